This is an optimization exercise on Yosys and OpenROAD, whose aim is small area, a short achievable clock period and few clock cycles per item, not a production implementation. RTL that was checked went through simulation tests only; none was proved equivalent to the original. The runs stand in the order in which they began. Some may have run side by side, so a run need not build on the results above it, and the first need not be the original design. Some runs may be left out. An edit can pass the tests and still lose a function that they never use. No functional check of the RTL was part of runs 15, 16, 24, 31 and 32. No driver is modelled on the clock port, so clocking that relies on it looks cheaper here than on a real chip. Power and IR drop assume default switching activity.

==> flow/design.v <==
module jpc_idecode(
    input  wire        clk,
    input  wire        rst,
    input  wire [31:0] instr_I,
    input  wire        instr_valid_I,
    input  wire        decode_ready_I,
    output reg         instr_ready_O,
    output reg  [6:0]  opcode_O,
    output reg  [2:0]  funct3_O,
    output reg  [4:0]  rd_O,
    output reg  [31:0] imm32_O,
    output reg  [4:0]  rs1_O,
    output reg  [4:0]  rs2_O,
    output reg  [6:0]  funct7_O,
    output reg         ecall_O,
    output reg         ebreak_O,
    output reg         fence_O,
    output reg         fence_i_O,
    output reg         error_O,
    output reg         decode_valid_O
);
    reg [31:0] instr_reg;
    reg        instr_reg_valid;
    reg [6:0]  opcode_dec;
    reg [2:0]  funct3_dec;
    reg [4:0]  rd_dec;
    reg [31:0] imm32_dec;
    reg [4:0]  rs1_dec;
    reg [4:0]  rs2_dec;
    reg [6:0]  funct7_dec;
    reg        ecall_dec;
    reg        ebreak_dec;
    reg        fence_dec;
    reg        fence_i_dec;
    reg        error_dec;
    reg [3-1:0] curr_state;
    wire [31:0] dec_src = (curr_state == 3'b001) ? instr_I : instr_reg;
    always @(*) begin
        opcode_dec    = 7'b0;
        funct3_dec    = 3'b0;
        rd_dec        = 5'b0;
        imm32_dec     = 32'b0;
        rs1_dec       = 5'b0;
        rs2_dec       = 5'b0;
        funct7_dec    = 7'b0;
        ecall_dec     = 1'b0;
        ebreak_dec    = 1'b0;
        fence_dec     = 1'b0;
        fence_i_dec   = 1'b0;
        error_dec     = 1'b0;
        opcode_dec    = dec_src[6:0];
        rd_dec        = dec_src[11:7];
        funct3_dec    = dec_src[14:12];
        rs1_dec       = dec_src[19:15];
        rs2_dec       = dec_src[24:20];
        funct7_dec    = dec_src[31:25];
        case (dec_src[6:0])
            7'b0010011, 7'b0000011:
                imm32_dec = {{20{dec_src[31]}}, dec_src[31:20]};
            7'b1100011: 
                imm32_dec = {{19{dec_src[31]}}, dec_src[31], dec_src[7], dec_src[30:25], dec_src[11:8], 1'b0};
            7'b0100011: 
                imm32_dec = {{20{dec_src[31]}}, dec_src[31:25], dec_src[11:7]};
            7'b0110111, 7'b0010111: 
                imm32_dec = {12'b0, dec_src[31:12]};
            7'b0110011:
                imm32_dec = 32'b0;
            7'b1101111: 
                imm32_dec = {{11{dec_src[31]}}, dec_src[31], dec_src[19:12], dec_src[20], dec_src[30:21], 1'b0};
            7'b1100111: begin
                rd_dec = dec_src[11:7];
                rs1_dec = dec_src[19:15];
                imm32_dec = {{20{dec_src[31]}}, dec_src[31:20]};
                if (dec_src[14:12] != 3'b000) begin
                    error_dec = 1'b1;
                end
            end
            7'b1110011: begin 
                if (dec_src[31:20] == 12'b000000000000) begin
                    ecall_dec = 1'b1;
                end else if (dec_src[31:20] == 12'b000000000001) begin
                    ebreak_dec = 1'b1; 
                end else begin
                    error_dec = 1'b1;
                end
            end
            7'b0001111: begin 
                case (dec_src[14:12])
                    3'b000: fence_dec = 1'b1;  
                    3'b001: fence_i_dec = 1'b1;
                    default:
                    error_dec = 1'b1;
                endcase
            end
            default: begin
                error_dec = 1'b1;
                imm32_dec = 32'b0;
            end
        endcase
    end
    always @(posedge clk or posedge rst) begin
        if (rst) begin
            instr_reg <= 32'b0;
            instr_reg_valid <= 1'b0;
            instr_ready_O <= 1'b1;
            opcode_O <= 7'b0;
            funct3_O <= 3'b0;
            rd_O <= 5'b0;
            imm32_O <= 32'b0;
            rs1_O <= 5'b0;
            rs2_O <= 5'b0;
            funct7_O <= 7'b0;
            ecall_O <= 1'b0;
            ebreak_O <= 1'b0;
            fence_O <= 1'b0;
            fence_i_O <= 1'b0;
            error_O <= 1'b0;
            decode_valid_O <= 1'b0;
            curr_state <= 3'b001;  
        end else begin
            instr_ready_O <= 1'b0;
            decode_valid_O <= 1'b0;
            opcode_O <= opcode_O;
            funct3_O <= funct3_O;
            rd_O <= rd_O;
            imm32_O <= imm32_O;
            rs1_O <= rs1_O;
            rs2_O <= rs2_O;
            funct7_O <= funct7_O;
            ecall_O <= ecall_O;
            ebreak_O <= ebreak_O;
            fence_O <= fence_O;
            fence_i_O <= fence_i_O;
            error_O <= error_O;
            curr_state <= 3'b000;
            case (curr_state)
                3'b000: begin
                    instr_ready_O <= 1'b1;
                    curr_state <= 3'b001;
                end
                3'b001: begin
                    if (instr_valid_I == 1'b1) begin
                        instr_reg <= instr_I;
                        instr_ready_O <= 1'b0;
                        curr_state <= 3'b011;
                        if (decode_ready_I == 1'b1) begin
                            opcode_O   <= opcode_dec;
                            funct3_O   <= funct3_dec;
                            rd_O       <= rd_dec;
                            imm32_O    <= imm32_dec;
                            rs1_O      <= rs1_dec;
                            rs2_O      <= rs2_dec;
                            funct7_O   <= funct7_dec;
                            ecall_O    <= ecall_dec;
                            ebreak_O   <= ebreak_dec;
                            fence_O    <= fence_dec;
                            fence_i_O  <= fence_i_dec;
                            error_O    <= error_dec;
                            decode_valid_O <= 1'b1;
                            curr_state <= 3'b000;
                        end else begin
                            curr_state <= 3'b011;
                        end
                    end else
                    begin
                        instr_ready_O <= 1'b1;
                        curr_state <= 3'b001;
                    end
                end
                3'b011: begin
                    if (decode_ready_I == 1'b1) begin
                        opcode_O   <= opcode_dec;
                        funct3_O   <= funct3_dec;
                        rd_O       <= rd_dec;
                        imm32_O    <= imm32_dec;
                        rs1_O      <= rs1_dec;
                        rs2_O      <= rs2_dec;
                        funct7_O   <= funct7_dec;
                        ecall_O    <= ecall_dec;
                        ebreak_O   <= ebreak_dec;
                        fence_O    <= fence_dec;
                        fence_i_O  <= fence_i_dec;
                        error_O    <= error_dec;
                        decode_valid_O <= 1'b1;
                        curr_state <= 3'b000;
                    end else
                    begin
                        decode_valid_O <= 1'b0;
                        curr_state <= 3'b011;
                    end
                end
                default: begin
                    curr_state <= 3'b000;
                end
            endcase
        end
    end
endmodule
==> flow/run.sh <==
#!/bin/bash
# synth_recipe.tcl (not shown) runs the flow's synth.tcl, then flattens the netlist and writes it again
# the make line also repeats each setting of config.mk as NAME=value (left out here)
make -C /OpenROAD-flow-scripts/flow DESIGN_CONFIG=/design/flow/config.mk WORK_HOME=/design/flow/orfs CLKGATE_MAP_FILE= SYNTH_SCRIPT=/design/flow/synth_recipe.tcl finish
==> flow/config.mk <==
export PLATFORM = sky130hd
export DESIGN_NAME = jpc_idecode
export DESIGN_NICKNAME = jpc_idecode
export VERILOG_FILES = /design/flow/design.v
export SDC_FILE = /design/flow/constraint.sdc
export NUM_CORES = 4
export LEC_CHECK = 0
export CAP_MARGIN = 20
export CORE_MARGIN = 2
export CORE_UTILIZATION = 40
export SLEW_MARGIN = 20
==> flow/constraint.sdc <==
create_clock -name core_clock -period 5.0 [get_ports {clk}]
set_input_delay 1.0000 -clock core_clock [delete_from_list [all_inputs] [get_ports {clk}]]
set_output_delay 1.0000 -clock core_clock [all_outputs]
set_load 0.01 [all_outputs]
==> flow_summary.json, run 1 <==
{
  "outcome": "timing/DRC/antenna clean",
  "min_path_cells": 2,
  "yosysWarningCount": 1,
  "drive_gt1_share_pct": 14.89,
  "maxSlewViolCount": 0,
  "die_area_um2": 12310,
  "core_region_area_um2": 11270,
  "synth-compound-area-share_pct": 14.44,
  "ys_ff_latch": 94,
  "htree_levels": 3,
  "rsz0062_at_grt": "false",
  "synthArstFlopShare_pct": 100.0,
  "r2r_slack_ns": 1.83,
  "finalHoldViolations": 0,
  "grt_max_degree": 73,
  "ys_seq_area_share_pct": 51.48,
  "p_int_mw": 1.840,
  "p_leak_nw": 2.501,
  "fillers": 1004,
  "yosys.area.top_type_share_pct": 50.33,
  "path_clk_slew_ns": 0.07,
  "cts_setup_buffers": 0,
  "routed_via_density": 5.374,
  "antenna_found_initial": 0,
  "worst_pin_slew_ns": 1.058,
  "cp-end-kind": "flip-flop",
  "routedWlPerCell_um": 18.15,
  "synth_nets": 461,
  "die_h_um": 110.9,
  "r2r-start": "curr_state[0]",
  "num_vias": 3547,
  "yosys.area_share.simple_pct": 13.95,
  "required_ns": 5.28,
  "p_sw_share_pct": 31.79,
  "synthFlopType": "dfrtp_1",
  "rows": 39,
  "root_buffer": "clkbuf_16",
  "place.gp.congestion": 0.8301,
  "io_pins": 107,
  "cts_sinks": 94,
  "rr_endpoint": "imm32_O[15]",
  "syn_area_um2": 4574,
  "drt_pass1_iterations": 4,
  "final_nets": 548,
  "synthTopCellsByCount": "dfrtp_1 (92), nand2_1 (75), mux2_2 (32), o21ai_0 (32), mux2i_1 (28)",
  "seq_power_share_pct": 40.5,
  "finalSetupTns_ns": 0,
  "grt_pass1_wl_um": 19420,
  "worstHoldStart": "rs2_O[2]",
  "yosys.area_share.xor_xnor_pct": 0,
  "worstPathCellList": "nor2b_4 > buf_4 > mux2i_1 > a22oi_2 > o21a_4 > o21ai_4 > o221a_2",
  "min_period_over_period_pct": 63.31,
  "num_antenna_cells": 0,
  "synth.avg_cell_area_um2": 10.76,
  "worstPathMaxFanout": 23,
  "grt_pass1_vias": 3508,
  "post-route-drc-count": 0,
  "setup.worst_path.class": "flip-flop to flip-flop",
  "largest_reg_flops": 32,
  "cts_max_path_buffers": 2,
  "r2r_cells": 7,
  "ctsResizeCount": 0,
  "grt_usage_pct": 20.00,
  "dp_hpwl_um": 8554,
  "synth_most_common_cell": "dfrtp_1",
  "postRouteAntennaNets": 0,
  "routed_wl_um": 11980,
  "synth_top_family_by_area": "multiplexers",
  "synth_edf_count": 0,
  "fmax_ghz": 0.3159,
  "synth.distinct_cells": 52,
  "placed_area_um2": 5649,
  "drtIter0Drc": 195,
  "setup_violations": 0,
  "clock_latency_ns": 0.34,
  "crit_slowest_cell": "nor2b_4",
  "cts_made_buffers": 9,
  "relSlewSlack_pct": 29.27,
  "switchingPower_mw": 0.8575,
  "die_x_um": 110.9,
  "skew_ns": 0.01055,
  "start_util_pct": 40.58,
  "layout_min_cycle_time_ns": 3.166,
  "drv_cap": 0,
  "cp-start-kind": "flip-flop",
  "cts_tree": "yes",
  "powerDensity_nw_per_um2": 451.8,
  "grt.overflow.total": 0,
  "hold_class": "flip-flop to flip-flop",
  "final_area_um2": 5971,
  "postCtsHoldBufs": 0,
  "p_clk_share_pct": 27.6,
  "finish.utilization_pct": 52.97,
  "syn2layout_area_growth_pct": 30.53,
  "syn_inst": 425,
  "synth_fa_ha_area_share_pct": 0,
  "cp_slowest_stage_delay_ns": 0.67,
  "synth_area_leaders": "dfrtp_1 (50%), mux2_2 (7.9%), nand2_1 (6.2%)",
  "vdd_drop_max_uv": 164.6,
  "synth.area.mux_share_pct": 15.10,
  "critPathArrivalTime_ns": 3.45,
  "port_buffers": 106,
  "yosys.area.top_type": "dfrtp_1",
  "holdPathEnd": "rs2_O[2]",
  "p_comb_share_pct": 31.9
}
## layer usage
layer,global-route usage (%),vias up,share of wire (%)
li1,-,1701,-
met1,29.65,1719,47
met2,29.57,116,45
met3,3.335,11,6.5
met4,7.333,0,1.5
met5,0,-,0
## power groups by stage
stage	Sequential [mW]	Combinational (mW)	Clock, mW
2_1_floorplan	1.13	0.417	0
3_3_place_gp	1.10	0.855	0
3_5_place_dp	1.11	0.868	0
4_1_cts	1.09	0.871	0.757
5_1_grt	1.12	0.937	0.791
6_report	1.09	0.861	0.744
## how the worst max path moves through the flow
stage | startpoint | endpoint | slack (ns) | cells after the start
2_1_floorplan | rst | curr_state[1] | 1.55 | 1
3_3_place_gp | instr_I[4] | imm32_O[11] | 1.71 | 6
3_5_place_dp | instr_I[4] | imm32_O[11] | 1.67 | 6
4_1_cts | curr_state[0] | imm32_O[16] | 1.84 | 7
5_1_grt | curr_state[0] | imm32_O[14] | 1.64 | 7
6_report | curr_state[0] | imm32_O[15] | 1.83 | 7
## layout make-up
type | count | area (um2) | share of cell area (%)
clock inverter | 6 | 92.59 | 1.551
multi-input combinational | 291 | 1997 | 33.45
timing repair buffer | 111 | 1099 | 18.40
sequential | 94 | 2355 | 39.44
clock buffer | 10 | 229.0 | 3.835
tap | 143 | 178.9 | 2.997
inverter | 5 | 20.02 | 0.3353
## cell usage in the layout (no fill, tap or decap), types with 3 or more instances in the layout
master,count
nand4_1,3
o22ai_1,8
clkbuf_16,9
clkdlybuf4s50_1,106
buf_4,5
o21ai_0,32
nand2_1,75
nor2_1,20
o211ai_1,3
o21ai_1,8
nand2b_1,6
a21oi_1,10
dfrtp_1,92
mux2_2,32
inv_1,3
a31oi_1,4
nor3_1,9
o221ai_1,5
o221a_1,4
mux2i_1,28
o221a_2,3
nor4_1,4
nor3b_1,6
o221ai_2,3
## logic make-up after synthesis
group | after synthesis
mux | 63
buf+inv | 40
flops | 94
simple gates | 135
compound gates | 93
## critical path: cells and delay by family, from the launching register on
family                 cells  cell delay (ns)
and+or+nand+nor            1             0.67
muxes                      1             0.48
AOI/OAI and AO/OA          4             0.86
buffers and inverters      1             0.46
DFF                        1             0.60
## metrics by stage
stage               hold slack [ns]  setup slack (ns)  power, mW  instances
floorplan                    0.4583             1.555      1.548        425
global placement             0.4605             1.712      1.957        644
detailed placement           0.4647             1.667      1.975        644
CTS                          0.4815             1.844      2.722        660
global route                 0.4934             1.638      2.848        660
finish                       0.4753             1.834      2.698        660
Testbench counts, summed over its fixed seeds: cycles 24,640, items 12,000.
==> run 2, diff against run 1 <==
==> flow/design.v (replaced) <==
module jpc_idecode(
    input  wire        clk,
    input  wire        rst,
    input  wire [31:0] instr_I,
    input  wire        instr_valid_I,
    input  wire        decode_ready_I,
    output wire        instr_ready_O,
    output wire [6:0]  opcode_O,
    output wire [2:0]  funct3_O,
    output wire [4:0]  rd_O,
    output reg  [31:0] imm32_O,
    output wire [4:0]  rs1_O,
    output wire [4:0]  rs2_O,
    output wire [6:0]  funct7_O,
    output reg         ecall_O,
    output reg         ebreak_O,
    output reg         fence_O,
    output reg         fence_i_O,
    output reg         error_O,
    output reg         decode_valid_O
);
    reg [31:0] instr_reg;
    assign instr_ready_O = decode_ready_I;
    always @(posedge clk)
        instr_reg <= instr_I;
    always @(posedge clk or posedge rst) begin
        if (rst)
            decode_valid_O <= 1'b0;
        else
            decode_valid_O <= instr_valid_I & decode_ready_I;
    end
    assign opcode_O = instr_reg[6:0];
    assign rd_O     = instr_reg[11:7];
    assign funct3_O = instr_reg[14:12];
    assign rs1_O    = instr_reg[19:15];
    assign rs2_O    = instr_reg[24:20];
    assign funct7_O = instr_reg[31:25];
    always @(*) begin
        imm32_O   = 32'b0;
        ecall_O   = 1'b0;
        ebreak_O  = 1'b0;
        fence_O   = 1'b0;
        fence_i_O = 1'b0;
        error_O   = 1'b0;
        case (instr_reg[6:0])
            7'b0010011, 7'b0000011:
                imm32_O = {{20{instr_reg[31]}}, instr_reg[31:20]};
            7'b1100111: begin
                imm32_O = {{20{instr_reg[31]}}, instr_reg[31:20]};
                if (instr_reg[14:12] != 3'b000)
                    error_O = 1'b1;
            end
            7'b1100011:
                imm32_O = {{19{instr_reg[31]}}, instr_reg[31], instr_reg[7], instr_reg[30:25], instr_reg[11:8], 1'b0};
            7'b0100011:
                imm32_O = {{20{instr_reg[31]}}, instr_reg[31:25], instr_reg[11:7]};
            7'b0110111, 7'b0010111:
                imm32_O = {12'b0, instr_reg[31:12]};
            7'b0110011:
                imm32_O = 32'b0;
            7'b1101111:
                imm32_O = {{11{instr_reg[31]}}, instr_reg[31], instr_reg[19:12], instr_reg[20], instr_reg[30:21], 1'b0};
            7'b1110011: begin
                if (instr_reg[31:20] == 12'd0)
                    ecall_O = 1'b1;
                else if (instr_reg[31:20] == 12'd1)
                    ebreak_O = 1'b1;
                else
                    error_O = 1'b1;
            end
            7'b0001111: begin
                case (instr_reg[14:12])
                    3'b000:  fence_O = 1'b1;
                    3'b001:  fence_i_O = 1'b1;
                    default: error_O = 1'b1;
                endcase
            end
            default:
                error_O = 1'b1;
        endcase
    end
endmodule
==> flow_summary.json, run 2 <==
{
  "grt_pass1_wl_um": 6258,
  "grt_pass1_vias": 1303,
  "setup_violations": 0,
  "placed_area_um2": 2332,
  "antenna_found_initial": 0,
  "vdd_drop_max_uv": 194.5,
  "cts_tree": "yes",
  "ys_seq_area_share_pct": 50.43,
  "worstPathCellList": "nand4bb_4 > nor3_2 > or2_1 > and2_1 > clkdlybuf4s50_1",
  "p_total_mw": 0.5821,
  "cts_setup_buffers": 0,
  "synth.avg_cell_area_um2": 10.65,
  "fmax_ghz": 0.2727,
  "syn2layout_area_growth_pct": 82.46,
  "layout_setup_ws_ns": 1.334,
  "synthTopCellsByCount": "dfxtp_1 (32), buf_4 (13), a221o_1 (8), inv_1 (8)",
  "synth_most_common_cell": "dfxtp_1",
  "synth.distinct_cells": 36,
  "die_h_um": 61.45,
  "crit_buf_inv": 1,
  "cp_slowest_stage_delay_ns": 0.61,
  "ys_ff_latch": 33,
  "start_util_pct": 42.54,
  "drtIter0Drc": 122,
  "syn_inst": 124,
  "io_pins": 107,
  "postRouteAntennaNets": 0,
  "num_antenna_cells": 0,
  "routed_via_density": 5.135,
  "drv_cap": 0,
  "dp_hpwl_um": 3302,
  "place.gp.congestion": 0.8032,
  "min_period_over_period_pct": 73.33,
  "cts_made_buffers": 5,
  "outcome": "timing/DRC/antenna clean",
  "post-route-drc-count": 0,
  "fillers": 227,
  "syn_area_um2": 1320,
  "grt_usage_pct": 22.74,
  "synth_nets": 160,
  "grt_max_degree": 21,
  "final_nets": 257,
  "synth_area_leaders": "dfxtp_1 (49%), buf_4 (7.4%), a221o_1 (6.1%)",
  "drt_pass1_iterations": 4,
  "required_ns": 4.00,
  "yosys.area.top_type_share_pct": 48.53,
  "dp_cells": 258,
  "place_ws_ns": 1.686,
  "die_area_um2": 3775,
  "layout_min_cycle_time_ns": 3.666,
  "synthFlopType": "dfxtp_1",
  "synthArstFlopShare_pct": 3.030,
  "crit_slowest_cell": "clkdlybuf4s50_1",
  "yosysWarningCount": 1,
  "p_leak_nw": 0.9385,
  "port_buffers": 106,
  "powerDensity_nw_per_um2": 241.7,
  "htree_levels": 2,
  "finalHoldViolations": 0,
  "hold_class": "primary input to asynchronous set/reset pin",
  "maxSlewViolCount": 0,
  "final_common_cell": "clkdlybuf4s50_1",
  "finalSetupTns_ns": 0,
  "worstPathMaxFanout": 12,
  "yosys.area.top_type": "dfxtp_1",
  "drive_gt1_share_pct": 6.306,
  "cp-start-kind": "flip-flop",
  "critPathArrivalTime_ns": 2.67,
  "worst_pin_slew_ns": 0.6314,
  "postCtsHoldBufs": 0,
  "largest_reg_flops": 32,
  "critPathTopFamily": "simple AND/OR/NAND/NOR gates",
  "synth_edf_count": 0,
  "rsz0062_at_grt": "false",
  "final_cell_mix": "clkdlybuf4s50_1 (106), dfxtp_1 (32), inv_1 (8), a221o_1 (8)",
  "die_x_um": 61.45,
  "hold_slack_ns": 0.7937,
  "ctsResizeCount": 0,
  "relSlewSlack_pct": 57.75,
  "grt.overflow.total": 0,
  "root_buffer": "clkbuf_4",
  "fin_cells": 266,
  "setup.worst_path.class": "flip-flop to primary output",
  "final_area_um2": 2409,
  "core_region_area_um2": 3103,
  "rows": 20,
  "path_clk_slew_ns": 0.10,
  "finish.utilization_pct": 77.62,
  "routed_wl_um": 4163,
  "routedWlPerCell_um": 15.65,
  "cts_sinks": 33,
  "cp-end-kind": "primary output",
  "cts_max_path_buffers": 2,
  "num_vias": 1366
}
[run 2: path summary, 6_finish.rpt]
kind / from / endpoint / cells after the start
max in group asynchronous: rst / decode_valid_O / 2
worst min-delay path: rst / decode_valid_O / 2
worst max-delay path: instr_reg[3] / imm32_O[23] / 5
min in group core_clock: instr_I[24] / instr_reg[24] / 1
[run 2: where the power goes]
part           switching, mW  total, mW  internal, mW
logic                 0.0309     0.0957        0.0648
registers             0.0183      0.296         0.277
clock network         0.0861      0.191         0.105
total                  0.135      0.582         0.447
[run 2: final cells by class]
| cell class | instances | area, um2 | share of cell area [%] |
|---|---|---|---|
| Clock buffer | 6 | 41.29 | 1.714 |
| Clock inverter | 2 | 35.03 | 1.455 |
| Inverter | 8 | 30.03 | 1.247 |
| Multi-Input combinational cell | 66 | 513.0 | 21.30 |
| Sequential cell | 33 | 665.6 | 27.64 |
| Tap cell | 44 | 55.05 | 2.286 |
| Timing Repair Buffer | 107 | 1069 | 44.36 |
[run 2: kinds of logic (layout without fill, tap and decap cells)]
| logic type | count (synthesis) | in the layout | share of synthesized area, % |
|---|---|---|---|
| AOI/OAI and AO/OA | 30 | 30 | 20.76 |
| DFF | 33 | 33 | 50.43 |
| buffers and inverters | 25 | 123 | 11.18 |
| and+or+nand+nor | 36 | 36 | 17.63 |
[run 2: per-layer routing]
layer	GRT usage, %	share of wire, %
met2	37.39	52
met3	9.664	11
met5	0	0
met4	6.383	0.62
met1	27.31	37
Testbench counts for the RTL of run 2, summed over its fixed seeds: cycles 12,646, items 12,000.
==> run 3, diff against run 2 <==
==> flow/flow/run.sh (new file) <==
#!/bin/bash
# Standard layout, except that the port buffers are the platform's smallest plain buffer
# (the default pick is a delay cell, clkdlybuf4s50_1) and timing repair aims for positive
# setup slack. Full tool output goes to flow_standard.log.
set -euo pipefail
bash standard.sh "BUFFER_PORTS_ARGS=-buffer_cell sky130_fd_sc_hd__buf_1" finish > flow_standard.log 2>&1
==> flow/standard.sh (new file) <==
#!/bin/bash
# synth_recipe.tcl (not shown) runs the flow's synth.tcl, then flattens the netlist and writes it again
# the make line also repeats each setting of config.mk as NAME=value (left out here)
make -C /OpenROAD-flow-scripts/flow DESIGN_CONFIG=/design/flow/config.mk WORK_HOME=/design/flow/orfs CLKGATE_MAP_FILE= SYNTH_SCRIPT=/design/flow/synth_recipe.tcl "${@:-finish}"
removed: flow/run.sh
==> flow_summary.json, run 3 <==
{
  "outcome": "timing/DRC/antenna clean",
  "grt_max_degree": 21,
  "cp-start-kind": "flip-flop",
  "ctsResizeCount": 0,
  "routed_wl_um": 3651,
  "yosysWarningCount": 1,
  "antenna_found_initial": 0,
  "cts_tree": "yes",
  "ys_ff_latch": 33,
  "grt_pass1_wl_um": 5230,
  "cts_max_path_buffers": 2,
  "io_pins": 107,
  "cts_made_buffers": 5,
  "p_total_mw": 0.5171,
  "root_buffer": "clkbuf_4",
  "synth.avg_cell_area_um2": 10.65,
  "fin_cells": 266,
  "dp_cells": 258,
  "worstPathCellList": "nand4bb_4 > nor3_2 > or2_1 > and2_1 > buf_1",
  "finalHoldViolations": 0,
  "die_area_um2": 3775,
  "port_buffers": 106,
  "drt_pass1_iterations": 4,
  "min_period_over_period_pct": 65.20,
  "hold_class": "primary input to asynchronous set/reset pin",
  "register_area_um2": 665.6,
  "fmax_ghz": 0.3068,
  "core_region_area_um2": 3103,
  "final_common_cell": "buf_1",
  "routed_via_density": 5.030,
  "yosys.area.top_type_share_pct": 48.53,
  "syn_area_um2": 1320,
  "die_x_um": 61.45,
  "routedWlPerCell_um": 13.73,
  "cts_setup_buffers": 0,
  "cts_sinks": 33,
  "syn_inst": 124,
  "synth.area.mux_share_pct": 0,
  "grt_usage_pct": 19.14,
  "start_util_pct": 42.54,
  "synth_fa_ha_area_share_pct": 0,
  "drive_gt1_share_pct": 6.757,
  "critPathArrivalTime_ns": 2.26,
  "synth_nets": 160,
  "synthFlopType": "dfxtp_1",
  "yosys.area.top_type": "dfxtp_1",
  "htree_levels": 2,
  "synth-compound-area-share_pct": 20.76,
  "route.met3.wl_um": 355,
  "p_leak_nw": 0.6658,
  "postCtsHoldBufs": 0,
  "top_layer": "met4",
  "grt.overflow.total": 0,
  "synth_area_leaders": "dfxtp_1 (49%), buf_4 (7.4%), a221o_1 (6.1%)",
  "path_clk_slew_ns": 0.10,
  "cp-end-kind": "primary output",
  "final_cell_mix": "buf_1 (106), dfxtp_1 (32), inv_1 (8), a221o_1 (8)",
  "die_h_um": 61.45,
  "setup.worst_path.class": "flip-flop to primary output",
  "multi_input_area_um2": 513.0,
  "setup_violations": 0,
  "worst_pin_slew_ns": 0.6567,
  "synth.distinct_cells": 36,
  "yosys.area_share.simple_pct": 17.63,
  "num_vias": 1338,
  "worstPathMaxFanout": 12,
  "synthTopCellsByCount": "dfxtp_1 (32), buf_4 (13), a221o_1 (8), inv_1 (8)",
  "post-route-drc-count": 0,
  "rows": 20,
  "ys_seq_area_share_pct": 50.43,
  "required_ns": 4.00,
  "drv_cap": 0,
  "finalSetupTns_ns": 0,
  "wl_met2_um": 1699,
  "synth_top_family_by_area": "compound AO/OA/AOI/OAI gates",
  "rsz0062_at_grt": "false",
  "num_antenna_cells": 0,
  "setup.worst_path.start": "instr_reg[3]",
  "place.gp.congestion": 0.7835,
  "synthArstFlopShare_pct": 3.030,
  "cp_slowest_stage_delay_ns": 0.41,
  "fillers": 312,
  "powerDensity_nw_per_um2": 297.3,
  "yosys.area_share.xor_xnor_pct": 0,
  "maxSlewViolCount": 0,
  "layout_min_cycle_time_ns": 3.260,
  "final_nets": 257,
  "drtIter0Drc": 60,
  "dp_hpwl_um": 2770,
  "largest_reg_flops": 32,
  "synth_most_common_cell": "dfxtp_1",
  "vdd_drop_max_uv": 195.1,
  "crit_end": "imm32_O[21]",
  "syn2layout_area_growth_pct": 31.75,
  "synth_edf_count": 0,
  "postRouteAntennaNets": 0,
  "crit_slowest_cell": "dfxtp_1",
  "grt_pass1_vias": 1150,
  "relSlewSlack_pct": 56.06,
  "met1Wirelength_um": 1545
}
## run 3: cell counts after synthesis
No cell type changed its count.
## run 3: worst min-delay path by stage
stage	to	slack, ns
6_report	decode_valid_O	0.46
5_1_grt	decode_valid_O	0.44
4_1_cts	decode_valid_O	0.45
3_5_place_dp	decode_valid_O	0.81
3_3_place_gp	decode_valid_O	0.81
2_1_floorplan	decode_valid_O	0.73
## run 3: per-stage QoR
| stage | util (%) | hold slack (ns) | instance area, um2 | worst slack (ns) |
|---|---|---|---|---|
| global route | 56.05 | 0.4449 | 1739 | 1.512 |
| floorplan | - | 0.7287 | 1320 | 2.244 |
| global placement | 53.79 | 0.8088 | 1669 | 2.220 |
| CTS | 56.05 | 0.4472 | 1739 | 1.723 |
| finish | 56.05 | 0.4551 | 1739 | 1.740 |
| detailed placement | 53.79 | 0.8091 | 1669 | 2.109 |
## run 3: logic make-up after synthesis
group / count (synthesis)
simple gates: 36
buf+inv: 25
flops: 33
compound gates: 30
## run 3: layout make-up
class                   instances  area share (%)
clock inverters                 1          0.2878
repair buffers                107           23.31
well taps                      44           3.165
multi-input cells              66           29.50
clock buffers                   7           3.741
inverters                       8           1.727
flip-flops and latches         33           38.27
## run 3: worst max-delay path, delay by kind of cell (launching register included)
family / cells / cell delay (ns)
DFF: 1 / 0.41
and+or+nand+nor: 4 / 1.31
buffers and inverters: 1 / 0.19
## run 3: power by group
| part | internal, mW | total [mW] | switching, mW |
|---|---|---|---|
| Combinational | 0.0231 | 0.0525 | 0.0294 |
| Sequential | 0.277 | 0.295 | 0.0178 |
| Clock | 0.0814 | 0.170 | 0.0882 |
## run 3: metal layers
layer  global-route usage (%)  vias to the layer above
met4                    7.295                        0
li1                         -                      651
met5                        0                        -
met2                    28.88                       81
met3                    6.933                        6
met1                    25.13                      600
==> run 4, diff against run 3 <==
==> flow/design.v (replaced) <==
module jpc_idecode(
    input  wire        clk,
    input  wire        rst,
    input  wire [31:0] instr_I,
    input  wire        instr_valid_I,
    input  wire        decode_ready_I,
    output wire        instr_ready_O,
    output wire [6:0]  opcode_O,
    output wire [2:0]  funct3_O,
    output wire [4:0]  rd_O,
    output wire [31:0] imm32_O,
    output wire [4:0]  rs1_O,
    output wire [4:0]  rs2_O,
    output wire [6:0]  funct7_O,
    output wire        ecall_O,
    output wire        ebreak_O,
    output wire        fence_O,
    output wire        fence_i_O,
    output wire        error_O,
    output reg         decode_valid_O
);
    assign instr_ready_O = decode_ready_I;
    always @(posedge clk or posedge rst) begin
        if (rst)
            decode_valid_O <= 1'b0;
        else
            decode_valid_O <= instr_valid_I & decode_ready_I;
    end
    wire [31:0] i  = instr_I;
    wire [6:0]  op = i[6:0];
    wire        s  = i[31];
    wire op_opimm = (op == 7'b0010011);
    wire op_load  = (op == 7'b0000011);
    wire op_jalr  = (op == 7'b1100111);
    wire op_store = (op == 7'b0100011);
    wire op_br    = (op == 7'b1100011);
    wire op_jal   = (op == 7'b1101111);
    wire op_lui   = (op == 7'b0110111);
    wire op_auipc = (op == 7'b0010111);
    wire op_op    = (op == 7'b0110011);
    wire op_sys   = (op == 7'b1110011);
    wire op_fence = (op == 7'b0001111);
    wire fmt_i = op_opimm | op_load | op_jalr;
    wire fmt_u = op_lui | op_auipc;
    wire upper_zero = (i[31:21] == 11'd0);
    wire d_imm0  = (fmt_i & i[20]) | (op_store & i[7]) | (fmt_u & i[12]);
    wire d_imm11 = ((fmt_i | op_store) & s) | (op_br & i[7]) | (op_jal & i[20]) | (fmt_u & i[23]);
    wire d_hi    = (fmt_i | op_store | op_br | op_jal) & s;
    wire d_mid   = (fmt_i | op_store | op_br) & s;
    wire d_ij    = fmt_i | op_jal;
    wire d_sb    = op_store | op_br;
    wire d_isbj  = fmt_i | op_store | op_br | op_jal;
    wire d_sysz  = op_sys & upper_zero;
    wire d_fen   = op_fence & (i[14:13] == 2'b00);
    wire d_err   = ~(fmt_i | op_store | op_br | op_jal | fmt_u | op_op | op_sys | op_fence)
                 | (op_jalr & (i[14:12] != 3'b000))
                 | (op_sys & ~upper_zero)
                 | (op_fence & (i[14:13] != 2'b00));
    reg [31:0] ir;
    reg        imm0_r, imm11_r, hi_r, mid_r, ij_r, sb_r, isbj_r, j_r, u_r;
    reg        sysz_r, fen_r, err_r;
    always @(posedge clk) begin
        ir      <= instr_I;
        imm0_r  <= d_imm0;
        imm11_r <= d_imm11;
        hi_r    <= d_hi;
        mid_r   <= d_mid;
        ij_r    <= d_ij;
        sb_r    <= d_sb;
        isbj_r  <= d_isbj;
        j_r     <= op_jal;
        u_r     <= fmt_u;
        sysz_r  <= d_sysz;
        fen_r   <= d_fen;
        err_r   <= d_err;
    end
    assign opcode_O = ir[6:0];
    assign rd_O     = ir[11:7];
    assign funct3_O = ir[14:12];
    assign rs1_O    = ir[19:15];
    assign rs2_O    = ir[24:20];
    assign funct7_O = ir[31:25];
    assign imm32_O[0]     = imm0_r;
    assign imm32_O[4:1]   = ({4{ij_r}} & ir[24:21]) | ({4{sb_r}} & ir[11:8]) | ({4{u_r}} & ir[16:13]);
    assign imm32_O[10:5]  = ({6{isbj_r}} & ir[30:25]) | ({6{u_r}} & ir[22:17]);
    assign imm32_O[11]    = imm11_r;
    assign imm32_O[19:12] = {8{mid_r}} | ({8{j_r}} & ir[19:12]) | ({8{u_r}} & ir[31:24]);
    assign imm32_O[31:20] = {12{hi_r}};
    assign ecall_O   = sysz_r & ~ir[20];
    assign ebreak_O  = sysz_r &  ir[20];
    assign fence_O   = fen_r  & ~ir[12];
    assign fence_i_O = fen_r  &  ir[12];
    assign error_O   = err_r;
endmodule
--- a/flow/config.mk
+++ b/flow/config.mk
@@ -8,4 +8,5 @@
 export CAP_MARGIN = 20
 export CORE_MARGIN = 2
 export CORE_UTILIZATION = 40
+export SETUP_SLACK_MARGIN = 3.0
 export SLEW_MARGIN = 20
==> flow_summary.json, run 4 <==
{
  "outcome": "timing/DRC/antenna clean",
  "drtIter0Drc": 74,
  "place.gp.congestion": 0.8871,
  "ys_seq_area_share_pct": 55.14,
  "synthFlopType": "dfxtp_1",
  "synth_nets": 182,
  "yosys.area.top_type": "dfxtp_1",
  "die_x_um": 68.09,
  "grt.overflow.total": 0,
  "routedWlPerCell_um": 14.98,
  "finalSetupTns_ns": 0,
  "cts_tree": "yes",
  "relSlewSlack_pct": 66.03,
  "powerDensity_nw_per_um2": 313.2,
  "ys_ff_latch": 45,
  "p_clk_share_pct": 31.6,
  "synth_most_common_cell": "dfxtp_1",
  "postCtsHoldBufs": 0,
  "grt_pass1_wl_um": 5927,
  "critical_path_depth": 3,
  "grt_usage_pct": 18.09,
  "synth.distinct_cells": 36,
  "hold_class": "primary input to asynchronous set/reset pin",
  "crit_slowest_cell": "dfxtp_4",
  "setup_violations": 0,
  "critPathTopFamily": "flip-flops",
  "htree_levels": 2,
  "grt_max_degree": 18,
  "synth_area_leaders": "dfxtp_1 (54%), buf_4 (6.9%), a221o_1 (5.5%)",
  "cts_sinks": 45,
  "routed_wl_um": 4389,
  "die_area_um2": 4636,
  "seq_power_share_pct": 58.4,
  "synthArstFlopShare_pct": 2.222,
  "port_buffers": 106,
  "syn2layout_area_growth_pct": 28.26,
  "switchingPower_mw": 0.1626,
  "p_sw_share_pct": 24.64,
  "maxSlewViolCount": 0,
  "p_comb_share_pct": 9.9,
  "path_clk_slew_ns": 0.08,
  "final_common_cell": "buf_1",
  "yosysWarningCount": 1,
  "synthTopCellsByCount": "dfxtp_1 (44), buf_4 (15), a221o_1 (9), nand2_1 (9), inv_1 (8)",
  "drv_cap": 0,
  "hold_slack_ns": 0.4981,
  "worst_pin_slew_ns": 0.5095,
  "crit_buf_inv": 2,
  "routed_via_density": 5.164,
  "cp-end-kind": "primary output",
  "layout_min_cycle_time_ns": 2.256,
  "rows": 23,
  "num_antenna_cells": 0,
  "register_area_um2": 918.4,
  "final_nets": 278,
  "worstPathCellList": "buf_4 > a221o_1 > buf_2",
  "start_util_pct": 41.37,
  "dp_hpwl_um": 3344,
  "cp-start-kind": "flip-flop",
  "fillers": 373,
  "cp_slowest_stage_delay_ns": 0.38,
  "largest_reg_flops": 32,
  "syn_area_um2": 1643,
  "cts_max_path_buffers": 2,
  "p_leak_nw": 0.8681,
  "io_pins": 107,
  "syn_inst": 146,
  "die_h_um": 68.09,
  "min_period_over_period_pct": 45.11,
  "setup.worst_path.class": "flip-flop to primary output",
  "vdd_drop_max_uv": 192.0,
  "fmax_ghz": 0.4433,
  "antenna_found_initial": 0,
  "synth.avg_cell_area_um2": 11.25,
  "post-route-drc-count": 0,
  "multi_input_area_um2": 550.5,
  "synth_edf_count": 0,
  "yosys.area.top_type_share_pct": 53.62,
  "cts_made_buffers": 5,
  "grt_pass1_vias": 1211,
  "drt_pass1_iterations": 4,
  "root_buffer": "clkbuf_8",
  "num_vias": 1513,
  "postRouteAntennaNets": 0,
  "finalHoldViolations": 0,
  "final_cell_mix": "buf_1 (88), dfxtp_1 (36)",
  "p_int_mw": 0.4973,
  "required_ns": 4.00,
  "critPathArrivalTime_ns": 1.26,
  "rsz0062_at_grt": "true",
  "worstPathMaxFanout": 8,
  "drive_gt1_share_pct": 18.52,
  "core_region_area_um2": 3971
}
-- run 4: layer usage --
metal	share of wire, %	GRT usage, %	vias to the layer above	wire length, um
met5	0	0	-	0
li1	-	-	717	-
met3	11	6.414	6	503
met2	45	27.31	109	1967
met1	42	22.46	681	1855
met4	1.4	9.750	0	63
-- run 4: area by class of cell --
| class | instances | share of cell area (%) |
|---|---|---|
| flip-flops and latches | 45 | 43.59 |
| multi-input cells | 71 | 26.13 |
| repair buffers | 111 | 21.91 |
| clock buffers | 7 | 3.622 |
| well taps | 50 | 2.969 |
| inverters | 8 | 1.425 |
| clock inverters | 1 | 0.3563 |
-- run 4: how the worst max path moves through the flow --
stage / start / end / slack [ns]
2_1_floorplan: decode_ready_I / instr_ready_O / 2.90
3_3_place_gp: instr_I[6] / imm11_r / 2.68
3_5_place_dp: instr_I[6] / imm11_r / 2.70
4_1_cts: u_r / imm32_O[1] / 2.76
5_1_grt: u_r / imm32_O[7] / 2.69
6_report: u_r / imm32_O[16] / 2.74
-- run 4: power by group through the flow --
| stage | sequential (mW) | clock [mW] | combinational [mW] |
|---|---|---|---|
| final | 0.386 | 0.209 | 0.0656 |
| after global routing | 0.387 | 0.239 | 0.0723 |
| after CTS | 0.385 | 0.221 | 0.0640 |
| after detailed placement | 0.394 | 0 | 0.0634 |
| after global placement | 0.394 | 0 | 0.0648 |
| after floorplan | 0.398 | 0 | 0.0283 |
-- run 4: per-stage QoR --
step | area [um2] | instances | power [mW] | util [%] | setup slack (ns)
detailed placement | 1947 | 280 | 0.4575 | 49.02 | 2.696
global placement | 1947 | 280 | 0.4590 | 49.02 | 2.683
finish | 2107 | 293 | 0.6599 | 53.06 | 2.744
global route | 2107 | 293 | 0.6984 | 53.06 | 2.689
CTS | 2047 | 289 | 0.6705 | 51.54 | 2.761
floorplan | 1648 | 146 | 0.4264 | - | 2.904
-- run 4: cell families (layout without fill, tap and decap cells) --
group                  Yosys count  count (layout)  share of synthesized area, %
AO/OA/AOI/OAI                   31              31                         17.37
flip-flops                      45              45                         55.14
buffers and inverters           30             127                         11.35
AND/OR/NAND/NOR                 39              39                         15.54
multiplexers                     1               1                        0.6093
-- run 4: repair_timing --
action,CTS,global route
gates resized for setup,6,31
pin swaps,1,10
setup buffers,1,4
setup endpoints to repair,19,35
Testbench counts for the RTL of run 4, summed over its fixed seeds: cycles 12,646, items 12,000.
==> run 5, diff against run 4 <==
--- a/flow/config.mk
+++ b/flow/config.mk
@@ -8,5 +8,4 @@
 export CAP_MARGIN = 20
 export CORE_MARGIN = 2
 export CORE_UTILIZATION = 40
-export SETUP_SLACK_MARGIN = 3.0
 export SLEW_MARGIN = 20
==> flow_summary.json, run 5 <==
{
  "outcome": "timing/DRC/antenna clean",
  "setup.worst_path.start": "u_r",
  "cp-end-kind": "primary output",
  "rsz0062_at_grt": "false",
  "synthTopCellsByCount": "dfxtp_1 (44), buf_4 (15), a221o_1 (9), nand2_1 (9), inv_1 (8)",
  "setup_violations": 0,
  "layout_min_cycle_time_ns": 2.517,
  "num_vias": 1486,
  "synth_most_common_cell": "dfxtp_1",
  "multi_input_area_um2": 550.5,
  "synth.distinct_cells": 36,
  "setup.worst_path.class": "flip-flop to primary output",
  "syn_inst": 146,
  "synthFlopType": "dfxtp_1",
  "cts_sinks": 45,
  "drv_cap": 0,
  "htree_levels": 2,
  "worst_pin_slew_ns": 0.6859,
  "synth_area_leaders": "dfxtp_1 (54%), buf_4 (6.9%), a221o_1 (5.5%)",
  "critPathArrivalTime_ns": 1.52,
  "vdd_drop_max_uv": 150.9,
  "cts_made_buffers": 5,
  "ctsResizeCount": 0,
  "worstPathMaxFanout": 18,
  "hold_class": "primary input to asynchronous set/reset pin",
  "grt_usage_pct": 18.05,
  "ys_seq_area_share_pct": 55.14,
  "die_area_um2": 4636,
  "p_leak_nw": 0.7764,
  "die_h_um": 68.09,
  "grt_max_degree": 19,
  "gr-usage-met1_pct": 22.76,
  "final_nets": 273,
  "synth_edf_count": 0,
  "root_buffer": "clkbuf_8",
  "grt.overflow.total": 0,
  "path_clk_slew_ns": 0.09,
  "final_common_cell": "buf_1",
  "fmax_ghz": 0.3973,
  "synthArstFlopShare_pct": 2.222,
  "die_x_um": 68.09,
  "cts_setup_buffers": 0,
  "cp-start-kind": "flip-flop",
  "min_period_over_period_pct": 50.34,
  "finish.utilization_pct": 51.29,
  "post-route-drc-count": 0,
  "place.gp.congestion": 0.8960,
  "antenna_found_initial": 0,
  "crit_end": "imm32_O[2]",
  "finalSetupTns_ns": 0,
  "drive_gt1_share_pct": 6.723,
  "largest_reg_flops": 32,
  "routed_wl_um": 4351,
  "register_area_um2": 905.9,
  "cts_tree": "yes",
  "core_region_area_um2": 3971,
  "grt_pass1_wl_um": 5968,
  "final_cell_mix": "buf_1 (106), dfxtp_1 (44), a221o_1 (9), nand2_1 (9), inv_1 (8)",
  "postRouteAntennaNets": 0,
  "drt_pass1_iterations": 4,
  "start_util_pct": 41.37,
  "port_buffers": 106,
  "yosys.area.top_type_share_pct": 53.62,
  "synth.avg_cell_area_um2": 11.25,
  "relSlewSlack_pct": 54.28,
  "num_antenna_cells": 0,
  "required_ns": 4.00,
  "routedWlPerCell_um": 15.11,
  "grt_pass1_vias": 1201,
  "synth_nets": 182,
  "drtIter0Drc": 99,
  "grt_use_met3_pct": 5.592,
  "syn_area_um2": 1643,
  "cts_max_path_buffers": 2,
  "busiest_layer": "met2",
  "finalHoldViolations": 0,
  "maxSlewViolCount": 0,
  "rows": 23,
  "ys_ff_latch": 45,
  "powerDensity_nw_per_um2": 330.8,
  "syn2layout_area_growth_pct": 23.99,
  "yosys.area.top_type": "dfxtp_1",
  "grt_use_met2_pct": 28.88,
  "dp_hpwl_um": 3380,
  "fillers": 399,
  "postCtsHoldBufs": 0,
  "io_pins": 107,
  "routed_via_density": 5.160,
  "yosysWarningCount": 1
}
[run 5: cell counts after synthesis]
No cell type changed its count.
[run 5: how the worst min path moves through the flow]
stage	depth (start not counted)	slack, ns	from	endpoint
2_1_floorplan	1	0.73	rst	decode_valid_O
3_3_place_gp	2	0.81	rst	decode_valid_O
3_5_place_dp	2	0.81	rst	decode_valid_O
4_1_cts	2	0.47	rst	decode_valid_O
5_1_grt	2	0.48	rst	decode_valid_O
6_report	2	0.48	rst	decode_valid_O
[run 5: layer usage]
layer / routed length, um / vias up
met1: 1865 / 683
met4: 55 / 0
li1: - / 710
met5: 0 / -
met3: 468 / 5
met2: 1962 / 88
[run 5: area by class of cell]
class                           count  share of cell area [%]
Timing Repair Buffer              106                   19.53
Clock inverter                      3                   1.044
Tap cell                           50                   3.071
Multi-Input combinational cell     71                   27.03
Sequential cell                    45                   44.47
Inverter                            8                   1.474
Clock buffer                        5                   3.378
[run 5: per-stage QoR]
| stage | std cells | cell area [um2] | power [mW] | hold slack [ns] | setup slack [ns] |
|---|---|---|---|---|---|
| 4_1_cts | 288 | 2037 | 0.6851 | 0.4710 | 2.506 |
| 3_3_place_gp | 280 | 1947 | 0.4585 | 0.8074 | 2.710 |
| 6_report | 288 | 2037 | 0.6739 | 0.4849 | 2.483 |
| 5_1_grt | 288 | 2037 | 0.7046 | 0.4811 | 2.362 |
| 3_5_place_dp | 280 | 1947 | 0.4579 | 0.8079 | 2.662 |
| 2_1_floorplan | 146 | 1643 | 0.4262 | 0.7287 | 2.881 |
[run 5: logic make-up (layout without fill, tap and decap cells)]
logic type / count (synthesis) / after routing / synth area share [%]
muxes: 1 / 1 / 0.6093
DFF: 45 / 45 / 55.14
AOI/OAI and AO/OA: 31 / 31 / 17.37
and+or+nand+nor: 39 / 39 / 15.54
buffers and inverters: 30 / 122 / 11.35
[run 5: worst max-delay path, stage by stage (launching register included)]
cell	delay, ns
dfxtp_1	0.73
a222oi_1	0.24
inv_1	0.09
buf_1	0.15
[run 5: power by group]
group          internal, mW  switching [mW]  total [mW]  leakage (nW)
Sequential            0.374          0.0115       0.386         0.380
Clock                0.0991           0.125       0.224        0.0445
Combinational        0.0230          0.0408      0.0638         0.352
Total                 0.496           0.178       0.674         0.776
==> run 6, diff against run 5 <==
--- a/flow/config.mk
+++ b/flow/config.mk
@@ -7,5 +7,8 @@
 export LEC_CHECK = 0
 export CAP_MARGIN = 20
 export CORE_MARGIN = 2
-export CORE_UTILIZATION = 40
+export CORE_UTILIZATION = 70
+export CTS_BUF_LIST = sky130_fd_sc_hd__clkbuf_8 sky130_fd_sc_hd__clkbuf_16
+export CTS_CLUSTER_SIZE = 50
+export SETUP_SLACK_MARGIN = 3.0
 export SLEW_MARGIN = 20
==> flow_summary.json, run 6 <==
{
  "place.gp.congestion": 1.021,
  "grt_usage_pct": 33.82,
  "setup.worst_path.class": "flip-flop to primary output",
  "htree_levels": 2,
  "ys_seq_area_share_pct": 55.14,
  "p_total_mw": 0.6617,
  "synth.avg_cell_area_um2": 11.25,
  "final_nets": 279,
  "routed_via_density": 6.337,
  "drtIter0Drc": 175,
  "yosysWarningCount": 1,
  "ys_ff_latch": 45,
  "die_x_um": 52.45,
  "vdd_drop_max_uv": 324.8,
  "final_cell_mix": "buf_1 (84), dfxtp_1 (38), buf_2 (12)",
  "p_leak_nw": 0.8897,
  "drv_cap": 0,
  "cts_tree": "yes",
  "drive_gt1_share_pct": 19.83,
  "yosys.area.top_type_share_pct": 53.62,
  "cp-end-kind": "primary output",
  "p_clk_share_pct": 31.1,
  "final_common_cell": "buf_1",
  "maxSlewViolCount": 0,
  "switchingPower_mw": 0.1706,
  "synth_edf_count": 0,
  "port_buffers": 106,
  "syn_inst": 146,
  "seq_power_share_pct": 58.4,
  "synth.distinct_cells": 36,
  "path_clk_slew_ns": 0.08,
  "setup_violations": 0,
  "rsz0062_at_grt": "true",
  "finish.utilization_pct": 94.17,
  "p_int_mw": 0.4911,
  "synthFlopType": "dfxtp_1",
  "p_comb_share_pct": 10.5,
  "rows": 17,
  "grt_max_degree": 18,
  "antenna_found_initial": 0,
  "critPathArrivalTime_ns": 1.28,
  "yosys.area.top_type": "dfxtp_1",
  "synthArstFlopShare_pct": 2.222,
  "finalSetupTns_ns": 0,
  "syn2layout_area_growth_pct": 26.81,
  "powerDensity_nw_per_um2": 317.6,
  "grt_pass1_wl_um": 6541,
  "synthTopCellsByCount": "dfxtp_1 (44), buf_4 (15), a221o_1 (9), nand2_1 (9), inv_1 (8)",
  "worst_pin_slew_ns": 0.4966,
  "num_vias": 1711,
  "dp_hpwl_um": 3336,
  "postCtsHoldBufs": 0,
  "root_buffer": "clkbuf_8",
  "cp-start-kind": "flip-flop",
  "cts_max_path_buffers": 2,
  "post-route-drc-count": 0,
  "die_h_um": 52.45,
  "io_pins": 107,
  "cts_made_buffers": 5,
  "worstPathMaxFanout": 8,
  "die_area_um2": 2750,
  "routedWlPerCell_um": 19.57,
  "num_antenna_cells": 0,
  "min_period_over_period_pct": 45.63,
  "drt_pass1_iterations": 5,
  "grt.overflow.total": 0,
  "hold_slack_ns": 0.5091,
  "outcome": "timing/DRC/antenna clean",
  "cts_sinks": 45,
  "largest_reg_flops": 32,
  "layout_min_cycle_time_ns": 2.281,
  "p_sw_share_pct": 25.78,
  "core_region_area_um2": 2212,
  "synth_nets": 182,
  "finalHoldViolations": 0,
  "synth_area_leaders": "dfxtp_1 (54%), buf_4 (6.9%), a221o_1 (5.5%)",
  "relSlewSlack_pct": 66.89,
  "syn_area_um2": 1643,
  "grt_pass1_vias": 1431,
  "fmax_ghz": 0.4383,
  "routed_wl_um": 5284,
  "postRouteAntennaNets": 0,
  "synth_most_common_cell": "dfxtp_1",
  "start_util_pct": 74.26,
  "required_ns": 4.00,
  "hold_class": "primary input to asynchronous set/reset pin"
}
## run 6: cells by family (layout without fill, tap and decap cells)
family                 after synthesis  after routing  share of synthesized area (%)
AOI/OAI and AO/OA                   31             31                          17.37
DFF                                 45             45                          55.14
muxes                                1              1                         0.6093
and+or+nand+nor                     39             39                          15.54
buffers and inverters               30            126                          11.35
## run 6: final cells by class
type	count	area (um2)
Clock buffer	5	68.82
Clock inverter	1	5.005
Fill cell	68	128.9
Inverter	8	30.03
Multi-Input combinational cell	71	550.5
Sequential cell	45	915.9
Tap cell	28	35.03
Timing Repair Buffer	112	478.0
## run 6: power by group through the flow
stage,registers [mW],clock network [mW],logic [mW]
6_report,0.386,0.206,0.0693
5_1_grt,0.387,0.217,0.0739
4_1_cts,0.385,0.206,0.0649
3_5_place_dp,0.394,0,0.0635
3_3_place_gp,0.393,0,0.0611
2_1_floorplan,0.398,0,0.0283
## run 6: routing by layer
metal	up-vias	routed length (um)	GRT usage (%)
li1	719	-	-
met4	0	281	22.22
met1	789	1697	34.75
met3	41	623	10.29
met2	162	2682	58.54
met5	-	0	0
## run 6: worst max-delay path by stage
stage              startpoint            end  slack [ns]  cells after the start
6_report                  u_r    imm32_O[15]        2.72                      3
3_3_place_gp       instr_I[6]        imm11_r        2.76                      5
2_1_floorplan  decode_ready_I  instr_ready_O        2.90                      1
5_1_grt                   u_r     imm32_O[2]        2.69                      3
3_5_place_dp       instr_I[6]        imm11_r        2.69                      5
4_1_cts                   u_r     imm32_O[1]        2.76                      3
## run 6: stage by stage
step	setup slack (ns)	cells	area, um2
finish	2.719	270	2083
global route	2.686	270	2083
CTS	2.760	266	2019
detailed placement	2.686	258	1919
global placement	2.763	258	1919
floorplan	2.904	146	1648
## run 6: timing repair
item / CTS / global route
gates resized for setup: 8 / 34
pin swaps: 0 / 13
hold endpoints to repair: 0 / 0
setup endpoints to repair: 21 / 35
cloned: 0 / 0
setup buffers: 2 / 4
## run 6: critical path, stage by stage, from the launching register on
cell,delay (ns)
dfxtp_4,0.39
buf_4,0.14
a221o_1,0.32
buf_1,0.14
==> run 7, diff against run 6 <==
==> flow/design.v: back to that of run 2 <==
--- a/flow/config.mk
+++ b/flow/config.mk
@@ -7,8 +7,6 @@
 export LEC_CHECK = 0
 export CAP_MARGIN = 20
 export CORE_MARGIN = 2
-export CORE_UTILIZATION = 70
-export CTS_BUF_LIST = sky130_fd_sc_hd__clkbuf_8 sky130_fd_sc_hd__clkbuf_16
-export CTS_CLUSTER_SIZE = 50
+export CORE_UTILIZATION = 40
 export SETUP_SLACK_MARGIN = 3.0
 export SLEW_MARGIN = 20
==> flow_summary.json, run 7 <==
{
  "grt_use_met2_pct": 38.30,
  "worstPathMaxFanout": 8,
  "grt_pass1_vias": 1378,
  "cp-start-kind": "flip-flop",
  "largest_reg_flops": 32,
  "post-route-drc-count": 0,
  "grt_pass1_wl_um": 6410,
  "die_x_um": 61.45,
  "synth_top_family_by_area": "compound AO/OA/AOI/OAI gates",
  "synth_most_common_cell": "dfxtp_1",
  "yosysWarningCount": 1,
  "ys_ff_latch": 33,
  "setup_violations": 0,
  "drive_gt1_share_pct": 48.79,
  "postRouteAntennaNets": 0,
  "vdd_drop_max_uv": 204.3,
  "place.gp.congestion": 0.7747,
  "synthArstFlopShare_pct": 3.030,
  "final_area_um2": 2313,
  "syn_area_um2": 1320,
  "finalSetupTns_ns": 0,
  "yosys.area.top_type_share_pct": 48.53,
  "cts_max_path_buffers": 2,
  "powerDensity_nw_per_um2": 233.7,
  "maxSlewViolCount": 0,
  "die_h_um": 61.45,
  "synthTopCellsByCount": "dfxtp_1 (32), buf_4 (13), a221o_1 (8), inv_1 (8)",
  "final_cell_mix": "buf_1 (66), buf_2 (30), buf_4 (17), dfxtp_1 (17), buf_6 (14)",
  "grt_max_degree": 12,
  "placed_area_um2": 1712,
  "yosys.area_share.simple_pct": 17.63,
  "synth.area.mux_share_pct": 0,
  "cp-end-kind": "primary output",
  "cts_tree": "yes",
  "outcome": "timing/DRC/antenna clean",
  "path_clk_slew_ns": 0.11,
  "required_ns": 4.00,
  "critPathArrivalTime_ns": 1.75,
  "io_pins": 107,
  "register_area_um2": 704.4,
  "die_area_um2": 3775,
  "p_leak_nw": 1.033,
  "synth_nets": 160,
  "synth-compound-area-share_pct": 20.76,
  "multi_input_area_um2": 748.2,
  "routed_via_density": 5.264,
  "setup.worst_path.class": "flip-flop to primary output",
  "cts_made_buffers": 5,
  "routed_wl_um": 4593,
  "grt_use_met3_pct": 9.664,
  "synth_area_leaders": "dfxtp_1 (49%), buf_4 (7.4%), a221o_1 (6.1%)",
  "drtIter0Drc": 74,
  "min_period_over_period_pct": 55.02,
  "worst_pin_slew_ns": 0.2894,
  "ys_seq_area_share_pct": 50.43,
  "final_nets": 283,
  "synth.distinct_cells": 36,
  "hold_class": "primary input to asynchronous set/reset pin",
  "fmax_ghz": 0.3635,
  "port_buffers": 106,
  "synth.avg_cell_area_um2": 10.65,
  "synthFlopType": "dfxtp_1",
  "gr-usage-met1_pct": 29.16,
  "fillers": 255,
  "drv_cap": 0,
  "grt_usage_pct": 23.96,
  "num_antenna_cells": 0,
  "start_util_pct": 42.54,
  "grt.overflow.total": 0,
  "syn_inst": 124,
  "final_common_cell": "buf_1",
  "syn2layout_area_growth_pct": 75.26,
  "busiest_layer": "met2",
  "layout_min_cycle_time_ns": 2.751,
  "num_vias": 1537,
  "cts_sinks": 33,
  "rsz0062_at_grt": "true",
  "relSlewSlack_pct": 80.54,
  "drt_pass1_iterations": 4,
  "antenna_found_initial": 0,
  "core_region_area_um2": 3103,
  "rows": 20,
  "finalHoldViolations": 0,
  "synth_fa_ha_area_share_pct": 0,
  "routedWlPerCell_um": 15.73,
  "root_buffer": "clkbuf_4",
  "postCtsHoldBufs": 0,
  "dp_hpwl_um": 2871,
  "yosys.area_share.xor_xnor_pct": 0,
  "synth_edf_count": 0,
  "yosys.area.top_type": "dfxtp_1",
  "htree_levels": 2
}
[run 7: final cells by class]
type / count / share of cell area [%]
Tap cell: 44 / 2.380
Sequential cell: 33 / 30.45
Timing Repair Buffer: 130 / 30.83
Clock inverter: 1 / 0.3245
Clock buffer: 7 / 2.380
Inverter: 8 / 1.298
Multi-Input combinational cell: 69 / 32.34
[run 7: stage by stage]
stage | hold slack, ns | util, % | instances | setup WS (ns) | total power, mW
finish | 0.4501 | 74.56 | 292 | 2.249 | 0.5406
detailed placement | 0.8119 | 55.16 | 257 | 2.138 | 0.3577
global placement | 0.8070 | 55.16 | 257 | 2.179 | 0.3569
CTS | 0.4501 | 69.88 | 291 | 2.234 | 0.5316
global route | 0.4259 | 74.56 | 292 | 2.153 | 0.5723
floorplan | 0.7287 | - | 124 | 2.543 | 0.3312
[run 7: kinds of logic (layout without fill, tap and decap cells)]
group,Yosys count,in the layout
AOI/OAI and AO/OA,30,30
buffers and inverters,25,146
DFF,33,33
and+or+nand+nor,36,39
[run 7: critical path: stages (launching register included)]
cell	delay [ns]
dfxtp_4	0.38
nand4bb_4	0.28
buf_6	0.16
o22ai_4	0.09
or2_4	0.19
and2_4	0.18
buf_2	0.13
[run 7: timing repair]
| action | in CTS | in global routing |
|---|---|---|
| cloned | 4 | 0 |
| pin swaps | 20 | 14 |
| setup endpoints to repair | 38 | 48 |
| setup buffers | 22 | 1 |
| gates resized for setup | 71 | 41 |
[run 7: worst paths after layout]
path	from	to	slack, ns	depth (start not counted)
min in group core_clock	instr_I[3]	instr_reg[3]	0.75	1
worst max-delay path	instr_reg[2]	imm32_O[28]	2.25	6
worst min-delay path	rst	decode_valid_O	0.45	2
max in group asynchronous	rst	decode_valid_O	4.46	2
[run 7: power breakdown]
group / internal (mW) / switching, mW / leakage (nW)
logic: 0.0412 / 0.0411 / 0.715
clock network: 0.0689 / 0.0917 / 0.0315
registers: 0.276 / 0.0214 / 0.286
[run 7: layer usage]
metal / routed length (um) / part of all wire (%)
met2: 2278 / 50
met3: 473 / 10
met1: 1790 / 39
met5: 0 / 0
met4: 50 / 1.1
Testbench counts for the RTL of run 7, summed over its fixed seeds: cycles 12,646, items 12,000.
==> run 8, diff against run 7 <==
==> flow/design.v: back to that of run 4 <==
==> flow/flow/run.sh (replaced) <==
#!/bin/bash
# The standard layout with two changes:
#  - the port buffers are the platform's smallest plain buffer (buf_1) instead of the
#    default pick, a delay cell;
#  - clock tree synthesis is replaced by flow/clock.tcl: a few clock buffers, each at the
#    centre of a group of nearby flip-flops, driven directly by the clock port.
# Each tool's full output goes to a log of its own in this folder.
set -euo pipefail
PORTS="BUFFER_PORTS_ARGS=-buffer_cell sky130_fd_sc_hd__buf_1"
bash standard.sh "$PORTS" place > flow_place.log 2>&1
MARGIN=$(sed -n "s/^export SETUP_SLACK_MARGIN *= *//p" config.mk)
SETUP_SLACK_MARGIN=${MARGIN:-0} RES_DIR=orfs/results/$FLOW_PLATFORM/jpc_idecode/base \
  CLOCK_GROUPS=2 CLOCK_BUF=sky130_fd_sc_hd__clkbuf_16 \
  openroad -no_init -exit flow/clock.tcl > flow_clock.log 2>&1
bash standard.sh "$PORTS" finish > flow_finish.log 2>&1
==> flow/flow/clock.tcl (new file) <==
# Clock distribution in place of ORFS's clock tree synthesis: the flip-flops are split into
# a few groups by position (k-means), and one clock buffer at the centre of each group drives
# that group's clock pins; the clock port drives only these buffers. Then the same timing
# repair and legalisation as ORFS's CTS step, and its outputs (4_1_cts.odb, 4_cts.sdc).
set res $::env(RES_DIR)
set k $::env(CLOCK_GROUPS)
set buf_cell $::env(CLOCK_BUF)
read_liberty $::env(FLOW_HOME)/platforms/sky130hd/lib/sky130_fd_sc_hd__tt_025C_1v80.lib
read_db $res/3_place.odb
read_sdc $res/3_place.sdc
source $::env(FLOW_HOME)/platforms/sky130hd/setRC.tcl

set block [ord::get_db_block]
set dbu [$block getDbUnitsPerMicron]

# clock pin of each flip-flop and its position in um
set pts {}
foreach pin [all_registers -clock_pins] {
  set bbox [[sta::sta_to_db_inst [get_cells -of_objects $pin]] getBBox]
  lappend pts [list $pin [expr {([$bbox xMin] + [$bbox xMax]) / 2.0 / $dbu}] \
                         [expr {([$bbox yMin] + [$bbox yMax]) / 2.0 / $dbu}]]
}
set n [llength $pts]

# k-means, seeded with points spread along x+y
set sorted [lsort -real -command {apply {{a b} {
  set d [expr {[lindex $a 1] + [lindex $a 2] - [lindex $b 1] - [lindex $b 2]}]
  expr {$d < 0 ? -1 : ($d > 0 ? 1 : 0)}}}} $pts]
set cents {}
for {set c 0} {$c < $k} {incr c} {
  set p [lindex $sorted [expr {int(($c + 0.5) * $n / $k)}]]
  lappend cents [list [lindex $p 1] [lindex $p 2]]
}
for {set it 0} {$it < 50} {incr it} {
  for {set c 0} {$c < $k} {incr c} { set grp($c) {}; set sx($c) 0.0; set sy($c) 0.0 }
  foreach p $pts {
    set best 0; set bd 1e30
    for {set c 0} {$c < $k} {incr c} {
      set dx [expr {[lindex $p 1] - [lindex $cents $c 0]}]
      set dy [expr {[lindex $p 2] - [lindex $cents $c 1]}]
      set d [expr {$dx * $dx + $dy * $dy}]
      if {$d < $bd} { set bd $d; set best $c }
    }
    lappend grp($best) [lindex $p 0]
    set sx($best) [expr {$sx($best) + [lindex $p 1]}]
    set sy($best) [expr {$sy($best) + [lindex $p 2]}]
  }
  set new {}
  for {set c 0} {$c < $k} {incr c} {
    set m [llength $grp($c)]
    if {$m == 0} { lappend new [lindex $cents $c] } else {
      lappend new [list [expr {$sx($c) / $m}] [expr {$sy($c) / $m}]]
    }
  }
  set cents $new
}

# final assignment with at most ceil(n/k) flip-flops per group: nearest pairs first
set cap [expr {($n + $k - 1) / $k}]
set pairs {}
foreach p $pts {
  for {set c 0} {$c < $k} {incr c} {
    set dx [expr {[lindex $p 1] - [lindex $cents $c 0]}]
    set dy [expr {[lindex $p 2] - [lindex $cents $c 1]}]
    lappend pairs [list [expr {$dx * $dx + $dy * $dy}] [lindex $p 0] $c [lindex $p 1] [lindex $p 2]]
  }
}
for {set c 0} {$c < $k} {incr c} { set grp($c) {}; set sx($c) 0.0; set sy($c) 0.0 }
set done [dict create]
foreach q [lsort -real -index 0 $pairs] {
  lassign $q d pin c x y
  if {[dict exists $done $pin] || [llength $grp($c)] >= $cap} { continue }
  dict set done $pin 1
  lappend grp($c) $pin
  set sx($c) [expr {$sx($c) + $x}]
  set sy($c) [expr {$sy($c) + $y}]
}
set cents {}
for {set c 0} {$c < $k} {incr c} {
  set m [llength $grp($c)]
  if {$m == 0} { lappend cents {0 0} } else { lappend cents [list [expr {$sx($c) / $m}] [expr {$sy($c) / $m}]] }
}

for {set c 0} {$c < $k} {incr c} {
  if {[llength $grp($c)] == 0} { continue }
  lassign [lindex $cents $c] x y
  puts "clock group $c: [llength $grp($c)] flip-flops, buffer at $x $y"
  set sta_buf [insert_buffer -buffer_cell $buf_cell -net clk -load_pins $grp($c) \
    -location [list $x $y] -buffer_name clkbuf_$c -net_name clknet_$c]
  set buf [sta::sta_to_db_inst $sta_buf]
  foreach term {A X} { [[$buf findITerm $term] getNet] setSigType CLOCK }
}

set_propagated_clock [all_clocks]
estimate_parasitics -placement
detailed_placement
estimate_parasitics -placement
set margin 0
if {[info exists ::env(SETUP_SLACK_MARGIN)]} { set margin $::env(SETUP_SLACK_MARGIN) }
repair_timing -setup -setup_margin $margin -repair_tns 100
repair_timing -hold -hold_margin 0
detailed_placement
check_placement -verbose
report_checks -path_delay max -group_path_count 5 -format end
report_check_types -max_slew -max_capacitance -violators
foreach pin [all_registers -clock_pins] {
  set s [get_property $pin slew_max]
  if {![info exists worst] || $s > $worst} { set worst $s }
}
puts "worst flip-flop clock slew (estimated): $worst"
write_db $res/4_1_cts.odb
write_sdc -no_timestamp $res/4_cts.sdc
--- a/flow/config.mk
+++ b/flow/config.mk
@@ -8,5 +8,5 @@
 export CAP_MARGIN = 20
 export CORE_MARGIN = 2
 export CORE_UTILIZATION = 40
-export SETUP_SLACK_MARGIN = 3.0
+export SETUP_SLACK_MARGIN = 2.75
 export SLEW_MARGIN = 20
==> flow_summary.json, run 8 <==
{
  "synthFlopType": "dfxtp_1",
  "layout_setup_ws_ns": 2.794,
  "cp_slowest_stage_delay_ns": 0.13,
  "path_clk_slew_ns": 0.09,
  "switchingPower_mw": 0.1428,
  "io_pins": 107,
  "grt_pass1_vias": 1176,
  "postRouteAntennaNets": 0,
  "seq_power_share_pct": 62.8,
  "outcome": "timing/DRC/antenna clean",
  "setup.worst_path.start": "decode_ready_I",
  "p_comb_share_pct": 10.5,
  "crit_slowest_cell": "clkbuf_2",
  "p_int_mw": 0.4702,
  "grt_pass1_wl_um": 5899,
  "setup_violations": 0,
  "relSlewSlack_pct": 55.62,
  "fillers": 396,
  "place_ws_ns": 2.662,
  "syn_inst": 146,
  "crit_buf_inv": 2,
  "die_x_um": 68.09,
  "routed_via_density": 5.204,
  "critical_path_depth": 2,
  "drv_cap": 0,
  "synth_nets": 182,
  "vdd_drop_max_uv": 215.0,
  "grt_use_met3_pct": 1.645,
  "routed_wl_um": 4325,
  "hold_slack_ns": 0.6331,
  "place.gp.congestion": 0.8960,
  "die_h_um": 68.09,
  "critPathTopFamily": "buffers and inverters",
  "drtIter0Drc": 54,
  "busiest_layer": "met2",
  "grt_max_degree": 24,
  "ys_ff_latch": 45,
  "final_common_cell": "buf_1",
  "p_sw_share_pct": 23.29,
  "critPathArrivalTime_ns": 1.21,
  "yosysWarningCount": 1,
  "syn_area_um2": 1643,
  "p_leak_nw": 0.7709,
  "synth_edf_count": 0,
  "required_ns": 4.00,
  "finish.utilization_pct": 50.79,
  "synth.avg_cell_area_um2": 11.25,
  "grt_usage_pct": 16.60,
  "post-route-drc-count": 0,
  "syn2layout_area_growth_pct": 22.77,
  "yosys.area.top_type": "dfxtp_1",
  "port_buffers": 106,
  "ys_seq_area_share_pct": 55.14,
  "core_region_area_um2": 3971,
  "maxSlewViolCount": 0,
  "register_area_um2": 909.6,
  "final_nets": 272,
  "num_vias": 1478,
  "multi_input_area_um2": 550.5,
  "worstPathMaxFanout": 2,
  "die_area_um2": 4636,
  "largest_reg_flops": 32,
  "num_antenna_cells": 0,
  "fmax_ghz": 0.4533,
  "p_clk_share_pct": 26.7,
  "p_total_mw": 0.6130,
  "synthTopCellsByCount": "dfxtp_1 (44), buf_4 (15), a221o_1 (9), nand2_1 (9), inv_1 (8)",
  "worstPathCellList": "buf_1 > clkbuf_2",
  "synth_most_common_cell": "dfxtp_1",
  "min_period_over_period_pct": 44.12,
  "cp-end-kind": "primary output",
  "start_util_pct": 41.37,
  "antenna_found_initial": 0,
  "final_cell_mix": "buf_1 (105), dfxtp_1 (43), a221o_1 (9), nand2_1 (9), inv_1 (8)",
  "gr-usage-met1_pct": 22.96,
  "grt_use_met2_pct": 29.37,
  "drive_gt1_share_pct": 5.983,
  "layout_min_cycle_time_ns": 2.206,
  "yosys.area.top_type_share_pct": 53.62,
  "crit_end": "instr_ready_O",
  "rows": 23,
  "setup.worst_path.class": "primary input to primary output",
  "hold_class": "primary input to asynchronous set/reset pin",
  "finalSetupTns_ns": 0,
  "rsz0062_at_grt": "false",
  "routedWlPerCell_um": 15.23,
  "synth_area_leaders": "dfxtp_1 (54%), buf_4 (6.9%), a221o_1 (5.5%)",
  "grt.overflow.total": 0,
  "finalHoldViolations": 0,
  "worst_pin_slew_ns": 0.6656,
  "drt_pass1_iterations": 5,
  "powerDensity_nw_per_um2": 303.9,
  "cp-start-kind": "primary input",
  "synthArstFlopShare_pct": 2.222,
  "dp_hpwl_um": 3380,
  "synth.distinct_cells": 36
}
## run 8: cell count changes after synthesis, sizes merged, moves of 2 or more
cell    delta
buf        +4
nand2      +3
and2       +2
o32a       -2
o311ai     +3
nor2b      +2
or2        -2
dfxtp     +12
nand3      -2
nor4       +2
## run 8: power groups by stage
stage	Clock [mW]	Combinational [mW]	Sequential, mW
floorplan	0	0.0281	0.398
global placement	0	0.0644	0.394
detailed placement	0	0.0638	0.394
global route	0.181	0.0710	0.387
finish	0.164	0.0644	0.385
## run 8: worst min-delay path by stage
stage | end | startpoint | cells past startpoint
finish | decode_valid_O | rst | 2
global route | decode_valid_O | rst | 2
detailed placement | decode_valid_O | rst | 2
global placement | decode_valid_O | rst | 2
floorplan | decode_valid_O | rst | 1
## run 8: cell families (layout without fill, tap and decap cells)
group / Yosys count / in the layout / share of synthesized area, %
AOI/OAI and AO/OA: 31 / 31 / 17.37
buffers and inverters: 30 / 118 / 11.35
DFF: 45 / 45 / 55.14
muxes: 1 / 1 / 0.6093
and+or+nand+nor: 39 / 39 / 15.54
## run 8: layer usage
layer | up-vias | routed length (um)
li1 | 702 | -
met1 | 681 | 1837
met2 | 93 | 1988
met3 | 2 | 481
met4 | 0 | 18
met5 | - | 0
## run 8: through the flow
stage | area, um2 | instances
2_1_floorplan | 1643 | 146
3_5_place_dp | 1947 | 280
6_report | 2017 | 284
5_1_grt | 2017 | 284
3_3_place_gp | 1947 | 280
## run 8: final cells by class
type                            instances  area share [%]
Clock buffer                            2           2.481
Inverter                                8           1.489
Multi-Input combinational cell         71           27.30
Sequential cell                        45           45.10
Tap cell                               50           3.102
Timing Repair Buffer                  108           20.53
Testbench counts for the RTL of run 8, summed over its fixed seeds: cycles 12,646, items 12,000.
==> run 9, diff against run 8 <==
--- a/flow/flow/run.sh
+++ b/flow/flow/run.sh
@@ -10,6 +10,6 @@
 bash standard.sh "$PORTS" place > flow_place.log 2>&1
 MARGIN=$(sed -n "s/^export SETUP_SLACK_MARGIN *= *//p" config.mk)
 SETUP_SLACK_MARGIN=${MARGIN:-0} RES_DIR=orfs/results/$FLOW_PLATFORM/jpc_idecode/base \
-  CLOCK_GROUPS=2 CLOCK_BUF=sky130_fd_sc_hd__clkbuf_16 \
+  CLOCK_GROUPS=3 CLOCK_BUF=sky130_fd_sc_hd__clkbuf_8 \
   openroad -no_init -exit flow/clock.tcl > flow_clock.log 2>&1
 bash standard.sh "$PORTS" finish > flow_finish.log 2>&1
==> flow_summary.json, run 9 <==
{
  "post-route-drc-count": 0,
  "place.gp.congestion": 0.8960,
  "crit_buf_inv": 2,
  "hold_class": "primary input to asynchronous set/reset pin",
  "yosys.area.top_type_share_pct": 53.62,
  "required_ns": 4.00,
  "num_vias": 1495,
  "vdd_drop_max_uv": 171.3,
  "synth_edf_count": 0,
  "powerDensity_nw_per_um2": 296.9,
  "layout_setup_ws_ns": 2.794,
  "synth_fa_ha_area_share_pct": 0,
  "hold_slack_ns": 0.6419,
  "synth_most_common_cell": "dfxtp_1",
  "placed_area_um2": 1947,
  "io_pins": 107,
  "synth.avg_cell_area_um2": 11.25,
  "synth-compound-area-share_pct": 17.36,
  "routedWlPerCell_um": 15.26,
  "num_antenna_cells": 0,
  "min_period_over_period_pct": 44.12,
  "setup.worst_path.class": "primary input to primary output",
  "start_util_pct": 41.37,
  "worstPathMaxFanout": 2,
  "setup_violations": 0,
  "die_area_um2": 4636,
  "worstPathCellList": "buf_1 > clkbuf_2",
  "finalHoldViolations": 0,
  "synthTopCellsByCount": "dfxtp_1 (44), buf_4 (15), a221o_1 (9), nand2_1 (9), inv_1 (8)",
  "routed_wl_um": 4350,
  "drive_gt1_share_pct": 6.809,
  "port_buffers": 106,
  "grt.overflow.total": 0,
  "grt_pass1_wl_um": 5934,
  "p_total_mw": 0.5965,
  "yosys.area.top_type": "dfxtp_1",
  "postRouteAntennaNets": 0,
  "synth_nets": 182,
  "rsz0062_at_grt": "false",
  "synth.distinct_cells": 36,
  "dp_hpwl_um": 3380,
  "die_h_um": 68.09,
  "grt_max_degree": 19,
  "fin_cells": 285,
  "largest_reg_flops": 32,
  "drt_pass1_iterations": 4,
  "cp-start-kind": "primary input",
  "finish.utilization_pct": 50.60,
  "drv_cap": 0,
  "synth_top_family_by_area": "compound AO/OA/AOI/OAI gates",
  "cp_slowest_stage_delay_ns": 0.13,
  "cp-end-kind": "primary output",
  "antenna_found_initial": 0,
  "yosys.area_share.xor_xnor_pct": 0,
  "drtIter0Drc": 58,
  "ys_ff_latch": 45,
  "relSlewSlack_pct": 66.24,
  "yosysWarningCount": 1,
  "die_x_um": 68.09,
  "crit_slowest_cell": "clkbuf_2",
  "outcome": "timing/DRC/antenna clean",
  "final_common_cell": "buf_1",
  "final_nets": 273,
  "final_cell_mix": "buf_1 (104), dfxtp_1 (43), a221o_1 (9), nand2_1 (9), inv_1 (8)",
  "syn2layout_area_growth_pct": 22.32,
  "yosys.area_share.simple_pct": 15.54,
  "syn_inst": 146,
  "ys_seq_area_share_pct": 55.14,
  "finalSetupTns_ns": 0,
  "fmax_ghz": 0.4533,
  "worst_pin_slew_ns": 0.5064,
  "dp_cells": 280,
  "synth.area.mux_share_pct": 0.6093,
  "critPathArrivalTime_ns": 1.21,
  "place_ws_ns": 2.662,
  "fillers": 396,
  "rows": 23,
  "routed_via_density": 5.246,
  "synth_area_leaders": "dfxtp_1 (54%), buf_4 (6.9%), a221o_1 (5.5%)",
  "grt_usage_pct": 16.67,
  "path_clk_slew_ns": 0.09,
  "layout_min_cycle_time_ns": 2.206,
  "syn_area_um2": 1643,
  "synthFlopType": "dfxtp_1",
  "critPathTopFamily": "buffers and inverters",
  "p_leak_nw": 0.7708,
  "final_area_um2": 2009,
  "grt_pass1_vias": 1200,
  "maxSlewViolCount": 0,
  "synthArstFlopShare_pct": 2.222,
  "core_region_area_um2": 3971
}
[run 9: changes by cell type in the layout (fill, tap and decap cells not counted), sizes merged]
cell	delta
buf	-1
clkbuf	+2
[run 9: final cells by class]
cell class                      instances  area, um2  share of cell area (%)
Tap cell                               50      62.56                   3.113
Timing Repair Buffer                  108      415.4                   20.67
Clock buffer                            3      41.29                   2.055
Inverter                                8      30.03                   1.494
Multi-Input combinational cell         71      550.5                   27.40
Sequential cell                        45      909.6                   45.27
[run 9: kinds of logic (layout without fill, tap and decap cells)]
kind of cell           count (synthesis)  in the layout
and+or+nand+nor                       39             39
buffers and inverters                 30            119
muxes                                  1              1
AOI/OAI and AO/OA                     31             31
DFF                                   45             45
[run 9: routing by layer]
layer,global-route usage [%],vias up,part of all wire (%),routed length [um]
li1,-,706,-,-
met1,22.86,693,42,1846
met2,29.25,92,46,1986
met3,1.809,4,11,478
met4,1.500,0,0.87,38
met5,0,-,0,0
[run 9: power breakdown]
group | leakage [nW] | internal (mW) | total [mW] | switching, mW
Combinational | 0.368 | 0.0234 | 0.0643 | 0.0409
Sequential | 0.381 | 0.374 | 0.385 | 0.0112
Clock | 0.0216 | 0.0555 | 0.147 | 0.0917
[run 9: worst paths after layout]
path,from,end,cells after the start
max,decode_ready_I,instr_ready_O,2
min,rst,decode_valid_O,2
max in group asynchronous,rst,decode_valid_O,2
min in group core_clock,instr_I[16],ir[16],1
==> run 10, diff against run 9 <==
==> flow/flow/run.sh (replaced) <==
#!/bin/bash
# The standard layout with three changes:
#  - synthesis maps the logic with an area-oriented ABC script (flow/synth.tcl is the standard flow's
#    standard synthesis script with only ABC's script replaced by flow/abc_area.script);
#  - the port buffers are the platform's smallest plain buffer (buf_1) instead of the
#    default pick, a delay cell;
#  - clock tree synthesis is replaced by flow/clock.tcl: a few clock buffers, each at the
#    centre of a group of nearby flip-flops, driven directly by the clock port.
# Each tool's full output goes to a log of its own in this folder.
set -euo pipefail
HERE=$(pwd)
export MY_ABC_SCRIPT=$HERE/flow/abc_area.script
SYN="SYNTH_SCRIPT=$HERE/flow/synth.tcl"
PORTS="BUFFER_PORTS_ARGS=-buffer_cell sky130_fd_sc_hd__buf_1"
bash standard.sh "$SYN" "$PORTS" place > flow_place.log 2>&1
MARGIN=$(sed -n "s/^export SETUP_SLACK_MARGIN *= *//p" config.mk)
SETUP_SLACK_MARGIN=${MARGIN:-0} RES_DIR=orfs/results/$FLOW_PLATFORM/jpc_idecode/base \
  CLOCK_GROUPS=3 CLOCK_BUF=sky130_fd_sc_hd__clkbuf_8 \
  openroad -no_init -exit flow/clock.tcl > flow_clock.log 2>&1
bash standard.sh "$SYN" "$PORTS" finish > flow_finish.log 2>&1
==> flow/flow/abc_area.script (new file) <==
&get -n
&st
&dch
&nf
&put
==> flow/flow/synth.tcl (new file) <==
proc synth {args} { yosys synth -nofsm -noshare {*}$args }
# Technology mapping with an area-oriented ABC script (flow/abc_area.script) in place of
# ORFS's; everything else is the standard synthesis.
proc abc {args} {
  set i [lsearch -exact $args -script]
  if {$i >= 0} { lset args [expr {$i + 1}] $::env(MY_ABC_SCRIPT) }
  yosys abc {*}$args
}
source $::env(SCRIPTS_DIR)/synth.tcl
# left out here: clear keep_hierarchy, flatten, clean up, hide names made inside functions, write 1_2_yosys.v
==> flow_summary.json, run 10 <==
{
  "routedWlPerCell_um": 13.96,
  "rows": 21,
  "drt_pass1_iterations": 5,
  "vdd_drop_max_uv": 175.9,
  "worst_pin_slew_ns": 0.4773,
  "finalSetupTns_ns": 0,
  "synthTopCellsByCount": "dfxtp_1 (44), buf_4 (15), a221o_1 (8)",
  "die_x_um": 64.50,
  "finalHoldViolations": 0,
  "synth.avg_cell_area_um2": 11.71,
  "final_common_cell": "buf_1",
  "drv_cap": 0,
  "largest_reg_flops": 32,
  "syn2layout_area_growth_pct": 29.06,
  "core_region_area_um2": 3416,
  "place.gp.congestion": 0.8822,
  "path_clk_slew_ns": 0.08,
  "antenna_found_initial": 0,
  "hold_class": "primary input to asynchronous set/reset pin",
  "synth_edf_count": 0,
  "grt_usage_pct": 16.51,
  "synth_nets": 161,
  "cp_slowest_stage_delay_ns": 0.13,
  "ys_ff_latch": 45,
  "num_antenna_cells": 0,
  "worstPathCellList": "buf_1 > clkbuf_2",
  "synthFlopType": "dfxtp_1",
  "yosysWarningCount": 1,
  "relSlewSlack_pct": 67.89,
  "final_nets": 260,
  "post-route-drc-count": 0,
  "outcome": "timing/DRC/antenna clean",
  "layout_min_cycle_time_ns": 2.207,
  "setup.worst_path.class": "primary input to primary output",
  "die_h_um": 64.50,
  "synth_most_common_cell": "dfxtp_1",
  "postRouteAntennaNets": 0,
  "critPathTopFamily": "buffers and inverters",
  "critPathArrivalTime_ns": 1.21,
  "drtIter0Drc": 43,
  "grt_pass1_vias": 1196,
  "routed_wl_um": 3741,
  "ys_seq_area_share_pct": 61.88,
  "powerDensity_nw_per_um2": 304.8,
  "yosys.area.top_type_share_pct": 60.17,
  "dp_hpwl_um": 2948,
  "syn_inst": 125,
  "worstPathMaxFanout": 2,
  "required_ns": 4.00,
  "cp-end-kind": "primary output",
  "routed_via_density": 5.007,
  "port_buffers": 106,
  "die_area_um2": 4160,
  "final_cell_mix": "buf_1 (104), dfxtp_1 (43), a221o_1 (8)",
  "grt.overflow.total": 0,
  "p_leak_nw": 0.6835,
  "hold_slack_ns": 0.6411,
  "start_util_pct": 42.86,
  "syn_area_um2": 1464,
  "crit_buf_inv": 2,
  "drive_gt1_share_pct": 4.955,
  "io_pins": 107,
  "crit_slowest_cell": "clkbuf_2",
  "yosys.area.top_type": "dfxtp_1",
  "setup_violations": 0,
  "synthArstFlopShare_pct": 2.222,
  "grt_max_degree": 19,
  "grt_pass1_wl_um": 5575,
  "synth_area_leaders": "dfxtp_1 (60%), buf_4 (7.7%), a221o_1 (5.5%)",
  "cp-start-kind": "primary input",
  "synth.distinct_cells": 29,
  "maxSlewViolCount": 0,
  "num_vias": 1342,
  "rsz0062_at_grt": "true",
  "fmax_ghz": 0.4532,
  "min_period_over_period_pct": 44.13
}
run 10: metrics by stage:
stage          instance area [um2]  instances  util [%]  total power, mW  setup slack [ns]
3_5_place_dp                  1807        262     52.89           0.4446             2.612
3_3_place_gp                  1807        262     52.89           0.4434             2.708
6_report                      1889        268     55.31           0.5759             2.793
2_1_floorplan                 1464        125         -           0.4144             2.881
5_1_grt                       1889        268     55.31           0.6026             2.738
run 10: final cells by class:
type                    count  area [um2]
multi-input cells          60       439.2
inverters                   5       18.77
flip-flops and latches     45       909.6
repair buffers            109       422.9
well taps                  46       57.56
clock buffers               3       41.29
fillers                   324        1526
run 10: cell families (layout without fill, tap and decap cells):
logic type             Yosys count  in the layout  synth area share, %
buffers and inverters           20            117                8.975
AND/OR/NAND/NOR                 34             34                13.33
flip-flops                      45             45                61.88
AO/OA/AOI/OAI                   26             26                15.81
run 10: metal layers:
layer	routed length (um)	GRT usage, %	part of all wire (%)
met1	1534	20.94	41
met2	1801	30.60	48
met3	358	1.736	9.6
met4	46	2.926	1.2
met5	0	0	0
run 10: worst paths after layout:
check                                from             end  slack (ns)  depth (start not counted)
min in group core_clock       instr_I[15]          ir[15]        0.94                          1
min                                   rst  decode_valid_O        0.64                          2
max                        decode_ready_I   instr_ready_O        2.79                          2
max in group asynchronous             rst  decode_valid_O        4.28                          2
run 10: power breakdown:
| group | switching [mW] | internal, mW | total, mW |
|---|---|---|---|
| combinational | 0.0315 | 0.0206 | 0.0521 |
| clock | 0.0837 | 0.0553 | 0.139 |
| sequential | 0.0112 | 0.374 | 0.385 |
==> run 11, diff against run 10 <==
--- a/flow/config.mk
+++ b/flow/config.mk
@@ -8,5 +8,5 @@
 export CAP_MARGIN = 20
 export CORE_MARGIN = 2
 export CORE_UTILIZATION = 40
-export SETUP_SLACK_MARGIN = 2.75
+export SETUP_SLACK_MARGIN = 2.85
 export SLEW_MARGIN = 20
==> flow_summary.json, run 11 <==
{
  "outcome": "timing/DRC/antenna clean",
  "drv_cap": 0,
  "hold_slack_ns": 0.6401,
  "route.met3.wl_um": 385,
  "final_nets": 262,
  "num_vias": 1363,
  "cp-start-kind": "primary input",
  "worstPathMaxFanout": 2,
  "critPathArrivalTime_ns": 1.20,
  "synth_nets": 161,
  "grt.overflow.total": 0,
  "antenna_found_initial": 0,
  "routedWlPerCell_um": 14.16,
  "dp_hpwl_um": 2948,
  "final_common_cell": "buf_1",
  "synth-compound-area-share_pct": 15.81,
  "required_ns": 4.00,
  "synthArstFlopShare_pct": 2.222,
  "ys_ff_latch": 45,
  "synthTopCellsByCount": "dfxtp_1 (44), buf_4 (15), a221o_1 (8)",
  "synth_edf_count": 0,
  "layout_min_cycle_time_ns": 2.202,
  "synth_top_family_by_area": "compound AO/OA/AOI/OAI gates",
  "synthFlopType": "dfxtp_1",
  "powerDensity_nw_per_um2": 298.5,
  "switchingPower_mw": 0.1273,
  "worstPathCellList": "buf_1 > buf_2",
  "die_area_um2": 4160,
  "drive_gt1_share_pct": 9.821,
  "drtIter0Drc": 49,
  "place.gp.congestion": 0.8822,
  "crit_slowest_cell": "buf_2",
  "post-route-drc-count": 0,
  "synth.area.mux_share_pct": 0,
  "seq_power_share_pct": 66.6,
  "num_antenna_cells": 0,
  "final_area_um2": 1937,
  "start_util_pct": 42.86,
  "setup_violations": 0,
  "p_clk_share_pct": 24.1,
  "finalHoldViolations": 0,
  "grt_usage_pct": 16.65,
  "vdd_drop_max_uv": 178.8,
  "yosys.area_share.simple_pct": 13.33,
  "maxSlewViolCount": 0,
  "fillers": 318,
  "fmax_ghz": 0.4541,
  "finalSetupTns_ns": 0,
  "setup.worst_path.class": "primary input to primary output",
  "die_x_um": 64.50,
  "hold_class": "primary input to asynchronous set/reset pin",
  "die_h_um": 64.50,
  "wl_met2_um": 1851,
  "min_period_over_period_pct": 44.05,
  "port_buffers": 106,
  "p_comb_share_pct": 9.4,
  "grt_max_degree": 19,
  "met1Wirelength_um": 1541,
  "postRouteAntennaNets": 0,
  "relSlewSlack_pct": 68.29,
  "synth_area_leaders": "dfxtp_1 (60%), buf_4 (7.7%), a221o_1 (5.5%)",
  "critical_path_depth": 2,
  "largest_reg_flops": 32,
  "register_area_um2": 909.6,
  "yosysWarningCount": 1,
  "final_cell_mix": "buf_1 (99), dfxtp_1 (43), a221o_1 (8)",
  "routed_wl_um": 3824,
  "critPathTopFamily": "buffers and inverters",
  "crit_buf_inv": 2,
  "synth_most_common_cell": "dfxtp_1",
  "syn_inst": 125,
  "ys_seq_area_share_pct": 61.88,
  "cp-end-kind": "primary output",
  "syn_area_um2": 1464,
  "synth.avg_cell_area_um2": 11.71,
  "path_clk_slew_ns": 0.08,
  "worst_pin_slew_ns": 0.4714,
  "p_int_mw": 0.4509,
  "top_layer": "met4",
  "routed_via_density": 5.048,
  "rsz0062_at_grt": "true",
  "drt_pass1_iterations": 4,
  "placed_area_um2": 1807,
  "synth.distinct_cells": 29,
  "layout_setup_ws_ns": 2.798,
  "grt_pass1_vias": 1200,
  "p_total_mw": 0.5782,
  "synth_fa_ha_area_share_pct": 0,
  "yosys.area.top_type_share_pct": 60.17,
  "yosys.area.top_type": "dfxtp_1",
  "syn2layout_area_growth_pct": 32.31,
  "yosys.area_share.xor_xnor_pct": 0,
  "io_pins": 107,
  "place_ws_ns": 2.612,
  "p_sw_share_pct": 22.02,
  "p_leak_nw": 0.7106,
  "multi_input_area_um2": 467.9,
  "core_region_area_um2": 3416,
  "rows": 21,
  "cp_slowest_stage_delay_ns": 0.13,
  "grt_pass1_wl_um": 5623
}
[run 11: final cells by class]
type,count,area share [%]
Clock buffer,3,2.132
Inverter,5,0.9690
Multi-Input combinational cell,60,24.16
Sequential cell,45,46.96
Tap cell,46,2.972
Timing Repair Buffer,111,22.80
[run 11: per-stage QoR]
stage / instances / utilization [%]
floorplan: 125 / -
global placement: 262 / 52.89
detailed placement: 262 / 52.89
global route: 270 / 56.70
finish: 270 / 56.70
[run 11: final timing paths]
| path | from | end | slack (ns) |
|---|---|---|---|
| max in group asynchronous | rst | decode_valid_O | 4.28 |
| hold / removal | rst | decode_valid_O | 0.64 |
| setup / recovery | decode_ready_I | instr_ready_O | 2.80 |
| min in group core_clock | instr_I[16] | ir[16] | 0.94 |
[run 11: kinds of logic (layout without fill, tap and decap cells)]
group                  Yosys count  in the layout
buffers and inverters           20            119
AO/OA/AOI/OAI                   26             26
flip-flops                      45             45
AND/OR/NAND/NOR                 34             34
[run 11: per-layer routing]
metal / up-vias / GRT usage (%)
li1: 649 / -
met1: 623 / 21.05
met2: 85 / 30.99
met3: 6 / 1.736
met4: 0 / 2.926
met5: - / 0
[run 11: power groups by stage]
stage / clock network, mW / registers (mW) / logic, mW
floorplan: 0 / 0.399 / 0.0156
global placement: 0 / 0.394 / 0.0498
detailed placement: 0 / 0.394 / 0.0506
global route: 0.159 / 0.387 / 0.0596
finish: 0.139 / 0.385 / 0.0543
==> run 12, diff against run 11 <==
--- a/flow/config.mk
+++ b/flow/config.mk
@@ -8,5 +8,5 @@
 export CAP_MARGIN = 20
 export CORE_MARGIN = 2
 export CORE_UTILIZATION = 40
-export SETUP_SLACK_MARGIN = 2.85
+export SETUP_SLACK_MARGIN = 2.3
 export SLEW_MARGIN = 20
==> flow_summary.json, run 12 <==
{
  "outcome": "timing/DRC/antenna clean",
  "io_pins": 107,
  "setup.worst_path.class": "flip-flop to primary output",
  "die_area_um2": 4160,
  "syn_inst": 125,
  "routed_via_density": 5.019,
  "finalSetupTns_ns": 0,
  "yosys.area.top_type": "dfxtp_1",
  "largest_reg_flops": 32,
  "routedWlPerCell_um": 13.91,
  "synth_edf_count": 0,
  "drtIter0Drc": 39,
  "syn_area_um2": 1464,
  "hold_slack_ns": 0.6410,
  "syn2layout_area_growth_pct": 26.24,
  "powerDensity_nw_per_um2": 311.1,
  "synth.avg_cell_area_um2": 11.71,
  "path_clk_slew_ns": 0.08,
  "synth_nets": 161,
  "finalHoldViolations": 0,
  "p_leak_nw": 0.6589,
  "die_x_um": 64.50,
  "grt.overflow.total": 0,
  "final_common_cell": "buf_1",
  "start_util_pct": 42.86,
  "yosysWarningCount": 1,
  "layout_setup_ws_ns": 2.670,
  "die_h_um": 64.50,
  "port_buffers": 106,
  "drt_pass1_iterations": 4,
  "final_nets": 257,
  "layout_min_cycle_time_ns": 2.330,
  "relSlewSlack_pct": 60.02,
  "synth_area_leaders": "dfxtp_1 (60%), buf_4 (7.7%), a221o_1 (5.5%)",
  "cp-end-kind": "primary output",
  "routed_wl_um": 3685,
  "crit_end": "imm32_O[2]",
  "place_ws_ns": 2.612,
  "critPathArrivalTime_ns": 1.33,
  "worstPathMaxFanout": 18,
  "grt_pass1_wl_um": 5575,
  "setup_violations": 0,
  "final_cell_mix": "buf_1 (106), dfxtp_1 (44), a221o_1 (8)",
  "fillers": 328,
  "min_period_over_period_pct": 46.59,
  "core_region_area_um2": 3416,
  "worst_pin_slew_ns": 0.5990,
  "drv_cap": 0,
  "num_antenna_cells": 0,
  "ys_ff_latch": 45,
  "rows": 21,
  "place.gp.congestion": 0.8822,
  "cp-start-kind": "flip-flop",
  "rsz0062_at_grt": "false",
  "grt_usage_pct": 16.51,
  "grt_max_degree": 19,
  "post-route-drc-count": 0,
  "antenna_found_initial": 0,
  "required_ns": 4.00,
  "grt_pass1_vias": 1196,
  "synthTopCellsByCount": "dfxtp_1 (44), buf_4 (15), a221o_1 (8)",
  "drive_gt1_share_pct": 1.370,
  "num_vias": 1330,
  "yosys.area.top_type_share_pct": 60.17,
  "dp_hpwl_um": 2948,
  "hold_class": "primary input to asynchronous set/reset pin",
  "postRouteAntennaNets": 0,
  "vdd_drop_max_uv": 175.2,
  "maxSlewViolCount": 0,
  "ys_seq_area_share_pct": 61.88,
  "synthArstFlopShare_pct": 2.222,
  "setup.worst_path.start": "u_r",
  "fmax_ghz": 0.4293,
  "synth.distinct_cells": 29,
  "synth_most_common_cell": "dfxtp_1",
  "synthFlopType": "dfxtp_1"
}
run 12: worst min-delay path by stage:
stage / from / endpoint / slack [ns] / depth (start not counted)
after global placement: rst / decode_valid_O / 0.81 / 2
after detailed placement: rst / decode_valid_O / 0.81 / 2
after global routing: rst / decode_valid_O / 0.64 / 2
after floorplan: rst / decode_valid_O / 0.72 / 1
final: rst / decode_valid_O / 0.64 / 2
run 12: kinds of logic after synthesis:
family                 after synthesis  synth area share [%]
flip-flops                          45                 61.88
AND/OR/NAND/NOR                     34                 13.33
AO/OA/AOI/OAI                       26                 15.81
buffers and inverters               20                 8.975
run 12: per-stage QoR:
step / utilization (%) / instance area, um2 / cells / power (mW)
2_1_floorplan: - / 1464 / 125 / 0.4144
3_3_place_gp: 52.89 / 1807 / 262 / 0.4434
3_5_place_dp: 52.89 / 1807 / 262 / 0.4446
5_1_grt: 54.10 / 1848 / 265 / 0.6014
6_report: 54.10 / 1848 / 265 / 0.5749
run 12: cell type report:
type                            count  area (um2)  area share, %
Sequential cell                    45       905.9          49.02
Inverter                            5       18.77          1.016
Tap cell                           46       57.56          3.114
Timing Repair Buffer              106       397.9          21.53
Clock buffer                        3       41.29          2.234
Multi-Input combinational cell     60       426.7          23.09
run 12: where the power goes:
group          leakage [nW]  switching [mW]  internal, mW
Combinational         0.257          0.0307        0.0195
Sequential            0.380          0.0113         0.374
Clock                0.0216          0.0838        0.0553
Total                 0.659           0.126         0.449
run 12: metal layers:
layer	track usage [%]	vias to the layer above	share of wire, %
li1	-	638	-
met3	1.736	6	11
met4	2.926	0	1.2
met1	20.94	600	39
met2	30.60	86	49
met5	0	-	0
run 12: worst max-delay path, stage by stage (launching register included):
cell,delay (ns)
dfxtp_1,0.50
a222oi_1,0.44
clkinv_1,0.11
buf_1,0.14
==> run 13, diff against run 12 <==
--- a/flow/config.mk
+++ b/flow/config.mk
@@ -8,5 +8,5 @@
 export CAP_MARGIN = 20
 export CORE_MARGIN = 2
 export CORE_UTILIZATION = 40
-export SETUP_SLACK_MARGIN = 2.3
+export SETUP_SLACK_MARGIN = 2.5
 export SLEW_MARGIN = 20
==> flow_summary.json, run 13 <==
{
  "worst_pin_slew_ns": 0.5990,
  "routed_wl_um": 3685,
  "fmax_ghz": 0.4293,
  "final_common_cell": "buf_1",
  "dp_cells": 262,
  "final_nets": 257,
  "synth_top_family_by_area": "compound AO/OA/AOI/OAI gates",
  "grt.overflow.total": 0,
  "postRouteAntennaNets": 0,
  "yosys.area_share.xor_xnor_pct": 0,
  "yosys.area.top_type_share_pct": 60.17,
  "fin_cells": 265,
  "grt_use_met2_pct": 30.60,
  "drv_cap": 0,
  "yosys.area_share.simple_pct": 13.33,
  "powerDensity_nw_per_um2": 311.1,
  "cp-start-kind": "flip-flop",
  "routed_via_density": 5.019,
  "rsz0062_at_grt": "false",
  "die_h_um": 64.50,
  "synthTopCellsByCount": "dfxtp_1 (44), buf_4 (15), a221o_1 (8)",
  "grt_pass1_vias": 1196,
  "start_util_pct": 42.86,
  "num_antenna_cells": 0,
  "routedWlPerCell_um": 13.91,
  "synth.avg_cell_area_um2": 11.71,
  "busiest_layer": "met2",
  "placed_area_um2": 1807,
  "finalHoldViolations": 0,
  "syn_area_um2": 1464,
  "synth-compound-area-share_pct": 15.81,
  "relSlewSlack_pct": 60.02,
  "io_pins": 107,
  "core_region_area_um2": 3416,
  "final_cell_mix": "buf_1 (106), dfxtp_1 (44), a221o_1 (8)",
  "post-route-drc-count": 0,
  "setup_violations": 0,
  "rows": 21,
  "largest_reg_flops": 32,
  "synth.area.mux_share_pct": 0,
  "synth_edf_count": 0,
  "antenna_found_initial": 0,
  "synthArstFlopShare_pct": 2.222,
  "vdd_drop_max_uv": 175.2,
  "grt_max_degree": 19,
  "dp_hpwl_um": 2948,
  "ys_seq_area_share_pct": 61.88,
  "gr-usage-met1_pct": 20.94,
  "worstPathMaxFanout": 18,
  "maxSlewViolCount": 0,
  "synth_fa_ha_area_share_pct": 0,
  "ys_ff_latch": 45,
  "die_x_um": 64.50,
  "synth_nets": 161,
  "yosysWarningCount": 1,
  "yosys.area.top_type": "dfxtp_1",
  "path_clk_slew_ns": 0.08,
  "p_leak_nw": 0.6589,
  "drtIter0Drc": 39,
  "setup.worst_path.class": "flip-flop to primary output",
  "drive_gt1_share_pct": 1.370,
  "min_period_over_period_pct": 46.59,
  "synth.distinct_cells": 29,
  "syn2layout_area_growth_pct": 26.24,
  "grt_pass1_wl_um": 5575,
  "outcome": "timing/DRC/antenna clean",
  "place.gp.congestion": 0.8822,
  "critPathArrivalTime_ns": 1.33,
  "cp-end-kind": "primary output",
  "drt_pass1_iterations": 4,
  "layout_min_cycle_time_ns": 2.330,
  "grt_use_met3_pct": 1.736,
  "syn_inst": 125,
  "hold_class": "primary input to asynchronous set/reset pin",
  "finalSetupTns_ns": 0,
  "grt_usage_pct": 16.51,
  "synth_area_leaders": "dfxtp_1 (60%), buf_4 (7.7%), a221o_1 (5.5%)",
  "port_buffers": 106,
  "synthFlopType": "dfxtp_1",
  "final_area_um2": 1848,
  "synth_most_common_cell": "dfxtp_1",
  "required_ns": 4.00,
  "die_area_um2": 4160,
  "num_vias": 1330
}
[run 13: cell counts after synthesis]
Identical to the previous run, type by type.
[run 13: how the worst max path moves through the flow]
stage / startpoint / endpoint / slack [ns] / cells past startpoint
5_1_grt: u_r / imm32_O[2] / 2.54 / 3
6_report: u_r / imm32_O[2] / 2.67 / 3
3_3_place_gp: instr_I[2] / err_r / 2.71 / 5
3_5_place_dp: instr_I[2] / err_r / 2.61 / 5
2_1_floorplan: decode_ready_I / instr_ready_O / 2.88 / 1
[run 13: logic make-up after synthesis]
family	Yosys count
AND/OR/NAND/NOR	34
flip-flops	45
buffers and inverters	20
AO/OA/AOI/OAI	26
[run 13: through the flow]
step	hold WS, ns	util (%)	worst slack (ns)	power (mW)
2_1_floorplan	0.7228	-	2.881	0.4144
3_3_place_gp	0.8062	52.89	2.708	0.4434
3_5_place_dp	0.8067	52.89	2.612	0.4446
5_1_grt	0.6425	54.10	2.540	0.6014
6_report	0.6410	54.10	2.670	0.5749
[run 13: where the power goes]
| group | total (mW) | internal (mW) | switching, mW |
|---|---|---|---|
| logic | 0.0502 | 0.0195 | 0.0307 |
| registers | 0.386 | 0.374 | 0.0113 |
| clock network | 0.139 | 0.0553 | 0.0838 |
[run 13: layout make-up]
cell class	count	area (um2)
inverter	5	18.77
multi-input combinational	60	426.7
sequential	45	905.9
timing repair buffer	106	397.9
tap	46	57.56
fill	328	1568
clock buffer	3	41.29
[run 13: metal layers]
| layer | vias to the layer above | wire length, um | part of all wire (%) |
|---|---|---|---|
| met5 | - | 0 | 0 |
| met4 | 0 | 46 | 1.2 |
| met3 | 6 | 396 | 11 |
| met2 | 86 | 1788 | 49 |
| met1 | 600 | 1454 | 39 |
| li1 | 638 | - | - |
[run 13: worst max-delay path, cell delays in order, from the launching register on]
cell and delay [ns]:
dfxtp_1 0.50, a222oi_1 0.44, clkinv_1 0.11, buf_1 0.14
==> run 14, diff against run 13 <==
--- a/flow/config.mk
+++ b/flow/config.mk
@@ -8,5 +8,5 @@
 export CAP_MARGIN = 20
 export CORE_MARGIN = 2
 export CORE_UTILIZATION = 40
-export SETUP_SLACK_MARGIN = 2.5
+export SETUP_SLACK_MARGIN = 2.65
 export SLEW_MARGIN = 20
==> flow_summary.json, run 14 <==
{
  "outcome": "timing/DRC/antenna clean",
  "maxSlewViolCount": 0,
  "synth_edf_count": 0,
  "syn_area_um2": 1464,
  "p_leak_nw": 0.6608,
  "grt_max_degree": 19,
  "grt_usage_pct": 16.51,
  "path_clk_slew_ns": 0.08,
  "antenna_found_initial": 0,
  "synthArstFlopShare_pct": 2.222,
  "drv_cap": 0,
  "synth_nets": 161,
  "ys_seq_area_share_pct": 61.88,
  "start_util_pct": 42.86,
  "crit_slowest_cell": "buf_1",
  "cp_slowest_stage_delay_ns": 0.15,
  "postRouteAntennaNets": 0,
  "final_cell_mix": "buf_1 (106), dfxtp_1 (43), a221o_1 (8)",
  "syn2layout_area_growth_pct": 26.84,
  "cp-start-kind": "primary input",
  "synthFlopType": "dfxtp_1",
  "worstPathCellList": "buf_1 > buf_1",
  "synth_area_leaders": "dfxtp_1 (60%), buf_4 (7.7%), a221o_1 (5.5%)",
  "die_h_um": 64.50,
  "finalSetupTns_ns": 0,
  "final_area_um2": 1857,
  "core_region_area_um2": 3416,
  "synth.distinct_cells": 29,
  "multi_input_area_um2": 434.2,
  "port_buffers": 106,
  "min_period_over_period_pct": 44.49,
  "die_area_um2": 4160,
  "place.gp.congestion": 0.8822,
  "final_nets": 257,
  "placed_area_um2": 1807,
  "synth_most_common_cell": "dfxtp_1",
  "routed_via_density": 4.989,
  "synthTopCellsByCount": "dfxtp_1 (44), buf_4 (15), a221o_1 (8)",
  "setup.worst_path.class": "primary input to primary output",
  "num_antenna_cells": 0,
  "cpMostUsedCell": "buf_1",
  "routed_wl_um": 3693,
  "cp-end-kind": "primary output",
  "rows": 21,
  "worst_pin_slew_ns": 0.4688,
  "critPathTopFamily": "buffers and inverters",
  "register_area_um2": 907.1,
  "grt_pass1_vias": 1196,
  "layout_min_cycle_time_ns": 2.225,
  "yosysWarningCount": 1,
  "post-route-drc-count": 0,
  "finish.utilization_pct": 54.36,
  "drt_pass1_iterations": 4,
  "relSlewSlack_pct": 68.46,
  "finalHoldViolations": 0,
  "crit_buf_inv": 2,
  "fillers": 328,
  "fmax_ghz": 0.4495,
  "grt.overflow.total": 0,
  "drive_gt1_share_pct": 2.283,
  "synth.avg_cell_area_um2": 11.71,
  "die_x_um": 64.50,
  "final_common_cell": "buf_1",
  "rsz0062_at_grt": "false",
  "num_vias": 1322,
  "powerDensity_nw_per_um2": 309.8,
  "ys_ff_latch": 45,
  "drtIter0Drc": 43,
  "largest_reg_flops": 32,
  "yosys.area.top_type_share_pct": 60.17,
  "hold_class": "primary input to asynchronous set/reset pin",
  "critPathArrivalTime_ns": 1.22,
  "routedWlPerCell_um": 13.94,
  "required_ns": 4.00,
  "worstPathMaxFanout": 2,
  "io_pins": 107,
  "dp_hpwl_um": 2948,
  "setup_violations": 0,
  "yosys.area.top_type": "dfxtp_1",
  "syn_inst": 125,
  "grt_pass1_wl_um": 5575,
  "vdd_drop_max_uv": 175.7
}
run 14: cell counts after synthesis:
Identical to the previous run, type by type.
run 14: through the flow:
stage	setup slack, ns	hold slack, ns	power, mW	std cells
6_report	2.775	0.6413	0.5753	265
5_1_grt	2.680	0.6425	0.6019	265
3_5_place_dp	2.612	0.8067	0.4446	262
3_3_place_gp	2.708	0.8062	0.4434	262
2_1_floorplan	2.881	0.7228	0.4144	125
run 14: where the power goes:
part | total (mW) | switching, mW | internal [mW]
logic | 0.0507 | 0.0311 | 0.0196
registers | 0.386 | 0.0113 | 0.374
clock network | 0.139 | 0.0837 | 0.0553
total | 0.575 | 0.126 | 0.449
run 14: final cells by class:
cell class / count / share of cell area, %
Inverter: 5 / 1.011
Timing Repair Buffer: 106 / 21.43
Sequential cell: 45 / 48.85
Multi-Input combinational cell: 60 / 23.38
Clock buffer: 3 / 2.224
Tap cell: 46 / 3.100
run 14: worst paths after layout:
check	from	endpoint	slack (ns)	depth (start not counted)
worst max-delay path	decode_ready_I	instr_ready_O	2.78	2
worst min-delay path	rst	decode_valid_O	0.64	2
max in group asynchronous	rst	decode_valid_O	4.28	2
min in group core_clock	instr_I[15]	ir[15]	0.94	1
run 14: logic make-up after synthesis:
logic type             Yosys count  synth area share, %
AO/OA/AOI/OAI                   26                15.81
flip-flops                      45                61.88
buffers and inverters           20                8.975
AND/OR/NAND/NOR                 34                13.33
run 14: layer usage:
metal,wire [um],track usage [%],share of wire (%),vias to the layer above
met3,374,1.736,10,6
li1,-,-,-,639
met2,1770,30.60,48,81
met4,46,2.926,1.2,0
met1,1502,20.94,41,596
met5,0,0,0,-
==> run 15, diff against run 14 <==
--- a/flow/design.v
+++ b/flow/design.v
@@ -46,7 +46,6 @@
     wire d_imm0  = (fmt_i & i[20]) | (op_store & i[7]) | (fmt_u & i[12]);
     wire d_imm11 = ((fmt_i | op_store) & s) | (op_br & i[7]) | (op_jal & i[20]) | (fmt_u & i[23]);
     wire d_hi    = (fmt_i | op_store | op_br | op_jal) & s;
-    wire d_mid   = (fmt_i | op_store | op_br) & s;
     wire d_ij    = fmt_i | op_jal;
     wire d_sb    = op_store | op_br;
     wire d_isbj  = fmt_i | op_store | op_br | op_jal;
@@ -57,14 +56,13 @@
                  | (op_sys & ~upper_zero)
                  | (op_fence & (i[14:13] != 2'b00));
     reg [31:0] ir;
-    reg        imm0_r, imm11_r, hi_r, mid_r, ij_r, sb_r, isbj_r, j_r, u_r;
+    reg        imm0_r, imm11_r, hi_r, ij_r, sb_r, isbj_r, j_r, u_r;
     reg        sysz_r, fen_r, err_r;
     always @(posedge clk) begin
         ir      <= instr_I;
         imm0_r  <= d_imm0;
         imm11_r <= d_imm11;
         hi_r    <= d_hi;
-        mid_r   <= d_mid;
         ij_r    <= d_ij;
         sb_r    <= d_sb;
         isbj_r  <= d_isbj;
@@ -84,7 +82,7 @@
     assign imm32_O[4:1]   = ({4{ij_r}} & ir[24:21]) | ({4{sb_r}} & ir[11:8]) | ({4{u_r}} & ir[16:13]);
     assign imm32_O[10:5]  = ({6{isbj_r}} & ir[30:25]) | ({6{u_r}} & ir[22:17]);
     assign imm32_O[11]    = imm11_r;
-    assign imm32_O[19:12] = {8{mid_r}} | ({8{j_r}} & ir[19:12]) | ({8{u_r}} & ir[31:24]);
+    assign imm32_O[19:12] = {8{hi_r & ~j_r}} | ({8{j_r}} & ir[19:12]) | ({8{u_r}} & ir[31:24]);
     assign imm32_O[31:20] = {12{hi_r}};
     assign ecall_O   = sysz_r & ~ir[20];
     assign ebreak_O  = sysz_r &  ir[20];
==> flow_summary.json, run 15 <==
{
  "p_leak_nw": 0.6574,
  "routed_via_density": 5.102,
  "synthFlopType": "dfxtp_1",
  "dp_cells": 262,
  "route.met3.wl_um": 367,
  "routed_wl_um": 3769,
  "grt_pass1_wl_um": 5830,
  "cp-start-kind": "flip-flop",
  "seq_power_share_pct": 66.6,
  "min_period_over_period_pct": 45.62,
  "syn_inst": 125,
  "final_common_cell": "buf_1",
  "ys_seq_area_share_pct": 61.35,
  "yosysWarningCount": 1,
  "layout_min_cycle_time_ns": 2.281,
  "hold_class": "primary input to asynchronous set/reset pin",
  "p_int_mw": 0.4413,
  "port_buffers": 106,
  "cp-end-kind": "primary output",
  "fmax_ghz": 0.4384,
  "outcome": "timing/DRC/antenna clean",
  "ys_ff_latch": 44,
  "setup_violations": 0,
  "drt_pass1_iterations": 5,
  "path_clk_slew_ns": 0.09,
  "largest_reg_flops": 32,
  "synth.avg_cell_area_um2": 11.55,
  "start_util_pct": 42.60,
  "grt_usage_pct": 17.51,
  "wl_met2_um": 1833,
  "grt.overflow.total": 0,
  "dp_hpwl_um": 2986,
  "drive_gt1_share_pct": 2.740,
  "synth_area_leaders": "dfxtp_1 (60%), buf_4 (7.8%), a221o_1 (5.5%)",
  "die_x_um": 64.08,
  "finalHoldViolations": 0,
  "p_clk_share_pct": 24.3,
  "synth_nets": 161,
  "top_layer": "met4",
  "synthTopCellsByCount": "dfxtp_1 (43), buf_4 (15), a221o_1 (8)",
  "required_ns": 4.00,
  "worst_pin_slew_ns": 0.4930,
  "synth_most_common_cell": "dfxtp_1",
  "relSlewSlack_pct": 67.03,
  "setup.worst_path.class": "flip-flop to primary output",
  "routedWlPerCell_um": 14.22,
  "yosys.area.top_type_share_pct": 59.62,
  "postRouteAntennaNets": 0,
  "finalSetupTns_ns": 0,
  "antenna_found_initial": 0,
  "hold_slack_ns": 0.6463,
  "met1Wirelength_um": 1516,
  "vdd_drop_max_uv": 158.8,
  "post-route-drc-count": 0,
  "die_area_um2": 4106,
  "core_region_area_um2": 3390,
  "syn2layout_area_growth_pct": 27.30,
  "synth_edf_count": 0,
  "io_pins": 107,
  "place.gp.congestion": 0.9175,
  "switchingPower_mw": 0.1260,
  "critPathArrivalTime_ns": 1.28,
  "yosys.area.top_type": "dfxtp_1",
  "synthArstFlopShare_pct": 2.273,
  "final_nets": 257,
  "num_antenna_cells": 0,
  "rsz0062_at_grt": "false",
  "fin_cells": 265,
  "grt_pass1_vias": 1236,
  "drv_cap": 0,
  "p_sw_share_pct": 22.21,
  "maxSlewViolCount": 0,
  "num_vias": 1352,
  "synth.distinct_cells": 27,
  "die_h_um": 64.08,
  "worstPathMaxFanout": 9,
  "drtIter0Drc": 59,
  "powerDensity_nw_per_um2": 308.6,
  "grt_max_degree": 19,
  "syn_area_um2": 1444,
  "p_comb_share_pct": 9.1,
  "rows": 21,
  "final_cell_mix": "buf_1 (106), dfxtp_1 (41), a221o_1 (8)"
}
-- run 15: cell type report --
| cell class | instances | area (um2) |
|---|---|---|
| fillers | 351 | 1551 |
| flip-flops and latches | 44 | 888.4 |
| multi-input cells | 61 | 434.2 |
| repair buffers | 106 | 397.9 |
| well taps | 46 | 57.56 |
| clock buffers | 3 | 41.29 |
| inverters | 5 | 18.77 |
-- run 15: per-stage QoR --
step	cell area [um2]	util, %	power, mW	worst slack (ns)
floorplan	1444	-	0.4065	2.881
global placement	1787	52.71	0.4354	2.661
detailed placement	1787	52.71	0.4372	2.621
global route	1838	54.23	0.5969	2.658
finish	1838	54.23	0.5673	2.719
-- run 15: worst max-delay path: stages, from the launching register on --
cell and delay, ns:
dfxtp_1 0.58, nor2b_4 0.13, a221o_1 0.29, buf_1 0.13
-- run 15: metal layers --
layer  global-route usage [%]  up-vias
met5                        0        -
li1                         -      635
met2                    32.29       82
met1                    22.30      630
met3                    1.937        5
met4                    2.446        0
-- run 15: power groups by stage --
stage               Sequential [mW]  Clock (mW)  Combinational [mW]
global placement              0.385           0              0.0503
floorplan                     0.390           0              0.0161
detailed placement            0.386           0              0.0515
global route                  0.380       0.160              0.0565
finish                        0.378       0.138              0.0514
-- run 15: cell families after synthesis --
family / after synthesis / share of synthesized area, %
flops: 44 / 61.35
simple gates: 37 / 14.73
compound gates: 24 / 14.82
buf+inv: 20 / 9.099
-- run 15: worst paths after layout --
path	start	endpoint	slack, ns	depth (start not counted)
setup / recovery	j_r	imm32_O[16]	2.72	3
max in group asynchronous	rst	decode_valid_O	4.27	2
hold / removal	rst	decode_valid_O	0.65	2
min in group core_clock	instr_I[17]	ir[17]	0.94	1
==> run 16, diff against run 15 <==
--- a/flow/design.v
+++ b/flow/design.v
@@ -45,10 +45,8 @@
     wire upper_zero = (i[31:21] == 11'd0);
     wire d_imm0  = (fmt_i & i[20]) | (op_store & i[7]) | (fmt_u & i[12]);
     wire d_imm11 = ((fmt_i | op_store) & s) | (op_br & i[7]) | (op_jal & i[20]) | (fmt_u & i[23]);
-    wire d_hi    = (fmt_i | op_store | op_br | op_jal) & s;
     wire d_ij    = fmt_i | op_jal;
     wire d_sb    = op_store | op_br;
-    wire d_isbj  = fmt_i | op_store | op_br | op_jal;
     wire d_sysz  = op_sys & upper_zero;
     wire d_fen   = op_fence & (i[14:13] == 2'b00);
     wire d_err   = ~(fmt_i | op_store | op_br | op_jal | fmt_u | op_op | op_sys | op_fence)
@@ -56,16 +54,14 @@
                  | (op_sys & ~upper_zero)
                  | (op_fence & (i[14:13] != 2'b00));
     reg [31:0] ir;
-    reg        imm0_r, imm11_r, hi_r, ij_r, sb_r, isbj_r, j_r, u_r;
+    reg        imm0_r, imm11_r, ij_r, sb_r, j_r, u_r;
     reg        sysz_r, fen_r, err_r;
     always @(posedge clk) begin
         ir      <= instr_I;
         imm0_r  <= d_imm0;
         imm11_r <= d_imm11;
-        hi_r    <= d_hi;
         ij_r    <= d_ij;
         sb_r    <= d_sb;
-        isbj_r  <= d_isbj;
         j_r     <= op_jal;
         u_r     <= fmt_u;
         sysz_r  <= d_sysz;
@@ -78,12 +74,13 @@
     assign rs1_O    = ir[19:15];
     assign rs2_O    = ir[24:20];
     assign funct7_O = ir[31:25];
+    wire   isbj_r = ij_r | sb_r;
     assign imm32_O[0]     = imm0_r;
     assign imm32_O[4:1]   = ({4{ij_r}} & ir[24:21]) | ({4{sb_r}} & ir[11:8]) | ({4{u_r}} & ir[16:13]);
     assign imm32_O[10:5]  = ({6{isbj_r}} & ir[30:25]) | ({6{u_r}} & ir[22:17]);
     assign imm32_O[11]    = imm11_r;
-    assign imm32_O[19:12] = {8{hi_r & ~j_r}} | ({8{j_r}} & ir[19:12]) | ({8{u_r}} & ir[31:24]);
-    assign imm32_O[31:20] = {12{hi_r}};
+    assign imm32_O[19:12] = {8{isbj_r & ~j_r & ir[31]}} | ({8{j_r}} & ir[19:12]) | ({8{u_r}} & ir[31:24]);
+    assign imm32_O[31:20] = {12{isbj_r & ir[31]}};
     assign ecall_O   = sysz_r & ~ir[20];
     assign ebreak_O  = sysz_r &  ir[20];
     assign fence_O   = fen_r  & ~ir[12];
==> flow_summary.json, run 16 <==
{
  "fmax_ghz": 0.4470,
  "final_common_cell": "buf_1",
  "rsz0062_at_grt": "false",
  "worst_pin_slew_ns": 0.4758,
  "worstPathMaxFanout": 7,
  "routed_via_density": 4.928,
  "required_ns": 5.06,
  "die_h_um": 63.30,
  "drt_pass1_iterations": 4,
  "synth_edf_count": 0,
  "synth_most_common_cell": "dfxtp_1",
  "core_region_area_um2": 3363,
  "p_total_mw": 0.5494,
  "vdd_drop_max_uv": 163.7,
  "critPathArrivalTime_ns": 2.30,
  "finalSetupTns_ns": 0,
  "multi_input_area_um2": 461.7,
  "drtIter0Drc": 78,
  "maxSlewViolCount": 0,
  "synth_nets": 166,
  "routedWlPerCell_um": 14.04,
  "ys_seq_area_share_pct": 60.14,
  "rows": 21,
  "outcome": "timing/DRC/antenna clean",
  "path_clk_slew_ns": 0.08,
  "relSlewSlack_pct": 68.21,
  "crit_slowest_cell": "or4_1",
  "setup_violations": 0,
  "die_area_um2": 4006,
  "fillers": 345,
  "die_x_um": 63.30,
  "grt_max_degree": 19,
  "hold_class": "primary input to asynchronous set/reset pin",
  "p_leak_nw": 0.7121,
  "grt_pass1_wl_um": 5837,
  "synth.avg_cell_area_um2": 10.82,
  "setup.worst_path.start": "instr_I[2]",
  "grt_use_met2_pct": 32.71,
  "register_area_um2": 852.1,
  "synth_area_leaders": "dfxtp_1 (58%), buf_4 (7.5%), a22oi_1 (4.8%)",
  "synthFlopType": "dfxtp_1",
  "post-route-drc-count": 0,
  "grt_pass1_vias": 1239,
  "num_vias": 1360,
  "final_nets": 268,
  "finalHoldViolations": 0,
  "io_pins": 107,
  "dp_hpwl_um": 3065,
  "final_cell_mix": "buf_1 (105), dfxtp_1 (38), nand2_1 (11)",
  "antenna_found_initial": 0,
  "worstPathCellList": "buf_1 > nand4bb_4 > o32a_1 > nand2b_1 > or4_1 > o21ai_0",
  "setup.worst_path.class": "primary input to flip-flop",
  "drv_cap": 0,
  "syn_inst": 130,
  "yosys.area.top_type_share_pct": 58.36,
  "synth.distinct_cells": 25,
  "layout_min_cycle_time_ns": 2.237,
  "num_antenna_cells": 0,
  "routed_wl_um": 3875,
  "start_util_pct": 41.82,
  "postRouteAntennaNets": 0,
  "largest_reg_flops": 32,
  "grt_usage_pct": 17.67,
  "min_period_over_period_pct": 44.75,
  "crit_end": "err_r",
  "cp_slowest_stage_delay_ns": 0.45,
  "gr-usage-met1_pct": 21.69,
  "grt.overflow.total": 0,
  "syn2layout_area_growth_pct": 33.10,
  "port_buffers": 106,
  "syn_area_um2": 1406,
  "ys_ff_latch": 42,
  "yosysWarningCount": 1,
  "yosys.area.top_type": "dfxtp_1",
  "place.gp.congestion": 0.8116,
  "drive_gt1_share_pct": 6.957,
  "busiest_layer": "met2",
  "cp-start-kind": "primary input",
  "grt_use_met3_pct": 2.143,
  "synthTopCellsByCount": "dfxtp_1 (41), buf_4 (14), nand2_1 (11)",
  "cp-end-kind": "flip-flop",
  "synthArstFlopShare_pct": 2.381,
  "powerDensity_nw_per_um2": 293.5
}
==> run 16: changes by cell type in the layout (fill, tap and decap cells not counted), sizes merged, moves of 2 or more <==
cell    before  now
or4          0    2
a22oi        2    9
a221o        8    0
nor2b        4    2
nand2        4   11
nand2b       1    3
dfxtp       43   41
o21ai        1    3
buf        106  110
or3          2    0
==> run 16: worst max-delay path, delay by kind of cell <==
kind / cells / cell delay, ns
compound gates: 2 / 0.40
buf+inv: 1 / 0.14
simple gates: 3 / 0.76
==> run 16: layout make-up <==
class | instances | share of cell area, %
Sequential cell | 42 | 45.52
Clock buffer | 3 | 2.206
Inverter | 6 | 1.203
Timing Repair Buffer | 111 | 23.33
Multi-Input combinational cell | 68 | 24.67
Tap cell | 46 | 3.075
==> run 16: worst min path at each step <==
stage,cells past startpoint,end
6_report,2,decode_valid_O
5_1_grt,2,decode_valid_O
3_5_place_dp,2,decode_valid_O
3_3_place_gp,2,decode_valid_O
2_1_floorplan,1,decode_valid_O
==> run 16: kinds of logic after synthesis <==
kind of cell           Yosys count  share of synthesized area [%]
AO/OA/AOI/OAI                   26                          14.59
flip-flops                      42                          60.14
AND/OR/NAND/NOR                 42                          16.19
buffers and inverters           20                          9.075
==> run 16: per-layer routing <==
metal / vias up / wire length (um)
met5: - / 0
met4: 0 / 44
met3: 5 / 325
met2: 78 / 1945
met1: 621 / 1560
li1: 656 / -
==> run 16: power by group <==
group	internal (mW)	switching (mW)
Sequential	0.349	0.0110
Combinational	0.0213	0.0335
Clock	0.0552	0.0790
Total	0.426	0.124
==> run 16: per-stage QoR <==
step	cells	utilization (%)	cell area (um2)	setup slack [ns]	hold slack [ns]
2_1_floorplan	130	-	1408	2.747	0.7228
3_3_place_gp	268	52.27	1758	2.492	0.8051
3_5_place_dp	268	52.27	1758	2.393	0.8094
5_1_grt	276	55.65	1872	2.637	0.6402
6_report	276	55.65	1872	2.763	0.6463
==> run 17, diff against run 16 <==
--- a/flow/design.v
+++ b/flow/design.v
@@ -45,8 +45,11 @@
     wire upper_zero = (i[31:21] == 11'd0);
     wire d_imm0  = (fmt_i & i[20]) | (op_store & i[7]) | (fmt_u & i[12]);
     wire d_imm11 = ((fmt_i | op_store) & s) | (op_br & i[7]) | (op_jal & i[20]) | (fmt_u & i[23]);
+    wire d_hi    = (fmt_i | op_store | op_br | op_jal) & s;
+    wire d_mid   = (fmt_i | op_store | op_br) & s;
     wire d_ij    = fmt_i | op_jal;
     wire d_sb    = op_store | op_br;
+    wire d_isbj  = fmt_i | op_store | op_br | op_jal;
     wire d_sysz  = op_sys & upper_zero;
     wire d_fen   = op_fence & (i[14:13] == 2'b00);
     wire d_err   = ~(fmt_i | op_store | op_br | op_jal | fmt_u | op_op | op_sys | op_fence)
@@ -54,14 +57,17 @@
                  | (op_sys & ~upper_zero)
                  | (op_fence & (i[14:13] != 2'b00));
     reg [31:0] ir;
-    reg        imm0_r, imm11_r, ij_r, sb_r, j_r, u_r;
+    reg        imm0_r, imm11_r, hi_r, mid_r, ij_r, sb_r, isbj_r, j_r, u_r;
     reg        sysz_r, fen_r, err_r;
     always @(posedge clk) begin
         ir      <= instr_I;
         imm0_r  <= d_imm0;
         imm11_r <= d_imm11;
+        hi_r    <= d_hi;
+        mid_r   <= d_mid;
         ij_r    <= d_ij;
         sb_r    <= d_sb;
+        isbj_r  <= d_isbj;
         j_r     <= op_jal;
         u_r     <= fmt_u;
         sysz_r  <= d_sysz;
@@ -74,13 +80,12 @@
     assign rs1_O    = ir[19:15];
     assign rs2_O    = ir[24:20];
     assign funct7_O = ir[31:25];
-    wire   isbj_r = ij_r | sb_r;
     assign imm32_O[0]     = imm0_r;
     assign imm32_O[4:1]   = ({4{ij_r}} & ir[24:21]) | ({4{sb_r}} & ir[11:8]) | ({4{u_r}} & ir[16:13]);
     assign imm32_O[10:5]  = ({6{isbj_r}} & ir[30:25]) | ({6{u_r}} & ir[22:17]);
     assign imm32_O[11]    = imm11_r;
-    assign imm32_O[19:12] = {8{isbj_r & ~j_r & ir[31]}} | ({8{j_r}} & ir[19:12]) | ({8{u_r}} & ir[31:24]);
-    assign imm32_O[31:20] = {12{isbj_r & ir[31]}};
+    assign imm32_O[19:12] = {8{mid_r}} | ({8{j_r}} & ir[19:12]) | ({8{u_r}} & ir[31:24]);
+    assign imm32_O[31:20] = {12{hi_r}};
     assign ecall_O   = sysz_r & ~ir[20];
     assign ebreak_O  = sysz_r &  ir[20];
     assign fence_O   = fen_r  & ~ir[12];
--- a/flow/config.mk
+++ b/flow/config.mk
@@ -7,6 +7,6 @@
 export LEC_CHECK = 0
 export CAP_MARGIN = 20
 export CORE_MARGIN = 2
-export CORE_UTILIZATION = 40
+export CORE_UTILIZATION = 55
 export SETUP_SLACK_MARGIN = 2.65
 export SLEW_MARGIN = 20
==> flow_summary.json, run 17 <==
{
  "cp_slowest_stage_delay_ns": 0.57,
  "synth_area_leaders": "dfxtp_1 (60%), buf_4 (7.7%), a221o_1 (5.5%)",
  "drive_gt1_share_pct": 1.826,
  "crit_buf_inv": 1,
  "cp-end-kind": "flip-flop",
  "worst_pin_slew_ns": 0.5750,
  "port_buffers": 106,
  "routed_via_density": 5.265,
  "p_total_mw": 0.5776,
  "synth.avg_cell_area_um2": 11.71,
  "synth-compound-area-share_pct": 15.81,
  "syn_inst": 125,
  "critPathArrivalTime_ns": 2.30,
  "routed_wl_um": 3507,
  "drt_pass1_iterations": 5,
  "min_period_over_period_pct": 45.24,
  "ys_seq_area_share_pct": 61.88,
  "fmax_ghz": 0.4421,
  "synth_fa_ha_area_share_pct": 0,
  "synth.distinct_cells": 29,
  "synth_most_common_cell": "dfxtp_1",
  "setup.worst_path.class": "primary input to flip-flop",
  "grt.overflow.total": 0,
  "worstPathMaxFanout": 6,
  "hold_class": "primary input to asynchronous set/reset pin",
  "place.gp.congestion": 0.8463,
  "start_util_pct": 58.56,
  "powerDensity_nw_per_um2": 315.7,
  "maxSlewViolCount": 0,
  "yosys.area.top_type_share_pct": 60.17,
  "num_antenna_cells": 0,
  "grt_pass1_wl_um": 5720,
  "path_clk_slew_ns": 0.09,
  "setup_violations": 0,
  "fillers": 191,
  "synth_edf_count": 0,
  "yosys.area.top_type": "dfxtp_1",
  "synthTopCellsByCount": "dfxtp_1 (44), buf_4 (15), a221o_1 (8)",
  "largest_reg_flops": 32,
  "dp_hpwl_um": 2766,
  "synth_nets": 161,
  "critPathTopFamily": "compound AO/OA/AOI/OAI gates",
  "worstPathCellList": "buf_1 > nand4bb_1 > o32ai_1 > or3_1 > o31ai_1",
  "final_cell_mix": "buf_1 (106), dfxtp_1 (43), a221o_1 (8)",
  "final_nets": 257,
  "finish.utilization_pct": 73.17,
  "crit_slowest_cell": "o32ai_1",
  "num_vias": 1311,
  "yosys.area_share.simple_pct": 13.33,
  "final_area_um2": 1829,
  "core_region_area_um2": 2500,
  "synth.area.mux_share_pct": 0,
  "die_h_um": 55.59,
  "die_x_um": 55.59,
  "die_area_um2": 3090,
  "final_common_cell": "buf_1",
  "p_leak_nw": 0.6594,
  "io_pins": 107,
  "postRouteAntennaNets": 0,
  "synthFlopType": "dfxtp_1",
  "antenna_found_initial": 0,
  "yosysWarningCount": 1,
  "syn_area_um2": 1464,
  "hold_slack_ns": 0.6419,
  "layout_min_cycle_time_ns": 2.262,
  "vdd_drop_max_uv": 250.2,
  "rows": 18,
  "grt_pass1_vias": 1232,
  "ys_ff_latch": 45,
  "synthArstFlopShare_pct": 2.222,
  "grt_usage_pct": 22.48,
  "yosys.area_share.xor_xnor_pct": 0,
  "outcome": "timing/DRC/antenna clean",
  "drv_cap": 0,
  "grt_max_degree": 19,
  "placed_area_um2": 1787,
  "required_ns": 5.03,
  "rsz0062_at_grt": "false",
  "drtIter0Drc": 77,
  "post-route-drc-count": 0,
  "relSlewSlack_pct": 61.55,
  "finalSetupTns_ns": 0,
  "cp-start-kind": "primary input",
  "finalHoldViolations": 0,
  "synth_top_family_by_area": "compound AO/OA/AOI/OAI gates",
  "syn2layout_area_growth_pct": 24.96,
  "routedWlPerCell_um": 14.08
}
run 17: changes by cell type after synthesis, moves of 2 or more:
cell	previous run	this run
nand2_1	11	3
or4_1	2	0
dfxtp_1	41	44
a22oi_1	9	2
nand2b_1	3	1
a221o_1	0	8
o21ai_0	3	1
run 17: metrics by stage:
stage	cells	setup WS [ns]
global route	249	2.661
detailed placement	246	2.593
finish	249	2.738
floorplan	125	2.881
global placement	246	2.709
run 17: how the worst max path moves through the flow:
stage,depth (start not counted),end,from,slack [ns]
2_1_floorplan,1,instr_ready_O,decode_ready_I,2.88
6_report,5,err_r,instr_I[2],2.74
5_1_grt,5,err_r,instr_I[2],2.66
3_5_place_dp,5,err_r,instr_I[2],2.59
3_3_place_gp,5,err_r,instr_I[2],2.71
run 17: area by class of cell:
cell class                      instances  area (um2)  share of cell area [%]
Sequential cell                        45       907.1                   49.59
Multi-Input combinational cell         60       426.7                   23.32
Timing Repair Buffer                  106       397.9                   21.75
Clock buffer                            3       41.29                   2.257
Tap cell                               30       37.54                   2.052
Inverter                                5       18.77                   1.026
run 17: cells by family (layout without fill, tap and decap cells):
kind of cell / after synthesis / in the layout
AOI/OAI and AO/OA: 26 / 26
buffers and inverters: 20 / 114
DFF: 45 / 45
and+or+nand+nor: 34 / 34
run 17: where the power goes:
part	leakage, nW	switching [mW]	internal [mW]
Clock	0.0216	0.0864	0.0554
Sequential	0.380	0.0118	0.374
Combinational	0.257	0.0301	0.0195
run 17: routing by layer:
layer	global-route usage (%)	part of all wire (%)	vias up
met5	0	0	-
met4	3.136	1.0	0
met3	2.093	8.8	4
met2	38.44	46	78
met1	31.87	44	582
li1	-	-	647
Testbench counts for the RTL of run 17, summed over its fixed seeds: cycles 12,646, items 12,000.
==> run 18, diff against run 17 <==
--- a/flow/config.mk
+++ b/flow/config.mk
@@ -7,6 +7,6 @@
 export LEC_CHECK = 0
 export CAP_MARGIN = 20
 export CORE_MARGIN = 2
-export CORE_UTILIZATION = 55
+export CORE_UTILIZATION = 70
 export SETUP_SLACK_MARGIN = 2.65
 export SLEW_MARGIN = 20
==> flow_summary.json, run 18 <==
{
  "layout_min_cycle_time_ns": 2.287,
  "setup_violations": 0,
  "synth_area_leaders": "dfxtp_1 (60%), buf_4 (7.7%), a221o_1 (5.5%)",
  "dp_hpwl_um": 3089,
  "hold_class": "primary input to asynchronous set/reset pin",
  "p_total_mw": 0.5908,
  "synth.distinct_cells": 29,
  "multi_input_area_um2": 434.2,
  "critPathArrivalTime_ns": 1.29,
  "yosysWarningCount": 1,
  "ys_seq_area_share_pct": 61.88,
  "register_area_um2": 909.6,
  "syn_area_um2": 1464,
  "synthArstFlopShare_pct": 2.222,
  "drt_pass1_iterations": 5,
  "ys_ff_latch": 45,
  "final_nets": 257,
  "worst_pin_slew_ns": 0.6196,
  "num_vias": 1508,
  "yosys.area.top_type_share_pct": 60.17,
  "drtIter0Drc": 108,
  "synthFlopType": "dfxtp_1",
  "synth_nets": 161,
  "num_antenna_cells": 0,
  "outcome": "timing/DRC/antenna clean",
  "grt_max_degree": 19,
  "hold_slack_ns": 0.6353,
  "die_h_um": 49.73,
  "maxSlewViolCount": 0,
  "powerDensity_nw_per_um2": 321.9,
  "routed_via_density": 6.130,
  "grt_pass1_wl_um": 7355,
  "synth.avg_cell_area_um2": 11.71,
  "cp-start-kind": "flip-flop",
  "layout_setup_ws_ns": 2.713,
  "cp-end-kind": "primary output",
  "rsz0062_at_grt": "false",
  "final_cell_mix": "buf_1 (106), dfxtp_1 (43), a221o_1 (8)",
  "yosys.area.top_type": "dfxtp_1",
  "fmax_ghz": 0.4373,
  "placed_area_um2": 1783,
  "final_common_cell": "buf_1",
  "largest_reg_flops": 32,
  "antenna_found_initial": 0,
  "port_buffers": 106,
  "die_x_um": 49.73,
  "fillers": 67,
  "p_leak_nw": 0.6609,
  "final_area_um2": 1836,
  "syn2layout_area_growth_pct": 25.38,
  "setup.worst_path.class": "flip-flop to primary output",
  "post-route-drc-count": 0,
  "rows": 16,
  "finalHoldViolations": 0,
  "io_pins": 107,
  "grt.overflow.total": 0,
  "worstPathMaxFanout": 18,
  "vdd_drop_max_uv": 338.8,
  "die_area_um2": 2473,
  "finalSetupTns_ns": 0,
  "place.gp.congestion": 0.8380,
  "min_period_over_period_pct": 45.73,
  "syn_inst": 125,
  "synthTopCellsByCount": "dfxtp_1 (44), buf_4 (15), a221o_1 (8)",
  "drive_gt1_share_pct": 2.283,
  "synth_most_common_cell": "dfxtp_1",
  "place_ws_ns": 2.622,
  "drv_cap": 0,
  "routedWlPerCell_um": 20.03,
  "routed_wl_um": 4927,
  "path_clk_slew_ns": 0.10,
  "relSlewSlack_pct": 58.60,
  "core_region_area_um2": 1962,
  "grt_pass1_vias": 1459,
  "grt_usage_pct": 38.85,
  "start_util_pct": 74.62,
  "postRouteAntennaNets": 0,
  "synth_edf_count": 0,
  "required_ns": 4.00
}
## run 18: cell counts after synthesis
No cell type changed its count.
## run 18: final timing paths
| path | startpoint | endpoint | depth (start not counted) |
|---|---|---|---|
| setup / recovery | u_r | imm32_O[2] | 3 |
| max in group asynchronous | rst | decode_valid_O | 2 |
| min in group core_clock | instr_I[11] | ir[11] | 1 |
| hold / removal | rst | decode_valid_O | 2 |
## run 18: report_power, final
group          switching [mW]  internal (mW)  leakage, nW  total (mW)
logic                  0.0345         0.0196        0.259      0.0541
clock network          0.0942         0.0556       0.0216       0.150
registers              0.0131          0.374        0.381       0.387
total                   0.142          0.449        0.661       0.591
## run 18: cells by family (layout without fill, tap and decap cells)
kind of cell	after synthesis	count (layout)	synth area share (%)
flip-flops	45	45	61.88
AND/OR/NAND/NOR	34	34	13.33
AO/OA/AOI/OAI	26	26	15.81
buffers and inverters	20	114	8.975
## run 18: area by class of cell
cell class	count	share of cell area, %
Clock buffer	3	2.249
Tap cell	27	1.840
Multi-Input combinational cell	60	23.65
Timing Repair Buffer	106	21.68
Inverter	5	1.022
Sequential cell	45	49.56
## run 18: per-layer routing
| layer | wire length (um) | track usage (%) |
|---|---|---|
| met1 | 1697 | 45.36 |
| met2 | 2554 | 67.78 |
| met3 | 425 | 6.061 |
| met4 | 249 | 21.30 |
| met5 | 0 | 0 |
## run 18: through the flow
stage          utilization, %  instances
5_1_grt                 93.56        246
3_3_place_gp            90.88        243
6_report                93.56        246
2_1_floorplan               -        125
3_5_place_dp            90.88        243
## run 18: worst max-delay path, stage by stage, from the launching register on
cell and delay, ns:
dfxtp_4 0.42, a222oi_1 0.41, clkinv_1 0.14, buf_1 0.15
==> run 19, diff against run 18 <==
==> flow/design.v: back to that of run 2 <==
--- a/flow/config.mk
+++ b/flow/config.mk
@@ -7,6 +7,6 @@
 export LEC_CHECK = 0
 export CAP_MARGIN = 20
 export CORE_MARGIN = 2
-export CORE_UTILIZATION = 70
+export CORE_UTILIZATION = 40
 export SETUP_SLACK_MARGIN = 2.65
 export SLEW_MARGIN = 20
==> flow_summary.json, run 19 <==
{
  "io_pins": 107,
  "setup_violations": 0,
  "grt_pass1_vias": 1314,
  "critPathArrivalTime_ns": 1.74,
  "port_buffers": 106,
  "fillers": 254,
  "crit_end": "imm32_O[31]",
  "synth_area_leaders": "dfxtp_1 (51%), buf_4 (7.1%), a22o_1 (6.9%)",
  "die_x_um": 60.29,
  "cp-start-kind": "flip-flop",
  "grt_usage_pct": 22.40,
  "path_clk_slew_ns": 0.08,
  "vdd_drop_max_uv": 181.1,
  "synthTopCellsByCount": "dfxtp_1 (32), buf_4 (12), nand3_1 (12)",
  "place.gp.congestion": 0.7947,
  "finalHoldViolations": 0,
  "critPathTopFamily": "simple AND/OR/NAND/NOR gates",
  "synth.distinct_cells": 28,
  "drt_pass1_iterations": 5,
  "setup.worst_path.class": "flip-flop to primary output",
  "min_period_over_period_pct": 54.87,
  "required_ns": 4.00,
  "final_nets": 280,
  "num_antenna_cells": 0,
  "final_common_cell": "buf_1",
  "p_leak_nw": 0.8562,
  "finalSetupTns_ns": 0,
  "antenna_found_initial": 0,
  "yosysWarningCount": 1,
  "crit_buf_inv": 2,
  "drtIter0Drc": 73,
  "postRouteAntennaNets": 0,
  "worstPathMaxFanout": 8,
  "worstPathCellList": "nand3b_1 > buf_6 > nor2_2 > or4_4 > and2_4 > clkbuf_2",
  "routedWlPerCell_um": 15.52,
  "routed_wl_um": 4438,
  "critical_path_depth": 6,
  "layout_min_cycle_time_ns": 2.743,
  "synth_most_common_cell": "dfxtp_1",
  "start_util_pct": 41.86,
  "outcome": "timing/DRC/antenna clean",
  "powerDensity_nw_per_um2": 235.8,
  "drv_cap": 0,
  "ys_ff_latch": 33,
  "syn_inst": 124,
  "grt_pass1_wl_um": 6182,
  "routed_via_density": 5.171,
  "core_region_area_um2": 3028,
  "synth.avg_cell_area_um2": 10.22,
  "dp_hpwl_um": 2875,
  "die_area_um2": 3635,
  "ys_seq_area_share_pct": 52.52,
  "grt.overflow.total": 0,
  "syn_area_um2": 1267,
  "num_vias": 1479,
  "drive_gt1_share_pct": 31.82,
  "largest_reg_flops": 32,
  "cp-end-kind": "primary output",
  "rows": 20,
  "yosys.area.top_type": "dfxtp_1",
  "grt_max_degree": 12,
  "crit_slowest_cell": "or4_4",
  "post-route-drc-count": 0,
  "syn2layout_area_growth_pct": 61.99,
  "synthFlopType": "dfxtp_1",
  "die_h_um": 60.29,
  "hold_class": "primary input to asynchronous set/reset pin",
  "maxSlewViolCount": 0,
  "synth_nets": 160,
  "p_total_mw": 0.4842,
  "rsz0062_at_grt": "true",
  "cp_slowest_stage_delay_ns": 0.55,
  "relSlewSlack_pct": 61.40,
  "synthArstFlopShare_pct": 3.030,
  "fin_cells": 286,
  "final_cell_mix": "buf_1 (82), dfxtp_1 (23), buf_4 (15)",
  "setup.worst_path.start": "instr_reg[5]",
  "yosys.area.top_type_share_pct": 50.54,
  "fmax_ghz": 0.3645,
  "synth_edf_count": 0,
  "worst_pin_slew_ns": 0.5751,
  "dp_cells": 262
}
-- run 19: metrics by stage --
step                cell area [um2]  util, %  worst slack (ns)  hold slack (ns)
floorplan                      1311        -             2.434           0.7228
global placement               1674    55.29             2.273           0.8055
detailed placement             1674    55.29             2.245           0.8065
global route                   2053    67.81             2.198           0.6532
finish                         2053    67.81             2.257           0.6484
-- run 19: cell families (layout without fill, tap and decap cells) --
| kind of cell | count (synthesis) | count (layout) | synth area share, % |
|---|---|---|---|
| compound gates | 33 | 33 | 20.04 |
| flops | 33 | 33 | 52.52 |
| buf+inv | 13 | 128 | 7.404 |
| simple gates | 45 | 48 | 20.04 |
-- run 19: worst min-delay path by stage --
stage          start             end  cells past startpoint
2_1_floorplan    rst  decode_valid_O                      1
3_3_place_gp     rst  decode_valid_O                      2
3_5_place_dp     rst  decode_valid_O                      2
5_1_grt          rst  decode_valid_O                      2
6_report         rst  decode_valid_O                      2
-- run 19: routing by layer --
layer  global-route usage (%)  routed length, um  vias to the layer above
met5                        0                  0                        -
met4                    5.714                 69                        0
met3                    3.463                373                        8
met2                    38.35               2179                       87
met1                    29.22               1816                      683
li1                         -                  -                      701
-- run 19: layout make-up --
type                       instances  area, um2  share of cell area [%]
timing repair buffer             124      605.6                   29.49
multi-input combinational         81      655.6                   31.93
sequential                        33      691.9                   33.70
clock buffer                       3      41.29                   2.011
inverter                           1      3.754                  0.1828
tap                               44      55.05                   2.681
-- run 19: power breakdown --
part           internal (mW)  switching [mW]
clock network         0.0549          0.0703
registers              0.276          0.0165
logic                 0.0312          0.0351
Testbench counts for the RTL of run 19, summed over its fixed seeds: cycles 12,646, items 12,000.
==> run 20, diff against run 19 <==
==> flow/design.v: back to that of run 4 <==
--- a/flow/config.mk
+++ b/flow/config.mk
@@ -7,6 +7,6 @@
 export LEC_CHECK = 0
 export CAP_MARGIN = 20
 export CORE_MARGIN = 2
-export CORE_UTILIZATION = 40
+export CORE_UTILIZATION = 30
 export SETUP_SLACK_MARGIN = 2.65
 export SLEW_MARGIN = 20
==> flow_summary.json, run 20 <==
{
  "outcome": "timing/DRC/antenna clean",
  "finalHoldViolations": 0,
  "p_comb_share_pct": 8.6,
  "grt_max_degree": 19,
  "cp-end-kind": "primary output",
  "relSlewSlack_pct": 69.32,
  "drive_gt1_share_pct": 2.283,
  "critical_path_depth": 2,
  "num_vias": 1306,
  "cp-start-kind": "primary input",
  "synthArstFlopShare_pct": 2.222,
  "cpMostUsedCell": "buf_1",
  "post-route-drc-count": 0,
  "synth-compound-area-share_pct": 15.81,
  "largest_reg_flops": 32,
  "syn2layout_area_growth_pct": 28.63,
  "synth.area.mux_share_pct": 0,
  "path_clk_slew_ns": 0.11,
  "drtIter0Drc": 36,
  "powerDensity_nw_per_um2": 310.3,
  "yosys.area.top_type": "dfxtp_1",
  "die_h_um": 73.86,
  "final_cell_mix": "buf_1 (106), dfxtp_1 (43), a221o_1 (8)",
  "synthFlopType": "dfxtp_1",
  "worstPathCellList": "buf_1 > buf_1",
  "crit_end": "instr_ready_O",
  "io_pins": 107,
  "fmax_ghz": 0.4491,
  "routed_via_density": 4.566,
  "hold_class": "primary input to asynchronous set/reset pin",
  "setup_violations": 0,
  "hold_slack_ns": 0.6197,
  "worstPathMaxFanout": 2,
  "synth_nets": 161,
  "p_sw_share_pct": 23.07,
  "yosys.area_share.xor_xnor_pct": 0,
  "place.gp.congestion": 0.7289,
  "port_buffers": 106,
  "grt_pass1_wl_um": 5595,
  "maxSlewViolCount": 0,
  "synth.distinct_cells": 29,
  "min_period_over_period_pct": 44.54,
  "yosys.area_share.simple_pct": 13.33,
  "layout_min_cycle_time_ns": 2.227,
  "final_common_cell": "buf_1",
  "postRouteAntennaNets": 0,
  "rsz0062_at_grt": "false",
  "finalSetupTns_ns": 0,
  "ys_seq_area_share_pct": 61.88,
  "worst_pin_slew_ns": 0.4560,
  "core_region_area_um2": 4723,
  "synth_most_common_cell": "dfxtp_1",
  "cp_slowest_stage_delay_ns": 0.15,
  "p_leak_nw": 0.6608,
  "num_antenna_cells": 0,
  "synth_top_family_by_area": "compound AO/OA/AOI/OAI gates",
  "dp_hpwl_um": 3162,
  "crit_buf_inv": 2,
  "die_area_um2": 5455,
  "finish.utilization_pct": 39.87,
  "critPathArrivalTime_ns": 1.23,
  "vdd_drop_max_uv": 175.9,
  "start_util_pct": 30.99,
  "synth_fa_ha_area_share_pct": 0,
  "synth.avg_cell_area_um2": 11.71,
  "switchingPower_mw": 0.1348,
  "routedWlPerCell_um": 13.65,
  "synthTopCellsByCount": "dfxtp_1 (44), buf_4 (15), a221o_1 (8)",
  "syn_area_um2": 1464,
  "syn_inst": 125,
  "synth_edf_count": 0,
  "drv_cap": 0,
  "crit_slowest_cell": "buf_1",
  "drt_pass1_iterations": 4,
  "grt_pass1_vias": 1149,
  "grt.overflow.total": 0,
  "p_clk_share_pct": 25.3,
  "routed_wl_um": 3903,
  "antenna_found_initial": 0,
  "ys_ff_latch": 45,
  "required_ns": 4.00,
  "yosysWarningCount": 1,
  "seq_power_share_pct": 66.1,
  "final_nets": 257,
  "setup.worst_path.class": "primary input to primary output",
  "grt_usage_pct": 13.05,
  "synth_area_leaders": "dfxtp_1 (60%), buf_4 (7.7%), a221o_1 (5.5%)",
  "yosys.area.top_type_share_pct": 60.17,
  "p_int_mw": 0.4495,
  "rows": 25,
  "critPathTopFamily": "buffers and inverters",
  "die_x_um": 73.86,
  "setup.worst_path.start": "decode_ready_I"
}
run 20: cell types whose count changed after synthesis, moves of 3 or more:
cell | before | now
dfxtp_1 | 32 | 44
nand3_1 | 12 | 3
a22oi_1 | 10 | 2
a221o_1 | 1 | 8
a21o_1 | 5 | 0
nor2_1 | 9 | 4
a222oi_1 | 0 | 4
a22o_1 | 10 | 6
clkinv_1 | 1 | 5
buf_4 | 12 | 15
nor2b_1 | 0 | 3
run 20: per-stage QoR:
step	instances	total power, mW	setup WS, ns	area, um2
detailed placement	283	0.4453	2.591	1833
finish	286	0.5843	2.773	1883
floorplan	125	0.4144	2.881	1464
global route	286	0.6114	2.722	1883
global placement	283	0.4449	2.659	1833
run 20: cell type report:
type	instances	area, um2
Timing Repair Buffer	106	397.9
Fill cell	495	2840
Tap cell	67	83.83
Inverter	5	18.77
Sequential cell	45	907.1
Multi-Input combinational cell	60	434.2
Clock buffer	3	41.29
run 20: power by group through the flow:
stage	combinational, mW	sequential [mW]	clock [mW]
final	0.0505	0.386	0.148
after global placement	0.0502	0.395	0
after detailed placement	0.0507	0.395	0
after global routing	0.0562	0.388	0.167
after floorplan	0.0156	0.399	0
run 20: worst min-delay path by stage:
| stage | startpoint | to | slack [ns] |
|---|---|---|---|
| 3_5_place_dp | rst | decode_valid_O | 0.81 |
| 3_3_place_gp | rst | decode_valid_O | 0.81 |
| 5_1_grt | rst | decode_valid_O | 0.61 |
| 2_1_floorplan | rst | decode_valid_O | 0.72 |
| 6_report | rst | decode_valid_O | 0.62 |
run 20: cell families (layout without fill, tap and decap cells):
group | Yosys count | in the layout
buf+inv | 20 | 114
compound gates | 26 | 26
flops | 45 | 45
simple gates | 34 | 34
run 20: metal layers:
layer	wire, um	vias to the layer above	GRT usage (%)	part of all wire, %
met5	0	-	0	0
met4	34	0	1.212	0.87
met3	432	4	2.606	11
met2	1775	85	23.61	45
met1	1661	577	16.53	43
li1	-	640	-	-
Testbench counts for the RTL of run 20, summed over its fixed seeds: cycles 12,646, items 12,000.
==> run 21, diff against run 20 <==
--- a/flow/config.mk
+++ b/flow/config.mk
@@ -7,6 +7,6 @@
 export LEC_CHECK = 0
 export CAP_MARGIN = 20
 export CORE_MARGIN = 2
-export CORE_UTILIZATION = 30
+export CORE_UTILIZATION = 35
 export SETUP_SLACK_MARGIN = 2.65
 export SLEW_MARGIN = 20
==> flow_summary.json, run 21 <==
{
  "fin_cells": 269,
  "rows": 23,
  "grt_usage_pct": 14.77,
  "routedWlPerCell_um": 14.07,
  "critPathArrivalTime_ns": 1.22,
  "finalSetupTns_ns": 0,
  "setup.worst_path.start": "decode_ready_I",
  "die_x_um": 68.67,
  "worstPathMaxFanout": 2,
  "syn_area_um2": 1464,
  "drive_gt1_share_pct": 2.283,
  "layout_setup_ws_ns": 2.777,
  "synth_most_common_cell": "dfxtp_1",
  "maxSlewViolCount": 0,
  "synthTopCellsByCount": "dfxtp_1 (44), buf_4 (15), a221o_1 (8)",
  "p_leak_nw": 0.6608,
  "path_clk_slew_ns": 0.10,
  "final_common_cell": "buf_1",
  "num_vias": 1324,
  "finish.utilization_pct": 46.54,
  "drv_cap": 0,
  "largest_reg_flops": 32,
  "syn_inst": 125,
  "grt_pass1_vias": 1174,
  "hold_slack_ns": 0.6221,
  "placed_area_um2": 1812,
  "crit_buf_inv": 2,
  "synth_nets": 161,
  "setup_violations": 0,
  "postRouteAntennaNets": 0,
  "num_antenna_cells": 0,
  "place_ws_ns": 2.574,
  "rsz0062_at_grt": "false",
  "hold_class": "primary input to asynchronous set/reset pin",
  "worstPathCellList": "buf_1 > buf_1",
  "setup.worst_path.class": "primary input to primary output",
  "synthArstFlopShare_pct": 2.222,
  "powerDensity_nw_per_um2": 312.7,
  "final_nets": 257,
  "drt_pass1_iterations": 6,
  "routed_via_density": 4.922,
  "required_ns": 4.00,
  "port_buffers": 106,
  "synth_area_leaders": "dfxtp_1 (60%), buf_4 (7.7%), a221o_1 (5.5%)",
  "final_cell_mix": "buf_1 (106), dfxtp_1 (43), a221o_1 (8)",
  "yosys.area.top_type_share_pct": 60.17,
  "post-route-drc-count": 0,
  "cp_slowest_stage_delay_ns": 0.15,
  "fmax_ghz": 0.4499,
  "core_region_area_um2": 4000,
  "min_period_over_period_pct": 44.46,
  "ys_ff_latch": 45,
  "antenna_found_initial": 0,
  "critPathTopFamily": "buffers and inverters",
  "synthFlopType": "dfxtp_1",
  "final_area_um2": 1862,
  "start_util_pct": 36.60,
  "routed_wl_um": 3785,
  "place.gp.congestion": 0.7678,
  "outcome": "timing/DRC/antenna clean",
  "dp_hpwl_um": 2980,
  "die_area_um2": 4716,
  "relSlewSlack_pct": 67.65,
  "p_total_mw": 0.5823,
  "cp-end-kind": "primary output",
  "ys_seq_area_share_pct": 61.88,
  "grt_pass1_wl_um": 5347,
  "yosysWarningCount": 1,
  "synth.avg_cell_area_um2": 11.71,
  "dp_cells": 266,
  "finalHoldViolations": 0,
  "layout_min_cycle_time_ns": 2.223,
  "cpMostUsedCell": "buf_1",
  "cp-start-kind": "primary input",
  "grt.overflow.total": 0,
  "io_pins": 107,
  "vdd_drop_max_uv": 178.4,
  "crit_slowest_cell": "buf_1",
  "die_h_um": 68.67,
  "yosys.area.top_type": "dfxtp_1",
  "synth_edf_count": 0,
  "drtIter0Drc": 100,
  "syn2layout_area_growth_pct": 27.18,
  "synth.distinct_cells": 29,
  "grt_max_degree": 19,
  "worst_pin_slew_ns": 0.4843
}
[run 21: cell counts after synthesis]
Identical to the previous run, type by type.
[run 21: cells by family after synthesis]
logic type / count (synthesis) / synth area share, %
compound gates: 26 / 15.81
flops: 45 / 61.88
buf+inv: 20 / 8.975
simple gates: 34 / 13.33
[run 21: power by group]
part	leakage, nW	total (mW)	switching (mW)	internal [mW]
registers	0.380	0.386	0.0117	0.374
logic	0.259	0.0503	0.0307	0.0196
clock network	0.0216	0.146	0.0904	0.0555
total	0.661	0.582	0.133	0.449
[run 21: worst max path at each step]
stage,to,slack (ns),depth (start not counted)
3_5_place_dp,err_r,2.57,5
2_1_floorplan,instr_ready_O,2.88,1
3_3_place_gp,err_r,2.67,5
6_report,instr_ready_O,2.78,2
5_1_grt,imm32_O[2],2.71,3
[run 21: area by class of cell]
type / instances / area, um2
repair buffers: 106 / 397.9
clock buffers: 3 / 41.29
well taps: 50 / 62.56
flip-flops and latches: 45 / 907.1
inverters: 5 / 18.77
fillers: 413 / 2138
multi-input cells: 60 / 434.2
[run 21: per-layer routing]
metal  wire length [um]  share of wire, %  vias to the layer above  track usage [%]
li1                   -                 -                      637                -
met5                  0                 0                        -                0
met2               1727                46                       85            26.92
met4                 36              0.95                        0            1.500
met3                451                12                        5            2.273
met1               1570                41                      597            18.89
==> run 22, diff against run 21 <==
--- a/flow/flow/run.sh
+++ b/flow/flow/run.sh
@@ -15,6 +15,6 @@
 bash standard.sh "$SYN" "$PORTS" place > flow_place.log 2>&1
 MARGIN=$(sed -n "s/^export SETUP_SLACK_MARGIN *= *//p" config.mk)
 SETUP_SLACK_MARGIN=${MARGIN:-0} RES_DIR=orfs/results/$FLOW_PLATFORM/jpc_idecode/base \
-  CLOCK_GROUPS=3 CLOCK_BUF=sky130_fd_sc_hd__clkbuf_8 \
+  CLOCK_GROUPS=4 CLOCK_BUF=sky130_fd_sc_hd__clkbuf_4 \
   openroad -no_init -exit flow/clock.tcl > flow_clock.log 2>&1
 bash standard.sh "$SYN" "$PORTS" finish > flow_finish.log 2>&1
--- a/flow/config.mk
+++ b/flow/config.mk
@@ -7,6 +7,6 @@
 export LEC_CHECK = 0
 export CAP_MARGIN = 20
 export CORE_MARGIN = 2
-export CORE_UTILIZATION = 35
+export CORE_UTILIZATION = 40
 export SETUP_SLACK_MARGIN = 2.65
 export SLEW_MARGIN = 20
==> flow_summary.json, run 22 <==
{
  "outcome": "timing/DRC/antenna clean",
  "synth_most_common_cell": "dfxtp_1",
  "critPathArrivalTime_ns": 1.23,
  "ys_seq_area_share_pct": 61.88,
  "grt_pass1_wl_um": 5664,
  "final_area_um2": 1846,
  "num_vias": 1346,
  "synthFlopType": "dfxtp_1",
  "worstPathMaxFanout": 18,
  "grt_usage_pct": 16.83,
  "cp-start-kind": "flip-flop",
  "io_pins": 107,
  "synth_edf_count": 0,
  "syn_area_um2": 1464,
  "drt_pass1_iterations": 4,
  "fin_cells": 266,
  "largest_reg_flops": 32,
  "grt_max_degree": 19,
  "grt_pass1_vias": 1202,
  "yosys.area.top_type": "dfxtp_1",
  "die_x_um": 64.50,
  "grt.overflow.total": 0,
  "port_buffers": 106,
  "fillers": 327,
  "dp_cells": 262,
  "syn2layout_area_growth_pct": 26.07,
  "final_common_cell": "buf_1",
  "routedWlPerCell_um": 14.09,
  "ys_ff_latch": 45,
  "synth.avg_cell_area_um2": 11.71,
  "routed_via_density": 5.060,
  "syn_inst": 125,
  "register_area_um2": 907.1,
  "drv_cap": 0,
  "synth.distinct_cells": 29,
  "synth_area_leaders": "dfxtp_1 (60%), buf_4 (7.7%), a221o_1 (5.5%)",
  "num_antenna_cells": 0,
  "hold_class": "primary input to asynchronous set/reset pin",
  "die_h_um": 64.50,
  "finalSetupTns_ns": 0,
  "die_area_um2": 4160,
  "maxSlewViolCount": 0,
  "worst_pin_slew_ns": 0.4933,
  "setup.worst_path.class": "flip-flop to primary output",
  "placed_area_um2": 1807,
  "path_clk_slew_ns": 0.12,
  "drive_gt1_share_pct": 2.727,
  "yosysWarningCount": 1,
  "min_period_over_period_pct": 44.51,
  "drtIter0Drc": 55,
  "synthArstFlopShare_pct": 2.222,
  "routed_wl_um": 3748,
  "finalHoldViolations": 0,
  "place.gp.congestion": 0.8822,
  "postRouteAntennaNets": 0,
  "powerDensity_nw_per_um2": 303.2,
  "rsz0062_at_grt": "false",
  "synth_nets": 161,
  "p_leak_nw": 0.6576,
  "dp_hpwl_um": 2948,
  "final_cell_mix": "buf_1 (106), dfxtp_1 (43), a221o_1 (8)",
  "core_region_area_um2": 3416,
  "fmax_ghz": 0.4494,
  "antenna_found_initial": 0,
  "synthTopCellsByCount": "dfxtp_1 (44), buf_4 (15), a221o_1 (8)",
  "post-route-drc-count": 0,
  "final_nets": 258,
  "multi_input_area_um2": 434.2,
  "start_util_pct": 42.86,
  "cp-end-kind": "primary output",
  "rows": 21,
  "setup_violations": 0,
  "yosys.area.top_type_share_pct": 60.17,
  "required_ns": 4.00,
  "relSlewSlack_pct": 66.81,
  "layout_min_cycle_time_ns": 2.225,
  "vdd_drop_max_uv": 166.7
}
[run 22: changes by cell type in the layout (fill, tap and decap cells not counted), sizes merged]
cell,previous run,this run
clkbuf,3,4
[run 22: final timing paths]
check | cells past startpoint | to | slack, ns | start
worst max-delay path | 3 | imm32_O[2] | 2.77 | u_r
worst min-delay path | 2 | decode_valid_O | 0.60 | rst
max in group asynchronous | 2 | decode_valid_O | 4.32 | rst
min in group core_clock | 1 | ir[16] | 0.91 | instr_I[16]
[run 22: through the flow]
| step | setup slack (ns) | hold WS (ns) | total power, mW | utilization [%] |
|---|---|---|---|---|
| 2_1_floorplan | 2.881 | 0.7228 | 0.4144 | - |
| 3_3_place_gp | 2.708 | 0.8062 | 0.4434 | 52.89 |
| 3_5_place_dp | 2.612 | 0.8067 | 0.4446 | 52.89 |
| 5_1_grt | 2.660 | 0.5936 | 0.5901 | 54.03 |
| 6_report | 2.775 | 0.6044 | 0.5595 | 54.03 |
[run 22: final cells by class]
| cell class | count | share of cell area, % |
|---|---|---|
| Multi-Input combinational cell | 60 | 23.53 |
| Timing Repair Buffer | 106 | 21.56 |
| Inverter | 5 | 1.017 |
| Clock buffer | 4 | 1.627 |
| Sequential cell | 45 | 49.15 |
| Tap cell | 46 | 3.119 |
[run 22: routing by layer]
layer | vias to the layer above | global-route usage (%) | wire length (um)
met1 | 611 | 21.47 | 1478
met5 | - | 0 | 0
li1 | 638 | - | -
met2 | 90 | 30.60 | 1822
met4 | 0 | 3.191 | 53
met3 | 7 | 2.257 | 394
[run 22: worst max-delay path, stage by stage (launching register included)]
cell      delay, ns
dfxtp_2        0.43
a222oi_1       0.39
clkinv_1       0.11
buf_1          0.14
[run 22: kinds of logic after synthesis]
group	after synthesis	synth area share, %
and+or+nand+nor	34	13.33
DFF	45	61.88
buffers and inverters	20	8.975
AOI/OAI and AO/OA	26	15.81
[run 22: power breakdown]
part	switching, mW	internal [mW]	total (mW)
logic	0.0309	0.0196	0.0506
clock network	0.0849	0.0385	0.123
registers	0.0112	0.374	0.386
total	0.127	0.433	0.560
==> run 23, diff against run 22 <==
--- a/flow/flow/run.sh
+++ b/flow/flow/run.sh
@@ -15,6 +15,6 @@
 bash standard.sh "$SYN" "$PORTS" place > flow_place.log 2>&1
 MARGIN=$(sed -n "s/^export SETUP_SLACK_MARGIN *= *//p" config.mk)
 SETUP_SLACK_MARGIN=${MARGIN:-0} RES_DIR=orfs/results/$FLOW_PLATFORM/jpc_idecode/base \
-  CLOCK_GROUPS=4 CLOCK_BUF=sky130_fd_sc_hd__clkbuf_4 \
+  CLOCK_GROUPS=2 CLOCK_BUF=sky130_fd_sc_hd__clkbuf_8 \
   openroad -no_init -exit flow/clock.tcl > flow_clock.log 2>&1
 bash standard.sh "$SYN" "$PORTS" finish > flow_finish.log 2>&1
==> flow_summary.json, run 23 <==
{
  "die_x_um": 64.50,
  "setup_violations": 0,
  "powerDensity_nw_per_um2": 302.3,
  "cp-start-kind": "flip-flop",
  "p_comb_share_pct": 9.1,
  "final_common_cell": "buf_1",
  "drt_pass1_iterations": 4,
  "crit_slowest_cell": "dfxtp_4",
  "layout_min_cycle_time_ns": 2.239,
  "dp_hpwl_um": 2948,
  "required_ns": 4.00,
  "die_area_um2": 4160,
  "finalSetupTns_ns": 0,
  "setup.worst_path.class": "flip-flop to primary output",
  "grt_max_degree": 24,
  "drive_gt1_share_pct": 1.835,
  "path_clk_slew_ns": 0.12,
  "ys_seq_area_share_pct": 61.88,
  "grt_pass1_vias": 1180,
  "routedWlPerCell_um": 14.03,
  "synthFlopType": "dfxtp_1",
  "cp_slowest_stage_delay_ns": 0.43,
  "port_buffers": 106,
  "p_leak_nw": 0.6537,
  "rows": 21,
  "synth_nets": 161,
  "grt.overflow.total": 0,
  "final_nets": 256,
  "die_h_um": 64.50,
  "grt_usage_pct": 16.47,
  "syn_inst": 125,
  "finish.utilization_pct": 54.03,
  "yosysWarningCount": 1,
  "num_antenna_cells": 0,
  "num_vias": 1340,
  "yosys.area.top_type": "dfxtp_1",
  "final_cell_mix": "buf_1 (106), dfxtp_1 (43), a221o_1 (8)",
  "cp-end-kind": "primary output",
  "maxSlewViolCount": 0,
  "drtIter0Drc": 44,
  "min_period_over_period_pct": 44.78,
  "worstPathMaxFanout": 18,
  "syn_area_um2": 1464,
  "p_int_mw": 0.4314,
  "worstPathCellList": "a222oi_1 > clkinv_1 > buf_1",
  "largest_reg_flops": 32,
  "relSlewSlack_pct": 66.01,
  "grt_pass1_wl_um": 5554,
  "fmax_ghz": 0.4467,
  "finalHoldViolations": 0,
  "post-route-drc-count": 0,
  "worst_pin_slew_ns": 0.5052,
  "yosys.area.top_type_share_pct": 60.17,
  "outcome": "timing/DRC/antenna clean",
  "vdd_drop_max_uv": 240.6,
  "synth_edf_count": 0,
  "synth.distinct_cells": 29,
  "routed_wl_um": 3705,
  "switchingPower_mw": 0.1266,
  "synthTopCellsByCount": "dfxtp_1 (44), buf_4 (15), a221o_1 (8)",
  "antenna_found_initial": 0,
  "start_util_pct": 42.86,
  "synth_area_leaders": "dfxtp_1 (60%), buf_4 (7.7%), a221o_1 (5.5%)",
  "synth_most_common_cell": "dfxtp_1",
  "io_pins": 107,
  "place.gp.congestion": 0.8822,
  "ys_ff_latch": 45,
  "hold_class": "primary input to asynchronous set/reset pin",
  "crit_buf_inv": 2,
  "p_sw_share_pct": 22.69,
  "rsz0062_at_grt": "false",
  "p_clk_share_pct": 21.9,
  "syn2layout_area_growth_pct": 26.07,
  "seq_power_share_pct": 69.1,
  "postRouteAntennaNets": 0,
  "critPathArrivalTime_ns": 1.24,
  "core_region_area_um2": 3416,
  "synth.avg_cell_area_um2": 11.71,
  "routed_via_density": 5.076,
  "critPathTopFamily": "flip-flops",
  "drv_cap": 0,
  "synthArstFlopShare_pct": 2.222
}
run 23: stage by stage:
step | setup WS [ns] | instance area, um2 | cells | hold WS, ns | total power [mW]
floorplan | 2.881 | 1464 | 125 | 0.7228 | 0.4144
global placement | 2.708 | 1807 | 262 | 0.8062 | 0.4434
detailed placement | 2.612 | 1807 | 262 | 0.8067 | 0.4446
global route | 2.651 | 1846 | 264 | 0.5912 | 0.5858
finish | 2.761 | 1846 | 264 | 0.5992 | 0.5580
run 23: area by class of cell:
class,instances,area [um2]
clock buffer,2,27.53
fill,331,1570
inverter,5,18.77
multi-input combinational,60,434.2
tap,46,57.56
timing repair buffer,106,397.9
sequential,45,909.6
run 23: routing by layer:
| metal | share of wire (%) | global-route usage (%) | vias to the layer above | wire, um |
|---|---|---|---|---|
| li1 | - | - | 636 | - |
| met1 | 41 | 21.38 | 613 | 1519 |
| met2 | 49 | 30.47 | 85 | 1809 |
| met3 | 9.2 | 1.563 | 6 | 342 |
| met4 | 0.92 | 2.128 | 0 | 34 |
| met5 | 0 | 0 | - | 0 |
run 23: worst max path at each step:
stage	startpoint	endpoint	slack, ns	cells past startpoint
2_1_floorplan	decode_ready_I	instr_ready_O	2.88	1
6_report	u_r	imm32_O[2]	2.76	3
5_1_grt	u_r	imm32_O[2]	2.65	3
3_5_place_dp	instr_I[2]	err_r	2.61	5
3_3_place_gp	instr_I[2]	err_r	2.71	5
run 23: cell families (layout without fill, tap and decap cells):
logic type / Yosys count / after routing / share of synthesized area [%]
and+or+nand+nor: 34 / 34 / 13.33
buffers and inverters: 20 / 113 / 8.975
DFF: 45 / 45 / 61.88
AOI/OAI and AO/OA: 26 / 26 / 15.81
run 23: power by group through the flow:
| stage | sequential (mW) | combinational (mW) | clock, mW |
|---|---|---|---|
| final | 0.385 | 0.0506 | 0.122 |
| after global routing | 0.387 | 0.0558 | 0.143 |
| after detailed placement | 0.394 | 0.0506 | 0 |
| after global placement | 0.394 | 0.0498 | 0 |
| after floorplan | 0.399 | 0.0156 | 0 |
==> run 24, diff against run 23 <==
--- a/flow/design.v
+++ b/flow/design.v
@@ -45,11 +45,9 @@
     wire upper_zero = (i[31:21] == 11'd0);
     wire d_imm0  = (fmt_i & i[20]) | (op_store & i[7]) | (fmt_u & i[12]);
     wire d_imm11 = ((fmt_i | op_store) & s) | (op_br & i[7]) | (op_jal & i[20]) | (fmt_u & i[23]);
-    wire d_hi    = (fmt_i | op_store | op_br | op_jal) & s;
     wire d_mid   = (fmt_i | op_store | op_br) & s;
     wire d_ij    = fmt_i | op_jal;
     wire d_sb    = op_store | op_br;
-    wire d_isbj  = fmt_i | op_store | op_br | op_jal;
     wire d_sysz  = op_sys & upper_zero;
     wire d_fen   = op_fence & (i[14:13] == 2'b00);
     wire d_err   = ~(fmt_i | op_store | op_br | op_jal | fmt_u | op_op | op_sys | op_fence)
@@ -57,17 +55,15 @@
                  | (op_sys & ~upper_zero)
                  | (op_fence & (i[14:13] != 2'b00));
     reg [31:0] ir;
-    reg        imm0_r, imm11_r, hi_r, mid_r, ij_r, sb_r, isbj_r, j_r, u_r;
+    reg        imm0_r, imm11_r, mid_r, ij_r, sb_r, j_r, u_r;
     reg        sysz_r, fen_r, err_r;
     always @(posedge clk) begin
         ir      <= instr_I;
         imm0_r  <= d_imm0;
         imm11_r <= d_imm11;
-        hi_r    <= d_hi;
         mid_r   <= d_mid;
         ij_r    <= d_ij;
         sb_r    <= d_sb;
-        isbj_r  <= d_isbj;
         j_r     <= op_jal;
         u_r     <= fmt_u;
         sysz_r  <= d_sysz;
@@ -80,12 +76,13 @@
     assign rs1_O    = ir[19:15];
     assign rs2_O    = ir[24:20];
     assign funct7_O = ir[31:25];
+    wire   isbj = ij_r | sb_r;
     assign imm32_O[0]     = imm0_r;
     assign imm32_O[4:1]   = ({4{ij_r}} & ir[24:21]) | ({4{sb_r}} & ir[11:8]) | ({4{u_r}} & ir[16:13]);
-    assign imm32_O[10:5]  = ({6{isbj_r}} & ir[30:25]) | ({6{u_r}} & ir[22:17]);
+    assign imm32_O[10:5]  = ({6{isbj}} & ir[30:25]) | ({6{u_r}} & ir[22:17]);
     assign imm32_O[11]    = imm11_r;
     assign imm32_O[19:12] = {8{mid_r}} | ({8{j_r}} & ir[19:12]) | ({8{u_r}} & ir[31:24]);
-    assign imm32_O[31:20] = {12{hi_r}};
+    assign imm32_O[31:20] = {12{isbj & ir[31]}};
     assign ecall_O   = sysz_r & ~ir[20];
     assign ebreak_O  = sysz_r &  ir[20];
     assign fence_O   = fen_r  & ~ir[12];
--- a/flow/flow/run.sh
+++ b/flow/flow/run.sh
@@ -15,6 +15,6 @@
 bash standard.sh "$SYN" "$PORTS" place > flow_place.log 2>&1
 MARGIN=$(sed -n "s/^export SETUP_SLACK_MARGIN *= *//p" config.mk)
 SETUP_SLACK_MARGIN=${MARGIN:-0} RES_DIR=orfs/results/$FLOW_PLATFORM/jpc_idecode/base \
-  CLOCK_GROUPS=2 CLOCK_BUF=sky130_fd_sc_hd__clkbuf_8 \
+  CLOCK_GROUPS=3 CLOCK_BUF=sky130_fd_sc_hd__clkbuf_8 \
   openroad -no_init -exit flow/clock.tcl > flow_clock.log 2>&1
 bash standard.sh "$SYN" "$PORTS" finish > flow_finish.log 2>&1
==> flow_summary.json, run 24 <==
{
  "synthArstFlopShare_pct": 2.326,
  "start_util_pct": 42.49,
  "vdd_drop_max_uv": 138.2,
  "synth_most_common_cell": "dfxtp_1",
  "hold_class": "primary input to asynchronous set/reset pin",
  "p_leak_nw": 0.6654,
  "path_clk_slew_ns": 0.09,
  "synth_nets": 160,
  "drive_gt1_share_pct": 2.740,
  "io_pins": 107,
  "final_common_cell": "buf_1",
  "routed_wl_um": 3884,
  "synth.avg_cell_area_um2": 11.61,
  "final_cell_mix": "buf_1 (106), dfxtp_1 (41), a221o_1 (8)",
  "largest_reg_flops": 32,
  "routedWlPerCell_um": 14.66,
  "powerDensity_nw_per_um2": 306.0,
  "syn_inst": 124,
  "core_region_area_um2": 3390,
  "setup.worst_path.start": "u_r",
  "worst_pin_slew_ns": 0.6027,
  "yosys.area.top_type": "dfxtp_1",
  "drv_cap": 0,
  "setup_violations": 0,
  "setup.worst_path.class": "flip-flop to primary output",
  "synth.distinct_cells": 29,
  "finalSetupTns_ns": 0,
  "cp_slowest_stage_delay_ns": 0.43,
  "rows": 21,
  "cp-start-kind": "flip-flop",
  "outcome": "timing/DRC/antenna clean",
  "port_buffers": 106,
  "num_vias": 1367,
  "dp_hpwl_um": 3118,
  "ys_seq_area_share_pct": 60.12,
  "synthFlopType": "dfxtp_1",
  "final_nets": 257,
  "num_antenna_cells": 0,
  "critPathArrivalTime_ns": 1.25,
  "die_area_um2": 4096,
  "crit_slowest_cell": "dfxtp_2",
  "layout_min_cycle_time_ns": 2.253,
  "grt.overflow.total": 0,
  "postRouteAntennaNets": 0,
  "drt_pass1_iterations": 4,
  "register_area_um2": 867.1,
  "min_period_over_period_pct": 45.06,
  "ys_ff_latch": 43,
  "fmax_ghz": 0.4438,
  "grt_max_degree": 19,
  "grt_usage_pct": 17.59,
  "synthTopCellsByCount": "dfxtp_1 (42), buf_4 (14), a221o_1 (8)",
  "final_area_um2": 1837,
  "worstPathMaxFanout": 18,
  "syn_area_um2": 1440,
  "die_x_um": 64,
  "finalHoldViolations": 0,
  "antenna_found_initial": 0,
  "post-route-drc-count": 0,
  "routed_via_density": 5.158,
  "yosys.area.top_type_share_pct": 58.38,
  "cp-end-kind": "primary output",
  "synth_area_leaders": "dfxtp_1 (58%), buf_4 (7.3%), a221o_1 (5.6%)",
  "maxSlewViolCount": 0,
  "drtIter0Drc": 130,
  "placed_area_um2": 1790,
  "relSlewSlack_pct": 59.70,
  "rsz0062_at_grt": "true",
  "die_h_um": 64,
  "worstPathCellList": "a222oi_1 > clkinv_1 > buf_1",
  "grt_pass1_wl_um": 5837,
  "fillers": 340,
  "multi_input_area_um2": 450.4,
  "required_ns": 4.00,
  "place.gp.congestion": 0.8664,
  "finish.utilization_pct": 54.19,
  "syn2layout_area_growth_pct": 27.54,
  "grt_pass1_vias": 1225,
  "crit_buf_inv": 2,
  "yosysWarningCount": 1,
  "critPathTopFamily": "flip-flops",
  "synth_edf_count": 0
}
run 24: area by class of cell:
type | count | area share, %
clock buffers | 3 | 2.248
multi-input cells | 61 | 24.52
inverters | 6 | 1.226
well taps | 46 | 3.134
flip-flops and latches | 43 | 47.21
repair buffers | 106 | 21.66
run 24: cell families after synthesis:
kind of cell           after synthesis  synth area share [%]
and+or+nand+nor                     34                 14.16
DFF                                 43                 60.12
AOI/OAI and AO/OA                   27                 16.86
buffers and inverters               20                 8.862
run 24: per-stage QoR:
stage	setup WS, ns	hold WS (ns)	cells	power [mW]
floorplan	2.679	0.7228	124	0.3977
global placement	2.677	0.8065	262	0.4287
detailed placement	2.588	0.8131	262	0.4300
global route	2.615	0.6403	265	0.5840
finish	2.747	0.6427	265	0.5621
run 24: path summary, 6_finish.rpt:
path                                  end  slack (ns)  depth (start not counted)
min in group core_clock            ir[18]        0.93                          1
setup / recovery               imm32_O[1]        2.75                          3
max in group asynchronous  decode_valid_O        4.28                          2
hold / removal             decode_valid_O        0.64                          2
run 24: power breakdown:
group | internal [mW] | switching (mW)
logic | 0.0198 | 0.0329
registers | 0.358 | 0.0113
clock network | 0.0553 | 0.0848
run 24: per-layer routing:
| layer | global-route usage, % | wire [um] | vias to the layer above |
|---|---|---|---|
| met1 | 22.36 | 1563 | 633 |
| li1 | - | - | 646 |
| met2 | 33.20 | 1935 | 85 |
| met3 | 1.585 | 363 | 3 |
| met4 | 1.630 | 21 | 0 |
| met5 | 0 | 0 | - |
==> run 25, diff against run 24 <==
--- a/flow/design.v
+++ b/flow/design.v
@@ -45,9 +45,11 @@
     wire upper_zero = (i[31:21] == 11'd0);
     wire d_imm0  = (fmt_i & i[20]) | (op_store & i[7]) | (fmt_u & i[12]);
     wire d_imm11 = ((fmt_i | op_store) & s) | (op_br & i[7]) | (op_jal & i[20]) | (fmt_u & i[23]);
+    wire d_hi    = (fmt_i | op_store | op_br | op_jal) & s;
     wire d_mid   = (fmt_i | op_store | op_br) & s;
     wire d_ij    = fmt_i | op_jal;
     wire d_sb    = op_store | op_br;
+    wire d_isbj  = fmt_i | op_store | op_br | op_jal;
     wire d_sysz  = op_sys & upper_zero;
     wire d_fen   = op_fence & (i[14:13] == 2'b00);
     wire d_err   = ~(fmt_i | op_store | op_br | op_jal | fmt_u | op_op | op_sys | op_fence)
@@ -55,15 +57,17 @@
                  | (op_sys & ~upper_zero)
                  | (op_fence & (i[14:13] != 2'b00));
     reg [31:0] ir;
-    reg        imm0_r, imm11_r, mid_r, ij_r, sb_r, j_r, u_r;
+    reg        imm0_r, imm11_r, hi_r, mid_r, ij_r, sb_r, isbj_r, j_r, u_r;
     reg        sysz_r, fen_r, err_r;
     always @(posedge clk) begin
         ir      <= instr_I;
         imm0_r  <= d_imm0;
         imm11_r <= d_imm11;
+        hi_r    <= d_hi;
         mid_r   <= d_mid;
         ij_r    <= d_ij;
         sb_r    <= d_sb;
+        isbj_r  <= d_isbj;
         j_r     <= op_jal;
         u_r     <= fmt_u;
         sysz_r  <= d_sysz;
@@ -76,13 +80,12 @@
     assign rs1_O    = ir[19:15];
     assign rs2_O    = ir[24:20];
     assign funct7_O = ir[31:25];
-    wire   isbj = ij_r | sb_r;
     assign imm32_O[0]     = imm0_r;
     assign imm32_O[4:1]   = ({4{ij_r}} & ir[24:21]) | ({4{sb_r}} & ir[11:8]) | ({4{u_r}} & ir[16:13]);
-    assign imm32_O[10:5]  = ({6{isbj}} & ir[30:25]) | ({6{u_r}} & ir[22:17]);
+    assign imm32_O[10:5]  = ({6{isbj_r}} & ir[30:25]) | ({6{u_r}} & ir[22:17]);
     assign imm32_O[11]    = imm11_r;
     assign imm32_O[19:12] = {8{mid_r}} | ({8{j_r}} & ir[19:12]) | ({8{u_r}} & ir[31:24]);
-    assign imm32_O[31:20] = {12{isbj & ir[31]}};
+    assign imm32_O[31:20] = {12{hi_r}};
     assign ecall_O   = sysz_r & ~ir[20];
     assign ebreak_O  = sysz_r &  ir[20];
     assign fence_O   = fen_r  & ~ir[12];
--- a/flow/config.mk
+++ b/flow/config.mk
@@ -8,5 +8,5 @@
 export CAP_MARGIN = 20
 export CORE_MARGIN = 2
 export CORE_UTILIZATION = 40
-export SETUP_SLACK_MARGIN = 2.65
+export SETUP_SLACK_MARGIN = 2.6
 export SLEW_MARGIN = 20
==> flow_summary.json, run 25 <==
{
  "yosysWarningCount": 1,
  "num_vias": 1322,
  "critPathTopFamily": "buffers and inverters",
  "finalSetupTns_ns": 0,
  "fillers": 328,
  "maxSlewViolCount": 0,
  "synth_edf_count": 0,
  "crit_slowest_cell": "buf_1",
  "synth_nets": 161,
  "yosys.area.top_type_share_pct": 60.17,
  "cp-start-kind": "primary input",
  "num_antenna_cells": 0,
  "layout_min_cycle_time_ns": 2.225,
  "grt_pass1_vias": 1196,
  "drtIter0Drc": 43,
  "setup_violations": 0,
  "port_buffers": 106,
  "min_period_over_period_pct": 44.49,
  "routed_wl_um": 3693,
  "final_cell_mix": "buf_1 (106), dfxtp_1 (43), a221o_1 (8)",
  "setup.worst_path.start": "decode_ready_I",
  "drive_gt1_share_pct": 2.283,
  "rsz0062_at_grt": "false",
  "crit_end": "instr_ready_O",
  "start_util_pct": 42.86,
  "die_x_um": 64.50,
  "synth.distinct_cells": 29,
  "die_h_um": 64.50,
  "vdd_drop_max_uv": 175.7,
  "synth_area_leaders": "dfxtp_1 (60%), buf_4 (7.7%), a221o_1 (5.5%)",
  "grt_max_degree": 19,
  "synthArstFlopShare_pct": 2.222,
  "grt.overflow.total": 0,
  "p_leak_nw": 0.6608,
  "fmax_ghz": 0.4495,
  "routed_via_density": 4.989,
  "largest_reg_flops": 32,
  "critical_path_depth": 2,
  "postRouteAntennaNets": 0,
  "worstPathMaxFanout": 2,
  "rows": 21,
  "path_clk_slew_ns": 0.08,
  "io_pins": 107,
  "place_ws_ns": 2.612,
  "setup.worst_path.class": "primary input to primary output",
  "routedWlPerCell_um": 13.94,
  "cpMostUsedCell": "buf_1",
  "worst_pin_slew_ns": 0.4688,
  "synthTopCellsByCount": "dfxtp_1 (44), buf_4 (15), a221o_1 (8)",
  "dp_hpwl_um": 2948,
  "cp-end-kind": "primary output",
  "crit_buf_inv": 2,
  "powerDensity_nw_per_um2": 309.8,
  "final_common_cell": "buf_1",
  "final_nets": 257,
  "drv_cap": 0,
  "syn_inst": 125,
  "die_area_um2": 4160,
  "syn_area_um2": 1464,
  "ys_seq_area_share_pct": 61.88,
  "finalHoldViolations": 0,
  "required_ns": 4.00,
  "worstPathCellList": "buf_1 > buf_1",
  "syn2layout_area_growth_pct": 26.84,
  "grt_pass1_wl_um": 5575,
  "place.gp.congestion": 0.8822,
  "core_region_area_um2": 3416,
  "post-route-drc-count": 0,
  "layout_setup_ws_ns": 2.775,
  "grt_usage_pct": 16.51,
  "hold_class": "primary input to asynchronous set/reset pin",
  "critPathArrivalTime_ns": 1.22,
  "yosys.area.top_type": "dfxtp_1",
  "antenna_found_initial": 0,
  "synthFlopType": "dfxtp_1",
  "synth.avg_cell_area_um2": 11.71,
  "relSlewSlack_pct": 68.46,
  "drt_pass1_iterations": 4,
  "outcome": "timing/DRC/antenna clean",
  "cp_slowest_stage_delay_ns": 0.15,
  "ys_ff_latch": 45,
  "synth_most_common_cell": "dfxtp_1"
}
run 25: kinds of logic (layout without fill, tap and decap cells):
logic type      count (synthesis)  in the layout  share of synthesized area, %
flops                          45             45                         61.88
compound gates                 26             26                         15.81
simple gates                   34             34                         13.33
buf+inv                        20            114                         8.975
run 25: metal layers:
| metal | wire (um) | vias to the layer above | track usage (%) |
|---|---|---|---|
| met3 | 374 | 6 | 1.736 |
| met5 | 0 | - | 0 |
| met2 | 1770 | 81 | 30.60 |
| li1 | - | 639 | - |
| met1 | 1502 | 596 | 20.94 |
| met4 | 46 | 0 | 2.926 |
run 25: through the flow:
step	area (um2)	std cells	hold slack (ns)	util, %	total power [mW]
after floorplan	1464	125	0.7228	-	0.4144
after global placement	1807	262	0.8062	52.89	0.4434
after detailed placement	1807	262	0.8067	52.89	0.4446
after global routing	1857	265	0.6425	54.36	0.6019
final	1857	265	0.6413	54.36	0.5753
run 25: worst min path at each step:
stage,start,slack (ns),end,cells past startpoint
after floorplan,rst,0.72,decode_valid_O,1
after global placement,rst,0.81,decode_valid_O,2
after detailed placement,rst,0.81,decode_valid_O,2
after global routing,rst,0.64,decode_valid_O,2
final,rst,0.64,decode_valid_O,2
run 25: final cells by class:
type	count	area [um2]	share of cell area, %
Clock buffer	3	41.29	2.224
Sequential cell	45	907.1	48.85
Multi-Input combinational cell	60	434.2	23.38
Tap cell	46	57.56	3.100
Inverter	5	18.77	1.011
Timing Repair Buffer	106	397.9	21.43
run 25: power by group:
part           leakage (nW)  internal [mW]  switching (mW)
sequential            0.380          0.374          0.0113
combinational         0.259         0.0196          0.0311
clock                0.0216         0.0553          0.0837
Testbench counts for the RTL of run 25, summed over its fixed seeds: cycles 12,646, items 12,000.
==> run 26, diff against run 25 <==
--- a/flow/config.mk
+++ b/flow/config.mk
@@ -8,5 +8,5 @@
 export CAP_MARGIN = 20
 export CORE_MARGIN = 2
 export CORE_UTILIZATION = 40
-export SETUP_SLACK_MARGIN = 2.6
+export SETUP_SLACK_MARGIN = 2.7
 export SLEW_MARGIN = 20
==> flow_summary.json, run 26 <==
{
  "outcome": "timing/DRC/antenna clean",
  "fillers": 326,
  "routed_wl_um": 3730,
  "routedWlPerCell_um": 13.97,
  "worst_pin_slew_ns": 0.4657,
  "relSlewSlack_pct": 68.67,
  "syn_area_um2": 1464,
  "dp_hpwl_um": 2948,
  "synthTopCellsByCount": "dfxtp_1 (44), buf_4 (15), a221o_1 (8)",
  "io_pins": 107,
  "synth_area_leaders": "dfxtp_1 (60%), buf_4 (7.7%), a221o_1 (5.5%)",
  "drive_gt1_share_pct": 3.167,
  "die_area_um2": 4160,
  "rsz0062_at_grt": "false",
  "synth_edf_count": 0,
  "path_clk_slew_ns": 0.08,
  "min_period_over_period_pct": 44.49,
  "synth_most_common_cell": "dfxtp_1",
  "die_h_um": 64.50,
  "synth.distinct_cells": 29,
  "finalHoldViolations": 0,
  "drv_cap": 0,
  "ys_seq_area_share_pct": 61.88,
  "port_buffers": 106,
  "multi_input_area_um2": 434.2,
  "start_util_pct": 42.86,
  "hold_class": "primary input to asynchronous set/reset pin",
  "synthFlopType": "dfxtp_1",
  "powerDensity_nw_per_um2": 306.7,
  "synthArstFlopShare_pct": 2.222,
  "postRouteAntennaNets": 0,
  "routed_via_density": 5.049,
  "p_total_mw": 0.5749,
  "vdd_drop_max_uv": 175.4,
  "worstPathCellList": "buf_1 > buf_1",
  "cpMostUsedCell": "buf_1",
  "syn_inst": 125,
  "drtIter0Drc": 40,
  "post-route-drc-count": 0,
  "worstPathMaxFanout": 2,
  "finish.utilization_pct": 54.87,
  "crit_buf_inv": 2,
  "critPathArrivalTime_ns": 1.22,
  "setup_violations": 0,
  "yosys.area.top_type_share_pct": 60.17,
  "num_vias": 1348,
  "required_ns": 4.00,
  "cp_slowest_stage_delay_ns": 0.15,
  "setup.worst_path.class": "primary input to primary output",
  "final_common_cell": "buf_1",
  "place.gp.congestion": 0.8822,
  "cp-end-kind": "primary output",
  "register_area_um2": 909.6,
  "grt_pass1_wl_um": 5575,
  "final_cell_mix": "buf_1 (106), dfxtp_1 (43), a221o_1 (8)",
  "critPathTopFamily": "buffers and inverters",
  "fmax_ghz": 0.4495,
  "yosysWarningCount": 1,
  "synth_nets": 161,
  "rows": 21,
  "p_leak_nw": 0.6718,
  "num_antenna_cells": 0,
  "drt_pass1_iterations": 5,
  "maxSlewViolCount": 0,
  "crit_slowest_cell": "buf_1",
  "yosys.area.top_type": "dfxtp_1",
  "finalSetupTns_ns": 0,
  "grt.overflow.total": 0,
  "grt_usage_pct": 16.51,
  "final_nets": 259,
  "largest_reg_flops": 32,
  "antenna_found_initial": 0,
  "core_region_area_um2": 3416,
  "die_x_um": 64.50,
  "synth.avg_cell_area_um2": 11.71,
  "layout_min_cycle_time_ns": 2.225,
  "grt_max_degree": 19,
  "grt_pass1_vias": 1196,
  "cp-start-kind": "primary input",
  "ys_ff_latch": 45,
  "syn2layout_area_growth_pct": 28.03
}
==> run 26: cell count changes in the layout (fill, tap and decap cells not counted) <==
| cell | change |
|---|---|
| buf_4 | +2 |
| dfxtp_4 | +1 |
| dfxtp_2 | -1 |
==> run 26: kinds of logic after synthesis <==
| logic type | count (synthesis) | share of synthesized area [%] |
|---|---|---|
| simple gates | 34 | 13.33 |
| flops | 45 | 61.88 |
| buf+inv | 20 | 8.975 |
| compound gates | 26 | 15.81 |
==> run 26: layout make-up <==
type / count / share of cell area, %
Multi-Input combinational cell: 60 / 23.16
Timing Repair Buffer: 108 / 22.03
Sequential cell: 45 / 48.53
Inverter: 5 / 1.001
Tap cell: 46 / 3.071
Clock buffer: 3 / 2.203
==> run 26: path summary, 6_finish.rpt <==
check	from	to	cells past startpoint	slack, ns
min in group core_clock	instr_I[15]	ir[15]	1	0.94
max in group asynchronous	rst	decode_valid_O	2	4.28
worst max-delay path	decode_ready_I	instr_ready_O	2	2.78
worst min-delay path	rst	decode_valid_O	2	0.64
==> run 26: metal layers <==
metal  track usage [%]  vias to the layer above  share of wire, %
met5                 0                        -                 0
met4             2.926                        0               1.2
met3             1.736                        6               9.8
met2             30.60                       82                48
met1             20.94                      617                41
li1                  -                      643                 -
==> run 26: report_power, final <==
group	internal, mW	leakage, nW	switching, mW	total, mW
sequential	0.374	0.381	0.0112	0.385
combinational	0.0198	0.269	0.0313	0.0512
clock	0.0553	0.0216	0.0835	0.139
total	0.449	0.672	0.126	0.575
==> run 26: metrics by stage <==
stage | setup slack, ns | cells | hold WS [ns] | cell area, um2
final | 2.775 | 267 | 0.6417 | 1874
after global routing | 2.721 | 267 | 0.6426 | 1874
after detailed placement | 2.612 | 262 | 0.8067 | 1807
after global placement | 2.708 | 262 | 0.8062 | 1807
after floorplan | 2.881 | 125 | 0.7228 | 1464
==> run 27, diff against run 26 <==
--- a/flow/config.mk
+++ b/flow/config.mk
@@ -8,5 +8,6 @@
 export CAP_MARGIN = 20
 export CORE_MARGIN = 2
 export CORE_UTILIZATION = 40
-export SETUP_SLACK_MARGIN = 2.7
+export GPL_TIMING_DRIVEN = 0
+export SETUP_SLACK_MARGIN = 2.65
 export SLEW_MARGIN = 20
==> flow_summary.json, run 27 <==
{
  "rsz0062_at_grt": "false",
  "ys_ff_latch": 45,
  "min_period_over_period_pct": 46.25,
  "finalHoldViolations": 0,
  "die_area_um2": 4160,
  "vdd_drop_max_uv": 173.2,
  "drv_cap": 0,
  "yosys.area.top_type": "dfxtp_1",
  "yosys.area.top_type_share_pct": 60.17,
  "cp-start-kind": "primary input",
  "placed_area_um2": 1919,
  "rows": 21,
  "synth.avg_cell_area_um2": 11.71,
  "setup_violations": 0,
  "worstPathMaxFanout": 2,
  "fmax_ghz": 0.4324,
  "grt.overflow.total": 0,
  "place.gp.congestion": 0.8344,
  "cp-end-kind": "primary output",
  "start_util_pct": 42.86,
  "grt_usage_pct": 17.42,
  "num_vias": 1345,
  "maxSlewViolCount": 0,
  "critPathTopFamily": "buffers and inverters",
  "postRouteAntennaNets": 0,
  "p_leak_nw": 0.7416,
  "finalSetupTns_ns": 0,
  "syn2layout_area_growth_pct": 34.53,
  "synth.distinct_cells": 29,
  "relSlewSlack_pct": 69.01,
  "post-route-drc-count": 0,
  "finish.utilization_pct": 57.66,
  "die_h_um": 64.50,
  "yosysWarningCount": 1,
  "crit_buf_inv": 3,
  "cp_slowest_stage_delay_ns": 0.14,
  "synth_edf_count": 0,
  "hold_class": "primary input to asynchronous set/reset pin",
  "routedWlPerCell_um": 13.69,
  "dp_hpwl_um": 2990,
  "drtIter0Drc": 55,
  "drt_pass1_iterations": 4,
  "io_pins": 107,
  "grt_max_degree": 19,
  "fin_cells": 280,
  "outcome": "timing/DRC/antenna clean",
  "final_area_um2": 1969,
  "syn_area_um2": 1464,
  "layout_min_cycle_time_ns": 2.313,
  "port_buffers": 106,
  "routed_wl_um": 3833,
  "ys_seq_area_share_pct": 61.88,
  "setup.worst_path.class": "primary input to primary output",
  "cpMostUsedCell": "buf_1",
  "drive_gt1_share_pct": 8.547,
  "synthTopCellsByCount": "dfxtp_1 (44), buf_4 (15), a221o_1 (8)",
  "die_x_um": 64.50,
  "antenna_found_initial": 0,
  "grt_pass1_wl_um": 5878,
  "final_cell_mix": "buf_1 (106), dfxtp_1 (43), buf_4 (15)",
  "largest_reg_flops": 32,
  "powerDensity_nw_per_um2": 296.1,
  "synthFlopType": "dfxtp_1",
  "dp_cells": 277,
  "critPathArrivalTime_ns": 1.31,
  "num_antenna_cells": 0,
  "syn_inst": 125,
  "final_nets": 272,
  "path_clk_slew_ns": 0.09,
  "synth_nets": 161,
  "final_common_cell": "buf_1",
  "worstPathCellList": "buf_1 > buf_4 > buf_1",
  "grt_pass1_vias": 1222,
  "synth_area_leaders": "dfxtp_1 (60%), buf_4 (7.7%), a221o_1 (5.5%)",
  "worst_pin_slew_ns": 0.4639,
  "core_region_area_um2": 3416,
  "synthArstFlopShare_pct": 2.222,
  "routed_via_density": 4.804,
  "required_ns": 4.00,
  "synth_most_common_cell": "dfxtp_1",
  "crit_slowest_cell": "buf_1"
}
## run 27: cell counts after synthesis
No cell type changed its count.
## run 27: worst paths after layout
kind	from	to	depth (start not counted)	slack, ns
max in group asynchronous	rst	decode_valid_O	2	4.28
max	decode_ready_I	instr_ready_O	3	2.69
min	rst	decode_valid_O	2	0.64
min in group core_clock	instr_I[15]	ir[15]	1	0.93
## run 27: stage by stage
stage               setup slack (ns)  hold slack [ns]  total power [mW]
floorplan                      2.881           0.7228            0.4144
global placement               2.576           0.8075            0.4467
detailed placement             2.593           0.8060            0.4479
global route                   2.655           0.6416            0.6112
finish                         2.687           0.6379            0.5832
## run 27: layout make-up
class                           count  area [um2]
Fill cell                         325        1446
Inverter                            5       18.77
Sequential cell                    45       907.1
Timing Repair Buffer              106       397.9
Buffer                             15       112.6
Multi-Input combinational cell     60       434.2
Tap cell                           46       57.56
Clock buffer                        3       41.29
## run 27: cell families (layout without fill, tap and decap cells)
family	after synthesis	in the layout	synth area share [%]
flip-flops	45	45	61.88
buffers and inverters	20	129	8.975
AND/OR/NAND/NOR	34	34	13.33
AO/OA/AOI/OAI	26	26	15.81
## run 27: power breakdown
part / total (mW) / internal, mW / switching [mW]
Clock: 0.144 / 0.0554 / 0.0882
Sequential: 0.386 / 0.374 / 0.0113
Combinational: 0.0539 / 0.0224 / 0.0316
Total: 0.583 / 0.452 / 0.131
## run 27: metal layers
metal	track usage, %	vias up	share of wire [%]
li1	-	666	-
met4	2.128	0	0.55
met1	21.53	602	43
met3	1.910	2	7.9
met2	33.33	75	48
met5	0	-	0
==> run 28, diff against run 27 <==
--- a/flow/config.mk
+++ b/flow/config.mk
@@ -8,6 +8,6 @@
 export CAP_MARGIN = 20
 export CORE_MARGIN = 2
 export CORE_UTILIZATION = 40
-export GPL_TIMING_DRIVEN = 0
+export PLACE_DENSITY = 0.7
 export SETUP_SLACK_MARGIN = 2.65
 export SLEW_MARGIN = 20
==> flow_summary.json, run 28 <==
{
  "largest_reg_flops": 32,
  "post-route-drc-count": 0,
  "routed_via_density": 4.951,
  "yosysWarningCount": 1,
  "hold_slack_ns": 0.6449,
  "synth_edf_count": 0,
  "finalHoldViolations": 0,
  "place.gp.congestion": 0.8654,
  "outcome": "timing/DRC/antenna clean",
  "synthFlopType": "dfxtp_1",
  "dp_hpwl_um": 2861,
  "drv_cap": 0,
  "grt_max_degree": 19,
  "crit_end": "instr_ready_O",
  "syn_inst": 125,
  "setup.worst_path.start": "decode_ready_I",
  "critPathArrivalTime_ns": 1.23,
  "required_ns": 4.00,
  "core_region_area_um2": 3416,
  "final_cell_mix": "buf_1 (106), dfxtp_1 (43), a221o_1 (8)",
  "routed_wl_um": 3586,
  "postRouteAntennaNets": 0,
  "yosys.area.top_type_share_pct": 60.17,
  "rsz0062_at_grt": "false",
  "crit_slowest_cell": "buf_1",
  "grt.overflow.total": 0,
  "relSlewSlack_pct": 64.96,
  "synth_area_leaders": "dfxtp_1 (60%), buf_4 (7.7%), a221o_1 (5.5%)",
  "worst_pin_slew_ns": 0.5240,
  "die_area_um2": 4160,
  "antenna_found_initial": 0,
  "critical_path_depth": 2,
  "setup_violations": 0,
  "syn2layout_area_growth_pct": 26.50,
  "p_leak_nw": 0.6595,
  "worstPathCellList": "buf_1 > buf_1",
  "io_pins": 107,
  "min_period_over_period_pct": 44.60,
  "grt_pass1_wl_um": 5464,
  "final_nets": 257,
  "crit_buf_inv": 2,
  "critPathTopFamily": "buffers and inverters",
  "fmax_ghz": 0.4484,
  "syn_area_um2": 1464,
  "drt_pass1_iterations": 4,
  "die_x_um": 64.50,
  "drive_gt1_share_pct": 1.826,
  "drtIter0Drc": 71,
  "routedWlPerCell_um": 13.53,
  "synth.avg_cell_area_um2": 11.71,
  "synthTopCellsByCount": "dfxtp_1 (44), buf_4 (15), a221o_1 (8)",
  "hold_class": "primary input to asynchronous set/reset pin",
  "vdd_drop_max_uv": 157.5,
  "setup.worst_path.class": "primary input to primary output",
  "layout_min_cycle_time_ns": 2.230,
  "final_common_cell": "buf_1",
  "ys_seq_area_share_pct": 61.88,
  "die_h_um": 64.50,
  "synthArstFlopShare_pct": 2.222,
  "synth.distinct_cells": 29,
  "worstPathMaxFanout": 2,
  "cp_slowest_stage_delay_ns": 0.15,
  "path_clk_slew_ns": 0.08,
  "grt_pass1_vias": 1175,
  "cp-end-kind": "primary output",
  "port_buffers": 106,
  "synth_nets": 161,
  "rows": 21,
  "num_vias": 1312,
  "maxSlewViolCount": 0,
  "ys_ff_latch": 45,
  "finalSetupTns_ns": 0,
  "synth_most_common_cell": "dfxtp_1",
  "yosys.area.top_type": "dfxtp_1",
  "cpMostUsedCell": "buf_1",
  "powerDensity_nw_per_um2": 312.0,
  "num_antenna_cells": 0,
  "cp-start-kind": "primary input",
  "grt_usage_pct": 16.00,
  "start_util_pct": 42.86
}
==> run 28: cell type report <==
class | count | area, um2
Sequential cell | 45 | 909.6
Tap cell | 46 | 57.56
Timing Repair Buffer | 106 | 397.9
Clock buffer | 3 | 41.29
Multi-Input combinational cell | 60 | 426.7
Fill cell | 342 | 1564
Inverter | 5 | 18.77
==> run 28: where the power goes <==
group          internal (mW)  switching [mW]  total (mW)
sequential             0.374          0.0111       0.385
combinational         0.0195          0.0301      0.0496
clock                 0.0554          0.0877       0.143
total                  0.449           0.129       0.578
==> run 28: metal layers <==
metal | up-vias | global-route usage (%) | share of wire, %
met5 | - | 0 | 0
met4 | 0 | 1.862 | 1.3
met3 | 4 | 1.736 | 8.2
met2 | 63 | 30.21 | 50
met1 | 606 | 20.20 | 40
li1 | 639 | - | -
==> run 28: worst min path at each step <==
stage                     start              to  slack (ns)  cells after the start
after floorplan             rst  decode_valid_O        0.72                      1
after global placement      rst  decode_valid_O        0.81                      2
after detailed placement    rst  decode_valid_O        0.81                      2
after global routing        rst  decode_valid_O        0.64                      2
final                       rst  decode_valid_O        0.64                      2
==> run 28: cell families (layout without fill, tap and decap cells) <==
family | count (synthesis) | after routing | share of synthesized area [%]
flops | 45 | 45 | 61.88
simple gates | 34 | 34 | 13.33
compound gates | 26 | 26 | 15.81
buf+inv | 20 | 114 | 8.975
==> run 28: stage by stage <==
| step | power, mW | instances | util [%] | worst slack [ns] | instance area [um2] |
|---|---|---|---|---|---|
| 3_5_place_dp | 0.4438 | 262 | 52.89 | 2.662 | 1807 |
| 2_1_floorplan | 0.4144 | 125 | - | 2.881 | 1464 |
| 5_1_grt | 0.6023 | 265 | 54.21 | 2.676 | 1852 |
| 3_3_place_gp | 0.4433 | 262 | 52.89 | 2.706 | 1807 |
| 6_report | 0.5777 | 265 | 54.21 | 2.770 | 1852 |
==> run 29, diff against run 28 <==
--- a/flow/config.mk
+++ b/flow/config.mk
@@ -8,6 +8,6 @@
 export CAP_MARGIN = 20
 export CORE_MARGIN = 2
 export CORE_UTILIZATION = 40
-export PLACE_DENSITY = 0.7
+export PLACE_DENSITY = 0.9
 export SETUP_SLACK_MARGIN = 2.65
 export SLEW_MARGIN = 20
==> flow_summary.json, run 29 <==
{
  "outcome": "timing/DRC/antenna clean",
  "grt_max_degree": 19,
  "port_buffers": 106,
  "synth_edf_count": 0,
  "drtIter0Drc": 88,
  "multi_input_area_um2": 434.2,
  "ys_ff_latch": 45,
  "vdd_drop_max_uv": 213.6,
  "grt_pass1_vias": 1239,
  "powerDensity_nw_per_um2": 310.4,
  "rows": 21,
  "antenna_found_initial": 0,
  "rsz0062_at_grt": "false",
  "num_vias": 1325,
  "start_util_pct": 42.86,
  "synth.avg_cell_area_um2": 11.71,
  "final_common_cell": "buf_1",
  "cp-start-kind": "flip-flop",
  "drt_pass1_iterations": 4,
  "largest_reg_flops": 32,
  "synth.distinct_cells": 29,
  "critPathArrivalTime_ns": 1.23,
  "yosysWarningCount": 1,
  "worstPathCellList": "a222oi_1 > clkinv_1 > buf_1",
  "min_period_over_period_pct": 44.66,
  "finalSetupTns_ns": 0,
  "fillers": 318,
  "post-route-drc-count": 0,
  "dp_hpwl_um": 3038,
  "drive_gt1_share_pct": 2.283,
  "die_x_um": 64.50,
  "p_leak_nw": 0.6608,
  "cp-end-kind": "primary output",
  "fmax_ghz": 0.4478,
  "die_area_um2": 4160,
  "cp_slowest_stage_delay_ns": 0.42,
  "relSlewSlack_pct": 64.00,
  "num_antenna_cells": 0,
  "die_h_um": 64.50,
  "synth_most_common_cell": "dfxtp_1",
  "path_clk_slew_ns": 0.10,
  "maxSlewViolCount": 0,
  "ys_seq_area_share_pct": 61.88,
  "synthArstFlopShare_pct": 2.222,
  "fin_cells": 265,
  "grt_usage_pct": 17.18,
  "place.gp.congestion": 0.9036,
  "syn2layout_area_growth_pct": 26.84,
  "worstPathMaxFanout": 18,
  "grt_pass1_wl_um": 5809,
  "routedWlPerCell_um": 14.40,
  "postRouteAntennaNets": 0,
  "hold_class": "primary input to asynchronous set/reset pin",
  "synth_area_leaders": "dfxtp_1 (60%), buf_4 (7.7%), a221o_1 (5.5%)",
  "final_area_um2": 1857,
  "required_ns": 4.00,
  "dp_cells": 262,
  "synth_nets": 161,
  "grt.overflow.total": 0,
  "yosys.area.top_type_share_pct": 60.17,
  "register_area_um2": 907.1,
  "finalHoldViolations": 0,
  "finish.utilization_pct": 54.36,
  "final_cell_mix": "buf_1 (106), dfxtp_1 (43), a221o_1 (8)",
  "synthTopCellsByCount": "dfxtp_1 (44), buf_4 (15), a221o_1 (8)",
  "placed_area_um2": 1807,
  "final_nets": 257,
  "routed_via_density": 5.000,
  "crit_slowest_cell": "dfxtp_2",
  "worst_pin_slew_ns": 0.5389,
  "hold_slack_ns": 0.6285,
  "syn_inst": 125,
  "io_pins": 107,
  "synthFlopType": "dfxtp_1",
  "layout_min_cycle_time_ns": 2.233,
  "routed_wl_um": 3817,
  "core_region_area_um2": 3416,
  "setup.worst_path.class": "flip-flop to primary output",
  "yosys.area.top_type": "dfxtp_1",
  "setup_violations": 0,
  "syn_area_um2": 1464,
  "drv_cap": 0
}
==> run 29: path summary, 6_finish.rpt <==
kind	startpoint	to	slack (ns)	cells after the start
max in group asynchronous	rst	decode_valid_O	4.29	2
worst min-delay path	rst	decode_valid_O	0.63	2
min in group core_clock	instr_I[8]	ir[8]	0.93	1
worst max-delay path	u_r	imm32_O[2]	2.77	3
==> run 29: routing by layer <==
| metal | share of wire (%) | track usage, % | vias up | routed length, um |
|---|---|---|---|---|
| met5 | 0 | 0 | - | 0 |
| met4 | 0 | 3.457 | 0 | 0 |
| met3 | 6.9 | 2.778 | 0 | 264 |
| met2 | 55 | 32.16 | 66 | 2084 |
| met1 | 38 | 20.71 | 620 | 1467 |
| li1 | - | - | 639 | - |
==> run 29: worst max-delay path: cells and delay by family (launching register included) <==
family	cells	cell delay [ns]
AOI/OAI and AO/OA	1	0.40
buffers and inverters	2	0.26
DFF	1	0.42
==> run 29: kinds of logic after synthesis <==
group	synth area share, %
AOI/OAI and AO/OA	15.81
buffers and inverters	8.975
DFF	61.88
and+or+nand+nor	13.33
==> run 29: cell type report <==
| type | instances | area share [%] |
|---|---|---|
| multi-input combinational | 60 | 23.38 |
| sequential | 45 | 48.85 |
| inverter | 5 | 1.011 |
| tap | 46 | 3.100 |
| timing repair buffer | 106 | 21.43 |
| clock buffer | 3 | 2.224 |
==> run 29: report_power, final <==
group          internal [mW]  switching (mW)  leakage [nW]  total, mW
Clock                 0.0553          0.0841        0.0216      0.139
Combinational         0.0196          0.0314         0.259     0.0510
Sequential             0.374          0.0117         0.380      0.386
==> run 29: through the flow <==
| stage | setup WS (ns) | power [mW] |
|---|---|---|
| after floorplan | 2.881 | 0.4144 |
| after global placement | 2.708 | 0.4432 |
| after detailed placement | 2.615 | 0.4448 |
| after global routing | 2.692 | 0.6003 |
| final | 2.767 | 0.5763 |
==> run 30, diff against run 29 <==
--- a/flow/config.mk
+++ b/flow/config.mk
@@ -8,6 +8,6 @@
 export CAP_MARGIN = 20
 export CORE_MARGIN = 2
 export CORE_UTILIZATION = 40
-export PLACE_DENSITY = 0.9
+export PLACE_DENSITY = 0.8
 export SETUP_SLACK_MARGIN = 2.65
 export SLEW_MARGIN = 20
==> flow_summary.json, run 30 <==
{
  "post-route-drc-count": 0,
  "place_ws_ns": 2.658,
  "syn_inst": 125,
  "setup.worst_path.start": "decode_ready_I",
  "routed_wl_um": 3640,
  "cpMostUsedCell": "buf_1",
  "synth.distinct_cells": 29,
  "synth_nets": 161,
  "grt_usage_pct": 16.25,
  "setup.worst_path.class": "primary input to primary output",
  "cp_slowest_stage_delay_ns": 0.15,
  "finalSetupTns_ns": 0,
  "fmax_ghz": 0.4493,
  "antenna_found_initial": 0,
  "switchingPower_mw": 0.1285,
  "outcome": "timing/DRC/antenna clean",
  "layout_min_cycle_time_ns": 2.226,
  "finalHoldViolations": 0,
  "die_h_um": 64.50,
  "cp-start-kind": "primary input",
  "multi_input_area_um2": 426.7,
  "dp_cells": 262,
  "place.gp.congestion": 0.8491,
  "drt_pass1_iterations": 4,
  "grt_pass1_wl_um": 5368,
  "register_area_um2": 907.1,
  "fillers": 320,
  "rows": 21,
  "grt_use_met3_pct": 4.861,
  "grt_pass1_vias": 1168,
  "busiest_layer": "met2",
  "ys_ff_latch": 45,
  "grt_use_met2_pct": 29.69,
  "grt.overflow.total": 0,
  "critPathArrivalTime_ns": 1.23,
  "crit_slowest_cell": "buf_1",
  "port_buffers": 106,
  "routedWlPerCell_um": 13.74,
  "gr-usage-met1_pct": 19.58,
  "vdd_drop_max_uv": 149.2,
  "synth_most_common_cell": "dfxtp_1",
  "final_cell_mix": "buf_1 (106), dfxtp_1 (43), a221o_1 (8)",
  "maxSlewViolCount": 0,
  "finish.utilization_pct": 54.14,
  "syn2layout_area_growth_pct": 26.32,
  "placed_area_um2": 1807,
  "path_clk_slew_ns": 0.10,
  "p_leak_nw": 0.6594,
  "layout_setup_ws_ns": 2.774,
  "critPathTopFamily": "buffers and inverters",
  "seq_power_share_pct": 66.7,
  "start_util_pct": 42.86,
  "synth_area_leaders": "dfxtp_1 (60%), buf_4 (7.7%), a221o_1 (5.5%)",
  "synth.avg_cell_area_um2": 11.71,
  "final_nets": 257,
  "synthArstFlopShare_pct": 2.222,
  "die_x_um": 64.50,
  "rsz0062_at_grt": "false",
  "setup_violations": 0,
  "crit_buf_inv": 2,
  "yosysWarningCount": 1,
  "p_comb_share_pct": 8.7,
  "p_int_mw": 0.4492,
  "num_antenna_cells": 0,
  "powerDensity_nw_per_um2": 312.4,
  "p_sw_share_pct": 22.24,
  "largest_reg_flops": 32,
  "drv_cap": 0,
  "dp_hpwl_um": 2885,
  "postRouteAntennaNets": 0,
  "grt_max_degree": 19,
  "fin_cells": 265,
  "yosys.area.top_type": "dfxtp_1",
  "ys_seq_area_share_pct": 61.88,
  "final_area_um2": 1849,
  "syn_area_um2": 1464,
  "cp-end-kind": "primary output",
  "min_period_over_period_pct": 44.51,
  "relSlewSlack_pct": 68.24,
  "routed_via_density": 5.053,
  "worstPathCellList": "buf_1 > buf_1",
  "drive_gt1_share_pct": 1.826,
  "drtIter0Drc": 46,
  "yosys.area.top_type_share_pct": 60.17,
  "required_ns": 4.00,
  "io_pins": 107,
  "synth_edf_count": 0,
  "num_vias": 1339,
  "core_region_area_um2": 3416,
  "p_clk_share_pct": 24.6,
  "final_common_cell": "buf_1",
  "die_area_um2": 4160,
  "hold_class": "primary input to asynchronous set/reset pin",
  "synthFlopType": "dfxtp_1",
  "worst_pin_slew_ns": 0.4753,
  "worstPathMaxFanout": 2,
  "synthTopCellsByCount": "dfxtp_1 (44), buf_4 (15), a221o_1 (8)"
}
-- run 30: worst max-delay path by stage --
stage | endpoint | slack, ns | cells past startpoint
after floorplan | instr_ready_O | 2.88 | 1
after global placement | err_r | 2.70 | 5
after detailed placement | err_r | 2.66 | 5
after global routing | imm32_O[2] | 2.70 | 3
final | instr_ready_O | 2.77 | 2
-- run 30: cell families (layout without fill, tap and decap cells) --
logic type / count (synthesis) / in the layout / share of synthesized area [%]
flops: 45 / 45 / 61.88
simple gates: 34 / 34 / 13.33
compound gates: 26 / 26 / 15.81
buf+inv: 20 / 114 / 8.975
-- run 30: layout make-up --
cell class,count,area share (%)
inverters,5,1.015
well taps,46,3.112
multi-input cells,60,23.07
repair buffers,106,21.52
clock buffers,3,2.233
flip-flops and latches,45,49.05
-- run 30: routing by layer --
metal	vias up	wire (um)
li1	639	-
met4	0	31
met2	92	1718
met3	3	479
met1	605	1410
met5	-	0
-- run 30: power by group through the flow --
stage | Sequential [mW] | Combinational, mW | Clock [mW]
3_5_place_dp | 0.394 | 0.0504 | 0
3_3_place_gp | 0.394 | 0.0498 | 0
6_report | 0.386 | 0.0501 | 0.142
2_1_floorplan | 0.399 | 0.0156 | 0
5_1_grt | 0.388 | 0.0552 | 0.159
-- run 30: per-stage QoR --
step,power (mW),hold slack (ns)
2_1_floorplan,0.4144,0.7228
3_3_place_gp,0.4437,0.8069
3_5_place_dp,0.4445,0.8079
5_1_grt,0.6014,0.6281
6_report,0.5777,0.6228
==> run 31, diff against run 30 <==
--- a/flow/design.v
+++ b/flow/design.v
@@ -45,11 +45,8 @@
     wire upper_zero = (i[31:21] == 11'd0);
     wire d_imm0  = (fmt_i & i[20]) | (op_store & i[7]) | (fmt_u & i[12]);
     wire d_imm11 = ((fmt_i | op_store) & s) | (op_br & i[7]) | (op_jal & i[20]) | (fmt_u & i[23]);
-    wire d_hi    = (fmt_i | op_store | op_br | op_jal) & s;
-    wire d_mid   = (fmt_i | op_store | op_br) & s;
     wire d_ij    = fmt_i | op_jal;
     wire d_sb    = op_store | op_br;
-    wire d_isbj  = fmt_i | op_store | op_br | op_jal;
     wire d_sysz  = op_sys & upper_zero;
     wire d_fen   = op_fence & (i[14:13] == 2'b00);
     wire d_err   = ~(fmt_i | op_store | op_br | op_jal | fmt_u | op_op | op_sys | op_fence)
@@ -57,17 +54,14 @@
                  | (op_sys & ~upper_zero)
                  | (op_fence & (i[14:13] != 2'b00));
     reg [31:0] ir;
-    reg        imm0_r, imm11_r, hi_r, mid_r, ij_r, sb_r, isbj_r, j_r, u_r;
+    reg        imm0_r, imm11_r, ij_r, sb_r, j_r, u_r;
     reg        sysz_r, fen_r, err_r;
     always @(posedge clk) begin
         ir      <= instr_I;
         imm0_r  <= d_imm0;
         imm11_r <= d_imm11;
-        hi_r    <= d_hi;
-        mid_r   <= d_mid;
         ij_r    <= d_ij;
         sb_r    <= d_sb;
-        isbj_r  <= d_isbj;
         j_r     <= op_jal;
         u_r     <= fmt_u;
         sysz_r  <= d_sysz;
@@ -80,12 +74,13 @@
     assign rs1_O    = ir[19:15];
     assign rs2_O    = ir[24:20];
     assign funct7_O = ir[31:25];
+    wire   isbj_r = ij_r | sb_r;
     assign imm32_O[0]     = imm0_r;
     assign imm32_O[4:1]   = ({4{ij_r}} & ir[24:21]) | ({4{sb_r}} & ir[11:8]) | ({4{u_r}} & ir[16:13]);
     assign imm32_O[10:5]  = ({6{isbj_r}} & ir[30:25]) | ({6{u_r}} & ir[22:17]);
     assign imm32_O[11]    = imm11_r;
-    assign imm32_O[19:12] = {8{mid_r}} | ({8{j_r}} & ir[19:12]) | ({8{u_r}} & ir[31:24]);
-    assign imm32_O[31:20] = {12{hi_r}};
+    assign imm32_O[19:12] = {8{isbj_r & ~j_r & ir[31]}} | ({8{j_r}} & ir[19:12]) | ({8{u_r}} & ir[31:24]);
+    assign imm32_O[31:20] = {12{isbj_r & ir[31]}};
     assign ecall_O   = sysz_r & ~ir[20];
     assign ebreak_O  = sysz_r &  ir[20];
     assign fence_O   = fen_r  & ~ir[12];
==> flow_summary.json, run 31 <==
{
  "grt.overflow.total": 0,
  "ys_ff_latch": 42,
  "routed_via_density": 4.974,
  "p_leak_nw": 0.6954,
  "setup.worst_path.start": "ij_r",
  "die_h_um": 63.30,
  "worstPathMaxFanout": 8,
  "vdd_drop_max_uv": 222.7,
  "syn2layout_area_growth_pct": 30.96,
  "io_pins": 107,
  "yosys.area.top_type_share_pct": 58.36,
  "synthFlopType": "dfxtp_1",
  "final_nets": 266,
  "multi_input_area_um2": 450.4,
  "fillers": 337,
  "rsz0062_at_grt": "true",
  "routedWlPerCell_um": 13.12,
  "synth.avg_cell_area_um2": 10.82,
  "routed_wl_um": 3595,
  "num_vias": 1363,
  "syn_area_um2": 1406,
  "path_clk_slew_ns": 0.08,
  "crit_end": "imm32_O[12]",
  "final_area_um2": 1842,
  "synth_area_leaders": "dfxtp_1 (58%), buf_4 (7.5%), a22oi_1 (4.8%)",
  "cp-end-kind": "primary output",
  "start_util_pct": 41.82,
  "synth_most_common_cell": "dfxtp_1",
  "min_period_over_period_pct": 45.20,
  "synth.distinct_cells": 25,
  "post-route-drc-count": 0,
  "syn_inst": 130,
  "finalSetupTns_ns": 0,
  "port_buffers": 106,
  "largest_reg_flops": 32,
  "synthArstFlopShare_pct": 2.381,
  "antenna_found_initial": 0,
  "grt_usage_pct": 17.20,
  "powerDensity_nw_per_um2": 299.2,
  "required_ns": 4.00,
  "die_x_um": 63.30,
  "synth_edf_count": 0,
  "die_area_um2": 4006,
  "cp-start-kind": "flip-flop",
  "fmax_ghz": 0.4425,
  "final_cell_mix": "buf_1 (106), dfxtp_1 (38), nand2_1 (11)",
  "yosys.area.top_type": "dfxtp_1",
  "layout_min_cycle_time_ns": 2.260,
  "core_region_area_um2": 3363,
  "maxSlewViolCount": 0,
  "ys_seq_area_share_pct": 60.14,
  "outcome": "timing/DRC/antenna clean",
  "synthTopCellsByCount": "dfxtp_1 (41), buf_4 (14), nand2_1 (11)",
  "hold_class": "primary input to asynchronous set/reset pin",
  "placed_area_um2": 1758,
  "relSlewSlack_pct": 66.57,
  "postRouteAntennaNets": 0,
  "drt_pass1_iterations": 4,
  "rows": 21,
  "finalHoldViolations": 0,
  "setup_violations": 0,
  "grt_pass1_vias": 1226,
  "place.gp.congestion": 0.8666,
  "worst_pin_slew_ns": 0.5003,
  "grt_pass1_wl_um": 5637,
  "yosysWarningCount": 1,
  "synth_nets": 166,
  "final_common_cell": "buf_1",
  "drtIter0Drc": 73,
  "register_area_um2": 849.6,
  "hold_slack_ns": 0.6450,
  "setup.worst_path.class": "flip-flop to primary output",
  "drive_gt1_share_pct": 5.702,
  "critPathArrivalTime_ns": 1.26,
  "drv_cap": 0,
  "grt_max_degree": 19,
  "num_antenna_cells": 0,
  "dp_hpwl_um": 2918
}
-- run 31: cell types whose count changed after synthesis, moves of 2 or more --
cell      before  now
dfxtp_1       44   41
nand2b_1       1    3
a221o_1        8    0
o21ai_0        1    3
nand2_1        3   11
or4_1          0    2
a22oi_1        2    9
-- run 31: through the flow --
stage | std cells | setup slack, ns | total power, mW | utilization (%)
3_3_place_gp | 268 | 2.522 | 0.4191 | 52.27
3_5_place_dp | 268 | 2.467 | 0.4199 | 52.27
2_1_floorplan | 130 | 2.747 | 0.3890 | -
5_1_grt | 274 | 2.648 | 0.5761 | 54.76
6_report | 274 | 2.740 | 0.5510 | 54.76
-- run 31: critical path, stage by stage, from the launching register on --
cell	delay [ns]
dfxtp_2	0.35
or2_4	0.28
and2_4	0.19
nand2b_4	0.10
nand2_1	0.07
buf_1	0.13
-- run 31: report_power, final --
part | internal [mW] | switching, mW
combinational | 0.0203 | 0.0322
clock | 0.0553 | 0.0823
sequential | 0.350 | 0.0111
total | 0.425 | 0.126
-- run 31: cell type report --
cell class              count  area share, %
flip-flops and latches     42          46.13
multi-input cells          68          24.46
repair buffers            109          22.83
well taps                  46          3.125
clock buffers               3          2.242
inverters                   6          1.223
-- run 31: cell families after synthesis --
logic type / share of synthesized area (%)
AND/OR/NAND/NOR: 16.19
flip-flops: 60.14
buffers and inverters: 9.075
AO/OA/AOI/OAI: 14.59
-- run 31: worst min-delay path by stage --
stage                endpoint  startpoint  slack, ns
6_report       decode_valid_O         rst       0.64
3_5_place_dp   decode_valid_O         rst       0.81
5_1_grt        decode_valid_O         rst       0.63
3_3_place_gp   decode_valid_O         rst       0.81
2_1_floorplan  decode_valid_O         rst       0.72
-- run 31: per-layer routing --
layer / global-route usage (%) / vias up / wire length [um]
li1: - / 653 / -
met1: 21.20 / 627 / 1422
met4: 1.359 / 0 / 29
met3: 2.500 / 2 / 344
met5: 0 / - / 0
met2: 32.85 / 81 / 1797
==> run 32, diff against run 31 <==
--- a/flow/design.v
+++ b/flow/design.v
@@ -45,6 +45,7 @@
     wire upper_zero = (i[31:21] == 11'd0);
     wire d_imm0  = (fmt_i & i[20]) | (op_store & i[7]) | (fmt_u & i[12]);
     wire d_imm11 = ((fmt_i | op_store) & s) | (op_br & i[7]) | (op_jal & i[20]) | (fmt_u & i[23]);
+    wire d_mid   = (fmt_i | op_store | op_br) & s;
     wire d_ij    = fmt_i | op_jal;
     wire d_sb    = op_store | op_br;
     wire d_sysz  = op_sys & upper_zero;
@@ -54,12 +55,13 @@
                  | (op_sys & ~upper_zero)
                  | (op_fence & (i[14:13] != 2'b00));
     reg [31:0] ir;
-    reg        imm0_r, imm11_r, ij_r, sb_r, j_r, u_r;
+    reg        imm0_r, imm11_r, mid_r, ij_r, sb_r, j_r, u_r;
     reg        sysz_r, fen_r, err_r;
     always @(posedge clk) begin
         ir      <= instr_I;
         imm0_r  <= d_imm0;
         imm11_r <= d_imm11;
+        mid_r   <= d_mid;
         ij_r    <= d_ij;
         sb_r    <= d_sb;
         j_r     <= op_jal;
@@ -74,13 +76,13 @@
     assign rs1_O    = ir[19:15];
     assign rs2_O    = ir[24:20];
     assign funct7_O = ir[31:25];
-    wire   isbj_r = ij_r | sb_r;
+    wire   isbj = ij_r | sb_r;
     assign imm32_O[0]     = imm0_r;
     assign imm32_O[4:1]   = ({4{ij_r}} & ir[24:21]) | ({4{sb_r}} & ir[11:8]) | ({4{u_r}} & ir[16:13]);
-    assign imm32_O[10:5]  = ({6{isbj_r}} & ir[30:25]) | ({6{u_r}} & ir[22:17]);
+    assign imm32_O[10:5]  = ({6{isbj}} & ir[30:25]) | ({6{u_r}} & ir[22:17]);
     assign imm32_O[11]    = imm11_r;
-    assign imm32_O[19:12] = {8{isbj_r & ~j_r & ir[31]}} | ({8{j_r}} & ir[19:12]) | ({8{u_r}} & ir[31:24]);
-    assign imm32_O[31:20] = {12{isbj_r & ir[31]}};
+    assign imm32_O[19:12] = {8{mid_r}} | ({8{j_r}} & ir[19:12]) | ({8{u_r}} & ir[31:24]);
+    assign imm32_O[31:20] = {12{isbj & ir[31]}};
     assign ecall_O   = sysz_r & ~ir[20];
     assign ebreak_O  = sysz_r &  ir[20];
     assign fence_O   = fen_r  & ~ir[12];
==> flow_summary.json, run 32 <==
{
  "outcome": "timing/DRC/antenna clean",
  "vdd_drop_max_uv": 263.2,
  "cp-end-kind": "primary output",
  "synth_fa_ha_area_share_pct": 0,
  "postRouteAntennaNets": 0,
  "io_pins": 107,
  "routedWlPerCell_um": 13.71,
  "num_antenna_cells": 0,
  "core_region_area_um2": 3390,
  "synthFlopType": "dfxtp_1",
  "p_comb_share_pct": 9.3,
  "synth_edf_count": 0,
  "drt_pass1_iterations": 4,
  "ys_ff_latch": 43,
  "start_util_pct": 42.49,
  "drtIter0Drc": 86,
  "cp-start-kind": "primary input",
  "synth_most_common_cell": "dfxtp_1",
  "syn_inst": 124,
  "cpMostUsedCell": "buf_1",
  "synth_area_leaders": "dfxtp_1 (58%), buf_4 (7.3%), a221o_1 (5.6%)",
  "min_period_over_period_pct": 44.62,
  "layout_setup_ws_ns": 2.769,
  "switchingPower_mw": 0.1275,
  "place.gp.congestion": 0.8511,
  "drv_cap": 0,
  "p_total_mw": 0.5606,
  "critPathArrivalTime_ns": 1.23,
  "dp_cells": 262,
  "yosys.area.top_type": "dfxtp_1",
  "drive_gt1_share_pct": 2.740,
  "syn_area_um2": 1440,
  "setup.worst_path.class": "primary input to primary output",
  "port_buffers": 106,
  "post-route-drc-count": 0,
  "yosys.area_share.xor_xnor_pct": 0,
  "syn2layout_area_growth_pct": 27.54,
  "setup_violations": 0,
  "num_vias": 1334,
  "synth-compound-area-share_pct": 16.85,
  "yosys.area.top_type_share_pct": 58.38,
  "yosys.area_share.simple_pct": 14.16,
  "synth_nets": 160,
  "final_common_cell": "buf_1",
  "powerDensity_nw_per_um2": 305.2,
  "synth_top_family_by_area": "compound AO/OA/AOI/OAI gates",
  "grt_pass1_vias": 1126,
  "synth.area.mux_share_pct": 0,
  "fin_cells": 265,
  "finalHoldViolations": 0,
  "layout_min_cycle_time_ns": 2.231,
  "relSlewSlack_pct": 61.12,
  "largest_reg_flops": 32,
  "rows": 21,
  "synthArstFlopShare_pct": 2.326,
  "grt.overflow.total": 0,
  "p_clk_share_pct": 24.8,
  "routed_wl_um": 3633,
  "required_ns": 4.00,
  "synth.distinct_cells": 29,
  "grt_pass1_wl_um": 5416,
  "dp_hpwl_um": 2869,
  "fillers": 330,
  "hold_slack_ns": 0.6392,
  "hold_class": "primary input to asynchronous set/reset pin",
  "worst_pin_slew_ns": 0.5815,
  "yosysWarningCount": 1,
  "antenna_found_initial": 0,
  "die_x_um": 64,
  "seq_power_share_pct": 65.8,
  "finalSetupTns_ns": 0,
  "p_leak_nw": 0.6656,
  "synth.avg_cell_area_um2": 11.61,
  "maxSlewViolCount": 0,
  "p_sw_share_pct": 22.74,
  "grt_usage_pct": 16.39,
  "die_area_um2": 4096,
  "place_ws_ns": 2.634,
  "final_cell_mix": "buf_1 (106), dfxtp_1 (41), a221o_1 (8)",
  "routed_via_density": 5.034,
  "cp_slowest_stage_delay_ns": 0.15,
  "critPathTopFamily": "buffers and inverters",
  "p_int_mw": 0.4331,
  "final_nets": 257,
  "fmax_ghz": 0.4483,
  "rsz0062_at_grt": "false",
  "worstPathMaxFanout": 2,
  "synthTopCellsByCount": "dfxtp_1 (42), buf_4 (14), a221o_1 (8)",
  "worstPathCellList": "buf_1 > buf_1",
  "ys_seq_area_share_pct": 60.12,
  "die_h_um": 64,
  "grt_max_degree": 19,
  "crit_slowest_cell": "buf_1",
  "path_clk_slew_ns": 0.09,
  "crit_buf_inv": 2
}
==> run 32: changes by cell type in the layout (fill, tap and decap cells not counted), moves of 3 or more <==
cell | before | now
a22oi_1 | 9 | 1
buf_4 | 3 | 0
a221o_1 | 0 | 8
nand2_1 | 11 | 2
dfxtp_1 | 38 | 41
==> run 32: final timing paths <==
kind	from	to	slack [ns]	cells after the start
worst min-delay path	rst	decode_valid_O	0.64	2
worst max-delay path	decode_ready_I	instr_ready_O	2.77	2
min in group core_clock	instr_I[8]	ir[8]	0.93	1
max in group asynchronous	rst	decode_valid_O	4.28	2
==> run 32: kinds of logic (layout without fill, tap and decap cells) <==
| family | count (synthesis) | count (layout) |
|---|---|---|
| AO/OA/AOI/OAI | 27 | 27 |
| AND/OR/NAND/NOR | 34 | 34 |
| buffers and inverters | 20 | 115 |
| flip-flops | 43 | 43 |
==> run 32: power by group through the flow <==
stage	logic, mW	registers, mW	clock network, mW
global placement	0.0517	0.377	0
global route	0.0569	0.371	0.158
floorplan	0.0161	0.382	0
detailed placement	0.0521	0.377	0
finish	0.0524	0.369	0.139
==> run 32: per-layer routing <==
layer  GRT usage, %  wire (um)
met1          21.26       1429
met2          29.95       1746
met3          1.937        418
met4          1.630         38
met5              0          0
==> run 32: cell type report <==
| class | count | area [um2] | area share, % |
|---|---|---|---|
| clock buffer | 3 | 41.29 | 2.248 |
| timing repair buffer | 106 | 397.9 | 21.66 |
| sequential | 43 | 867.1 | 47.21 |
| inverter | 6 | 22.52 | 1.226 |
| tap | 46 | 57.56 | 3.134 |
| multi-input combinational | 61 | 450.4 | 24.52 |
==> run 32: stage by stage <==
stage	instance area (um2)	util, %
3_3_place_gp	1790	52.82
2_1_floorplan	1440	-
5_1_grt	1837	54.19
3_5_place_dp	1790	52.82
6_report	1837	54.19
==> run 33, diff against run 32 <==
--- a/flow/design.v
+++ b/flow/design.v
@@ -45,9 +45,11 @@
     wire upper_zero = (i[31:21] == 11'd0);
     wire d_imm0  = (fmt_i & i[20]) | (op_store & i[7]) | (fmt_u & i[12]);
     wire d_imm11 = ((fmt_i | op_store) & s) | (op_br & i[7]) | (op_jal & i[20]) | (fmt_u & i[23]);
+    wire d_hi    = (fmt_i | op_store | op_br | op_jal) & s;
     wire d_mid   = (fmt_i | op_store | op_br) & s;
     wire d_ij    = fmt_i | op_jal;
     wire d_sb    = op_store | op_br;
+    wire d_isbj  = fmt_i | op_store | op_br | op_jal;
     wire d_sysz  = op_sys & upper_zero;
     wire d_fen   = op_fence & (i[14:13] == 2'b00);
     wire d_err   = ~(fmt_i | op_store | op_br | op_jal | fmt_u | op_op | op_sys | op_fence)
@@ -55,15 +57,17 @@
                  | (op_sys & ~upper_zero)
                  | (op_fence & (i[14:13] != 2'b00));
     reg [31:0] ir;
-    reg        imm0_r, imm11_r, mid_r, ij_r, sb_r, j_r, u_r;
+    reg        imm0_r, imm11_r, hi_r, mid_r, ij_r, sb_r, isbj_r, j_r, u_r;
     reg        sysz_r, fen_r, err_r;
     always @(posedge clk) begin
         ir      <= instr_I;
         imm0_r  <= d_imm0;
         imm11_r <= d_imm11;
+        hi_r    <= d_hi;
         mid_r   <= d_mid;
         ij_r    <= d_ij;
         sb_r    <= d_sb;
+        isbj_r  <= d_isbj;
         j_r     <= op_jal;
         u_r     <= fmt_u;
         sysz_r  <= d_sysz;
@@ -76,13 +80,12 @@
     assign rs1_O    = ir[19:15];
     assign rs2_O    = ir[24:20];
     assign funct7_O = ir[31:25];
-    wire   isbj = ij_r | sb_r;
     assign imm32_O[0]     = imm0_r;
     assign imm32_O[4:1]   = ({4{ij_r}} & ir[24:21]) | ({4{sb_r}} & ir[11:8]) | ({4{u_r}} & ir[16:13]);
-    assign imm32_O[10:5]  = ({6{isbj}} & ir[30:25]) | ({6{u_r}} & ir[22:17]);
+    assign imm32_O[10:5]  = ({6{isbj_r}} & ir[30:25]) | ({6{u_r}} & ir[22:17]);
     assign imm32_O[11]    = imm11_r;
     assign imm32_O[19:12] = {8{mid_r}} | ({8{j_r}} & ir[19:12]) | ({8{u_r}} & ir[31:24]);
-    assign imm32_O[31:20] = {12{isbj & ir[31]}};
+    assign imm32_O[31:20] = {12{hi_r}};
     assign ecall_O   = sysz_r & ~ir[20];
     assign ebreak_O  = sysz_r &  ir[20];
     assign fence_O   = fen_r  & ~ir[12];
--- a/flow/config.mk
+++ b/flow/config.mk
@@ -8,6 +8,6 @@
 export CAP_MARGIN = 20
 export CORE_MARGIN = 2
 export CORE_UTILIZATION = 40
-export PLACE_DENSITY = 0.8
+export PLACE_DENSITY = 0.75
 export SETUP_SLACK_MARGIN = 2.65
 export SLEW_MARGIN = 20
==> flow_summary.json, run 33 <==
{
  "p_sw_share_pct": 22.06,
  "setup_violations": 0,
  "die_x_um": 64.50,
  "synth.distinct_cells": 29,
  "final_cell_mix": "buf_1 (106), dfxtp_1 (43), a221o_1 (8)",
  "fmax_ghz": 0.4472,
  "setup.worst_path.start": "instr_I[2]",
  "largest_reg_flops": 32,
  "place.gp.congestion": 0.9253,
  "synth_most_common_cell": "dfxtp_1",
  "yosys.area_share.xor_xnor_pct": 0,
  "p_leak_nw": 0.6595,
  "grt_max_degree": 19,
  "min_period_over_period_pct": 44.72,
  "synth_nets": 161,
  "seq_power_share_pct": 66.9,
  "layout_setup_ws_ns": 2.764,
  "synth_edf_count": 0,
  "syn_inst": 125,
  "drive_gt1_share_pct": 1.826,
  "grt_usage_pct": 16.09,
  "fillers": 341,
  "finalHoldViolations": 0,
  "worst_pin_slew_ns": 0.5186,
  "cp-start-kind": "primary input",
  "final_common_cell": "buf_1",
  "num_antenna_cells": 0,
  "die_area_um2": 4160,
  "switchingPower_mw": 0.1270,
  "dp_hpwl_um": 2856,
  "final_nets": 257,
  "post-route-drc-count": 0,
  "syn_area_um2": 1464,
  "critPathArrivalTime_ns": 2.28,
  "setup.worst_path.class": "primary input to flip-flop",
  "drv_cap": 0,
  "maxSlewViolCount": 0,
  "grt_pass1_wl_um": 5382,
  "grt_pass1_vias": 1165,
  "num_vias": 1313,
  "grt.overflow.total": 0,
  "core_region_area_um2": 3416,
  "ys_ff_latch": 45,
  "synthTopCellsByCount": "dfxtp_1 (44), buf_4 (15), a221o_1 (8)",
  "vdd_drop_max_uv": 165.3,
  "hold_class": "primary input to asynchronous set/reset pin",
  "synth.avg_cell_area_um2": 11.71,
  "start_util_pct": 42.86,
  "routedWlPerCell_um": 13.72,
  "relSlewSlack_pct": 65.11,
  "synthFlopType": "dfxtp_1",
  "synth_top_family_by_area": "compound AO/OA/AOI/OAI gates",
  "syn2layout_area_growth_pct": 26.50,
  "worstPathMaxFanout": 6,
  "synth_fa_ha_area_share_pct": 0,
  "layout_min_cycle_time_ns": 2.236,
  "port_buffers": 106,
  "cp-end-kind": "flip-flop",
  "yosys.area.top_type_share_pct": 60.17,
  "p_clk_share_pct": 24.3,
  "p_int_mw": 0.4486,
  "synth_area_leaders": "dfxtp_1 (60%), buf_4 (7.7%), a221o_1 (5.5%)",
  "routed_via_density": 4.955,
  "drtIter0Drc": 75,
  "finalSetupTns_ns": 0,
  "synth-compound-area-share_pct": 15.81,
  "rsz0062_at_grt": "false",
  "postRouteAntennaNets": 0,
  "p_comb_share_pct": 8.7,
  "required_ns": 5.04,
  "yosys.area.top_type": "dfxtp_1",
  "place_ws_ns": 2.592,
  "drt_pass1_iterations": 4,
  "outcome": "timing/DRC/antenna clean",
  "ys_seq_area_share_pct": 61.88,
  "routed_wl_um": 3637,
  "antenna_found_initial": 0,
  "yosysWarningCount": 1,
  "rows": 21,
  "yosys.area_share.simple_pct": 13.33,
  "synth.area.mux_share_pct": 0,
  "io_pins": 107,
  "synthArstFlopShare_pct": 2.222,
  "die_h_um": 64.50,
  "powerDensity_nw_per_um2": 310.8,
  "path_clk_slew_ns": 0.09
}
run 33: per-layer routing:
metal	up-vias	GRT usage [%]	part of all wire [%]
li1	639	-	-
met1	581	20.97	43
met2	90	29.17	46
met3	3	2.778	10
met4	0	1.064	0.38
met5	-	0	0
run 33: layout make-up:
cell class	count	area [um2]	share of cell area, %
clock buffer	3	41.29	2.230
timing repair buffer	106	397.9	21.49
inverter	5	18.77	1.014
tap	46	57.56	3.108
sequential	45	909.6	49.12
multi-input combinational	60	426.7	23.04
run 33: power by group through the flow:
stage	Sequential (mW)	Clock, mW	Combinational, mW
final	0.385	0.140	0.0503
after global routing	0.387	0.163	0.0550
after floorplan	0.399	0	0.0156
after global placement	0.394	0	0.0499
after detailed placement	0.394	0	0.0505
run 33: critical path: stages:
cell	delay (ns)
buf_1	0.10
nand4bb_1	0.33
o32ai_1	0.54
or3_1	0.22
o31ai_1	0.08
run 33: final timing paths:
path                                   to  slack (ns)  depth (start not counted)
setup / recovery                    err_r        2.76                          5
hold / removal             decode_valid_O        0.63                          2
min in group core_clock            ir[10]        0.93                          1
max in group asynchronous  decode_valid_O        4.29                          2
run 33: cells by family after synthesis:
group / count (synthesis)
DFF: 45
buffers and inverters: 20
and+or+nand+nor: 34
AOI/OAI and AO/OA: 26
run 33: through the flow:
stage | std cells | utilization (%) | power (mW) | area (um2) | hold WS (ns)
floorplan | 125 | - | 0.4144 | 1464 | 0.7228
global placement | 262 | 52.89 | 0.4437 | 1807 | 0.8081
detailed placement | 262 | 52.89 | 0.4443 | 1807 | 0.8106
global route | 265 | 54.21 | 0.6053 | 1852 | 0.6225
finish | 265 | 54.21 | 0.5756 | 1852 | 0.6315
Testbench counts for the RTL of run 33, summed over its fixed seeds: cycles 12,646, items 12,000.
==> run 34, diff against run 33 <==
==> flow/config.mk (replaced) <==
export PLATFORM = sky130hd
export DESIGN_NAME = jpc_idecode
export DESIGN_NICKNAME = jpc_idecode
export VERILOG_FILES = /design/flow/design.v
export SDC_FILE = /design/flow/constraint.sdc
export NUM_CORES = 4
export LEC_CHECK = 0
export CAP_MARGIN = 0
export CORE_MARGIN = 2
export CORE_UTILIZATION = 40
export PLACE_DENSITY = 0.8
export SETUP_SLACK_MARGIN = 2.65
export SLEW_MARGIN = 0
==> flow_summary.json, run 34 <==
{
  "drtIter0Drc": 46,
  "drive_gt1_share_pct": 1.826,
  "syn_area_um2": 1464,
  "port_buffers": 106,
  "die_x_um": 64.50,
  "cp_slowest_stage_delay_ns": 0.15,
  "num_vias": 1339,
  "grt_usage_pct": 16.25,
  "fillers": 320,
  "io_pins": 107,
  "layout_setup_ws_ns": 2.774,
  "die_h_um": 64.50,
  "maxSlewViolCount": 0,
  "antenna_found_initial": 0,
  "layout_min_cycle_time_ns": 2.226,
  "min_period_over_period_pct": 44.51,
  "cp-start-kind": "primary input",
  "synthFlopType": "dfxtp_1",
  "routed_via_density": 5.053,
  "synth_nets": 161,
  "outcome": "timing/DRC/antenna clean",
  "grt_pass1_wl_um": 5368,
  "vdd_drop_max_uv": 149.2,
  "drt_pass1_iterations": 4,
  "synth_most_common_cell": "dfxtp_1",
  "dp_hpwl_um": 2885,
  "synthTopCellsByCount": "dfxtp_1 (44), buf_4 (15), a221o_1 (8)",
  "yosys.area.top_type": "dfxtp_1",
  "synthArstFlopShare_pct": 2.222,
  "register_area_um2": 907.1,
  "finalSetupTns_ns": 0,
  "p_leak_nw": 0.6594,
  "required_ns": 4.00,
  "setup.worst_path.class": "primary input to primary output",
  "num_antenna_cells": 0,
  "final_cell_mix": "buf_1 (106), dfxtp_1 (43), a221o_1 (8)",
  "worstPathCellList": "buf_1 > buf_1",
  "critPathArrivalTime_ns": 1.23,
  "final_nets": 257,
  "place.gp.congestion": 0.8491,
  "grt_max_degree": 19,
  "syn_inst": 125,
  "hold_class": "primary input to asynchronous set/reset pin",
  "die_area_um2": 4160,
  "drv_cap": 0,
  "path_clk_slew_ns": 0.10,
  "dp_cells": 262,
  "finalHoldViolations": 0,
  "crit_slowest_cell": "buf_1",
  "hold_slack_ns": 0.6228,
  "yosysWarningCount": 1,
  "fin_cells": 265,
  "place_ws_ns": 2.658,
  "yosys.area.top_type_share_pct": 60.17,
  "synth.distinct_cells": 29,
  "finish.utilization_pct": 54.14,
  "setup_violations": 0,
  "cp-end-kind": "primary output",
  "worstPathMaxFanout": 2,
  "routedWlPerCell_um": 13.74,
  "final_common_cell": "buf_1",
  "synth_area_leaders": "dfxtp_1 (60%), buf_4 (7.7%), a221o_1 (5.5%)",
  "post-route-drc-count": 0,
  "powerDensity_nw_per_um2": 312.4,
  "final_area_um2": 1849,
  "largest_reg_flops": 32,
  "grt.overflow.total": 0,
  "synth_edf_count": 0,
  "synth.avg_cell_area_um2": 11.71,
  "crit_buf_inv": 2,
  "grt_pass1_vias": 1168,
  "worst_pin_slew_ns": 0.4753,
  "fmax_ghz": 0.4493,
  "critPathTopFamily": "buffers and inverters",
  "cpMostUsedCell": "buf_1",
  "syn2layout_area_growth_pct": 26.32,
  "routed_wl_um": 3640,
  "start_util_pct": 42.86,
  "postRouteAntennaNets": 0,
  "ys_ff_latch": 45,
  "rsz0062_at_grt": "false",
  "placed_area_um2": 1807,
  "relSlewSlack_pct": 68.24,
  "rows": 21,
  "multi_input_area_um2": 426.7,
  "core_region_area_um2": 3416,
  "ys_seq_area_share_pct": 61.88,
  "p_total_mw": 0.5777
}
-- run 34: final cells by class --
cell class	instances	share of cell area (%)
clock buffer	3	2.233
sequential	45	49.05
multi-input combinational	60	23.07
timing repair buffer	106	21.52
inverter	5	1.015
tap	46	3.112
-- run 34: cell families after synthesis --
group / share of synthesized area [%]
AND/OR/NAND/NOR: 13.33
AO/OA/AOI/OAI: 15.81
flip-flops: 61.88
buffers and inverters: 8.975
-- run 34: final timing paths --
kind	startpoint	to	cells after the start	slack, ns
max	decode_ready_I	instr_ready_O	2	2.77
min	rst	decode_valid_O	2	0.62
max in group asynchronous	rst	decode_valid_O	2	4.30
min in group core_clock	instr_I[17]	ir[17]	1	0.93
-- run 34: routing by layer --
layer	wire length (um)	track usage [%]	share of wire, %	vias up
met4	31	1.330	0.85	0
met5	0	0	0	-
met1	1410	19.58	39	605
met2	1718	29.69	47	92
li1	-	-	-	639
met3	479	4.861	13	3
-- run 34: power by group --
| group | internal (mW) | switching [mW] |
|---|---|---|
| Clock | 0.0554 | 0.0866 |
| Combinational | 0.0195 | 0.0306 |
| Sequential | 0.374 | 0.0113 |

[port drivers added, routing unchanged]
The flow's constraints put no driver on any port. The routed layouts listed below were extracted and timed again, unchanged, in two steps. Step 1 (the two cells are an assumption about what drives the block):
set clk [get_ports {clk}]
set_driving_cell -lib_cell sky130_fd_sc_hd__clkbuf_16 $clk
set_driving_cell -lib_cell sky130_fd_sc_hd__buf_2 [delete_from_list [all_inputs] $clk]
Step 2 also shifts input and output timing later by t, the mid clock arrival at the registers, as if the neighbouring blocks saw the same clock. Slacks: ideal / step 1 / step 2; pairs: ideal / step 1.
run	t, ns	slack for setup (ns)	cell pins on the clock port's net
run 1	0.377	1.834 / 1.834 / 1.630	1
run 2	0.344	1.334 / 1.311 / 1.654	1
run 3	0.356	1.740 / 1.717 / 2.073	1
run 4	0.312	2.744 / 2.717 / 2.771	1
run 5	0.319	2.483 / 2.458 / 2.638	1
run 6	0.320	2.719 / 2.693 / 2.757	1
run 7	0.349	2.249 / 2.224 / 2.573	1
run 8	0.192	2.794 / 2.768 / 2.647	2
run 9	0.197	2.794 / 2.769 / 2.768	3
run 10	0.189	2.793 / 2.772 / 2.721	3
run 11	0.189	2.798 / 2.779 / 2.778	3
run 12	0.188	2.670 / 2.627 / 2.594	3
run 13	0.188	2.670 / 2.627 / 2.594	3
run 14	0.189	2.775 / 2.747 / 2.717	3
run 15	0.185	2.719 / 2.679 / 2.603	3
run 16	0.189	2.763 / 2.719 / 2.594	3
run 17	0.189	2.738 / 2.749 / 2.566	3
run 18	0.190	2.713 / 2.676 / 2.594	3
run 19	0.182	2.257 / 2.212 / 2.394	3
run 20	0.194	2.773 / 2.750 / 2.714	3
run 21	0.194	2.777 / 2.747 / 2.725	3
run 22	0.207	2.775 / 2.733 / 2.688	4
run 23	0.203	2.761 / 2.730 / 2.702	2
run 24	0.188	2.747 / 2.705 / 2.672	3
run 25	0.189	2.775 / 2.747 / 2.717	3
run 26	0.189	2.775 / 2.755 / 2.712	3
run 27	0.192	2.687 / 2.667 / 2.667	3
run 28	0.190	2.770 / 2.745 / 2.639	3
run 29	0.187	2.767 / 2.729 / 2.722	3
run 30	0.193	2.774 / 2.752 / 2.660	3
run 31	0.190	2.740 / 2.697 / 2.600	3
run 32	0.187	2.769 / 2.730 / 2.724	3
run 33	0.187	2.764 / 2.750 / 2.597	3
run 34	0.193	2.774 / 2.752 / 2.660	3
After both steps every run listed still meets setup and hold. The setup slack of run 1, which loses most, moves by 0.000 ns with the drivers and by -0.204 ns with both steps.
